What follows belongs to an exercise in optimizing a design on an open flow for small area; a production flow would make more cautious choices.
RTL that was checked went through simulation tests only; none was proved equivalent to the original.
Runs are listed by start time; runs that overlapped did not see each other's results, and the first one shown may already differ from the original design.
The series may have gaps, and a smaller design here may also do less where the tests do not look.
No functional check of the RTL was part of run 1.
The clock port is modelled as an ideal driver; clocking choices that lean on that would not hold on a real chip.
Power is estimated from default activity; no workload was simulated.

==> design/flow/design.v <==
module BCD7(din,dout);
input [3:0] din;
output [6:0] dout;
assign dout=(din==4'h1)?7'b1111001:
			(din==4'h0)?7'b1000000:
            (din==4'h2)?7'b0100100:
            (din==4'h3)?7'b0110000:
            (din==4'h4)?7'b0011001:
            (din==4'h5)?7'b0010010:
            (din==4'h6)?7'b0000010:
            (din==4'h7)?7'b1111000:
            (din==4'h8)?7'b0000000:
            (din==4'h9)?7'b0010000:
			(din==4'hA)?7'b0001000:
			(din==4'hB)?7'b0000011:
			(din==4'hC)?7'b1000110:
			(din==4'hD)?7'b0100001:
			(din==4'hE)?7'b0000110:
			(din==4'hF)?7'b0001110:7'b0;
endmodule
module hertz_clk_generation(hz_rise,system_clk,rst);
input system_clk,rst;
output hz_rise;
reg hz_clk;
reg [25:0] s;
assign hz_rise=(s==26'd50000)&&~hz_clk;
always @(posedge system_clk)
begin
if (rst)
begin
s<=1;
hz_clk<=0;
end
else
begin
s<=s+1;
if(s==26'd50000)
begin
hz_clk<=~hz_clk;
s<=1;
end
end
end
endmodule
module thousand_hertz_clk_generation(hz_rise,system_clk,rst);
input system_clk,rst;
output hz_rise;
reg hz_clk;
reg [15:0] s;
assign hz_rise=(s==16'd50)&&~hz_clk;
always @(posedge system_clk)
begin
if (rst)
begin
s<=1;
hz_clk<=0;
end
else
begin
s<=s+1;
if(s==16'd50)
begin
hz_clk<=~hz_clk;
s<=1;
end
end
end
endmodule
module ten_frequency_divider(otput,iput_rise,sysclk,rst);
output reg otput;
input iput_rise,sysclk,rst;
reg [4:0] s;
always @(posedge sysclk)
begin
if (rst)
begin
s<=4'd0;
otput<=0;
end
else if (iput_rise)
begin
s<=s+1;
if (s==4'd4)
begin
s<=4'd0;
otput<=~otput;
end
end
end
endmodule
module range_switch(otput_rise,iput,modecontrol,sysclk,rst);
output otput_rise;
input iput,modecontrol,sysclk,rst;
reg iput_q,iput_qq,otput_q;
reg otput;
wire iput_rise=iput_q&~iput_qq;
ten_frequency_divider tn_freq_div(.otput(ten_otput),.iput_rise(iput_rise),.sysclk(sysclk),.rst(rst));
always @*
begin
if (modecontrol)
otput<=ten_otput;
else
otput<=iput_q;
end
assign otput_rise=otput&~otput_q;
always @(posedge sysclk)
begin
if (rst)
begin
iput_q<=0;
iput_qq<=0;
otput_q<=0;
end
else
begin
iput_q<=iput;
iput_qq<=iput_q;
otput_q<=otput;
end
end
endmodule
module control_signal(save,enable,reset,hz_rise,sysclk,rst);
input hz_rise,sysclk,rst;
output reg save,enable,reset;
always @(posedge sysclk)
begin
if (rst)
begin
save<=0;
enable<=1;
reset<=0;
end
else if (hz_rise)
begin
save<=~save;
enable<=~enable;
reset<=~reset;
end
end
endmodule
module decimal_counter(s3,s2,s1,s0,iput_rise,enable,reset,sysclk,rst);
output reg [3:0] s3;
output reg [3:0] s2;
output reg [3:0] s1;
output reg [3:0] s0;
reg [15:0] s;
input iput_rise,enable,reset,sysclk,rst;
always @*
begin
s3[3:0]<=(s/1000)%10;
s2[3:0]<=(s/100)%10;
s1[3:0]<=(s/10)%10;
s0[3:0]<=s%10;
end
always @(posedge sysclk)
begin
if (rst||reset)
s<=0;
else if(enable&&iput_rise)
s<=s+1;
end
endmodule
module saver(saved_s3,saved_s2,saved_s1,saved_s0,save,s3,s2,s1,s0,sysclk,rst);
input save,sysclk,rst;
input [3:0] s3;
input [3:0] s2;
input [3:0] s1;
input [3:0] s0;
output reg [3:0] saved_s3;
output reg [3:0] saved_s2;
output reg [3:0] saved_s1;
output reg [3:0] saved_s0;
always @(posedge sysclk)
begin
if (rst)
begin
saved_s3<=0;
saved_s2<=0;
saved_s1<=0;
saved_s0<=0;
end
else if(~save)
begin
saved_s3<=s3;
saved_s2<=s2;
saved_s1<=s1;
saved_s0<=s0;
end
end
endmodule
module show(dout,an3,an2,an1,an0,th_hz_rise,s3,s2,s1,s0,sysclk,rst);
input [3:0] s3;
input [3:0] s2;
input [3:0] s1;
input [3:0] s0;
input th_hz_rise,sysclk,rst;
output reg [7:0] dout;
output reg an3,an2,an1,an0;
wire [6:0] d0;
wire [6:0] d1;
wire [6:0] d2;
wire [6:0] d3;
BCD7 bcd1(.din(s0),.dout(d0));
BCD7 bcd2(.din(s1),.dout(d1));
BCD7 bcd3(.din(s2),.dout(d2));
BCD7 bcd4(.din(s3),.dout(d3));
reg [1:0] choice;
always@ (posedge sysclk)
begin
if (rst)
begin
choice<=0;
dout<=8'hFF;
an0<=1;
an1<=1;
an2<=1;
an3<=1;
end
else if (th_hz_rise)
begin
choice<=choice+1;
if(choice==0)
begin
an0<=0;
an1<=1;
an2<=1;
an3<=1;
dout[6:0]<=d0;
end
else if (choice==1)
begin
an0<=1;
an1<=0;
an2<=1;
an3<=1;
dout[6:0]<=d1;
end
else if (choice==2)
begin
an0<=1;
an1<=1;
an2<=0;
an3<=1;
dout[6:0]<=d2;
end
else if (choice==3)
begin
an0<=1;
an1<=1;
an2<=1;
an3<=0;
dout[6:0]<=d3;
end
end
end
endmodule
module frequency (sigin,sysclk,rst,modecontrol,highfreq,cathodes,AN);
input sigin,sysclk,rst,modecontrol;
output [7:0] cathodes;
output [3:0] AN;
output reg highfreq;
always @*
begin
highfreq<=modecontrol;
end
wire [3:0] s3;
wire [3:0] s2;
wire [3:0] s1;
wire [3:0] s0;
wire [3:0] saved_s3;
wire [3:0] saved_s2;
wire [3:0] saved_s1;
wire [3:0] saved_s0;
hertz_clk_generation hz_clk_gn(.hz_rise(hz_rise),.system_clk(sysclk),.rst(rst));
thousand_hertz_clk_generation th_hz_clk_gn(.hz_rise(th_hz_rise),.system_clk(sysclk),.rst(rst));
range_switch rg_sw(.otput_rise(otput_rise),.iput(sigin),.modecontrol(modecontrol),.sysclk(sysclk),.rst(rst));
control_signal ct_sg(.save(save),.enable(enable),.reset(reset),.hz_rise(hz_rise),.sysclk(sysclk),.rst(rst));
decimal_counter dcm_ct(.s3(s3),.s2(s2),.s1(s1),.s0(s0),.iput_rise(otput_rise),.enable(enable),.reset(reset),.sysclk(sysclk),.rst(rst));
saver svr(.saved_s3(saved_s3),.saved_s2(saved_s2),.saved_s1(saved_s1),.saved_s0(saved_s0),.save(save),.s3(s3),.s2(s2),.s1(s1),.s0(s0),.sysclk(sysclk),.rst(rst));
show sh(.dout(cathodes),.an3(AN[3]),.an2(AN[2]),.an1(AN[1]),.an0(AN[0]),.th_hz_rise(th_hz_rise),.s3(saved_s3),.s2(saved_s2),.s1(saved_s1),.s0(saved_s0),.sysclk(sysclk),.rst(rst));
endmodule
module test(
input rst,
input sigin,
input sysclk,
input modecontrol,
output highfreq,
output [7:0]Cathodes,
output[3:0] AN
);
frequency freq(sigin,sysclk,rst,modecontrol,highfreq,Cathodes,AN);
endmodule
==> design/flow/run.sh <==
#!/bin/bash
# synth_recipe.tcl (not shown) runs the flow's synth.tcl, then flattens the netlist and writes it again
# the make line also repeats each setting of config.mk as NAME=value (left out here)
make -C /OpenROAD-flow-scripts/flow DESIGN_CONFIG=/design/flow/config.mk WORK_HOME=/design/flow/orfs CLKGATE_MAP_FILE= SYNTH_SCRIPT=/design/flow/synth_recipe.tcl finish
==> design/flow/config.mk <==
export PLATFORM = sky130hd
export DESIGN_NAME = test
export DESIGN_NICKNAME = test
export VERILOG_FILES = /design/flow/design.v
export SDC_FILE = /design/flow/constraint.sdc
export NUM_CORES = 4
export LEC_CHECK = 0
export CAP_MARGIN = 20
export CORE_MARGIN = 2
export CORE_UTILIZATION = 40
export SLEW_MARGIN = 20
==> design/flow/constraint.sdc <==
create_clock -name core_clock -period 15.0 [get_ports {sysclk}]
set_input_delay 3.0000 -clock core_clock [delete_from_list [all_inputs] [get_ports {sysclk}]]
set_output_delay 3.0000 -clock core_clock [all_outputs]
set_load 0.01 [all_outputs]
==> flow_summary_export.csv, run 1 <==
group,metric,value,unit
clock_network,cts_buffers,9,
setup_path,worst-setup-path-type,"flip-flop to flip-flop",
routing,wl_per_cell,17.08,µm
clock_network,cts_resized,0,
job,cap_violations,0,
logic_synthesis,yosys.area_share.simple,31.12,%
min_path,holdPathStages,1,
outcome,status,"complete, no violations",
logic_synthesis,synth-adder-area-share,3.647,%
logic_synthesis,synth_cell_types,123,
place,port_buffers,15,
floorplanning,rows,70,
global_routing,grt_pass1_wl,71.77,mm
global_routing,grt.met1_usage,30.67,%
finish,antenna_cells,0,
finish,drive_above_1_share,6.129,%
sta,finalSetupTns,0,ns
sta,slew_violations,0,
finish,areaGrowthSynthToFinish,4.375,%
routing,first_iter_violations,1673,
setup_path,crit_top_cell,"nand3_1",
min_path,whs_endpoint,"freq.sh.an2$_SDFFE_PP1P_",
sta,fin_skew,0.01579,ns
clock_network,hold_buffers,0,
floorplanning,fp.dieArea,38080,µm²
min_path,hp-start,"freq.sh.an2$_SDFFE_PP1P_",
setup_path,slowest_stage,"a21oi_2",
setup_path,critPathArrivalTime,12.99,ns
routing,final_antenna_net_count,0,
logic_synthesis,synth_compound_area_share,34.18,%
place,dp_hpwl,31.71,mm
sta,max_freq,78.64,MHz
logic_synthesis,ys.warnings.count,16,
clock_network,cts_setup_buffers,0,
global_routing,busiest_layer,"met2",
finish,fillers,3797,
logic_synthesis,synth_xor_area_share,8.913,%
setup_path,critPathTopFamily,"compound AO/OA/AOI/OAI gates",
logic_synthesis,synthMuxAreaShare,2.517,%
global_routing,antenna_found_initial,0,
routing,drc,0,
sta,worstMarginPinSlew,1.039,ns
setup_path,r2r_setup_slack,2.28,ns
logic_synthesis,syn_nets,2200,
routing,via_per_inst,6.370,
floorplanning,core_area,36260,µm²
clock_network,clock_sinks,101,
logic_synthesis,synth-seq-cells,101,
logic_synthesis,synth_top_family_by_area,"compound AO/OA/AOI/OAI gates",
sta,relSlewSlack,30.51,%
routing,dr_total_vias,16180,
finish,final_nets,2099,
sta,hold_viol,0,
floorplanning,dieHeight,195.1,µm
global_routing,track_usage,21.97,%
setup_path,regToRegStartpoint,"freq.dcm_ct.s[14]$_SDFFE_PP0P_",
routing,first_pass_iters,7,
setup_path,r2r_end,"freq.svr.saved_s1[2]$_SDFFE_PP0N_",
sta,finalSetupViolCount,0,
routing,routed_wl,43.38,mm
global_routing,met2_usage,35.77,%
sta,period_needed,12.72,ns
setup_path,r2r_cells,34,
logic_synthesis,synth-edff-count,0,
floorplanning,pin_count,17,
clock_network,clockBufferDepth,2,
clock_network,cts_max_level,3,
setup_path,critPathBufInv,2,
place,gp_congestion,0.9542,
clock_network,clkSlewWorstSetupHoldPaths,0.09,ns
logic_synthesis,synth_area,14610,µm²
logic_synthesis,synthFlopType,"dfxtp_1",
floorplanning,initial_core_util,40.30,%
setup_path,cp-end-kind,"flip-flop",
logic_synthesis,syn_inst,2168,
setup_path,max_stage_delay,0.79,ns
global_routing,grtUsageMet3,2.073,%
min_path,hp-class,"flip-flop to flip-flop",
logic_synthesis,yosysSeqAreaShare,13.84,%
global_routing,grt_pass1_vias,14530,
clock_network,root_buffer,"clkbuf_16",
global_routing,grt_max_degree,47,
clock_network,cts_tree,"yes",
sta,rsz0062_at_grt,"no",
setup_path,cp_max_fo,31,
floorplanning,fp.dieW,195.1,µm
global_routing,grt.overflow.total,0,
logic_synthesis,ys_async_sr_fraction,0,%
clock_network,clk_latency,0.36,ns
logic_synthesis,avgSynthCellArea,6.741,µm²
sta,fin_crit_sh,84.77,%
setup_path,critPathLaunchType,"flip-flop",
setup_path,cp.required,15.27,ns
-- cell type report --
class	count	area [µm²]	share of cell area, %
repair buffers	35	295.3	1.936
clock buffers	9	225.2	1.476
flip-flops and latches	101	2022	13.26
inverters	62	232.7	1.526
well taps	468	585.6	3.839
multi-input cells	1858	11780	77.24
clock inverters	7	111.4	0.7300
-- cells by family after synthesis --
logic type / count (synthesis)
multiplexers: 36
AO/OA/AOI/OAI: 712
AND/OR/NAND/NOR: 916
buffers and inverters: 209
XOR/XNOR: 147
other: 1
adder cells (fa/ha/maj): 46
flip-flops: 101
-- per-stage QoR --
stage | area, µm² | utilization, % | instances | hold slack (ns) | setup slack [ns]
2_1_floorplan | 14610 | - | 2168 | 0.4367 | 5.682
3_3_place_gp | 14900 | 41.10 | 2524 | 0.4449 | 2.907
3_5_place_dp | 14900 | 41.10 | 2524 | 0.4554 | 2.425
4_1_cts | 15240 | 42.03 | 2540 | 0.4745 | 2.360
5_1_grt | 15250 | 42.07 | 2540 | 0.5003 | 1.206
6_report | 15250 | 42.07 | 2540 | 0.4711 | 2.285
-- state kept, by name, summed over array words and instances (netlist names), 2 cells and up --
signal                    count
freq.th_hz_clk_gn.s          16
freq.sh.dout                  7
freq.svr.saved_s3             4
freq.sh.choice                2
freq.svr.saved_s2             4
freq.svr.saved_s1             4
freq.rg_sw.tn_freq_div.s      5
freq.dcm_ct.s                16
freq.svr.saved_s0             4
freq.hz_clk_gn.s             26
-- per-layer routing --
metal  vias up  wire [µm]
li1       7950          -
met1      7613      20290
met2       542      19710
met3        75       2424
met4         0        953
met5         -          0
-- Yosys cell counts, drive strengths merged, types with 9 or more instances --
| master | n | area, µm² |
|---|---|---|
| buf | 43 | 219.0 |
| or3 | 30 | 192.7 |
| o21ai | 150 | 765.7 |
| a2111oi | 12 | 131.4 |
| a311oi | 10 | 93.84 |
| o211ai | 35 | 267.8 |
| a21o | 11 | 82.58 |
| maj3 | 18 | 182.7 |
| mux2i | 30 | 300.3 |
| nor3 | 87 | 451.7 |
| or2 | 18 | 112.6 |
| o21a | 15 | 112.6 |
| a21oi | 150 | 762.0 |
| xnor2 | 99 | 882.1 |
| nand4 | 40 | 250.2 |
| xor2 | 48 | 420.4 |
| o31ai | 28 | 215.2 |
| and4 | 15 | 133.9 |
| clkbuf | 104 | 390.4 |
| nor3b | 11 | 82.58 |
| nor2 | 256 | 963.4 |
| o32ai | 15 | 165.2 |
| and3 | 27 | 173.9 |
| o221ai | 15 | 131.4 |
| a31o | 9 | 78.83 |
| a221oi | 13 | 131.4 |
| inv | 56 | 210.2 |
| nand2b | 28 | 175.2 |
| a31oi | 43 | 269.0 |
| nor4 | 26 | 198.9 |
| nand3 | 91 | 470.5 |
| and2 | 22 | 137.6 |
| a21boi | 10 | 75.07 |
| a211oi | 33 | 280.3 |
| nand2 | 211 | 794.5 |
| ha | 28 | 350.3 |
| a211o | 25 | 220.2 |
| nor2b | 23 | 143.9 |
| dfxtp | 101 | 2022 |
| o22ai | 22 | 137.6 |
-- placed cells by master, fill, tap and decap left out, types with 14 or more instances in the layout --
master,n
a211o_1,24
a211oi_1,28
a21oi_1,147
a31oi_1,43
and2_1,21
and3_1,26
and4_1,14
buf_4,20
clkdlybuf4s50_1,14
dfxtp_1,101
ha_1,28
inv_1,52
maj3_1,16
mux2i_1,30
nand2_1,210
nand2b_1,28
nand3_1,88
nand4_1,40
nor2_1,255
nor2b_1,23
nor3_1,84
nor4_1,23
o211ai_1,34
o21a_1,15
o21ai_0,134
o21ai_1,14
o221ai_1,15
o22ai_1,22
o31ai_1,26
or2_2,17
or3_1,29
xnor2_1,96
xor2_1,48
-- worst max-delay path by stage --
stage / from / to / cells after the start
floorplan: freq.dcm_ct.s[14]$_SDFFE_PP0P_ / freq.svr.saved_s1[2]$_SDFFE_PP0N_ / 36
global placement: freq.dcm_ct.s[14]$_SDFFE_PP0P_ / freq.svr.saved_s1[2]$_SDFFE_PP0N_ / 34
detailed placement: freq.dcm_ct.s[14]$_SDFFE_PP0P_ / freq.svr.saved_s1[2]$_SDFFE_PP0N_ / 34
CTS: freq.dcm_ct.s[14]$_SDFFE_PP0P_ / freq.svr.saved_s1[2]$_SDFFE_PP0N_ / 34
global route: freq.dcm_ct.s[14]$_SDFFE_PP0P_ / freq.svr.saved_s1[3]$_SDFFE_PP0N_ / 34
finish: freq.dcm_ct.s[14]$_SDFFE_PP0P_ / freq.svr.saved_s1[2]$_SDFFE_PP0N_ / 34
Power of run 1 is not shown: the default activity estimate is doubtful for this run.
==> run 2, diff against run 1 <==
==> design/flow/design.v (replaced) <==
module test(
input rst,
input sigin,
input sysclk,
input modecontrol,
output highfreq,
output [7:0]Cathodes,
output[3:0] AN
);
assign highfreq = modecontrol;
reg iq, iqq, oq;
reg [2:0] ts;
reg tout;
wire irise = iq & ~iqq;
wire osig = modecontrol ? tout : iq;
wire orise = osig & ~oq;
always @(posedge sysclk) begin
  if (rst) begin
    iq <= 0; iqq <= 0; oq <= 0; ts <= 0; tout <= 0;
  end else begin
    iq <= sigin; iqq <= iq; oq <= osig;
    if (irise) begin
      if (ts == 3'd4) begin ts <= 0; tout <= ~tout; end
      else ts <= ts + 1'b1;
    end
  end
end
reg [6:0] p;
reg [9:0] q;
reg ph;                       
wire tick = (p == 7'd99);
wire g = (p == 7'd49) && (q == 10'd500);
always @(posedge sysclk) begin
  if (rst) begin
    p <= 7'd50; q <= 0; ph <= 0;
  end else begin
    p <= tick ? 7'd0 : p + 1'b1;
    if (tick) q <= (q == 10'd999) ? 10'd0 : q + 1'b1;
    if (g) ph <= ~ph;
  end
end
reg r;
reg [3:0] c0, c1, c2, c3;
wire clr = rst | (g & ph);
always @(posedge sysclk) begin
  r <= ~rst & orise & ~ph & ~g;
  if (clr) begin
    c0 <= 0; c1 <= 0; c2 <= 0; c3 <= 0;
  end else if (r) begin
    c0 <= (c0 == 4'd9) ? 4'd0 : c0 + 1'b1;
    if (c0 == 4'd9) begin
      c1 <= (c1 == 4'd9) ? 4'd0 : c1 + 1'b1;
      if (c1 == 4'd9) begin
        c2 <= (c2 == 4'd9) ? 4'd0 : c2 + 1'b1;
        if (c2 == 4'd9)
          c3 <= (c3 == 4'd9) ? 4'd0 : c3 + 1'b1;
      end
    end
  end
end
reg [3:0] dig;
always @(posedge sysclk) begin
  if (rst) dig <= 4'hF;
  else if (tick)
    case (q[1:0])
      2'd0: dig <= c0;
      2'd1: dig <= c1;
      2'd2: dig <= c2;
      default: dig <= c3;
    endcase
end
wire [3:0] d = dig;
wire [6:0] seg;
assign seg[0] = (d[0] & ~d[1] & ~d[2] & ~d[3]) | (d[2] & d[3]) | (~d[0] & ~d[1] & d[2]);
assign seg[1] = (~d[0] & d[1] & d[2]) | (d[1] & d[3]) | (d[0] & ~d[1] & d[2]);
assign seg[2] = (d[1] & d[3]) | (~d[0] & d[1] & ~d[2]);
assign seg[3] = (~d[0] & ~d[1] & d[2]) | (d[0] & ~d[1] & ~d[2] & ~d[3]) | (d[0] & d[1] & d[2]);
assign seg[4] = (~d[1] & d[2]) | d[0];
assign seg[5] = (d[1] & ~d[2]) | (d[0] & ~d[2] & ~d[3]) | (d[0] & d[1]);
assign seg[6] = (~d[1] & ~d[2] & ~d[3]) | (d[0] & d[1] & d[2]);
wire blank = d[3] & d[1];
assign Cathodes = {1'b1, seg};
assign AN = {4{blank}} | ~{q[1:0] == 2'd0, q[1:0] == 2'd3, q[1:0] == 2'd2, q[1:0] == 2'd1};
endmodule
==> run 2 against run 1 <==
  * Fmax up 81%
  * Utilization up 5.5 points
  * Wire length down 90%
  * Largest cell class unchanged
  * Global-route usage down 6.5 points
  * Via count down 88%
  * Clock skew down 0.0099 ns
  * Final area down 83%
==> flow_summary_export.csv, run 2 <==
group,metric,value,unit
outcome,status,"complete, no violations",
logic_synthesis,synth.area.top_cells,"dfxtp_1 (39%), nand2_1 (4.3%), ha_1 (4.3%)",
logic_synthesis,synth_top_area_share,39.25,%
finish,top_regs,"q x10, p x7",
logic_synthesis,ys.warnings.count,1,
clock_network,cts_setup_buffers,0,
finish,largest-register,"q",
sta,fin_crit_sh,46.88,%
place,gp_congestion,0.8327,
sta,relSlewSlack,62.06,%
logic_synthesis,yosys.area_share.simple,28.91,%
clock_network,cts_tree,"yes",
pwr,power_density,85.18,nW/µm²
floorplanning,pin_count,17,
clock_network,cts_max_level,2,
setup_path,crit_top_cell,"clkdlybuf4s50_1",
finish,final_core_util,47.59,%
routing,via_per_inst,5.273,
sta,worstMarginPinSlew,0.5612,ns
routing,final_antenna_net_count,0,
floorplanning,fp.dieArea,6494,µm²
setup_path,crit_path_cell_trace,"clkdlybuf4s50_1 -> clkdlybuf4s50_1",
min_path,hp-class,"flip-flop to flip-flop",
sta,hold_viol,0,
global_routing,grt_pass1_vias,1813,
routing,drc,0,
global_routing,grt.overflow.total,0,
logic_synthesis,synthFlopType,"dfxtp_1",
clock_network,cts_resized,0,
finish,areaGrowthSynthToFinish,13.07,%
clock_network,clk_latency,0.30,ns
finish,final_cell_mix,"dfxtp_1 (46), nand2_1 (27), nor2_1 (26)",
place,dp_hpwl,3.236,mm
setup_path,cp-end-kind,"output pin",
logic_synthesis,synth_xor_area_share,5.600,%
finish,largest_reg_flops,10,
logic_synthesis,synth-seq-cells,46,
routing,first_iter_violations,71,
logic_synthesis,yosysMostFrequentCell,"dfxtp_1",
logic_synthesis,syn_nets,290,
routing,routed_wl,4.531,mm
floorplanning,core_area,5574,µm²
global_routing,track_usage,15.50,%
global_routing,grt_pass1_wl,7.969,mm
setup_path,critPathBufInv,2,
pwr,vdd.ir_drop.worst,0.00004273,V
sta,fin_skew,0.005852,ns
finish,layout_commonest_cell,"dfxtp_1",
pwr,p_leak,0.0009666,µW
logic_synthesis,synth_cell_types,51,
logic_synthesis,synth_largest_area_cell,"dfxtp_1",
setup_path,critPathArrivalTime,4.03,ns
setup_path,worst-setup-path-type,"input pin to output pin",
logic_synthesis,synth_top_family_by_area,"simple AND/OR/NAND/NOR gates",
global_routing,grt_max_degree,21,
clock_network,clkSlewWorstSetupHoldPaths,0.08,ns
setup_path,cp.required,12.00,ns
sta,slew_violations,0,
setup_path,cp_max_fo,2,
logic_synthesis,ys_top_cells_by_count,"dfxtp_1 (46), nand2_1 (27), nor2_1 (26), a21oi_1 (17), o21ai_0 (16)",
place,port_buffers,15,
clock_network,clock_sinks,46,
floorplanning,dieHeight,80.59,µm
sta,finalSetupViolCount,0,
setup_path,slowest_stage,"clkdlybuf4s50_1",
job,cap_violations,0,
finish,final_cell_area,2653,µm²
place,placed_area,2544,µm²
clock_network,hold_buffers,0,
logic_synthesis,ys_async_sr_fraction,0,%
routing,wl_per_cell,12.52,µm
logic_synthesis,syn_inst,278,
setup_path,max_stage_delay,0.54,ns
logic_synthesis,synth_area,2346,µm²
sta,finalSetupTns,0,ns
floorplanning,initial_core_util,42.09,%
clock_network,root_buffer,"clkbuf_8",
routing,first_pass_iters,5,
clock_network,clockBufferDepth,2,
logic_synthesis,yosysSeqAreaShare,39.25,%
finish,antenna_cells,0,
logic_synthesis,synthMuxAreaShare,1.280,%
global_routing,antenna_found_initial,0,
setup_path,critPathTopFamily,"buffers and inverters",
finish,final_nets,301,
logic_synthesis,avgSynthCellArea,8.439,µm²
floorplanning,fp.dieW,80.59,µm
logic_synthesis,synth-edff-count,0,
routing,dr_total_vias,1909,
logic_synthesis,synth-adder-area-share,4.267,%
setup_path,critPathLaunchType,"input pin",
clock_network,cts_buffers,5,
finish,drive_above_1_share,6.552,%
finish,fillers,566,
sta,max_freq,142.2,MHz
floorplanning,rows,27,
sta,period_needed,7.032,ns
sta,rsz0062_at_grt,"no",
logic_synthesis,synth_compound_area_share,16.16,%
[run 2: cell count changes after synthesis, sizes merged, moves of 35 or more]
cell / delta
nor2: -230
nand2: -184
o21ai: -134
a21oi: -132
clkbuf: -95
xnor2: -91
nand3: -85
nor3: -81
dfxtp: -55
inv: -44
a31oi: -41
xor2: -41
buf: -39
nand4: -35
[run 2: cells by family after synthesis]
| group | after synthesis |
|---|---|
| compound gates | 57 |
| fa+ha+maj | 8 |
| flops | 46 |
| other cells | 1 |
| mux | 3 |
| simple gates | 123 |
| xor+xnor | 15 |
| buf+inv | 25 |
[run 2: final cells by class]
| class | instances | area, µm² | area share (%) |
|---|---|---|---|
| Clock buffer | 5 | 68.82 | 2.594 |
| Clock inverter | 3 | 40.04 | 1.509 |
| Inverter | 12 | 45.04 | 1.698 |
| Multi-Input combinational cell | 207 | 1323 | 49.86 |
| Sequential cell | 46 | 920.9 | 34.72 |
| Tap cell | 72 | 90.09 | 3.396 |
| Timing Repair Buffer | 17 | 165.2 | 6.226 |
[run 2: power breakdown]
group,total [µW],internal [µW],leakage (µW),switching [µW]
clock,91.1,49.1,0.0000579,42.0
combinational,9.39,4.10,0.000536,5.29
sequential,125,124,0.000372,1.63
[run 2: path summary, 6_finish.rpt]
path                                           end  cells past startpoint          startpoint  slack, ns
worst max-delay path                      highfreq                      2         modecontrol       7.97
worst min-delay path                     r$_DFF_P_                      1       oq$_SDFF_PP0_       0.39
worst max register to register  c3[0]$_SDFFE_PP0P_                      4  c1[1]$_SDFFE_PP0P_      12.86
worst min register to register           r$_DFF_P_                      1       oq$_SDFF_PP0_       0.39
[run 2: stage by stage]
stage               power (µW)  hold slack [ns]  instances  worst slack [ns]
global placement         137.7           0.3814        354             7.972
detailed placement       138.0           0.3865        354             7.964
floorplan                135.1           0.3762        278             8.881
CTS                      228.8           0.3936        362             7.964
finish                   225.9           0.3901        362             7.968
global route             236.6           0.4145        362             7.934
[run 2: metal layers]
layer  part of all wire [%]  track usage, %
met3                    2.3           3.483
met2                     48           26.25
met4                    1.2           5.932
met5                      0               0
met1                     49           19.04
==> run 3, diff against run 2 <==
--- a/design/flow/config.mk
+++ b/design/flow/config.mk
@@ -10,2 +10,5 @@
 export CORE_UTILIZATION = 40
+export CTS_BUF_LIST = sky130_fd_sc_hd__clkbuf_8
+export CTS_CLUSTER_DIAMETER = 200
+export CTS_CLUSTER_SIZE = 60
 export SLEW_MARGIN = 20
==> run 3 against run 2 <==
  * Wire length did not move
  * Utilization did not move
  * Die area did not move
  * Final area did not move
  * Area after synthesis did not move
  * Sequential cell count did not move
  * Combinational power barely moved
==> flow_summary_export.csv, run 3 <==
group,metric,value,unit
finish,drive_above_1_share,6.552,%
clock_network,hold_buffers,0,
setup_path,worst-setup-path-type,"input pin to output pin",
clock_network,clk_latency,0.30,ns
pwr,p_sw,48.93,µW
finish,final_nets,301,
finish,largest-register,"q",
job,cap_violations,0,
sta,relSlewSlack,62.06,%
sta,finalSetupTns,0,ns
clock_network,cts_resized,0,
logic_synthesis,ys_top_cells_by_count,"dfxtp_1 (46), nand2_1 (27), nor2_1 (26), a21oi_1 (17), o21ai_0 (16)",
finish,largest_reg_flops,10,
pwr,pwr-share-clk,40.3,%
floorplanning,rows,27,
clock_network,cts_tree,"yes",
routing,first_pass_iters,5,
logic_synthesis,synth-seq-cells,46,
floorplanning,fp.dieArea,6494,µm²
routing,first_iter_violations,71,
routing,routed_wl,4.531,mm
sta,finalSetupViolCount,0,
place,placed_area,2544,µm²
global_routing,grt_pass1_wl,7.969,mm
clock_network,root_buffer,"clkbuf_8",
logic_synthesis,yosysSeqAreaShare,39.25,%
setup_path,cp_max_fo,2,
setup_path,slowest_stage,"clkdlybuf4s50_1",
setup_path,r2r_setup_slack,12.86,ns
pwr,comb_power_share,4.2,%
place,dp_hpwl,3.236,mm
sta,fin_skew,0.005852,ns
routing,wl_per_cell,12.52,µm
place,gp_congestion,0.8327,
setup_path,critPathArrivalTime,4.03,ns
min_path,hp-class,"flip-flop to flip-flop",
pwr,vdd.ir_drop.worst,0.00004273,V
sta,setup_ws,7.968,ns
logic_synthesis,synth_largest_area_cell,"dfxtp_1",
setup_path,r2r_cells,4,
sta,hold_ws,0.3901,ns
min_path,hp-start,"oq$_SDFF_PP0_",
setup_path,r2r_end,"c3[0]$_SDFFE_PP0P_",
floorplanning,initial_core_util,42.09,%
outcome,status,"complete, no violations",
place,dp_slack,7.964,ns
clock_network,cts_max_level,2,
pwr,power_density,85.18,nW/µm²
setup_path,critPathBufInv,2,
sta,rsz0062_at_grt,"no",
routing,final_antenna_net_count,0,
pwr,report.power.total,225.9,µW
clock_network,cts_buffers,5,
clock_network,clkSlewWorstSetupHoldPaths,0.08,ns
sta,worstMarginPinSlew,0.5612,ns
global_routing,grt.overflow.total,0,
global_routing,track_usage,15.50,%
floorplanning,fp.dieW,80.59,µm
setup_path,crit_path_cell_trace,"clkdlybuf4s50_1 -> clkdlybuf4s50_1",
global_routing,grt_max_degree,21,
routing,drc,0,
setup_path,regToRegStartpoint,"c1[1]$_SDFFE_PP0P_",
setup_path,crit_top_cell,"clkdlybuf4s50_1",
finish,fillers,566,
setup_path,cp.required,12.00,ns
place,port_buffers,15,
global_routing,antenna_found_initial,0,
routing,dr_total_vias,1909,
clock_network,clockBufferDepth,2,
logic_synthesis,synth-edff-count,0,
clock_network,clock_sinks,46,
global_routing,grt_pass1_vias,1813,
floorplanning,pin_count,17,
finish,layout_commonest_cell,"dfxtp_1",
pwr,pwr-share-seq,55.5,%
routing,via_per_inst,5.273,
finish,final_cell_mix,"dfxtp_1 (46), nand2_1 (27), nor2_1 (26)",
floorplanning,core_area,5574,µm²
min_path,whs_endpoint,"r$_DFF_P_",
pwr,p_int,177.0,µW
setup_path,critPathLaunchType,"input pin",
logic_synthesis,ys_async_sr_fraction,0,%
logic_synthesis,synth_cell_types,51,
sta,period_needed,7.032,ns
logic_synthesis,ys.warnings.count,1,
setup_path,critPathTopFamily,"buffers and inverters",
logic_synthesis,synth_area,2346,µm²
logic_synthesis,synthFlopType,"dfxtp_1",
logic_synthesis,synth_top_area_share,39.25,%
logic_synthesis,syn_inst,278,
floorplanning,dieHeight,80.59,µm
sta,hold_viol,0,
logic_synthesis,synth.area.top_cells,"dfxtp_1 (39%), nand2_1 (4.3%), ha_1 (4.3%)",
logic_synthesis,syn_nets,290,
setup_path,cp-end-kind,"output pin",
sta,slew_violations,0,
logic_synthesis,avgSynthCellArea,8.439,µm²
pwr,swShare,21.66,%
sta,max_freq,142.2,MHz
sta,fin_crit_sh,46.88,%
clock_network,cts_setup_buffers,0,
pwr,p_leak,0.0009666,µW
finish,top_regs,"q x10, p x7",
finish,areaGrowthSynthToFinish,13.07,%
finish,antenna_cells,0,
setup_path,max_stage_delay,0.54,ns
logic_synthesis,yosysMostFrequentCell,"dfxtp_1",
min_path,holdPathStages,1,
finish,final_cell_area,2653,µm²
run 3: power by group through the flow:
stage	sequential [µW]	combinational, µW	clock, µW
2_1_floorplan	128	7.10	0
3_3_place_gp	128	9.39	0
3_5_place_dp	128	9.62	0
4_1_cts	125	9.59	93.7
5_1_grt	126	10.7	100
6_report	125	9.39	91.1
run 3: cell families (layout without fill, tap and decap cells):
| logic type | Yosys count | count (layout) | share of synthesized area (%) |
|---|---|---|---|
| buffers and inverters | 25 | 37 | 4.373 |
| DFF | 46 | 46 | 39.25 |
| and+or+nand+nor | 123 | 123 | 28.91 |
| other | 1 | 1 | 0.1598 |
| muxes | 3 | 3 | 1.280 |
| adders and majority gates | 8 | 8 | 4.267 |
| AOI/OAI and AO/OA | 57 | 57 | 16.16 |
| xor gates and xnor gates | 15 | 15 | 5.600 |
run 3: worst max-delay path by stage:
stage / start / to / slack, ns / cells after the start
2_1_floorplan: modecontrol / highfreq / 8.88 / 1
3_3_place_gp: modecontrol / highfreq / 7.97 / 2
3_5_place_dp: modecontrol / highfreq / 7.96 / 2
4_1_cts: modecontrol / highfreq / 7.96 / 2
5_1_grt: modecontrol / highfreq / 7.93 / 2
6_report: modecontrol / highfreq / 7.97 / 2
run 3: metal layers:
layer	GRT usage [%]	vias up	part of all wire, %	wire length (µm)
li1	-	999	-	-
met1	19.04	890	49	2216
met2	26.25	15	48	2154
met3	3.483	5	2.3	103
met4	5.932	0	1.2	55
met5	0	-	0	0
run 3: metrics by stage:
| stage | util (%) | cells |
|---|---|---|
| floorplan | - | 278 |
| global placement | 45.63 | 354 |
| detailed placement | 45.63 | 354 |
| CTS | 47.59 | 362 |
| global route | 47.59 | 362 |
| finish | 47.59 | 362 |
run 3: final cells by class:
type | instances | area (µm²) | area share, %
Multi-Input combinational cell | 207 | 1323 | 49.86
Tap cell | 72 | 90.09 | 3.396
Timing Repair Buffer | 17 | 165.2 | 6.226
Sequential cell | 46 | 920.9 | 34.72
Inverter | 12 | 45.04 | 1.698
Clock buffer | 5 | 68.82 | 2.594
Clock inverter | 3 | 40.04 | 1.509
==> run 4, diff against run 3 <==
--- a/design/flow/design.v
+++ b/design/flow/design.v
@@ -30,10 +30,11 @@
 reg ph;                       
-wire tick = (p == 7'd99);
-wire g = (p == 7'd49) && (q == 10'd500);
+wire tick = (p == 7'd93);
+wire g = (p == 7'd125) && (q == 10'd524);
+wire [10:0] qn = q + tick;
 always @(posedge sysclk) begin
   if (rst) begin
-    p <= 7'd50; q <= 0; ph <= 0;
+    p <= 7'd122; q <= 10'd24; ph <= 0;
   end else begin
-    p <= tick ? 7'd0 : p + 1'b1;
-    if (tick) q <= (q == 10'd999) ? 10'd0 : q + 1'b1;
+    p <= tick ? 7'd1 : {p[5:0], p[6] ^ p[5]};
+    q <= qn[9:0] | {5'd0, qn[10], qn[10], 3'd0};
     if (g) ph <= ~ph;
@@ -42,31 +43,22 @@
 reg r;
-reg [3:0] c0, c1, c2, c3;
+reg [15:0] c;
 wire clr = rst | (g & ph);
-always @(posedge sysclk) begin
-  r <= ~rst & orise & ~ph & ~g;
-  if (clr) begin
-    c0 <= 0; c1 <= 0; c2 <= 0; c3 <= 0;
-  end else if (r) begin
-    c0 <= (c0 == 4'd9) ? 4'd0 : c0 + 1'b1;
-    if (c0 == 4'd9) begin
-      c1 <= (c1 == 4'd9) ? 4'd0 : c1 + 1'b1;
-      if (c1 == 4'd9) begin
-        c2 <= (c2 == 4'd9) ? 4'd0 : c2 + 1'b1;
-        if (c2 == 4'd9)
-          c3 <= (c3 == 4'd9) ? 4'd0 : c3 + 1'b1;
-      end
-    end
-  end
-end
+wire [4:0] e;
+assign e[0] = r;
+genvar i;
+generate for (i = 0; i < 4; i = i + 1) begin : dg
+  wire [3:0] b = c[4*i+3:4*i];
+  wire [3:0] t;
+  assign t[0] = e[i];
+  assign t[1] = e[i] & b[0] & ~b[3];
+  assign t[2] = e[i] & b[0] & b[1];
+  assign t[3] = e[i] & b[0] & (b[3] | (b[1] & b[2]));
+  assign e[i+1] = e[i] & b[0] & b[3];
+  always @(posedge sysclk) c[4*i+3:4*i] <= clr ? 4'd0 : b ^ t;
+end endgenerate
+always @(posedge sysclk) r <= ~rst & orise & ~ph & ~g;
 reg [3:0] dig;
-always @(posedge sysclk) begin
-  if (rst) dig <= 4'hF;
-  else if (tick)
-    case (q[1:0])
-      2'd0: dig <= c0;
-      2'd1: dig <= c1;
-      2'd2: dig <= c2;
-      default: dig <= c3;
-    endcase
-end
+wire [1:0] sel = q[1:0];
+wire [3:0] m = sel[1] ? (sel[0] ? c[15:12] : c[11:8]) : (sel[0] ? c[7:4] : c[3:0]);
+always @(posedge sysclk) dig <= rst ? 4'hF : tick ? m : dig;
 wire [3:0] d = dig;
@@ -82,3 +74,3 @@
 assign Cathodes = {1'b1, seg};
-assign AN = {4{blank}} | ~{q[1:0] == 2'd0, q[1:0] == 2'd3, q[1:0] == 2'd2, q[1:0] == 2'd1};
+assign AN = {4{blank}} | ~{sel == 2'd0, sel == 2'd3, sel == 2'd2, sel == 2'd1};
 endmodule
==> design/flow/flow/run.sh (new file) <==
#!/bin/bash
# Standard ORFS layout (standard.sh, standard synthesis) with two
# changes: the port buffers are the smallest buffer cell, and the clock tree
# is flat, four clock buffers (clkbuf_8) fed by the clock port, each driving the
# registers of one quarter of the core (flow/pre_cts.tcl; TritonCTS then
# finds the clock already buffered and leaves it).
set -euo pipefail
export BUFFER_PORTS_ARGS="-buffer_cell sky130_fd_sc_hd__buf_1"
export PRE_CTS_TCL="$PWD/flow/pre_cts.tcl"
bash standard.sh > standard.log 2>&1
==> design/flow/flow/pre_cts.tcl (new file) <==
# Flat clock tree: split the clock sinks into four groups by position (two
# halves by x, each split in two by y) and drive each group from the clock
# port through one clock buffer placed at the group's centroid.
set block [ord::get_db_block]
set dbu [$block getDbUnitsPerMicron]
set sinks {}
foreach it [[$block findNet sysclk] getITerms] {
  set inst [$it getInst]
  set loc [$inst getLocation]
  lappend sinks [list [lindex $loc 0] [lindex $loc 1] "[$inst getName]/[[$it getMTerm] getName]"]
}
set groups {}
set byx [lsort -integer -index 0 $sinks]
set h [expr {[llength $byx] / 2}]
foreach half [list [lrange $byx 0 [expr {$h - 1}]] [lrange $byx $h end]] {
  set byy [lsort -integer -index 1 $half]
  set q [expr {[llength $byy] / 2}]
  lappend groups [lrange $byy 0 [expr {$q - 1}]] [lrange $byy $q end]
}
set k 0
foreach grp $groups {
  set sx 0; set sy 0; set pins {}
  foreach s $grp {
    set sx [expr {$sx + [lindex $s 0]}]; set sy [expr {$sy + [lindex $s 1]}]
    lappend pins [get_pins [lindex $s 2]]
  }
  set n [llength $grp]
  set x [expr {double($sx) / $n / $dbu}]; set y [expr {double($sy) / $n / $dbu}]
  puts "clock group $k: $n sinks, buffer at $x $y"
  insert_buffer -buffer_cell sky130_fd_sc_hd__clkbuf_8 -net sysclk -load_pins $pins \
    -location [list $x $y] -buffer_name clkleaf_$k -net_name clkleaf_net_$k
  incr k
}
detailed_placement
==> design/flow/standard.sh (new file) <==
#!/bin/bash
# synth_recipe.tcl (not shown) runs the flow's synth.tcl, then flattens the netlist and writes it again
# the make line also repeats each setting of config.mk as NAME=value (left out here)
make -C /OpenROAD-flow-scripts/flow DESIGN_CONFIG=/design/flow/config.mk WORK_HOME=/design/flow/orfs CLKGATE_MAP_FILE= SYNTH_SCRIPT=/design/flow/synth_recipe.tcl "${@:-finish}"
--- a/design/flow/config.mk
+++ b/design/flow/config.mk
@@ -10,5 +10,2 @@
 export CORE_UTILIZATION = 40
-export CTS_BUF_LIST = sky130_fd_sc_hd__clkbuf_8
-export CTS_CLUSTER_DIAMETER = 200
-export CTS_CLUSTER_SIZE = 60
 export SLEW_MARGIN = 20
removed: design/flow/run.sh
==> run 4 against run 3 <==
  * Clock skew grew 0.0016 ns
  * Largest cell class unchanged
  * Critical endpoint unchanged
  * Via count decreased by 21%
  * Sequential power about the same
  * Fmax increased by 12%
  * Critical path type unchanged
==> flow_summary_export.csv, run 4 <==
group,metric,value,unit
outcome,status,"complete, no violations",
routing,routed_wl,3.473,mm
routing,dr_total_vias,1504,
clock_network,clk_latency,0.14,ns
setup_path,cp.required,12.00,ns
finish,final_nets,260,
min_path,hp-class,"flip-flop to flip-flop",
sta,slew_violations,0,
finish,fillers,528,
logic_synthesis,yosysSeqAreaShare,44.05,%
routing,final_antenna_net_count,0,
logic_synthesis,syn_inst,237,
logic_synthesis,ys_top_cells_by_count,"dfxtp_1 (46), nor2_1 (34), nand2_1 (28), nand3_1 (16), nor2b_1 (12)",
routing,via_per_inst,4.759,
sta,worstMarginPinSlew,0.6700,ns
sta,finalSetupViolCount,0,
global_routing,track_usage,12.06,%
global_routing,grt_max_degree,24,
finish,top_regs,"c x16, q x10, p x7",
floorplanning,fp.dieW,76.30,µm
sta,hold_viol,0,
floorplanning,dieHeight,76.30,µm
finish,largest_reg_flops,16,
logic_synthesis,ys_async_sr_fraction,0,%
clock_network,cts_resized,0,
pwr,p_leak,0.0008363,µW
global_routing,grt_pass1_wl,6.106,mm
logic_synthesis,avgSynthCellArea,8.822,µm²
sta,fin_skew,0.007407,ns
finish,layout_commonest_cell,"dfxtp_1",
logic_synthesis,synth_cell_types,40,
finish,final_cell_mix,"dfxtp_1 (46), nor2_1 (34), nand2_1 (28)",
logic_synthesis,synth_largest_area_cell,"dfxtp_1",
logic_synthesis,synthFlopType,"dfxtp_1",
setup_path,cp-end-kind,"output pin",
floorplanning,fp.dieArea,5821,µm²
finish,antenna_cells,0,
min_path,hp-start,"oq$_SDFF_PP0_",
routing,wl_per_cell,10.99,µm
min_path,whs_endpoint,"r$_DFF_P_",
pwr,power_density,83.17,nW/µm²
finish,largest-register,"c",
global_routing,grt.overflow.total,0,
logic_synthesis,synth_area,2091,µm²
global_routing,antenna_found_initial,0,
setup_path,regToRegStartpoint,"q[4]$_SDFF_PP1_",
setup_path,critPathArrivalTime,3.27,ns
sta,relSlewSlack,55.33,%
setup_path,max_stage_delay,0.16,ns
sta,max_freq,159.4,MHz
setup_path,crit_path_cell_trace,"buf_1 -> buf_1",
sta,setup_ws,8.728,ns
logic_synthesis,synth_top_area_share,44.05,%
place,dp_slack,8.735,ns
logic_synthesis,ys.warnings.count,1,
global_routing,grt_pass1_vias,1335,
routing,drc,0,
logic_synthesis,syn_nets,249,
place,dp_hpwl,2.564,mm
setup_path,cp_max_fo,2,
logic_synthesis,synth.area.top_cells,"dfxtp_1 (44%), nor2_1 (6.1%), nand2_1 (5.0%)",
routing,first_pass_iters,4,
logic_synthesis,synth-seq-cells,46,
clock_network,cts_setup_buffers,0,
clock_network,clkSlewWorstSetupHoldPaths,0.08,ns
finish,drive_above_1_share,7.317,%
floorplanning,pin_count,17,
place,port_buffers,15,
sta,period_needed,6.272,ns
pwr,vdd.ir_drop.worst,0.00005268,V
logic_synthesis,synth-edff-count,0,
setup_path,critPathTopFamily,"buffers and inverters",
routing,first_iter_violations,67,
floorplanning,core_area,5075,µm²
finish,areaGrowthSynthToFinish,7.181,%
sta,rsz0062_at_grt,"no",
setup_path,critPathLaunchType,"input pin",
logic_synthesis,yosysMostFrequentCell,"dfxtp_1",
place,gp_congestion,0.7581,
sta,finalSetupTns,0,ns
min_path,holdPathStages,1,
setup_path,worst-setup-path-type,"input pin to output pin",
sta,fin_crit_sh,41.81,%
setup_path,r2r_cells,4,
clock_network,hold_buffers,0,
floorplanning,initial_core_util,41.20,%
setup_path,r2r_setup_slack,12.71,ns
setup_path,slowest_stage,"buf_1",
setup_path,r2r_end,"c[3]$_SDFF_PP0_",
job,cap_violations,0,
setup_path,critPathBufInv,2,
floorplanning,rows,26,
setup_path,crit_top_cell,"buf_1",
run 4: changes by cell type after synthesis, moves of 4 or more:
| cell | change |
|---|---|
| or3_1 | -7 |
| a222oi_1 | -4 |
| nand4_1 | -4 |
| nand3_1 | +10 |
| mux4_2 | +4 |
| o21ai_0 | -10 |
| nor2_1 | +8 |
| a21oi_1 | -8 |
run 4: stage by stage:
step | utilization, % | hold WS (ns) | cell area, µm² | total power, µW | std cells
floorplan | - | 0.3762 | 2091 | 132.9 | 237
global placement | 43.07 | 0.3815 | 2186 | 134.1 | 312
detailed placement | 43.07 | 0.3876 | 2186 | 134.3 | 312
CTS | 44.16 | 0.3887 | 2241 | 177.0 | 316
global route | 44.16 | 0.4295 | 2241 | 195.1 | 316
finish | 44.16 | 0.4020 | 2241 | 186.4 | 316
run 4: routing by layer:
layer,track usage (%),part of all wire (%),vias to the layer above
met2,19.65,44,28
li1,-,-,800
met4,1.273,1.0,0
met1,17.83,52,674
met3,1.303,3.7,2
met5,0,0,-
run 4: logic make-up (layout without fill, tap and decap cells):
kind of cell,after synthesis,count (layout),share of synthesized area [%]
AOI/OAI and AO/OA,22,22,6.822
xor gates and xnor gates,16,16,6.703
adders and majority gates,8,8,4.788
buffers and inverters,22,31,4.668
DFF,46,46,44.05
muxes,7,7,5.865
other,1,1,0.1794
and+or+nand+nor,115,115,26.93
run 4: worst max-delay path by stage:
| stage | start | endpoint | slack (ns) | cells after the start |
|---|---|---|---|---|
| after detailed placement | modecontrol | highfreq | 8.73 | 2 |
| after CTS | modecontrol | highfreq | 8.73 | 2 |
| after floorplan | modecontrol | highfreq | 8.88 | 1 |
| after global placement | modecontrol | highfreq | 8.74 | 2 |
| after global routing | modecontrol | highfreq | 8.72 | 2 |
| final | modecontrol | highfreq | 8.73 | 2 |
run 4: power by group:
| group | switching [µW] | total, µW | internal (µW) | leakage [µW] |
|---|---|---|---|---|
| combinational | 3.95 | 6.39 | 2.44 | 0.000434 |
| clock | 30.8 | 55.2 | 24.4 | 0.0000288 |
| sequential | 1.06 | 125 | 124 | 0.000373 |
| total | 35.8 | 186 | 151 | 0.000836 |
run 4: area by class of cell, clock buffers not listed:
| cell class | instances | area [µm²] | share of cell area (%) |
|---|---|---|---|
| Sequential cell | 46 | 920.9 | 41.09 |
| Tap cell | 70 | 87.58 | 3.908 |
| Timing Repair Buffer | 16 | 63.81 | 2.848 |
| Multi-Input combinational cell | 169 | 1072 | 47.85 |
| Inverter | 11 | 41.29 | 1.843 |
==> run 5, diff against run 4 <==
==> design/flow/flow/run.sh (replaced) <==
#!/bin/bash
# The standard ORFS layout (standard.sh) with these changes:
# - synthesis is standard.sh's own script (synth_recipe.tcl, unchanged) but
#   the ABC technology mapping runs the area-oriented script flow/area.abc in
#   place of ORFS's speed script (the 15 ns clock leaves ample slack);
# - before floorplanning, each gate is swapped for the smallest cell of the
#   same function (flow/downsize.tcl); repair steps size up where needed;
# - port buffers are the smallest buffer cell;
# - the clock tree is flat: four clock buffers fed by the clock port, each
#   driving the registers of one quarter of the core (flow/pre_cts.tcl;
#   TritonCTS then finds the clock already buffered and leaves it).
# Each tool's output goes to standard.log here and to ORFS's logs under orfs/.
set -euo pipefail
W=$PWD
cat > "$W/my_synth.tcl" <<EOT
# Run synth_recipe.tcl with flow/area.abc as the ABC script.
proc abc {args} {
  set i [lsearch -exact \$args -script]
  if {\$i >= 0} { lset args [expr {\$i + 1}] $W/flow/area.abc }
  yosys abc {*}\$args
}
source $W/synth_recipe.tcl
EOT
sed "s#SYNTH_SCRIPT=[^ ]*synth_recipe.tcl#SYNTH_SCRIPT=$W/my_synth.tcl#" standard.sh > my_standard.sh
grep -q "SYNTH_SCRIPT=$W/my_synth.tcl" my_standard.sh
export BUFFER_PORTS_ARGS="-buffer_cell sky130_fd_sc_hd__buf_1"
export PRE_FLOORPLAN_TCL="$W/flow/downsize.tcl"
export PRE_CTS_TCL="$W/flow/pre_cts.tcl"
bash my_standard.sh > standard.log 2>&1
==> design/flow/flow/area.abc (new file) <==
strash
ifraig
scorr
dc2
strash
&get -n
&dch -f
&nf -R 1000
&put
==> design/flow/flow/downsize.tcl (new file) <==
# Gate sizing for area: the synthesis mapper sizes gates for a much tighter
# clock than the 15 ns target, so swap each gate for the smallest cell of the
# same function (same sky130 cell name without the drive suffix). Later
# repair_design and repair_timing steps size up again wherever slew,
# capacitance or timing need it.
set nswap 0
set saved 0.0
foreach inst [get_cells *] {
  set ref [get_property $inst ref_name]
  if {![regexp {^(sky130_fd_sc_hd__[a-z0-9]+)_([0-9]+)$} $ref -> base drive]} { continue }
  set best $ref
  set best_area [get_property [get_lib_cells $ref] area]
  foreach lc [get_lib_cells ${base}_*] {
    set n [get_property $lc name]
    if {![regexp {_[0-9]+$} $n]} { continue }
    if {[string first $n $::env(DONT_USE_CELLS)] >= 0} { continue }
    set a [get_property $lc area]
    if {$a < $best_area - 1e-6} { set best $n; set best_area $a }
  }
  if {$best ne $ref} {
    set saved [expr {$saved + [get_property [get_lib_cells $ref] area] - $best_area}]
    replace_cell $inst $best
    incr nswap
  }
}
puts "downsize: $nswap cells swapped, [format %.1f $saved] um2 saved"
--- a/design/flow/flow/pre_cts.tcl
+++ b/design/flow/flow/pre_cts.tcl
@@ -29,3 +29,3 @@
   puts "clock group $k: $n sinks, buffer at $x $y"
-  insert_buffer -buffer_cell sky130_fd_sc_hd__clkbuf_8 -net sysclk -load_pins $pins \
+  insert_buffer -buffer_cell sky130_fd_sc_hd__clkbuf_4 -net sysclk -load_pins $pins \
     -location [list $x $y] -buffer_name clkleaf_$k -net_name clkleaf_net_$k
--- a/design/flow/config.mk
+++ b/design/flow/config.mk
@@ -9,3 +9,3 @@
 export CORE_MARGIN = 2
-export CORE_UTILIZATION = 40
+export CORE_UTILIZATION = 70
 export SLEW_MARGIN = 20
==> run 5 against run 4 <==
  * Still clean
  * Sequential share of layout area is 4.6 points higher
  * Critical path depth is the same
  * Register-to-register slack worse by 0.37 ns
  * Worst hold slack improved by 0.0085 ns
  * Fmax fell by 0.10%
  * Sequential power is essentially flat
  * Wire length is 2.7% lower
  * Final area shrank 10%
  * Setup slack worse by 0.0064 ns
  * First-iteration DRC count decreased by 4.5%
  * Highest routed layer unchanged
==> flow_summary_export.csv, run 5 <==
group,metric,value,unit
outcome,status,"complete, no violations",
clock_network,hold_buffers,0,
floorplanning,core_area,2522,µm²
routing,final_antenna_net_count,0,
setup_path,cp_max_fo,3,
clock_network,clkSlewWorstSetupHoldPaths,0.10,ns
finish,antenna_cells,0,
global_routing,antenna_found_initial,0,
sta,period_needed,6.278,ns
finish,drive_above_1_share,1.709,%
global_routing,grt.overflow.total,0,
logic_synthesis,syn_inst,217,
sta,finalSetupViolCount,0,
routing,dr_total_vias,1516,
setup_path,worst-setup-path-type,"input pin to output pin",
setup_path,crit_top_cell,"buf_1",
sta,fin_crit_sh,41.85,%
floorplanning,fp.dieW,56.07,µm
logic_synthesis,synth_top_area_share,48.33,%
logic_synthesis,synth_cell_types,29,
floorplanning,initial_core_util,75.25,%
setup_path,max_stage_delay,0.16,ns
floorplanning,fp.dieArea,3144,µm²
setup_path,slowest_stage,"buf_1",
floorplanning,dieHeight,56.07,µm
sta,relSlewSlack,28.74,%
sta,fin_skew,0.01090,ns
floorplanning,pin_count,17,
pwr,p_leak,0.0007987,µW
setup_path,regToRegStartpoint,"p[0]$_SDFF_PP0_",
logic_synthesis,synth.area.top_cells,"dfxtp_1 (48%), nor2_1 (5.9%), ha_1 (5.3%)",
clock_network,cts_setup_buffers,0,
setup_path,r2r_cells,10,
routing,first_pass_iters,4,
finish,largest-register,"c",
global_routing,grt_pass1_vias,1389,
pwr,vdd.ir_drop.worst,0.00008517,V
logic_synthesis,synth-seq-cells,46,
min_path,hp-start,"oq$_SDFF_PP0_",
global_routing,grt_pass1_wl,5.851,mm
global_routing,track_usage,21.85,%
clock_network,clk_latency,0.17,ns
setup_path,critPathBufInv,2,
finish,largest_reg_flops,16,
logic_synthesis,synthFlopType,"dfxtp_1",
logic_synthesis,ys_async_sr_fraction,0,%
place,gp_congestion,0.7939,
min_path,holdPathStages,1,
routing,routed_wl,3.379,mm
setup_path,critPathArrivalTime,3.28,ns
logic_synthesis,ys.warnings.count,1,
setup_path,r2r_setup_slack,12.34,ns
setup_path,crit_path_cell_trace,"buf_1 -> buf_1",
routing,wl_per_cell,12.80,µm
logic_synthesis,yosysSeqAreaShare,48.33,%
pwr,power_density,86.12,nW/µm²
place,dp_hpwl,2.503,mm
finish,layout_commonest_cell,"dfxtp_1",
finish,final_cell_mix,"dfxtp_1 (46), nor2_1 (30), nand2_1 (21)",
logic_synthesis,ys_top_cells_by_count,"dfxtp_1 (46), nor2_1 (30), nand2_1 (21), nor3_1 (12)",
setup_path,r2r_end,"q[4]$_SDFF_PP1_",
logic_synthesis,synth_chip_area,1906,µm²
setup_path,cp.required,12.00,ns
place,port_buffers,15,
setup_path,critPathLaunchType,"input pin",
logic_synthesis,synth-edff-count,0,
pwr,report.power.total,173.5,µW
setup_path,critPathTopFamily,"buffers and inverters",
job,cap_violations,0,
sta,hold_viol,0,
min_path,hp-class,"flip-flop to flip-flop",
finish,top_regs,"c x16, q x10, p x7",
finish,final_nets,248,
routing,via_per_inst,5.742,
logic_synthesis,yosysMostFrequentCell,"dfxtp_1",
routing,drc,0,
global_routing,grt_max_degree,28,
sta,rsz0062_at_grt,"no",
sta,worstMarginPinSlew,1.069,ns
sta,slew_violations,0,
floorplanning,rows,18,
setup_path,cp-end-kind,"output pin",
finish,final_core_util,79.86,%
sta,max_freq,159.3,MHz
sta,finalSetupTns,0,ns
sta,hold_ws,0.4105,ns
routing,first_iter_violations,64,
clock_network,cts_resized,0,
logic_synthesis,syn_nets,229,
min_path,whs_endpoint,"r$_DFF_P_",
logic_synthesis,synth_largest_area_cell,"dfxtp_1",
-- run 5: changes by cell type in the layout (fill, tap and decap cells not counted), moves of 5 or more --
cell	delta
and2_0	+5
nand3_1	-8
inv_1	-10
clkinv_1	+9
nand2_1	-7
and3_1	+8
a21o_1	+6
nor3_1	+9
-- run 5: layout make-up, clock buffers not listed --
type                            count  area, µm²
Timing Repair Buffer               15      56.30
Tap cell                           30      37.54
Multi-Input combinational cell    159      932.1
Sequential cell                    46      920.9
Fill cell                         191      508.0
Inverter                           10      37.54
-- run 5: stage by stage --
stage	worst slack, ns	std cells	area [µm²]
after floorplan	8.878	217	1898
after global placement	8.733	260	1984
after detailed placement	8.727	260	1984
after CTS	8.723	264	2014
after global routing	8.709	264	2014
final	8.722	264	2014
-- run 5: power by group --
part	internal, µW	switching (µW)
combinational	2.54	3.84
sequential	124	1.28
clock	12.8	28.8
total	140	33.9
-- run 5: how the worst max path moves through the flow --
stage | start | end | slack, ns | cells past startpoint
after floorplan | modecontrol | highfreq | 8.88 | 1
after global placement | modecontrol | highfreq | 8.73 | 2
after detailed placement | modecontrol | highfreq | 8.73 | 2
after CTS | modecontrol | highfreq | 8.72 | 2
after global routing | modecontrol | highfreq | 8.71 | 2
final | modecontrol | highfreq | 8.72 | 2
-- run 5: layer usage --
layer	wire [µm]	global-route usage [%]	part of all wire, %
met4	48	4.762	1.4
met3	129	1.163	3.8
met5	0	0	0
met2	1625	39.50	48
met1	1575	28.68	47
-- run 5: cell families after synthesis --
logic type               Yosys count  synth area share [%]
flip-flops                        46                 48.33
AO/OA/AOI/OAI                     35                 11.69
other                              1                0.1968
AND/OR/NAND/NOR                  105                 27.18
adder cells (fa/ha/maj)            8                 5.253
buffers and inverters             12                 2.758
XOR/XNOR                          10                 4.597
==> run 6, diff against run 5 <==
--- a/design/flow/flow/pre_cts.tcl
+++ b/design/flow/flow/pre_cts.tcl
@@ -29,3 +29,3 @@
   puts "clock group $k: $n sinks, buffer at $x $y"
-  insert_buffer -buffer_cell sky130_fd_sc_hd__clkbuf_4 -net sysclk -load_pins $pins \
+  insert_buffer -buffer_cell sky130_fd_sc_hd__clkbuf_8 -net sysclk -load_pins $pins \
     -location [list $x $y] -buffer_name clkleaf_$k -net_name clkleaf_net_$k
--- a/design/flow/config.mk
+++ b/design/flow/config.mk
@@ -9,3 +9,3 @@
 export CORE_MARGIN = 2
-export CORE_UTILIZATION = 70
+export CORE_UTILIZATION = 40
 export SLEW_MARGIN = 20
==> run 6 against run 5 <==
  * Synthesized cell count is the same
  * Critical path depth is the same
  * Via count shrank 3.7%
  * Die area grew 69%
  * Worst hold slack lost 0.0086 ns
  * Clock skew shrank 0.0012 ns
  * Still clean
  * Critical endpoint unchanged
  * Utilization shrank 35 points
  * First-iteration DRC count shrank 38%
  * Critical path type unchanged
  * Final area grew 3.1%
==> flow_summary_export.csv, run 6 <==
group,metric,value,unit
outcome,status,"complete, no violations",
sta,hold_ws,0.4019,ns
floorplanning,fp.dieArea,5312,µm²
global_routing,grt_max_degree,28,
finish,final_nets,249,
pwr,p_leak,0.0008139,µW
pwr,vdd.ir_drop.worst,0.00005586,V
floorplanning,rows,25,
routing,dr_total_vias,1460,
pwr,comb_power_share,3.4,%
routing,final_antenna_net_count,0,
place,dp_hpwl,2.383,mm
sta,period_needed,6.277,ns
pwr,p_int,151.1,µW
logic_synthesis,synth_top_area_share,48.33,%
floorplanning,initial_core_util,40.72,%
setup_path,slowest_stage,"buf_1",
setup_path,critPathTopFamily,"buffers and inverters",
global_routing,track_usage,12.20,%
floorplanning,fp.dieW,72.89,µm
finish,final_cell_mix,"dfxtp_1 (46), nor2_1 (30), nand2_1 (21)",
logic_synthesis,ys_async_sr_fraction,0,%
global_routing,grt_pass1_wl,5.506,mm
pwr,pwr-share-seq,67.3,%
logic_synthesis,synth-edff-count,0,
logic_synthesis,syn_inst,217,
sta,fin_crit_sh,41.84,%
sta,rsz0062_at_grt,"no",
floorplanning,dieHeight,72.89,µm
finish,largest_reg_flops,16,
logic_synthesis,synth_chip_area,1906,µm²
logic_synthesis,synthFlopType,"dfxtp_1",
job,cap_violations,0,
logic_synthesis,ys_top_cells_by_count,"dfxtp_1 (46), nor2_1 (30), nand2_1 (21), nor3_1 (12)",
routing,first_iter_violations,40,
sta,finalSetupViolCount,0,
sta,worstMarginPinSlew,0.5285,ns
pwr,power_density,89.68,nW/µm²
sta,fin_skew,0.009727,ns
clock_network,clkSlewWorstSetupHoldPaths,0.07,ns
finish,largest-register,"c",
clock_network,cts_setup_buffers,0,
logic_synthesis,yosysMostFrequentCell,"dfxtp_1",
logic_synthesis,synth-seq-cells,46,
logic_synthesis,syn_nets,229,
pwr,pwr-share-clk,29.3,%
routing,routed_wl,3.314,mm
floorplanning,core_area,4661,µm²
setup_path,cp_max_fo,3,
logic_synthesis,synth.area.top_cells,"dfxtp_1 (48%), nor2_1 (5.9%), ha_1 (5.3%)",
global_routing,antenna_found_initial,0,
finish,top_regs,"c x16, q x10, p x7",
setup_path,worst-setup-path-type,"input pin to output pin",
finish,antenna_cells,0,
pwr,p_sw,35.13,µW
sta,relSlewSlack,64.77,%
floorplanning,pin_count,17,
global_routing,grt_pass1_vias,1318,
setup_path,cp.required,12.00,ns
setup_path,crit_top_cell,"buf_1",
setup_path,critPathLaunchType,"input pin",
finish,layout_commonest_cell,"dfxtp_1",
routing,drc,0,
pwr,swShare,18.86,%
logic_synthesis,synth_cell_types,29,
place,gp_congestion,0.7437,
clock_network,cts_resized,0,
setup_path,critPathBufInv,2,
routing,first_pass_iters,4,
routing,via_per_inst,5.052,
routing,wl_per_cell,11.47,µm
logic_synthesis,yosysSeqAreaShare,48.33,%
sta,finalSetupTns,0,ns
finish,drive_above_1_share,2.128,%
place,port_buffers,15,
setup_path,cp-end-kind,"output pin",
setup_path,crit_path_cell_trace,"buf_1 -> buf_1",
logic_synthesis,ys.warnings.count,1,
sta,max_freq,159.3,MHz
min_path,hp-class,"flip-flop to flip-flop",
clock_network,hold_buffers,0,
setup_path,critPathArrivalTime,3.28,ns
sta,slew_violations,0,
setup_path,max_stage_delay,0.16,ns
clock_network,clk_latency,0.14,ns
logic_synthesis,synth_largest_area_cell,"dfxtp_1",
global_routing,grt.overflow.total,0,
sta,hold_viol,0,
-- run 6: cell counts after synthesis --
Identical to the previous run, type by type.
-- run 6: power by group through the flow --
stage	clock network [µW]	logic, µW	registers (µW)
3_3_place_gp	0	6.42	128
2_1_floorplan	0	4.32	128
4_1_cts	42.7	6.56	128
3_5_place_dp	0	6.53	128
6_report	54.5	6.41	125
5_1_grt	60.0	7.44	126
-- run 6: layout make-up, clock buffers not listed --
| type | count | area, µm² |
|---|---|---|
| Fill cell | 461 | 2584 |
| Inverter | 10 | 37.54 |
| Multi-Input combinational cell | 159 | 932.1 |
| Sequential cell | 46 | 920.9 |
| Tap cell | 54 | 67.56 |
| Timing Repair Buffer | 16 | 63.81 |
-- run 6: metal layers --
layer	vias up	part of all wire (%)	track usage [%]
met5	-	0	0
met4	0	1.8	1.646
met3	8	2.0	0.9669
met2	9	47	22.02
met1	668	49	16.31
li1	775	-	-
-- run 6: path summary, 6_finish.rpt --
path / slack (ns) / cells after the start / endpoint / start
setup / recovery: 8.72 / 2 / highfreq / modecontrol
hold / removal: 0.40 / 1 / r$_DFF_P_ / oq$_SDFF_PP0_
setup reg to reg: 12.42 / 10 / q[4]$_SDFF_PP1_ / p[0]$_SDFF_PP0_
hold reg to reg: 0.40 / 1 / r$_DFF_P_ / oq$_SDFF_PP0_
-- run 6: cells by family after synthesis --
kind of cell	synth area share, %
AO/OA/AOI/OAI	11.69
XOR/XNOR	4.597
adder cells (fa/ha/maj)	5.253
buffers and inverters	2.758
flip-flops	48.33
other	0.1968
AND/OR/NAND/NOR	27.18
-- run 6: metrics by stage --
step                setup WS, ns  utilization, %  instance area [µm²]  power [µW]  std cells
floorplan                  8.878               -                 1898       132.2        217
global placement           8.736           43.38                 2022       134.6        285
detailed placement         8.723           43.38                 2022       134.7        285
CTS                        8.719           44.56                 2077       177.5        289
global route               8.712           44.56                 2077       193.0        289
finish                     8.724           44.56                 2077       186.3        289
==> run 7, diff against run 6 <==
--- a/design/flow/design.v
+++ b/design/flow/design.v
@@ -17,6 +17,7 @@
 always @(posedge sysclk) begin
+  iqq <= iq; oq <= osig;
   if (rst) begin
-    iq <= 0; iqq <= 0; oq <= 0; ts <= 0; tout <= 0;
+    iq <= 0; ts <= 0; tout <= 0;
   end else begin
-    iq <= sigin; iqq <= iq; oq <= osig;
+    iq <= sigin;
     if (irise) begin
--- a/design/flow/flow/run.sh
+++ b/design/flow/flow/run.sh
@@ -8,4 +8,4 @@
 # - port buffers are the smallest buffer cell;
-# - the clock tree is flat: four clock buffers fed by the clock port, each
-#   driving the registers of one quarter of the core (flow/pre_cts.tcl;
+# - the clock tree is flat: three clock buffers fed by the clock port, each
+#   driving the registers of one third of the core (split by x) (flow/pre_cts.tcl;
 #   TritonCTS then finds the clock already buffered and leaves it).
==> design/flow/flow/area.abc (replaced) <==
strash
ifraig
scorr
&get -n
&deepsyn -T 20
&put
strash
&get -n
&dch -f
&nf -R 1000
&put
==> design/flow/flow/pre_cts.tcl (replaced) <==
# Flat clock tree: split the clock sinks into three groups by x position and
# drive each group from the clock port through one clock buffer placed at the
# group's centroid.
set block [ord::get_db_block]
set dbu [$block getDbUnitsPerMicron]
set sinks {}
foreach it [[$block findNet sysclk] getITerms] {
  set inst [$it getInst]
  set loc [$inst getLocation]
  lappend sinks [list [lindex $loc 0] [lindex $loc 1] "[$inst getName]/[[$it getMTerm] getName]"]
}
set ngroups 3
set byx [lsort -integer -index 0 $sinks]
set n [llength $byx]
for {set k 0} {$k < $ngroups} {incr k} {
  set grp [lrange $byx [expr {$k * $n / $ngroups}] [expr {($k + 1) * $n / $ngroups - 1}]]
  set sx 0; set sy 0; set pins {}
  foreach s $grp {
    set sx [expr {$sx + [lindex $s 0]}]; set sy [expr {$sy + [lindex $s 1]}]
    lappend pins [get_pins [lindex $s 2]]
  }
  set m [llength $grp]
  set x [expr {double($sx) / $m / $dbu}]; set y [expr {double($sy) / $m / $dbu}]
  puts "clock group $k: $m sinks, buffer at $x $y"
  insert_buffer -buffer_cell sky130_fd_sc_hd__clkbuf_8 -net sysclk -load_pins $pins \
    -location [list $x $y] -buffer_name clkleaf_$k -net_name clkleaf_net_$k
}
detailed_placement
==> run 7 against run 6 <==
  * Still clean on timing, DRC and antenna
  * Combinational power fell by about 10%
  * Clock skew shrank 0.0046 ns
  * Die area fell by 1.5%
  * Sequential share of layout area rose by 1.0 points
  * Register-to-register slack improved by 0.29 ns
  * Final area fell by 2.2%
  * Utilization up 1.4 points
  * Synthesized cell count fell by 2.3%
  * Wire length decreased by 3.4%
  * Global-route usage increased by 0.46 points
  * Critical path type unchanged
==> flow_summary_export.csv, run 7 <==
group,metric,value,unit
setup_path,worst-setup-path-type,"input pin to output pin",
logic_synthesis,synth_top_area_share,49.10,%
global_routing,track_usage,12.66,%
floorplanning,rows,24,
logic_synthesis,syn_nets,224,
finish,final_cell_mix,"dfxtp_1 (46), nor2_1 (39), buf_1 (15)",
place,dp_slack,8.750,ns
logic_synthesis,yosysMostFrequentCell,"dfxtp_1",
routing,first_iter_violations,79,
setup_path,cp_max_fo,2,
clock_network,clk_latency,0.15,ns
sta,max_freq,160.0,MHz
sta,finalSetupTns,0,ns
setup_path,r2r_end,"c[15]$_SDFF_PP0_",
global_routing,antenna_found_initial,0,
clock_network,cts_resized,0,
setup_path,r2r_setup_slack,12.71,ns
logic_synthesis,ys_async_sr_fraction,0,%
sta,hold_ws,0.3623,ns
routing,via_per_inst,5.125,
sta,hold_viol,0,
finish,drive_above_1_share,1.747,%
logic_synthesis,synth_cell_types,30,
floorplanning,dieHeight,72.34,µm
pwr,report.power.total,179.4,µW
finish,largest-register,"c",
setup_path,critPathBufInv,2,
min_path,hp-class,"flip-flop to flip-flop",
floorplanning,core_area,4414,µm²
logic_synthesis,ys.warnings.count,1,
routing,drc,0,
global_routing,grt_max_degree,24,
place,dp_hpwl,2.373,mm
finish,top_regs,"c x16, q x10, p x7",
logic_synthesis,yosysSeqAreaShare,49.10,%
pwr,vdd.ir_drop.worst,0.00006270,V
sta,fin_crit_sh,41.68,%
clock_network,cts_setup_buffers,0,
global_routing,grt.overflow.total,0,
logic_synthesis,syn_inst,212,
floorplanning,fp.dieW,72.34,µm
logic_synthesis,synth_chip_area,1876,µm²
outcome,status,"complete, no violations",
setup_path,critPathTopFamily,"buffers and inverters",
setup_path,cp.required,12.00,ns
routing,first_pass_iters,4,
sta,relSlewSlack,61.17,%
finish,largest_reg_flops,16,
global_routing,grt_pass1_vias,1292,
pwr,power_density,88.35,nW/µm²
routing,final_antenna_net_count,0,
logic_synthesis,synth-seq-cells,46,
logic_synthesis,synth_largest_area_cell,"dfxtp_1",
sta,slew_violations,0,
place,port_buffers,15,
setup_path,slowest_stage,"buf_1",
floorplanning,pin_count,17,
min_path,hp-start,"iq$_SDFF_PP0_",
setup_path,regToRegStartpoint,"c[0]$_SDFF_PP0_",
sta,setup_ws,8.748,ns
routing,wl_per_cell,11.40,µm
min_path,holdPathStages,0,
sta,finalSetupViolCount,0,
job,cap_violations,0,
floorplanning,fp.dieArea,5233,µm²
setup_path,crit_path_cell_trace,"buf_1 -> buf_1",
setup_path,critPathArrivalTime,3.25,ns
setup_path,critPathLaunchType,"input pin",
setup_path,cp-end-kind,"output pin",
pwr,p_leak,0.0008004,µW
finish,fillers,440,
setup_path,crit_top_cell,"buf_1",
sta,fin_skew,0.005079,ns
finish,final_nets,243,
min_path,whs_endpoint,"iqq$_DFF_P_",
setup_path,r2r_cells,10,
routing,routed_wl,3.202,mm
clock_network,clkSlewWorstSetupHoldPaths,0.09,ns
floorplanning,initial_core_util,42.32,%
sta,rsz0062_at_grt,"no",
clock_network,hold_buffers,0,
finish,layout_commonest_cell,"dfxtp_1",
sta,worstMarginPinSlew,0.5824,ns
logic_synthesis,ys_top_cells_by_count,"dfxtp_1 (46), nor2_1 (39), a21oi_1 (14), nor3_1 (13), and3_1 (12)",
place,gp_congestion,0.7322,
finish,antenna_cells,0,
routing,dr_total_vias,1440,
setup_path,max_stage_delay,0.16,ns
global_routing,grt_pass1_wl,5.644,mm
logic_synthesis,synthFlopType,"dfxtp_1",
logic_synthesis,synth.area.top_cells,"dfxtp_1 (49%), nor2_1 (7.8%), ha_1 (5.3%)",
sta,period_needed,6.252,ns
logic_synthesis,synth-edff-count,0,
## run 7: cell count changes in the layout (fill, tap and decap cells not counted), sizes merged, moves of 2 or more
| cell | change |
|---|---|
| nor2 | +9 |
| a211o | -3 |
| nand2 | -10 |
| nand3 | -2 |
| and2 | -2 |
| and3 | +4 |
| a21oi | +3 |
| a21o | -4 |
| clkinv | -3 |
| a41oi | +2 |
## run 7: worst max-delay path by stage
stage / cells past startpoint / to / startpoint
finish: 2 / highfreq / modecontrol
global route: 2 / highfreq / modecontrol
CTS: 2 / highfreq / modecontrol
detailed placement: 2 / highfreq / modecontrol
global placement: 2 / highfreq / modecontrol
floorplan: 1 / highfreq / modecontrol
## run 7: per-layer routing
layer,global-route usage [%],wire length [µm]
met5,0,0
met4,1.048,33
met3,0.8333,108
met2,20.90,1350
met1,18.96,1709
## run 7: final cells by class, clock buffers not listed
class	count	area, µm²	share of cell area, %
tap	52	65.06	3.204
multi-input combinational	157	913.4	44.98
inverter	7	26.28	1.294
timing repair buffer	16	63.81	3.142
sequential	46	920.9	45.35
## run 7: cell families (layout without fill, tap and decap cells)
family / count (synthesis) / after routing / share of synthesized area [%]
AO/OA/AOI/OAI: 33 / 33 / 10.67
XOR/XNOR: 9 / 9 / 4.203
adder cells (fa/ha/maj): 8 / 8 / 5.337
buffers and inverters: 9 / 26 / 2.201
flip-flops: 46 / 46 / 49.10
multiplexers: 1 / 1 / 0.6004
other: 1 / 1 / 0.1999
AND/OR/NAND/NOR: 105 / 105 / 27.69
## run 7: per-stage QoR
| step | util [%] | instances | cell area, µm² |
|---|---|---|---|
| 5_1_grt | 46.00 | 281 | 2031 |
| 3_3_place_gp | 45.07 | 278 | 1989 |
| 6_report | 46.00 | 281 | 2031 |
| 4_1_cts | 46.00 | 281 | 2031 |
| 3_5_place_dp | 45.07 | 278 | 1989 |
| 2_1_floorplan | - | 212 | 1868 |
## run 7: report_power, final
| part | internal, µW | switching, µW | leakage, µW |
|---|---|---|---|
| clock | 18.5 | 30.3 | 0.0000216 |
| combinational | 2.21 | 3.56 | 0.000405 |
| sequential | 124 | 1.01 | 0.000373 |
| total | 145 | 34.8 | 0.000800 |
==> run 8, diff against run 7 <==
--- a/design/flow/design.v
+++ b/design/flow/design.v
@@ -32,3 +32,3 @@
 wire tick = (p == 7'd93);
-wire g = (p == 7'd125) && (q == 10'd524);
+wire g = (p == 7'd125) && (&q);
 wire [10:0] qn = q + tick;
@@ -36,3 +36,3 @@
   if (rst) begin
-    p <= 7'd122; q <= 10'd24; ph <= 0;
+    p <= 7'd122; q <= 10'd523; ph <= 0;
   end else begin
@@ -62,3 +62,3 @@
 wire [1:0] sel = q[1:0];
-wire [3:0] m = sel[1] ? (sel[0] ? c[15:12] : c[11:8]) : (sel[0] ? c[7:4] : c[3:0]);
+wire [3:0] m = sel[1] ? (sel[0] ? c[3:0] : c[15:12]) : (sel[0] ? c[11:8] : c[7:4]);
 always @(posedge sysclk) dig <= rst ? 4'hF : tick ? m : dig;
@@ -75,3 +75,3 @@
 assign Cathodes = {1'b1, seg};
-assign AN = {4{blank}} | ~{sel == 2'd0, sel == 2'd3, sel == 2'd2, sel == 2'd1};
+assign AN = {4{blank}} | ~{sel == 2'd3, sel == 2'd2, sel == 2'd1, sel == 2'd0};
 endmodule
==> run 8 against run 7 <==
  * Global-route usage is 0.21 points lower
  * Synthesized cell count shrank 0.47%
  * Register-to-register slack gained 0.04 ns
  * Still clean on timing, DRC and antenna
  * Largest power group unchanged
  * Sequential cell count unchanged
  * Highest routed layer unchanged
==> flow_summary_export.csv, run 8 <==
group,metric,value,unit
outcome,status,"complete, no violations",
routing,final_antenna_net_count,0,
clock_network,hold_buffers,0,
sta,finalSetupTns,0,ns
job,cap_violations,0,
setup_path,cp.required,12.00,ns
sta,hold_ws,0.3652,ns
min_path,holdPathStages,0,
sta,rsz0062_at_grt,"no",
finish,final_nets,242,
setup_path,cp-end-kind,"output pin",
global_routing,antenna_found_initial,0,
setup_path,r2r_end,"c[15]$_SDFF_PP0_",
finish,largest_reg_flops,16,
min_path,hp-start,"iq$_SDFF_PP0_",
floorplanning,fp.dieArea,5193,µm²
sta,period_needed,6.255,ns
clock_network,clk_latency,0.15,ns
logic_synthesis,ys_async_sr_fraction,0,%
routing,drc,0,
global_routing,track_usage,12.45,%
logic_synthesis,synth_largest_area_cell,"dfxtp_1",
setup_path,max_stage_delay,0.16,ns
finish,drive_above_1_share,1.754,%
pwr,p_leak,0.0007571,µW
sta,slew_violations,0,
floorplanning,initial_core_util,41.98,%
global_routing,grt_max_degree,25,
finish,final_core_util,45.66,%
floorplanning,fp.dieW,72.06,µm
logic_synthesis,synth.area.top_cells,"dfxtp_1 (49%), nor2_1 (8.3%), ha_1 (5.4%)",
logic_synthesis,synth-seq-cells,46,
sta,finalSetupViolCount,0,
logic_synthesis,syn_inst,211,
pwr,power_density,89.28,nW/µm²
routing,dr_total_vias,1418,
logic_synthesis,synth-edff-count,0,
setup_path,crit_top_cell,"buf_1",
pwr,vdd.ir_drop.worst,0.00006133,V
routing,via_per_inst,5.064,
sta,worstMarginPinSlew,0.5472,ns
pwr,report.power.total,180.0,µW
logic_synthesis,synth_top_area_share,49.50,%
sta,relSlewSlack,63.52,%
setup_path,critPathBufInv,2,
sta,max_freq,159.9,MHz
logic_synthesis,ys.warnings.count,1,
sta,fin_crit_sh,41.70,%
setup_path,slowest_stage,"buf_1",
setup_path,regToRegStartpoint,"c[0]$_SDFF_PP0_",
logic_synthesis,yosysSeqAreaShare,49.50,%
clock_network,cts_setup_buffers,0,
floorplanning,pin_count,17,
setup_path,critPathLaunchType,"input pin",
floorplanning,dieHeight,72.06,µm
logic_synthesis,syn_nets,223,
routing,first_iter_violations,56,
routing,first_pass_iters,4,
global_routing,grt_pass1_vias,1222,
finish,layout_commonest_cell,"dfxtp_1",
global_routing,grt_pass1_wl,5.540,mm
finish,top_regs,"c x16, q x10, p x7",
min_path,hp-class,"flip-flop to flip-flop",
sta,hold_viol,0,
setup_path,worst-setup-path-type,"input pin to output pin",
setup_path,cp_num_cells,2,
clock_network,cts_resized,0,
logic_synthesis,synth_cell_types,31,
setup_path,critPathTopFamily,"buffers and inverters",
finish,final_cell_mix,"dfxtp_1 (46), nor2_1 (41), buf_1 (15)",
floorplanning,core_area,4414,µm²
global_routing,grt.overflow.total,0,
place,gp_congestion,0.7213,
place,dpl.cell_count,277,
floorplanning,rows,24,
finish,layoutNonFillerInstCount,280,
logic_synthesis,yosysMostFrequentCell,"dfxtp_1",
routing,wl_per_cell,11.48,µm
setup_path,r2r_cells,11,
clock_network,clkSlewWorstSetupHoldPaths,0.09,ns
setup_path,cp_max_fo,2,
logic_synthesis,synth_chip_area,1861,µm²
routing,routed_wl,3.214,mm
setup_path,r2r_setup_slack,12.75,ns
sta,fin_skew,0.005303,ns
place,dp_hpwl,2.341,mm
setup_path,critPathArrivalTime,3.25,ns
finish,largest-register,"c",
place,port_buffers,15,
finish,antenna_cells,0,
min_path,whs_endpoint,"iqq$_DFF_P_",
setup_path,crit_path_cell_trace,"buf_1 -> buf_1",
logic_synthesis,synthFlopType,"dfxtp_1",
logic_synthesis,ys_top_cells_by_count,"dfxtp_1 (46), nor2_1 (41), a21oi_1 (13), nand2_1 (13), nor3_1 (9)",
[run 8: cell types whose count changed after synthesis, sizes merged, moves of 3 or more]
cell,previous run,this run
nor2b,11,8
nor3,13,9
and3,12,6
a22oi,4,8
[run 8: area by class of cell, clock buffers not listed]
cell class              count  area, µm²
fillers                   442       2399
repair buffers             16      63.81
well taps                  52      65.06
inverters                   8      30.03
multi-input cells         155      894.6
flip-flops and latches     46      920.9
[run 8: worst max-delay path by stage]
stage | endpoint | slack (ns) | start
after floorplan | highfreq | 8.88 | modecontrol
after global placement | highfreq | 8.75 | modecontrol
after detailed placement | highfreq | 8.75 | modecontrol
after CTS | highfreq | 8.75 | modecontrol
after global routing | highfreq | 8.74 | modecontrol
final | highfreq | 8.75 | modecontrol
[run 8: routing by layer]
| layer | track usage (%) | vias up | share of wire [%] |
|---|---|---|---|
| met5 | 0 | - | 0 |
| met4 | 1.048 | 0 | 1.0 |
| met3 | 0.9722 | 4 | 3.3 |
| met2 | 19.88 | 23 | 41 |
| met1 | 19.19 | 635 | 55 |
| li1 | - | 756 | - |
[run 8: stage by stage]
step           area (µm²)  setup WS (ns)
2_1_floorplan        1853          8.878
3_3_place_gp         1974          8.750
3_5_place_dp         1974          8.749
4_1_cts              2016          8.747
5_1_grt              2016          8.741
6_report             2016          8.745
[run 8: cells by family after synthesis]
| family | synth area share [%] |
|---|---|
| fa+ha+maj | 5.380 |
| mux | 0.6052 |
| compound gates | 13.31 |
| flops | 49.50 |
| other cells | 0.2016 |
| simple gates | 24.82 |
| buf+inv | 2.421 |
| xor+xnor | 3.766 |
[run 8: power by group]
part | internal, µW | switching (µW)
Clock | 18.5 | 30.7
Combinational | 2.26 | 3.59
Sequential | 124 | 1.05
Total | 145 | 35.3
[run 8: worst register-to-register path: cells and delay by family (launching register included)]
kind	cells	cell delay (ns)
and+or+nand+nor	6	0.77
DFF	1	0.32
AOI/OAI and AO/OA	1	0.15
adders and majority gates	4	0.88
==> run 9, diff against run 8 <==
==> design/flow/flow/area.abc (replaced) <==
strash
ifraig
scorr
&get -n
&deepsyn -T 20
&put
strash
&get -n
&dch -f
&nf -R 1000 -p
&put
--- a/design/flow/config.mk
+++ b/design/flow/config.mk
@@ -7,5 +7,5 @@
 export LEC_CHECK = 0
-export CAP_MARGIN = 20
+export CAP_MARGIN = 0
 export CORE_MARGIN = 2
 export CORE_UTILIZATION = 40
-export SLEW_MARGIN = 20
+export SLEW_MARGIN = 0
==> run 9 against run 8 <==
  * Sequential share of layout area grew 0.14 points
  * Final area shrank 0.31%
  * Fmax hardly changed
  * Wire length fell by 2.4%
  * Power hardly changed
  * Worst hold slack hardly changed
  * Critical endpoint unchanged
  * Still clean on timing, DRC and antenna
  * Combinational power is 3.9% lower
  * First-iteration DRC count grew 20%
==> flow_summary_export.csv, run 9 <==
group,metric,value,unit
logic_synthesis,yosysMostFrequentCell,"dfxtp_1",
place,gp_congestion,0.7390,
sta,worstMarginPinSlew,0.5422,ns
global_routing,grt.overflow.total,0,
finish,drive_above_1_share,1.786,%
setup_path,r2r_end,"c[15]$_SDFF_PP0_",
pwr,report.power.total,180.0,µW
clock_network,clk_latency,0.16,ns
sta,rsz0062_at_grt,"no",
logic_synthesis,syn_nets,219,
logic_synthesis,ys_async_sr_fraction,0,%
setup_path,cp.required,12.00,ns
setup_path,crit_start,"modecontrol",
finish,final_nets,238,
setup_path,slowest_stage,"buf_1",
finish,final_cell_mix,"dfxtp_1 (46), nor2_1 (38), buf_1 (15)",
setup_path,worst-setup-path-type,"input pin to output pin",
setup_path,critPathTopFamily,"buffers and inverters",
setup_path,regToRegStartpoint,"c[0]$_SDFF_PP0_",
routing,final_antenna_net_count,0,
logic_synthesis,synthFlopType,"dfxtp_1",
floorplanning,core_area,4414,µm²
sta,slew_violations,0,
setup_path,r2r_setup_slack,12.75,ns
min_path,hp-class,"flip-flop to flip-flop",
global_routing,grt_pass1_wl,5.754,mm
min_path,holdPathStages,0,
min_path,whs_endpoint,"iqq$_DFF_P_",
global_routing,grt_max_degree,25,
sta,max_freq,160.0,MHz
sta,hold_viol,0,
place,placed_area,1968,µm²
outcome,status,"complete, no violations",
sta,finalSetupViolCount,0,
sta,finalSetupTns,0,ns
global_routing,track_usage,12.89,%
setup_path,crit_top_cell,"buf_1",
logic_synthesis,synth-seq-cells,46,
routing,first_pass_iters,4,
floorplanning,rows,24,
job,cap_violations,0,
finish,largest-register,"c",
setup_path,cp-end-kind,"output pin",
finish,final_cell_area,2009,µm²
floorplanning,fp.dieArea,5176,µm²
place,port_buffers,15,
pwr,vdd.ir_drop.worst,0.00007210,V
setup_path,cp_max_fo,2,
min_path,hp-start,"iq$_SDFF_PP0_",
routing,wl_per_cell,11.37,µm
pwr,p_leak,0.0007565,µW
routing,drc,0,
logic_synthesis,syn_inst,207,
clock_network,hold_buffers,0,
finish,top_regs,"c x16, q x10, p x7",
logic_synthesis,synth_top_area_share,49.66,%
global_routing,grt_pass1_vias,1379,
floorplanning,dieHeight,71.95,µm
sta,relSlewSlack,63.85,%
global_routing,antenna_found_initial,0,
finish,largest_reg_flops,16,
logic_synthesis,synth.area.top_cells,"dfxtp_1 (50%), nor2_1 (7.7%), ha_1 (5.4%)",
logic_synthesis,synth_cell_types,32,
routing,via_per_inst,5.076,
setup_path,r2r_cells,11,
routing,dr_total_vias,1401,
routing,routed_wl,3.137,mm
routing,first_iter_violations,67,
setup_path,critPathArrivalTime,3.25,ns
floorplanning,initial_core_util,41.84,%
sta,period_needed,6.249,ns
clock_network,clkSlewWorstSetupHoldPaths,0.09,ns
setup_path,crit_path_cell_trace,"buf_1 -> buf_1",
floorplanning,fp.dieW,71.95,µm
sta,fin_crit_sh,41.66,%
setup_path,max_stage_delay,0.15,ns
finish,layout_commonest_cell,"dfxtp_1",
logic_synthesis,synth_largest_area_cell,"dfxtp_1",
clock_network,cts_setup_buffers,0,
logic_synthesis,ys_top_cells_by_count,"dfxtp_1 (46), nor2_1 (38), nand2_1 (13), a21oi_1 (12), nor2b_1 (12)",
finish,antenna_cells,0,
clock_network,cts_resized,0,
logic_synthesis,synth_chip_area,1854,µm²
setup_path,critPathBufInv,2,
floorplanning,pin_count,17,
pwr,power_density,89.56,nW/µm²
sta,fin_skew,0.01042,ns
logic_synthesis,synth-edff-count,0,
place,dp_hpwl,2.330,mm
logic_synthesis,yosysSeqAreaShare,49.66,%
setup_path,critPathLaunchType,"input pin",
logic_synthesis,ys.warnings.count,1,
run 9: report_power, final:
group / leakage (µW) / switching, µW / internal (µW)
Clock: 0.0000216 / 30.9 / 18.5
Sequential: 0.000373 / 1.05 / 124
Combinational: 0.000362 / 3.41 / 2.21
run 9: layout make-up, clock buffers not listed:
type	instances	area, µm²
repair buffers	16	63.81
flip-flops and latches	46	920.9
inverters	4	15.01
fillers	426	2405
well taps	52	65.06
multi-input cells	155	903.4
run 9: how the worst max path moves through the flow:
stage                           to  cells past startpoint
after CTS                 highfreq                      2
after detailed placement  highfreq                      2
after global placement    highfreq                      2
after floorplan           highfreq                      1
final                     highfreq                      2
after global routing      highfreq                      2
run 9: cells by family (layout without fill, tap and decap cells):
logic type | Yosys count | count (layout) | share of synthesized area [%]
compound gates | 37 | 37 | 12.69
xor+xnor | 8 | 8 | 3.779
fa+ha+maj | 8 | 8 | 5.398
buf+inv | 6 | 23 | 1.619
flops | 46 | 46 | 49.66
mux | 1 | 1 | 0.6072
other cells | 1 | 1 | 0.2022
simple gates | 100 | 100 | 26.05
run 9: stage by stage:
step | instances | util [%] | setup slack, ns | hold slack (ns)
final | 276 | 45.52 | 8.751 | 0.3654
after global placement | 273 | 44.59 | 8.751 | 0.3536
after global routing | 276 | 45.52 | 8.737 | 0.3754
after detailed placement | 273 | 44.59 | 8.750 | 0.3569
after floorplan | 207 | - | 8.878 | 0.3372
after CTS | 276 | 45.52 | 8.749 | 0.3569
run 9: routing by layer:
layer | track usage, % | wire length, µm
met1 | 17.73 | 1612
met2 | 23.15 | 1397
met3 | 0.9722 | 100
met4 | 1.048 | 27
met5 | 0 | 0
==> run 10, diff against run 9 <==
--- a/design/flow/flow/pre_cts.tcl
+++ b/design/flow/flow/pre_cts.tcl
@@ -11,7 +11,12 @@
 }
-set ngroups 3
+# group sizes and buffers: the two larger groups get clkbuf_8, the smallest
+# (a fifth of the sinks) clkbuf_4
 set byx [lsort -integer -index 0 $sinks]
 set n [llength $byx]
-for {set k 0} {$k < $ngroups} {incr k} {
-  set grp [lrange $byx [expr {$k * $n / $ngroups}] [expr {($k + 1) * $n / $ngroups - 1}]]
+set n3 [expr {$n / 5}]
+set n1 [expr {($n - $n3) / 2}]
+set bounds [list 0 $n1 [expr {$n - $n3}] $n]
+set cells {sky130_fd_sc_hd__clkbuf_8 sky130_fd_sc_hd__clkbuf_8 sky130_fd_sc_hd__clkbuf_4}
+for {set k 0} {$k < 3} {incr k} {
+  set grp [lrange $byx [lindex $bounds $k] [expr {[lindex $bounds [expr {$k + 1}]] - 1}]]
   set sx 0; set sy 0; set pins {}
@@ -23,4 +28,4 @@
   set x [expr {double($sx) / $m / $dbu}]; set y [expr {double($sy) / $m / $dbu}]
-  puts "clock group $k: $m sinks, buffer at $x $y"
-  insert_buffer -buffer_cell sky130_fd_sc_hd__clkbuf_8 -net sysclk -load_pins $pins \
+  puts "clock group $k: $m sinks, [lindex $cells $k] at $x $y"
+  insert_buffer -buffer_cell [lindex $cells $k] -net sysclk -load_pins $pins \
     -location [list $x $y] -buffer_name clkleaf_$k -net_name clkleaf_net_$k
==> run 10 against run 9 <==
  * Setup slack did not move
  * Final area fell by 0.31%
  * Worst hold slack improved by 0.0023 ns
  * Utilization fell by 0.14 points
  * Clock power fell by 6.7%
  * Via count rose by 0.57%
  * Combinational power barely moved
  * Critical endpoint unchanged
  * Largest cell class unchanged
==> flow_summary_export.csv, run 10 <==
group,metric,value,unit
routing,first_iter_violations,54,
global_routing,antenna_found_initial,0,
finish,final_cell_area,2003,µm²
setup_path,crit_path_cell_trace,"buf_1 -> buf_1",
pwr,power_density,88.22,nW/µm²
finish,largest_reg_flops,16,
setup_path,cp.required,12.00,ns
routing,via_per_inst,5.105,
logic_synthesis,synth_top_area_share,49.66,%
logic_synthesis,yosysMostFrequentCell,"dfxtp_1",
setup_path,crit_top_cell,"buf_1",
pwr,comb_power_share,3.2,%
routing,wl_per_cell,11.43,µm
clock_network,clk_latency,0.17,ns
sta,max_freq,160.0,MHz
finish,fillers,429,
setup_path,regToRegStartpoint,"c[0]$_SDFF_PP0_",
place,placed_area,1968,µm²
logic_synthesis,synth_cell_types,32,
setup_path,worst-setup-path-type,"input pin to output pin",
sta,finalSetupTns,0,ns
setup_path,max_stage_delay,0.15,ns
logic_synthesis,ys_top_cells_by_count,"dfxtp_1 (46), nor2_1 (38), nand2_1 (13), a21oi_1 (12), nor2b_1 (12)",
pwr,p_sw,34.92,µW
floorplanning,rows,24,
logic_synthesis,yosysSeqAreaShare,49.66,%
place,port_buffers,15,
clock_network,clkSlewWorstSetupHoldPaths,0.10,ns
routing,drc,0,
finish,layout_commonest_cell,"dfxtp_1",
outcome,status,"complete, no violations",
place,dpl.cell_count,273,
floorplanning,core_area,4414,µm²
logic_synthesis,ys_async_sr_fraction,0,%
sta,slew_violations,0,
sta,rsz0062_at_grt,"no",
pwr,swShare,19.76,%
finish,largest-register,"c",
place,dp_hpwl,2.330,mm
logic_synthesis,synth-seq-cells,46,
setup_path,crit_start,"modecontrol",
pwr,pwr-share-clk,26.1,%
job,cap_violations,0,
clock_network,cts_resized,0,
finish,top_regs,"c x16, q x10, p x7",
sta,finalSetupViolCount,0,
floorplanning,initial_core_util,41.84,%
global_routing,grt.overflow.total,0,
pwr,pwr-share-seq,70.7,%
setup_path,critPathTopFamily,"buffers and inverters",
routing,wl_met2,1.388,mm
pwr,p_leak,0.0007539,µW
finish,final_cell_mix,"dfxtp_1 (46), nor2_1 (38), buf_1 (15)",
setup_path,slowest_stage,"buf_1",
logic_synthesis,synth-edff-count,0,
sta,hold_viol,0,
floorplanning,fp.dieW,71.95,µm
logic_synthesis,synth_largest_area_cell,"dfxtp_1",
logic_synthesis,syn_nets,219,
finish,antenna_cells,0,
finish,multi_input_area,903.4,µm²
global_routing,track_usage,12.95,%
floorplanning,dieHeight,71.95,µm
setup_path,critPathBufInv,2,
setup_path,cp_max_fo,2,
finish,drive_above_1_share,1.786,%
sta,period_needed,6.249,ns
min_path,hp-class,"flip-flop to flip-flop",
routing,final_antenna_net_count,0,
routing,met1Wirelength,1.654,mm
routing,wl_met3,88,µm
sta,hold_ws,0.3677,ns
routing,first_pass_iters,4,
clock_network,hold_buffers,0,
sta,relSlewSlack,63.94,%
pwr,vdd.ir_drop.worst,0.00008417,V
logic_synthesis,synth_chip_area,1854,µm²
finish,final_core_util,45.38,%
place,gp_congestion,0.7390,
logic_synthesis,synthFlopType,"dfxtp_1",
finish,seq_area,920.9,µm²
sta,fin_skew,0.01388,ns
global_routing,grt_pass1_vias,1371,
routing,routed_wl,3.154,mm
clock_network,cts_setup_buffers,0,
routing,dr_total_vias,1409,
finish,layoutNonFillerInstCount,276,
routing,highest_layer,"met4",
logic_synthesis,ys.warnings.count,1,
finish,final_nets,238,
setup_path,critPathArrivalTime,3.25,ns
logic_synthesis,synth.area.top_cells,"dfxtp_1 (50%), nor2_1 (7.7%), ha_1 (5.4%)",
global_routing,grt_max_degree,25,
sta,fin_crit_sh,41.66,%
logic_synthesis,syn_inst,207,
pwr,p_int,141.8,µW
setup_path,critPathLaunchType,"input pin",
min_path,hp-start,"iq$_SDFF_PP0_",
sta,worstMarginPinSlew,0.5408,ns
setup_path,cp-end-kind,"output pin",
floorplanning,fp.dieArea,5176,µm²
global_routing,grt_pass1_wl,5.789,mm
floorplanning,pin_count,17,
-- run 10: layer usage --
layer	global-route usage, %	vias to the layer above
met4	1.048	0
met5	0	-
met3	0.9722	2
met2	23.05	17
li1	-	752
met1	17.99	638
-- run 10: metrics by stage --
step | setup WS (ns) | power [µW]
final | 8.751 | 176.7
after global placement | 8.751 | 133.5
after CTS | 8.749 | 167.6
after global routing | 8.737 | 184.2
after detailed placement | 8.750 | 133.5
after floorplan | 8.878 | 131.3
-- run 10: path summary, 6_finish.rpt --
kind                       to  slack [ns]  depth (start not counted)
max                  highfreq        8.75                          2
max reg2reg  c[15]$_SDFF_PP0_       12.74                         11
min reg2reg       iqq$_DFF_P_        0.37                          0
min               iqq$_DFF_P_        0.37                          0
-- run 10: cells by family after synthesis --
logic type               Yosys count  synth area share (%)
multiplexers                       1                0.6072
other                              1                0.2022
adder cells (fa/ha/maj)            8                 5.398
buffers and inverters              6                 1.619
AO/OA/AOI/OAI                     37                 12.69
flip-flops                        46                 49.66
XOR/XNOR                           8                 3.779
AND/OR/NAND/NOR                  100                 26.05
-- run 10: final cells by class, clock buffers not listed --
cell class / count / area share (%)
multi-input cells: 155 / 45.10
inverters: 4 / 0.7495
flip-flops and latches: 46 / 45.97
repair buffers: 16 / 3.186
well taps: 52 / 3.248
-- run 10: power groups by stage --
stage / clock network (µW) / registers [µW] / logic, µW
after floorplan: 0 / 127 / 3.79
after global placement: 0 / 128 / 5.69
after detailed placement: 0 / 128 / 5.74
after CTS: 34.0 / 128 / 5.76
after global routing: 52.2 / 125 / 6.62
final: 46.1 / 125 / 5.62
==> run 11, diff against run 10 <==
--- a/design/flow/flow/run.sh
+++ b/design/flow/flow/run.sh
@@ -8,4 +8,5 @@
 # - port buffers are the smallest buffer cell;
-# - the clock tree is flat: three clock buffers fed by the clock port, each
-#   driving the registers of one third of the core (split by x) (flow/pre_cts.tcl;
+# - the clock tree is flat: three clock buffers fed by the clock port (two
+#   clkbuf_8 and one clkbuf_4 for the smallest group), each driving the
+#   registers of one slice of the core, split by x (flow/pre_cts.tcl;
 #   TritonCTS then finds the clock already buffered and leaves it).
--- a/design/flow/flow/pre_cts.tcl
+++ b/design/flow/flow/pre_cts.tcl
@@ -1,4 +1,4 @@
-# Flat clock tree: split the clock sinks into three groups by x position and
-# drive each group from the clock port through one clock buffer placed at the
-# group's centroid.
+# Flat clock tree: split the clock sinks into three groups by x position (two
+# of two fifths each, one of a fifth) and drive each group from the clock port
+# through one clock buffer placed at the group's centroid.
 set block [ord::get_db_block]
==> run 11 against run 10 <==
  * Sequential share of layout area stayed put
  * Fmax stayed put
  * Setup slack unchanged
  * Highest routed layer unchanged
==> flow_summary_export.csv, run 11 <==
group,metric,value,unit
logic_synthesis,synth_top_area_share,49.66,%
job,cap_violations,0,
finish,fillers,429,
logic_synthesis,synth-adder-area-share,5.398,%
setup_path,cp-end-kind,"output pin",
global_routing,grt_max_degree,25,
routing,via_per_inst,5.105,
finish,antenna_cells,0,
logic_synthesis,synth_xor_area_share,3.779,%
floorplanning,core_area,4414,µm²
pwr,pwr-share-clk,26.1,%
logic_synthesis,synth-edff-count,0,
sta,max_freq,160.0,MHz
finish,final_cell_mix,"dfxtp_1 (46), nor2_1 (38), buf_1 (15)",
finish,multi_input_area,903.4,µm²
floorplanning,fp.dieArea,5176,µm²
global_routing,antenna_found_initial,0,
sta,fin_skew,0.01388,ns
floorplanning,dieHeight,71.95,µm
sta,fin_crit_sh,41.66,%
logic_synthesis,yosysMostFrequentCell,"dfxtp_1",
finish,layout_commonest_cell,"dfxtp_1",
logic_synthesis,yosysSeqAreaShare,49.66,%
pwr,swShare,19.76,%
setup_path,critPathArrivalTime,3.25,ns
global_routing,track_usage,12.95,%
setup_path,crit_path_cell_trace,"buf_1 -> buf_1",
routing,wl_per_cell,11.43,µm
min_path,hp-class,"flip-flop to flip-flop",
logic_synthesis,synth_largest_area_cell,"dfxtp_1",
routing,drc,0,
logic_synthesis,synth-seq-cells,46,
pwr,p_leak,0.0007539,µW
finish,drive_above_1_share,1.786,%
floorplanning,pin_count,17,
floorplanning,rows,24,
routing,final_antenna_net_count,0,
logic_synthesis,synth_compound_area_share,12.69,%
pwr,comb_power_share,3.2,%
sta,hold_viol,0,
pwr,power_density,88.22,nW/µm²
pwr,pwr-share-seq,70.7,%
finish,largest_reg_flops,16,
pwr,p_sw,34.92,µW
routing,first_pass_iters,4,
place,gp_congestion,0.7390,
setup_path,critPathTopFamily,"buffers and inverters",
logic_synthesis,synth.area.top_cells,"dfxtp_1 (50%), nor2_1 (7.7%), ha_1 (5.4%)",
routing,first_iter_violations,54,
routing,routed_wl,3.154,mm
clock_network,cts_setup_buffers,0,
outcome,status,"complete, no violations",
setup_path,crit_top_cell,"buf_1",
floorplanning,fp.dieW,71.95,µm
setup_path,max_stage_delay,0.15,ns
logic_synthesis,syn_nets,219,
setup_path,cp_max_fo,2,
logic_synthesis,synth_cell_types,32,
logic_synthesis,synth_top_family_by_area,"simple AND/OR/NAND/NOR gates",
logic_synthesis,synthMuxAreaShare,0.6073,%
sta,worstMarginPinSlew,0.5408,ns
finish,top_regs,"c x16, q x10, p x7",
clock_network,hold_buffers,0,
logic_synthesis,ys_top_cells_by_count,"dfxtp_1 (46), nor2_1 (38), nand2_1 (13), a21oi_1 (12), nor2b_1 (12)",
logic_synthesis,yosys.area_share.simple,26.05,%
place,dp_hpwl,2.330,mm
finish,largest-register,"c",
pwr,p_int,141.8,µW
sta,rsz0062_at_grt,"no",
sta,period_needed,6.249,ns
setup_path,critPathBufInv,2,
logic_synthesis,ys_async_sr_fraction,0,%
sta,finalSetupTns,0,ns
clock_network,cts_resized,0,
pwr,vdd.ir_drop.worst,0.00008417,V
setup_path,worst-setup-path-type,"input pin to output pin",
finish,seq_area,920.9,µm²
global_routing,grt_pass1_wl,5.789,mm
global_routing,grt.overflow.total,0,
logic_synthesis,synth_chip_area,1854,µm²
sta,relSlewSlack,63.94,%
sta,slew_violations,0,
sta,finalSetupViolCount,0,
sta,hold_ws,0.3677,ns
global_routing,grtUsageMet3,0.9722,%
floorplanning,initial_core_util,41.84,%
routing,dr_total_vias,1409,
clock_network,clkSlewWorstSetupHoldPaths,0.10,ns
finish,final_nets,238,
logic_synthesis,ys.warnings.count,1,
clock_network,clk_latency,0.17,ns
global_routing,met2_usage,23.05,%
setup_path,cp.required,12.00,ns
place,port_buffers,15,
global_routing,grt.met1_usage,17.99,%
setup_path,critPathLaunchType,"input pin",
setup_path,slowest_stage,"buf_1",
global_routing,grt_pass1_vias,1371,
global_routing,busiest_layer,"met2",
logic_synthesis,synthFlopType,"dfxtp_1",
logic_synthesis,syn_inst,207,
run 11: cell counts in the layout (fill, tap and decap cells not counted):
Identical to the previous run, type by type.
run 11: worst paths after layout:
check             startpoint                to  slack, ns  depth (start not counted)
max              modecontrol          highfreq       8.75                          2
min            iq$_SDFF_PP0_       iqq$_DFF_P_       0.37                          0
max reg2reg  c[0]$_SDFF_PP0_  c[15]$_SDFF_PP0_      12.74                         11
min reg2reg    iq$_SDFF_PP0_       iqq$_DFF_P_       0.37                          0
run 11: worst reg2reg max path, delay by kind of cell, from the launching register on:
kind | cells | cell delay, ns
adders and majority gates | 4 | 0.89
and+or+nand+nor | 6 | 0.78
DFF | 1 | 0.33
AOI/OAI and AO/OA | 1 | 0.15
run 11: cells by family (layout without fill, tap and decap cells):
group	count (synthesis)	after routing
and+or+nand+nor	100	100
adders and majority gates	8	8
muxes	1	1
DFF	46	46
AOI/OAI and AO/OA	37	37
xor gates and xnor gates	8	8
other	1	1
buffers and inverters	6	23
run 11: per-stage QoR:
step	worst slack (ns)	power, µW	area (µm²)	cells	util [%]
detailed placement	8.750	133.5	1968	273	44.59
finish	8.751	176.7	2003	276	45.38
CTS	8.749	167.6	2003	276	45.38
global route	8.737	184.2	2003	276	45.38
global placement	8.751	133.5	1968	273	44.59
floorplan	8.878	131.3	1847	207	-
run 11: power groups by stage:
stage	combinational, µW	sequential [µW]	clock [µW]
floorplan	3.79	127	0
global placement	5.69	128	0
detailed placement	5.74	128	0
CTS	5.76	128	34.0
global route	6.62	125	52.2
finish	5.62	125	46.1
run 11: area by class of cell, clock buffers not listed:
type / count / area share, %
flip-flops and latches: 46 / 45.97
multi-input cells: 155 / 45.10
well taps: 52 / 3.248
repair buffers: 16 / 3.186
inverters: 4 / 0.7495
run 11: routing by layer:
| layer | vias up | wire, µm |
|---|---|---|
| li1 | 752 | - |
| met1 | 638 | 1654 |
| met2 | 17 | 1388 |
| met3 | 2 | 88 |
| met4 | 0 | 23 |
| met5 | - | 0 |
==> run 12, diff against run 11 <==
--- a/design/flow/design.v
+++ b/design/flow/design.v
@@ -23,4 +23,4 @@
     if (irise) begin
-      if (ts == 3'd4) begin ts <= 0; tout <= ~tout; end
-      else ts <= ts + 1'b1;
+      ts <= {ts[1:0], ~ts[2] & ~ts[1]};
+      if (ts[2] & ~ts[1]) tout <= ~tout;
     end
==> run 12 against run 11 <==
  * Cell count shrank 4.3%
  * Still clean on timing, DRC and antenna
  * Die area shrank 0.18%
  * Critical path depth is the same
  * Largest power group unchanged
  * Final area shrank 0.19%
  * Largest cell class unchanged
==> flow_summary_export.csv, run 12 <==
group,metric,value,unit
sta,worstMarginPinSlew,0.5208,ns
logic_synthesis,synth_chip_area,1851,µm²
setup_path,worst-setup-path-type,"input pin to output pin",
setup_path,cp_max_fo,2,
sta,finalSetupViolCount,0,
routing,first_pass_iters,4,
finish,final_nets,224,
sta,finalSetupTns,0,ns
sta,hold_ws,0.3798,ns
global_routing,grt.overflow.total,0,
sta,fin_crit_sh,41.73,%
place,port_buffers,15,
place,placed_area,1964,µm²
setup_path,max_stage_delay,0.16,ns
setup_path,critPathTopFamily,"buffers and inverters",
floorplanning,fp.dieArea,5167,µm²
finish,layout_commonest_cell,"dfxtp_1",
setup_path,critPathLaunchType,"input pin",
routing,final_antenna_net_count,0,
setup_path,critPathArrivalTime,3.26,ns
finish,final_cell_mix,"dfxtp_1 (46), nor2_1 (33), buf_1 (15)",
finish,antenna_cells,0,
logic_synthesis,synth.area.top_cells,"dfxtp_1 (50%), nor2_1 (6.7%), mux4_2 (4.9%)",
min_path,hp-class,"flip-flop to flip-flop",
logic_synthesis,synth_top_area_share,49.76,%
global_routing,grt_max_degree,26,
sta,fin_skew,0.008593,ns
clock_network,clk_latency,0.16,ns
logic_synthesis,synth-seq-cells,46,
finish,top_regs,"c x16, q x10, p x7",
floorplanning,pin_count,17,
job,cap_violations,0,
setup_path,critPathBufInv,2,
routing,drc,0,
routing,dr_total_vias,1345,
floorplanning,dieHeight,71.88,µm
setup_path,slowest_stage,"buf_1",
setup_path,crit_path_cell_trace,"buf_1 -> buf_1",
floorplanning,fp.dieW,71.88,µm
clock_network,cts_resized,0,
logic_synthesis,synth-edff-count,0,
global_routing,track_usage,12.73,%
logic_synthesis,synthFlopType,"dfxtp_1",
logic_synthesis,yosysSeqAreaShare,49.76,%
global_routing,grt_pass1_wl,5.595,mm
routing,wl_per_cell,11.60,µm
routing,via_per_inst,5.095,
clock_network,cts_setup_buffers,0,
logic_synthesis,syn_nets,205,
logic_synthesis,ys.warnings.count,1,
floorplanning,rows,24,
logic_synthesis,ys_top_cells_by_count,"dfxtp_1 (46), nor2_1 (33), nor3_1 (14), a21oi_1 (12), nor2b_1 (12)",
routing,routed_wl,3.062,mm
outcome,status,"complete, no violations",
logic_synthesis,synth_cell_types,30,
setup_path,cp-end-kind,"output pin",
finish,largest_reg_flops,16,
logic_synthesis,syn_inst,195,
clock_network,hold_buffers,0,
finish,final_cell_area,1999,µm²
sta,hold_viol,0,
logic_synthesis,synth_largest_area_cell,"dfxtp_1",
pwr,vdd.ir_drop.worst,0.0001000,V
finish,largest-register,"c",
place,dp_hpwl,2.274,mm
pwr,power_density,88.19,nW/µm²
global_routing,antenna_found_initial,0,
logic_synthesis,yosysMostFrequentCell,"dfxtp_1",
sta,rsz0062_at_grt,"no",
finish,fillers,438,
sta,slew_violations,0,
pwr,p_leak,0.0007697,µW
floorplanning,core_area,4384,µm²
sta,period_needed,6.259,ns
logic_synthesis,ys_async_sr_fraction,0,%
sta,relSlewSlack,65.28,%
finish,drive_above_1_share,3.774,%
sta,max_freq,159.8,MHz
clock_network,clkSlewWorstSetupHoldPaths,0.10,ns
setup_path,crit_top_cell,"buf_1",
place,gp_congestion,0.7582,
global_routing,grt_pass1_vias,1305,
setup_path,cp.required,12.00,ns
floorplanning,initial_core_util,42.04,%
routing,first_iter_violations,54,
-- run 12: area by class of cell, clock buffers not listed --
type	count	area (µm²)	share of cell area (%)
Sequential cell	46	920.9	46.06
Inverter	1	3.754	0.1877
Tap cell	52	65.06	3.254
Timing Repair Buffer	16	63.81	3.191
Multi-Input combinational cell	146	910.9	45.56
-- run 12: metal layers --
metal	vias to the layer above	wire [µm]	global-route usage, %
met5	-	0	0
met4	0	21	1.887
met3	2	111	1.125
met2	20	1401	23.56
met1	607	1527	16.42
li1	716	-	-
-- run 12: power by group --
part | internal (µW) | switching, µW | total, µW
Sequential | 124 | 1.09 | 125
Clock | 15.6 | 29.8 | 45.5
Combinational | 2.16 | 3.48 | 5.64
-- run 12: worst paths after layout --
check             startpoint          endpoint  slack, ns  cells past startpoint
min reg2reg    iq$_SDFF_PP0_       iqq$_DFF_P_       0.38                      0
max              modecontrol          highfreq       8.74                      2
max reg2reg  c[0]$_SDFF_PP0_  c[15]$_SDFF_PP0_      12.76                     10
min            iq$_SDFF_PP0_       iqq$_DFF_P_       0.38                      0
-- run 12: per-stage QoR --
step	util, %	power, µW	setup WS, ns	instances
floorplan	-	131.4	8.878	195
global placement	44.81	133.7	8.752	261
detailed placement	44.81	133.8	8.738	261
CTS	45.61	167.8	8.737	264
global route	45.61	184.4	8.695	264
finish	45.61	176.3	8.741	264
-- run 12: logic make-up after synthesis --
family | Yosys count | share of synthesized area [%]
xor+xnor | 7 | 3.313
buf+inv | 3 | 1.014
other cells | 1 | 0.2026
simple gates | 102 | 27.65
compound gates | 24 | 7.978
flops | 46 | 49.76
fa+ha+maj | 6 | 4.057
mux | 6 | 6.018
==> run 13, diff against run 12 <==
--- a/design/flow/config.mk
+++ b/design/flow/config.mk
@@ -10,2 +10,3 @@
 export CORE_UTILIZATION = 40
+export GPL_TIMING_DRIVEN = 0
 export SLEW_MARGIN = 0
==> run 13 against run 12 <==
  * Die area is the same
  * Utilization unchanged
  * Final area is the same
  * Combinational power decreased by 1%
  * Register-to-register slack worse by 0.04 ns
  * Cell count rose by 0.38%
  * Global-route usage is 0.55 points lower
  * Clock skew rose by 0.0021 ns
  * Largest cell class unchanged
  * Highest routed layer unchanged
==> flow_summary_export.csv, run 13 <==
group,metric,value,unit
finish,fillers,442,
sta,finalSetupTns,0,ns
global_routing,grt_pass1_wl,5.416,mm
pwr,swShare,19.37,%
sta,finalSetupViolCount,0,
outcome,status,"complete, no violations",
sta,fin_crit_sh,42.36,%
finish,largest-register,"c",
logic_synthesis,synth-edff-count,0,
sta,hold_viol,0,
logic_synthesis,ys_async_sr_fraction,0,%
global_routing,grt_max_degree,26,
routing,drc,0,
setup_path,max_stage_delay,0.14,ns
floorplanning,rows,24,
sta,relSlewSlack,32.48,%
global_routing,antenna_found_initial,0,
routing,final_antenna_net_count,0,
setup_path,crit_top_cell,"buf_1",
routing,wl_per_cell,11.46,µm
routing,first_pass_iters,4,
logic_synthesis,synth.area.top_cells,"dfxtp_1 (50%), nor2_1 (6.7%), mux4_2 (4.9%)",
global_routing,track_usage,12.17,%
place,dpl.cell_count,262,
finish,multi_input_area,910.9,µm²
pwr,pwr-share-clk,25.7,%
floorplanning,core_area,4384,µm²
clock_network,clk_latency,0.16,ns
logic_synthesis,synth_chip_area,1851,µm²
setup_path,critPathBufInv,3,
clock_network,hold_buffers,0,
routing,via_per_inst,5.057,
routing,first_iter_violations,102,
finish,seq_area,920.9,µm²
pwr,p_leak,0.0007673,µW
logic_synthesis,ys_top_cells_by_count,"dfxtp_1 (46), nor2_1 (33), nor3_1 (14), a21oi_1 (12), nor2b_1 (12)",
logic_synthesis,synthFlopType,"dfxtp_1",
sta,worstMarginPinSlew,1.013,ns
routing,dr_total_vias,1340,
clock_network,cts_resized,0,
finish,final_core_util,45.61,%
finish,largest_reg_flops,16,
finish,final_cell_mix,"dfxtp_1 (46), nor2_1 (33), buf_1 (17)",
logic_synthesis,synth_cell_types,30,
job,cap_violations,0,
logic_synthesis,synth_top_area_share,49.76,%
logic_synthesis,syn_inst,195,
finish,top_regs,"c x16, q x10, p x7",
pwr,power_density,88.01,nW/µm²
logic_synthesis,yosysSeqAreaShare,49.76,%
finish,antenna_cells,0,
place,port_buffers,15,
sta,slew_violations,0,
finish,drive_above_1_share,3.286,%
global_routing,grt.overflow.total,0,
setup_path,critPathLaunchType,"input pin",
setup_path,slowest_stage,"buf_1",
logic_synthesis,synth-seq-cells,46,
routing,routed_wl,3.037,mm
pwr,p_int,141.9,µW
setup_path,r2r_cells,10,
setup_path,critPathTopFamily,"buffers and inverters",
sta,rsz0062_at_grt,"no",
setup_path,cp_num_cells,3,
sta,period_needed,6.354,ns
floorplanning,initial_core_util,42.04,%
sta,max_freq,157.4,MHz
finish,final_nets,225,
setup_path,cp.required,12.00,ns
finish,layout_commonest_cell,"dfxtp_1",
setup_path,cp-end-kind,"output pin",
min_path,hp-class,"flip-flop to flip-flop",
place,dp_hpwl,2.235,mm
logic_synthesis,syn_nets,205,
setup_path,crit_path_cell_trace,"buf_1 -> buf_1 -> buf_1",
pwr,p_sw,34.09,µW
min_path,holdPathStages,0,
setup_path,cp_max_fo,2,
logic_synthesis,yosysMostFrequentCell,"dfxtp_1",
place,gp_congestion,0.7587,
sta,fin_skew,0.01070,ns
finish,layoutNonFillerInstCount,265,
setup_path,critPathArrivalTime,3.35,ns
pwr,vdd.ir_drop.worst,0.00007720,V
clock_network,cts_setup_buffers,0,
sta,hold_ws,0.3712,ns
floorplanning,fp.dieW,71.88,µm
logic_synthesis,ys.warnings.count,1,
setup_path,worst-setup-path-type,"input pin to output pin",
logic_synthesis,synth_largest_area_cell,"dfxtp_1",
floorplanning,dieHeight,71.88,µm
floorplanning,pin_count,17,
global_routing,grt_pass1_vias,1252,
floorplanning,fp.dieArea,5167,µm²
pwr,pwr-share-seq,71.2,%
pwr,comb_power_share,3.2,%
clock_network,clkSlewWorstSetupHoldPaths,0.10,ns
[run 13: cell counts after synthesis]
Identical to the previous run, type by type.
[run 13: final cells by class, clock buffers not listed]
type	instances	share of cell area [%]
flip-flops and latches	46	46.06
well taps	52	3.254
inverters	1	0.1877
repair buffers	15	2.816
plain buffers	2	0.3755
multi-input cells	146	45.56
[run 13: per-layer routing]
metal | track usage [%] | vias to the layer above | wire, µm
met4 | 0.8386 | 0 | 21
li1 | - | 717 | -
met5 | 0 | - | 0
met3 | 1.125 | 2 | 126
met2 | 22.02 | 24 | 1349
met1 | 16.53 | 597 | 1540
[run 13: power by group through the flow]
stage / combinational (µW) / clock, µW / sequential (µW)
global placement: 5.63 / 0 / 128
global route: 6.47 / 51.7 / 126
finish: 5.56 / 45.2 / 125
detailed placement: 5.76 / 0 / 128
CTS: 5.75 / 34.0 / 128
floorplan: 3.69 / 0 / 128
[run 13: per-stage QoR]
stage	setup WS [ns]	area (µm²)	power, µW
6_report	8.646	1999	176.0
5_1_grt	8.614	1999	183.8
4_1_cts	8.636	1999	167.8
3_5_place_dp	8.639	1964	133.8
3_3_place_gp	8.664	1964	133.7
2_1_floorplan	8.878	1843	131.4
[run 13: cell families after synthesis]
logic type,synth area share (%)
fa+ha+maj,4.057
simple gates,27.65
flops,49.76
buf+inv,1.014
xor+xnor,3.313
other cells,0.2026
compound gates,7.978
mux,6.018
[run 13: final timing paths]
kind,endpoint,startpoint,slack [ns]
hold / removal,iqq$_DFF_P_,iq$_SDFF_PP0_,0.37
setup reg to reg,c[15]$_SDFF_PP0_,c[0]$_SDFF_PP0_,12.72
hold reg to reg,iqq$_DFF_P_,iq$_SDFF_PP0_,0.37
setup / recovery,highfreq,modecontrol,8.65
==> run 14, diff against run 13 <==
==> design/flow/flow/pre_cts.tcl (replaced) <==
# Flat clock tree: split the clock sinks into four groups by position (two
# halves by x, each split in two by y) and drive each group from the clock
# port through one clock buffer placed at the group's centroid.
set block [ord::get_db_block]
set dbu [$block getDbUnitsPerMicron]
set sinks {}
foreach it [[$block findNet sysclk] getITerms] {
  set inst [$it getInst]
  set loc [$inst getLocation]
  lappend sinks [list [lindex $loc 0] [lindex $loc 1] "[$inst getName]/[[$it getMTerm] getName]"]
}
set groups {}
set byx [lsort -integer -index 0 $sinks]
set h [expr {[llength $byx] / 2}]
foreach half [list [lrange $byx 0 [expr {$h - 1}]] [lrange $byx $h end]] {
  set byy [lsort -integer -index 1 $half]
  set q [expr {[llength $byy] / 2}]
  lappend groups [lrange $byy 0 [expr {$q - 1}]] [lrange $byy $q end]
}
set k 0
foreach grp $groups {
  set sx 0; set sy 0; set pins {}
  foreach s $grp {
    set sx [expr {$sx + [lindex $s 0]}]; set sy [expr {$sy + [lindex $s 1]}]
    lappend pins [get_pins [lindex $s 2]]
  }
  set n [llength $grp]
  set x [expr {double($sx) / $n / $dbu}]; set y [expr {double($sy) / $n / $dbu}]
  puts "clock group $k: $n sinks, buffer at $x $y"
  insert_buffer -buffer_cell sky130_fd_sc_hd__clkbuf_4 -net sysclk -load_pins $pins \
    -location [list $x $y] -buffer_name clkleaf_$k -net_name clkleaf_net_$k
  incr k
}
detailed_placement
--- a/design/flow/config.mk
+++ b/design/flow/config.mk
@@ -10,3 +10,3 @@
 export CORE_UTILIZATION = 40
-export GPL_TIMING_DRIVEN = 0
+export PLACE_DENSITY = 0.9
 export SLEW_MARGIN = 0
==> run 14 against run 13 <==
  * Clock power fell by 8.0%
  * First-iteration DRC count decreased by 59%
  * Power is 2.0% lower
  * Critical endpoint unchanged
  * Sequential power about the same
  * Worst hold slack improved by 0.0046 ns
  * Cell count stayed put
  * Sequential cell count did not move
  * Fmax grew 1.6%
  * Critical path type unchanged
  * Combinational power grew 2%
  * Clock skew is 0.0032 ns higher
  * Largest cell class unchanged
  * Setup slack improved by 0.098 ns
==> flow_summary_export.csv, run 14 <==
group,metric,value,unit
sta,finalSetupViolCount,0,
routing,dr_total_vias,1365,
setup_path,cp.required,12.00,ns
logic_synthesis,synth_largest_area_cell,"dfxtp_1",
logic_synthesis,synth_chip_area,1851,µm²
floorplanning,rows,24,
logic_synthesis,syn_inst,195,
setup_path,crit_top_cell,"buf_1",
sta,max_freq,159.8,MHz
setup_path,cp-end-kind,"output pin",
routing,wl_per_cell,11.52,µm
place,gp_congestion,0.7278,
routing,first_iter_violations,42,
logic_synthesis,synth.area.top_cells,"dfxtp_1 (50%), nor2_1 (6.7%), mux4_2 (4.9%)",
finish,final_nets,225,
sta,fin_crit_sh,41.71,%
routing,wl_met2,1.456,mm
logic_synthesis,yosysMostFrequentCell,"dfxtp_1",
global_routing,antenna_found_initial,0,
sta,fin_skew,0.01386,ns
routing,drc,0,
finish,drive_above_1_share,4.225,%
global_routing,grt_pass1_vias,1303,
pwr,vdd.ir_drop.worst,0.00003553,V
setup_path,critPathTopFamily,"buffers and inverters",
clock_network,clk_latency,0.17,ns
logic_synthesis,yosysSeqAreaShare,49.76,%
outcome,status,"complete, no violations",
logic_synthesis,synth_top_area_share,49.76,%
routing,highest_layer,"met4",
sta,worstMarginPinSlew,0.5191,ns
clock_network,cts_setup_buffers,0,
pwr,p_leak,0.0007691,µW
sta,hold_viol,0,
setup_path,critPathArrivalTime,3.26,ns
floorplanning,fp.dieW,71.88,µm
floorplanning,fp.dieArea,5167,µm²
logic_synthesis,ys_top_cells_by_count,"dfxtp_1 (46), nor2_1 (33), nor3_1 (14), a21oi_1 (12), nor2b_1 (12)",
setup_path,max_stage_delay,0.16,ns
setup_path,slowest_stage,"buf_1",
setup_path,critPathBufInv,2,
finish,antenna_cells,0,
sta,finalSetupTns,0,ns
setup_path,cp_max_fo,2,
place,dpl.cell_count,261,
logic_synthesis,synth-seq-cells,46,
logic_synthesis,ys.warnings.count,1,
finish,layoutNonFillerInstCount,265,
sta,slew_violations,0,
floorplanning,core_area,4384,µm²
job,cap_violations,0,
clock_network,hold_buffers,0,
floorplanning,dieHeight,71.88,µm
setup_path,worst-setup-path-type,"input pin to output pin",
global_routing,track_usage,12.36,%
floorplanning,initial_core_util,42.04,%
routing,met1Wirelength,1.417,mm
routing,wl_met3,133,µm
global_routing,grt_max_degree,26,
pwr,power_density,86.47,nW/µm²
global_routing,grt.overflow.total,0,
sta,rsz0062_at_grt,"no",
setup_path,critPathLaunchType,"input pin",
finish,largest-register,"c",
place,port_buffers,15,
routing,via_per_inst,5.151,
finish,layout_commonest_cell,"dfxtp_1",
logic_synthesis,syn_nets,205,
sta,period_needed,6.257,ns
routing,first_pass_iters,4,
sta,relSlewSlack,65.39,%
clock_network,cts_resized,0,
finish,largest_reg_flops,16,
floorplanning,pin_count,17,
logic_synthesis,synthFlopType,"dfxtp_1",
finish,top_regs,"c x16, q x10, p x7",
logic_synthesis,synth-edff-count,0,
place,dp_hpwl,2.256,mm
setup_path,crit_path_cell_trace,"buf_1 -> buf_1",
finish,final_cell_mix,"dfxtp_1 (46), nor2_1 (33), buf_1 (15)",
routing,final_antenna_net_count,0,
logic_synthesis,synth_cell_types,30,
min_path,hp-class,"flip-flop to flip-flop",
logic_synthesis,ys_async_sr_fraction,0,%
global_routing,grt_pass1_wl,5.388,mm
clock_network,clkSlewWorstSetupHoldPaths,0.10,ns
routing,routed_wl,3.054,mm
run 14: cell counts after synthesis:
Identical to the previous run, type by type.
run 14: cells by family after synthesis:
logic type / after synthesis / share of synthesized area, %
other: 1 / 0.2026
buffers and inverters: 3 / 1.014
flip-flops: 46 / 49.76
adder cells (fa/ha/maj): 6 / 4.057
AO/OA/AOI/OAI: 24 / 7.978
XOR/XNOR: 7 / 3.313
AND/OR/NAND/NOR: 102 / 27.65
multiplexers: 6 / 6.018
run 14: routing by layer:
layer,vias to the layer above,GRT usage (%)
met2,24,22.94
met4,0,2.096
li1,714,-
met1,623,15.57
met3,4,1.406
met5,-,0
run 14: layout make-up, clock buffers not listed:
cell class              instances  area (µm²)
fillers                       416        2390
flip-flops and latches         46       920.9
multi-input cells             146       910.9
well taps                      52       65.06
repair buffers                 16       63.81
inverters                       1       3.754
run 14: worst paths after layout:
check,startpoint,cells after the start,slack [ns],end
worst min register to register,iq$_SDFF_PP0_,0,0.38,iqq$_DFF_P_
worst min-delay path,iq$_SDFF_PP0_,0,0.38,iqq$_DFF_P_
worst max-delay path,modecontrol,2,8.74,highfreq
worst max register to register,c[0]$_SDFF_PP0_,10,12.75,c[15]$_SDFF_PP0_
run 14: per-stage QoR:
step	area, µm²	hold slack [ns]	setup WS, ns	total power, µW	utilization [%]
after global placement	1964	0.3553	8.750	133.4	44.81
after CTS	1994	0.3653	8.739	165.2	45.49
after global routing	1994	0.4013	8.699	180.5	45.49
after floorplan	1843	0.3454	8.878	131.4	-
after detailed placement	1964	0.3654	8.742	133.8	44.81
final	1994	0.3758	8.743	172.5	45.49
run 14: where the power goes:
group / switching, µW / internal (µW) / total [µW]
registers: 1.08 / 124 / 125
clock network: 28.7 / 12.8 / 41.6
logic: 3.47 / 2.19 / 5.66
==> run 15, diff against run 14 <==
--- a/design/flow/flow/run.sh
+++ b/design/flow/flow/run.sh
@@ -8,5 +8,4 @@
 # - port buffers are the smallest buffer cell;
-# - the clock tree is flat: three clock buffers fed by the clock port (two
-#   clkbuf_8 and one clkbuf_4 for the smallest group), each driving the
-#   registers of one slice of the core, split by x (flow/pre_cts.tcl;
+# - the clock tree is flat: four clkbuf_4 clock buffers fed by the clock
+#   port, each driving the registers of one quarter of the core (flow/pre_cts.tcl;
 #   TritonCTS then finds the clock already buffered and leaves it).
==> run 15 against run 14 <==
  * Fmax did not move
  * Sequential share of layout area did not move
  * Utilization did not move
  * Global-route usage did not move
  * Worst hold slack did not move
  * Sequential cell count did not move
  * Sequential power barely moved
  * Combinational power barely moved
  * Clock power barely moved
  * Critical path type unchanged
  * Largest cell class unchanged
  * Highest routed layer unchanged
==> flow_summary_export.csv, run 15 <==
group,metric,value,unit
clock_network,cts_setup_buffers,0,
pwr,comb_power_share,3.3,%
logic_synthesis,synth_largest_area_cell,"dfxtp_1",
global_routing,grt_max_degree,26,
place,dp_hpwl,2.256,mm
clock_network,cts_resized,0,
pwr,p_leak,0.0007691,µW
floorplanning,core_area,4384,µm²
logic_synthesis,syn_inst,195,
place,port_buffers,15,
logic_synthesis,ys.warnings.count,1,
setup_path,critPathArrivalTime,3.26,ns
clock_network,clk_latency,0.17,ns
logic_synthesis,yosysSeqAreaShare,49.76,%
sta,rsz0062_at_grt,"no",
logic_synthesis,ys_async_sr_fraction,0,%
finish,layout_commonest_cell,"dfxtp_1",
global_routing,antenna_found_initial,0,
setup_path,critPathLaunchType,"input pin",
setup_path,regToRegStartpoint,"c[0]$_SDFF_PP0_",
routing,wl_per_cell,11.52,µm
finish,final_cell_mix,"dfxtp_1 (46), nor2_1 (33), buf_1 (15)",
floorplanning,pin_count,17,
sta,fin_skew,0.01386,ns
routing,routed_wl,3.054,mm
pwr,pwr-share-clk,24.1,%
setup_path,crit_path_cell_trace,"buf_1 -> buf_1",
pwr,pwr-share-seq,72.6,%
routing,first_pass_iters,4,
sta,hold_viol,0,
setup_path,slowest_stage,"buf_1",
finish,antenna_cells,0,
logic_synthesis,synth_top_area_share,49.76,%
clock_network,clkSlewWorstSetupHoldPaths,0.10,ns
finish,top_regs,"c x16, q x10, p x7",
pwr,power_density,86.47,nW/µm²
floorplanning,rows,24,
finish,largest-register,"c",
routing,dr_total_vias,1365,
floorplanning,fp.dieArea,5167,µm²
routing,wl_met3,133,µm
min_path,whs_endpoint,"iqq$_DFF_P_",
routing,wl_met2,1.456,mm
routing,highest_layer,"met4",
place,gp_congestion,0.7278,
job,cap_violations,0,
sta,max_freq,159.8,MHz
sta,hold_ws,0.3758,ns
clock_network,hold_buffers,0,
setup_path,cp-end-kind,"output pin",
routing,drc,0,
pwr,swShare,19.30,%
setup_path,crit_top_cell,"buf_1",
setup_path,cp.required,12.00,ns
logic_synthesis,synth_cell_types,30,
setup_path,cp_max_fo,2,
setup_path,max_stage_delay,0.16,ns
logic_synthesis,synth.area.top_cells,"dfxtp_1 (50%), nor2_1 (6.7%), mux4_2 (4.9%)",
routing,final_antenna_net_count,0,
routing,met1Wirelength,1.417,mm
pwr,p_sw,33.29,µW
logic_synthesis,yosysMostFrequentCell,"dfxtp_1",
global_routing,track_usage,12.36,%
routing,via_per_inst,5.151,
logic_synthesis,synth_chip_area,1851,µm²
sta,worstMarginPinSlew,0.5191,ns
sta,finalSetupViolCount,0,
finish,largest_reg_flops,16,
floorplanning,fp.dieW,71.88,µm
setup_path,r2r_setup_slack,12.75,ns
logic_synthesis,ys_top_cells_by_count,"dfxtp_1 (46), nor2_1 (33), nor3_1 (14), a21oi_1 (12), nor2b_1 (12)",
floorplanning,dieHeight,71.88,µm
finish,drive_above_1_share,4.225,%
finish,final_nets,225,
logic_synthesis,syn_nets,205,
setup_path,worst-setup-path-type,"input pin to output pin",
logic_synthesis,synth-seq-cells,46,
sta,relSlewSlack,65.39,%
setup_path,critPathBufInv,2,
global_routing,grt_pass1_vias,1303,
pwr,vdd.ir_drop.worst,0.00003553,V
sta,fin_crit_sh,41.71,%
global_routing,grt_pass1_wl,5.388,mm
outcome,status,"complete, no violations",
sta,finalSetupTns,0,ns
logic_synthesis,synthFlopType,"dfxtp_1",
pwr,p_int,139.2,µW
sta,slew_violations,0,
finish,fillers,416,
floorplanning,initial_core_util,42.04,%
logic_synthesis,synth-edff-count,0,
setup_path,critPathTopFamily,"buffers and inverters",
setup_path,r2r_end,"c[15]$_SDFF_PP0_",
routing,first_iter_violations,42,
global_routing,grt.overflow.total,0,
setup_path,r2r_cells,10,
sta,period_needed,6.257,ns
min_path,holdPathStages,0,
min_path,hp-start,"iq$_SDFF_PP0_",
min_path,hp-class,"flip-flop to flip-flop",
[run 15: stage by stage]
step | cell area (µm²) | std cells | util (%) | power (µW) | setup slack [ns]
finish | 1994 | 265 | 45.49 | 172.5 | 8.743
CTS | 1994 | 265 | 45.49 | 165.2 | 8.739
floorplan | 1843 | 195 | - | 131.4 | 8.878
global route | 1994 | 265 | 45.49 | 180.5 | 8.699
global placement | 1964 | 261 | 44.81 | 133.4 | 8.750
detailed placement | 1964 | 261 | 44.81 | 133.8 | 8.742
[run 15: power groups by stage]
stage	sequential, µW	clock, µW	combinational (µW)
floorplan	128	0	3.69
global placement	128	0	5.47
detailed placement	128	0	5.72
CTS	128	31.4	5.76
global route	126	48.4	6.52
finish	125	41.6	5.66
[run 15: cell type report, clock buffers not listed]
type,count,area (µm²),share of cell area [%]
Sequential cell,46,920.9,46.17
Multi-Input combinational cell,146,910.9,45.67
Tap cell,52,65.06,3.262
Timing Repair Buffer,16,63.81,3.200
Inverter,1,3.754,0.1882
[run 15: cells by family after synthesis]
group,after synthesis,share of synthesized area [%]
xor+xnor,7,3.313
other cells,1,0.2026
simple gates,102,27.65
flops,46,49.76
fa+ha+maj,6,4.057
mux,6,6.018
buf+inv,3,1.014
compound gates,24,7.978
[run 15: worst max path at each step]
stage                     endpoint  depth (start not counted)  slack [ns]         from
final                     highfreq                          2        8.74  modecontrol
after global routing      highfreq                          2        8.70  modecontrol
after CTS                 highfreq                          2        8.74  modecontrol
after detailed placement  highfreq                          2        8.74  modecontrol
after global placement    highfreq                          2        8.75  modecontrol
after floorplan           highfreq                          1        8.88  modecontrol
[run 15: routing by layer]
metal	GRT usage (%)	vias up
met5	0	-
met4	2.096	0
met3	1.406	4
met2	22.94	24
met1	15.57	623
li1	-	714
==> run 16, diff against run 15 <==
--- a/design/flow/design.v
+++ b/design/flow/design.v
@@ -75,3 +75,3 @@
 assign Cathodes = {1'b1, seg};
-assign AN = {4{blank}} | ~{sel == 2'd3, sel == 2'd2, sel == 2'd1, sel == 2'd0};
+assign AN = {blank | (sel != 2'd3), sel != 2'd2, sel != 2'd1, sel != 2'd0};
 endmodule
==> run 16 against run 15 <==
  * Setup slack got worse by 0.0069 ns
  * Critical path depth did not move
  * Clock skew fell by 0.0041 ns
  * Via count up 5.6%
  * Sequential power barely moved
  * Register-to-register slack is essentially flat
  * Global-route usage shrank 0.50 points
  * Cell count rose by 4.2%
  * Final area is 1.0% lower
  * Die area shrank 1.0%
  * Wire length up 2.4%
  * First-iteration DRC count is 52% higher
  * Largest cell class unchanged
  * Largest power group unchanged
  * Highest routed layer unchanged
==> flow_summary_export.csv, run 16 <==
group,metric,value,unit
setup_path,critPathBufInv,2,
finish,layout_commonest_cell,"dfxtp_1",
routing,highest_layer,"met4",
clock_network,cts_setup_buffers,0,
logic_synthesis,synth_top_area_share,50.31,%
logic_synthesis,syn_inst,206,
finish,largest-register,"c",
global_routing,grt_max_degree,26,
setup_path,cp.required,12.00,ns
floorplanning,fp.dieArea,5114,µm²
logic_synthesis,synthFlopType,"dfxtp_1",
setup_path,critPathLaunchType,"input pin",
logic_synthesis,synth_chip_area,1831,µm²
finish,drive_above_1_share,2.232,%
setup_path,cp_max_fo,2,
global_routing,grt.overflow.total,0,
sta,worstMarginPinSlew,0.5220,ns
setup_path,critPathTopFamily,"buffers and inverters",
sta,period_needed,6.264,ns
place,port_buffers,15,
setup_path,r2r_end,"c[14]$_SDFF_PP0_",
sta,fin_crit_sh,41.76,%
logic_synthesis,ys_top_cells_by_count,"dfxtp_1 (46), nor2_1 (37), a21oi_1 (18), nor2b_1 (13), nor3_1 (13)",
logic_synthesis,yosysSeqAreaShare,50.31,%
routing,first_pass_iters,4,
clock_network,clk_latency,0.17,ns
finish,fillers,429,
finish,largest_reg_flops,16,
logic_synthesis,synth-edff-count,0,
logic_synthesis,ys.warnings.count,1,
floorplanning,initial_core_util,41.58,%
sta,hold_viol,0,
clock_network,clkSlewWorstSetupHoldPaths,0.10,ns
routing,via_per_inst,5.221,
outcome,status,"complete, no violations",
setup_path,max_stage_delay,0.16,ns
routing,wl_met3,143,µm
job,cap_violations,0,
setup_path,r2r_cells,9,
setup_path,worst-setup-path-type,"input pin to output pin",
setup_path,critPathArrivalTime,3.26,ns
floorplanning,core_area,4384,µm²
logic_synthesis,yosysMostFrequentCell,"dfxtp_1",
routing,wl_met2,1.408,mm
finish,final_core_util,45.03,%
finish,multi_input_area,875.8,µm²
min_path,holdPathStages,0,
sta,slew_violations,0,
routing,wl_per_cell,11.33,µm
logic_synthesis,synth-seq-cells,46,
finish,top_regs,"c x16, q x10, p x7",
global_routing,grt_pass1_wl,5.278,mm
setup_path,r2r_setup_slack,12.76,ns
clock_network,hold_buffers,0,
min_path,hp-start,"iq$_SDFF_PP0_",
global_routing,track_usage,11.85,%
floorplanning,pin_count,17,
place,dp_hpwl,2.271,mm
logic_synthesis,syn_nets,216,
global_routing,grt_pass1_vias,1298,
global_routing,antenna_found_initial,0,
pwr,vdd.ir_drop.worst,0.00005485,V
routing,drc,0,
logic_synthesis,ys_async_sr_fraction,0,%
sta,relSlewSlack,65.07,%
sta,finalSetupViolCount,0,
min_path,hp-class,"flip-flop to flip-flop",
routing,dr_total_vias,1441,
logic_synthesis,synth.area.top_cells,"dfxtp_1 (50%), nor2_1 (7.6%), a21oi_1 (4.9%)",
routing,met1Wirelength,1.514,mm
sta,fin_skew,0.009781,ns
finish,final_cell_mix,"dfxtp_1 (46), nor2_1 (37), a21oi_1 (18)",
finish,final_nets,236,
pwr,power_density,87.60,nW/µm²
routing,first_iter_violations,64,
finish,antenna_cells,0,
setup_path,crit_path_cell_trace,"buf_1 -> buf_1",
setup_path,cp-end-kind,"output pin",
min_path,whs_endpoint,"iqq$_DFF_P_",
finish,seq_area,920.9,µm²
place,gp_congestion,0.7816,
setup_path,crit_top_cell,"buf_1",
sta,rsz0062_at_grt,"no",
floorplanning,fp.dieW,71.51,µm
pwr,p_leak,0.0007573,µW
setup_path,regToRegStartpoint,"c[0]$_SDFF_PP0_",
sta,finalSetupTns,0,ns
floorplanning,rows,24,
floorplanning,dieHeight,71.51,µm
sta,max_freq,159.6,MHz
clock_network,cts_resized,0,
setup_path,slowest_stage,"buf_1",
logic_synthesis,synth_largest_area_cell,"dfxtp_1",
routing,routed_wl,3.128,mm
logic_synthesis,synth_cell_types,29,
routing,final_antenna_net_count,0,
-- run 16: cell types whose count changed after synthesis, sizes merged, moves of 2 or more --
cell	change
nor2	+4
a22oi	+4
mux4	-4
nand3b	-2
o21a	+2
a21oi	+6
clkinv	+4
o22a	-4
nand2	-3
a31oi	+5
nand3	-3
-- run 16: logic make-up after synthesis --
family,count (synthesis),share of synthesized area (%)
AO/OA/AOI/OAI,38,12.24
AND/OR/NAND/NOR,100,27.27
multiplexers,2,1.162
buffers and inverters,7,1.845
XOR/XNOR,6,2.871
adder cells (fa/ha/maj),6,4.101
other,1,0.2049
flip-flops,46,50.31
-- run 16: layer usage --
| metal | up-vias | track usage, % |
|---|---|---|
| met1 | 652 | 15.99 |
| met2 | 27 | 21.09 |
| met4 | 0 | 1.258 |
| li1 | 757 | - |
| met5 | - | 0 |
| met3 | 5 | 1.406 |
-- run 16: stage by stage --
step                instances  area (µm²)  power (µW)  setup WS [ns]  hold WS [ns]
global placement          272        1944       133.6          8.750        0.3558
global route              276        1974       180.0          8.711        0.3791
finish                    276        1974       173.0          8.736        0.3722
CTS                       276        1974       165.2          8.730        0.3583
detailed placement        272        1944       133.7          8.732        0.3630
floorplan                 206        1823       131.5          8.878        0.3454
-- run 16: power by group --
group	internal [µW]	leakage [µW]	total, µW	switching (µW)
logic	2.21	0.000365	5.67	3.46
clock network	12.8	0.0000184	42.1	29.3
registers	124	0.000374	125	1.03
-- run 16: area by class of cell, clock buffers not listed --
cell class,instances,area share [%]
Multi-Input combinational cell,153,44.36
Tap cell,52,3.295
Timing Repair Buffer,16,3.232
Sequential cell,46,46.64
Inverter,5,0.9506
-- run 16: how the worst max path moves through the flow --
| stage | startpoint | cells past startpoint | end |
|---|---|---|---|
| final | modecontrol | 2 | highfreq |
| after detailed placement | modecontrol | 2 | highfreq |
| after CTS | modecontrol | 2 | highfreq |
| after global routing | modecontrol | 2 | highfreq |
| after floorplan | modecontrol | 1 | highfreq |
| after global placement | modecontrol | 2 | highfreq |
==> run 17, diff against run 16 <==
--- a/design/flow/design.v
+++ b/design/flow/design.v
@@ -38,3 +38,3 @@
   end else begin
-    p <= tick ? 7'd1 : {p[5:0], p[6] ^ p[5]};
+    p <= {p[5:0], p[6] ^ p[5]} ^ ({7{tick}} & 7'b0111010);
     q <= qn[9:0] | {5'd0, qn[10], qn[10], 3'd0};
==> run 17 against run 16 <==
  * Largest power group unchanged
  * Largest cell class unchanged
  * Combinational power decreased by 6.9%
  * Cell count is 1.1% lower
  * Critical endpoint unchanged
  * Wire length fell by 5.2%
==> flow_summary_export.csv, run 17 <==
group,metric,value,unit
routing,via_per_inst,5.037,
logic_synthesis,ys_top_cells_by_count,"dfxtp_1 (46), nor2_1 (38), nor3_1 (15), nor2b_1 (13), nand2_1 (11)",
logic_synthesis,synth-seq-cells,46,
sta,hold_ws,0.3689,ns
sta,worstMarginPinSlew,0.9959,ns
global_routing,grt_max_degree,26,
routing,wl_per_cell,10.86,µm
outcome,status,"complete, no violations",
setup_path,critPathBufInv,2,
place,dp_slack,8.740,ns
setup_path,critPathTopFamily,"buffers and inverters",
floorplanning,fp.dieW,71.44,µm
setup_path,critPathLaunchType,"input pin",
logic_synthesis,synth_cell_types,30,
routing,first_pass_iters,4,
setup_path,worst-setup-path-type,"input pin to output pin",
setup_path,r2r_cells,10,
floorplanning,rows,24,
setup_path,cp.required,12.00,ns
setup_path,cp_max_fo,2,
finish,final_cell_mix,"dfxtp_1 (46), nor2_1 (38), nor3_1 (15), buf_1 (15), nor2b_1 (13)",
sta,finalSetupViolCount,0,
min_path,holdPathStages,0,
logic_synthesis,ys.warnings.count,1,
sta,fin_crit_sh,41.69,%
sta,period_needed,6.253,ns
sta,slew_violations,0,
clock_network,cts_resized,0,
setup_path,regToRegStartpoint,"c[0]$_SDFF_PP0_",
logic_synthesis,yosysSeqAreaShare,50.41,%
setup_path,slowest_stage,"buf_1",
finish,layoutNonFillerInstCount,273,
floorplanning,pin_count,17,
sta,rsz0062_at_grt,"no",
finish,layout_commonest_cell,"dfxtp_1",
floorplanning,dieHeight,71.44,µm
logic_synthesis,synth_top_area_share,50.41,%
pwr,vdd.ir_drop.worst,0.00004619,V
routing,first_iter_violations,88,
pwr,p_leak,0.0007298,µW
place,gp_congestion,0.8150,
logic_synthesis,ys_async_sr_fraction,0,%
job,cap_violations,0,
routing,routed_wl,2.966,mm
global_routing,antenna_found_initial,0,
floorplanning,initial_core_util,41.78,%
routing,dr_total_vias,1375,
min_path,hp-start,"iq$_SDFF_PP0_",
logic_synthesis,yosysMostFrequentCell,"dfxtp_1",
finish,largest_reg_flops,16,
logic_synthesis,synth.area.top_cells,"dfxtp_1 (50%), nor2_1 (7.8%), nor2b_1 (4.5%)",
logic_synthesis,synth_chip_area,1827,µm²
routing,drc,0,
setup_path,critPathArrivalTime,3.25,ns
min_path,whs_endpoint,"iqq$_DFF_P_",
logic_synthesis,synth_largest_area_cell,"dfxtp_1",
logic_synthesis,syn_inst,204,
floorplanning,fp.dieArea,5104,µm²
global_routing,grt_pass1_vias,1266,
global_routing,grt.overflow.total,0,
routing,final_antenna_net_count,0,
setup_path,crit_top_cell,"buf_1",
global_routing,grt_pass1_wl,5.292,mm
floorplanning,core_area,4354,µm²
clock_network,clkSlewWorstSetupHoldPaths,0.10,ns
finish,top_regs,"c x16, q x10, p x7",
finish,fillers,410,
sta,setup_ws,8.747,ns
global_routing,track_usage,11.84,%
setup_path,r2r_setup_slack,12.80,ns
setup_path,cp-end-kind,"output pin",
place,port_buffers,15,
logic_synthesis,syn_nets,214,
setup_path,r2r_end,"c[13]$_SDFF_PP0_",
sta,finalSetupTns,0,ns
sta,hold_viol,0,
finish,antenna_cells,0,
clock_network,hold_buffers,0,
setup_path,max_stage_delay,0.16,ns
finish,final_nets,233,
logic_synthesis,synth-edff-count,0,
finish,largest-register,"c",
sta,relSlewSlack,33.61,%
place,dp_hpwl,2.213,mm
min_path,hp-class,"flip-flop to flip-flop",
clock_network,cts_setup_buffers,0,
pwr,power_density,87.89,nW/µm²
setup_path,crit_path_cell_trace,"buf_1 -> buf_1",
finish,drive_above_1_share,1.810,%
place,dpl.cell_count,269,
logic_synthesis,synthFlopType,"dfxtp_1",
sta,fin_skew,0.01586,ns
clock_network,clk_latency,0.17,ns
sta,max_freq,159.9,MHz
run 17: changes by cell type in the layout (fill, tap and decap cells not counted), moves of 2 or more:
cell	before	now
nor3_1	13	15
a21oi_1	18	9
xor2_1	0	2
and3_1	10	7
nand2_1	6	11
o21a_1	2	0
a22oi_1	4	8
nand4_1	3	1
run 17: metrics by stage:
stage / area, µm² / total power (µW) / util, %
2_1_floorplan: 1819 / 131.4 / -
5_1_grt: 1963 / 179.6 / 45.09
3_3_place_gp: 1933 / 133.2 / 44.40
6_report: 1963 / 172.5 / 45.09
3_5_place_dp: 1933 / 133.4 / 44.40
4_1_cts: 1963 / 164.8 / 45.09
run 17: cell type report, clock buffers not listed:
cell class	instances	area [µm²]	share of cell area (%)
Inverter	4	15.01	0.7648
Multi-Input combinational cell	152	875.8	44.61
Sequential cell	46	920.9	46.91
Tap cell	52	65.06	3.314
Timing Repair Buffer	15	56.30	2.868
run 17: cells by family after synthesis:
group	share of synthesized area, %
buffers and inverters	1.643
AOI/OAI and AO/OA	10.89
DFF	50.41
muxes	1.164
adders and majority gates	4.109
xor gates and xnor gates	3.836
and+or+nand+nor	27.74
other	0.2053
run 17: worst max path at each step:
stage / from / end / depth (start not counted)
finish: modecontrol / highfreq / 2
floorplan: modecontrol / highfreq / 1
global route: modecontrol / highfreq / 2
global placement: modecontrol / highfreq / 2
detailed placement: modecontrol / highfreq / 2
CTS: modecontrol / highfreq / 2
run 17: where the power goes:
part | total (µW) | switching [µW] | internal (µW)
combinational | 5.28 | 3.34 | 1.94
clock | 42.1 | 29.2 | 12.8
sequential | 125 | 1.03 | 124
total | 173 | 33.6 | 139
run 17: routing by layer:
layer  vias to the layer above  GRT usage, %  routed length [µm]
li1                        737             -                   -
met1                       625         15.97                1414
met2                        11         20.99                1434
met5                         -             0                   0
met3                         2         1.547                  97
met4                         0         1.258                  20
==> run 18, diff against run 17 <==
--- a/design/flow/flow/run.sh
+++ b/design/flow/flow/run.sh
@@ -8,4 +8,5 @@
 # - port buffers are the smallest buffer cell;
-# - the clock tree is flat: four clkbuf_4 clock buffers fed by the clock
-#   port, each driving the registers of one quarter of the core (flow/pre_cts.tcl;
+# - the clock tree is flat: three clock buffers fed by the clock port (two
+#   clkbuf_8 and one clkbuf_4 for the smallest group), each driving the
+#   registers of one slice of the core, split by x (flow/pre_cts.tcl;
 #   TritonCTS then finds the clock already buffered and leaves it).
==> design/flow/flow/pre_cts.tcl (replaced) <==
# Flat clock tree: split the clock sinks into three groups by x position (two
# of two fifths each, one of a fifth) and drive each group from the clock port
# through one clock buffer placed at the group's centroid.
set block [ord::get_db_block]
set dbu [$block getDbUnitsPerMicron]
set sinks {}
foreach it [[$block findNet sysclk] getITerms] {
  set inst [$it getInst]
  set loc [$inst getLocation]
  lappend sinks [list [lindex $loc 0] [lindex $loc 1] "[$inst getName]/[[$it getMTerm] getName]"]
}
# group sizes and buffers: the two larger groups get clkbuf_8, the smallest
# (a fifth of the sinks) clkbuf_4
set byx [lsort -integer -index 0 $sinks]
set n [llength $byx]
set n3 [expr {$n / 5}]
set n1 [expr {($n - $n3) / 2}]
set bounds [list 0 $n1 [expr {$n - $n3}] $n]
set cells {sky130_fd_sc_hd__clkbuf_8 sky130_fd_sc_hd__clkbuf_8 sky130_fd_sc_hd__clkbuf_4}
for {set k 0} {$k < 3} {incr k} {
  set grp [lrange $byx [lindex $bounds $k] [expr {[lindex $bounds [expr {$k + 1}]] - 1}]]
  set sx 0; set sy 0; set pins {}
  foreach s $grp {
    set sx [expr {$sx + [lindex $s 0]}]; set sy [expr {$sy + [lindex $s 1]}]
    lappend pins [get_pins [lindex $s 2]]
  }
  set m [llength $grp]
  set x [expr {double($sx) / $m / $dbu}]; set y [expr {double($sy) / $m / $dbu}]
  puts "clock group $k: $m sinks, [lindex $cells $k] at $x $y"
  insert_buffer -buffer_cell [lindex $cells $k] -net sysclk -load_pins $pins \
    -location [list $x $y] -buffer_name clkleaf_$k -net_name clkleaf_net_$k
}
detailed_placement
==> run 18 against run 17 <==
  * Clock skew fell by 0.0075 ns
  * First-iteration DRC count up 8.0%
  * Largest power group unchanged
  * Critical path type unchanged
  * Worst hold slack worse by 0.0065 ns
  * Die area is the same
  * Cell count down 0.37%
  * Utilization increased by 0.11 points
  * Combinational power about the same
  * Via count is 1.1% higher
  * Sequential cell count is the same
  * Register-to-register slack worse by 0.02 ns
==> flow_summary_export.csv, run 18 <==
group,metric,value,unit
logic_synthesis,synth_largest_area_cell,"dfxtp_1",
logic_synthesis,synth_cell_types,30,
floorplanning,fp.dieW,71.44,µm
global_routing,track_usage,11.87,%
pwr,power_density,88.84,nW/µm²
clock_network,clkSlewWorstSetupHoldPaths,0.11,ns
finish,layoutNonFillerInstCount,272,
finish,final_cell_area,1968,µm²
setup_path,cp_max_fo,2,
finish,layout_commonest_cell,"dfxtp_1",
logic_synthesis,yosysSeqAreaShare,50.41,%
finish,largest-register,"c",
finish,final_cell_mix,"dfxtp_1 (46), nor2_1 (38), nor3_1 (15), buf_1 (15), nor2b_1 (13)",
setup_path,r2r_setup_slack,12.78,ns
logic_synthesis,ys.warnings.count,1,
sta,finalSetupViolCount,0,
place,dp_hpwl,2.213,mm
job,cap_violations,0,
setup_path,crit_top_cell,"buf_1",
logic_synthesis,syn_inst,204,
logic_synthesis,syn_nets,214,
setup_path,crit_start,"modecontrol",
floorplanning,initial_core_util,41.78,%
routing,dr_total_vias,1390,
setup_path,critPathTopFamily,"buffers and inverters",
floorplanning,rows,24,
floorplanning,pin_count,17,
global_routing,grt.overflow.total,0,
finish,drive_above_1_share,1.364,%
finish,largest_reg_flops,16,
clock_network,cts_setup_buffers,0,
pwr,report.power.total,174.9,µW
setup_path,critPathBufInv,2,
pwr,p_leak,0.0007304,µW
pwr,vdd.ir_drop.worst,0.00005459,V
place,placed_area,1933,µm²
logic_synthesis,synth_top_area_share,50.41,%
setup_path,slowest_stage,"buf_1",
logic_synthesis,synth_chip_area,1827,µm²
global_routing,grt_pass1_wl,5.313,mm
logic_synthesis,synthFlopType,"dfxtp_1",
min_path,hp-start,"iq$_SDFF_PP0_",
logic_synthesis,yosysMostFrequentCell,"dfxtp_1",
logic_synthesis,synth.area.top_cells,"dfxtp_1 (50%), nor2_1 (7.8%), nor2b_1 (4.5%)",
finish,final_nets,232,
setup_path,cp-end-kind,"output pin",
logic_synthesis,ys_top_cells_by_count,"dfxtp_1 (46), nor2_1 (38), nor3_1 (15), nor2b_1 (13), nand2_1 (11)",
routing,routed_wl,2.961,mm
finish,final_core_util,45.20,%
sta,slew_violations,0,
global_routing,grt_pass1_vias,1264,
global_routing,grt_max_degree,26,
logic_synthesis,synth-edff-count,0,
sta,rsz0062_at_grt,"no",
clock_network,hold_buffers,0,
floorplanning,core_area,4354,µm²
sta,fin_crit_sh,41.71,%
sta,finalSetupTns,0,ns
setup_path,regToRegStartpoint,"c[0]$_SDFF_PP0_",
routing,wl_per_cell,10.89,µm
setup_path,critPathLaunchType,"input pin",
global_routing,antenna_found_initial,0,
place,dpl.cell_count,269,
routing,final_antenna_net_count,0,
floorplanning,fp.dieArea,5104,µm²
clock_network,cts_resized,0,
sta,hold_viol,0,
routing,first_pass_iters,4,
finish,antenna_cells,0,
setup_path,max_stage_delay,0.16,ns
sta,max_freq,159.8,MHz
routing,drc,0,
logic_synthesis,synth-seq-cells,46,
min_path,hp-class,"flip-flop to flip-flop",
setup_path,cp.required,12.00,ns
setup_path,crit_path_cell_trace,"buf_1 -> buf_1",
setup_path,critPathArrivalTime,3.26,ns
setup_path,worst-setup-path-type,"input pin to output pin",
place,gp_congestion,0.8150,
outcome,status,"complete, no violations",
sta,fin_skew,0.008333,ns
logic_synthesis,ys_async_sr_fraction,0,%
sta,worstMarginPinSlew,1.009,ns
routing,first_iter_violations,95,
place,port_buffers,15,
clock_network,clk_latency,0.16,ns
sta,relSlewSlack,32.74,%
routing,via_per_inst,5.110,
floorplanning,dieHeight,71.44,µm
finish,top_regs,"c x16, q x10, p x7",
sta,period_needed,6.257,ns
==> run 18: cell types whose count changed in the layout (fill, tap and decap cells not counted) <==
cell	before	now
clkbuf_4	4	1
clkbuf_8	0	2
==> run 18: stage by stage <==
step | hold slack, ns | setup slack (ns)
3_5_place_dp | 0.3579 | 8.740
6_report | 0.3624 | 8.743
3_3_place_gp | 0.3568 | 8.751
5_1_grt | 0.3849 | 8.702
4_1_cts | 0.3579 | 8.741
2_1_floorplan | 0.3454 | 8.878
==> run 18: layout make-up, clock buffers not listed <==
class | count | area [µm²]
Fill cell | 406 | 2386
Sequential cell | 46 | 920.9
Multi-Input combinational cell | 152 | 875.8
Tap cell | 52 | 65.06
Timing Repair Buffer | 15 | 56.30
Inverter | 4 | 15.01
==> run 18: path summary, 6_finish.rpt <==
path | cells past startpoint | endpoint
setup / recovery | 2 | highfreq
setup reg to reg | 10 | c[15]$_SDFF_PP0_
hold / removal | 0 | iqq$_DFF_P_
hold reg to reg | 0 | iqq$_DFF_P_
==> run 18: metal layers <==
metal / vias up / GRT usage [%] / share of wire (%)
met5: - / 0 / 0
met2: 16 / 21.40 / 49
met3: 3 / 1.547 / 3.2
met4: 0 / 1.468 / 0.81
met1: 634 / 15.62 / 47
li1: 737 / - / -
==> run 18: power by group <==
part           internal, µW  total, µW  switching, µW
clock network          15.6       44.4           28.8
logic                  1.94       5.29           3.34
registers               124        125           1.03
==> run 18: logic make-up after synthesis <==
kind of cell	synth area share [%]
AND/OR/NAND/NOR	27.74
flip-flops	50.41
AO/OA/AOI/OAI	10.89
XOR/XNOR	3.836
adder cells (fa/ha/maj)	4.109
buffers and inverters	1.643
multiplexers	1.164
other	0.2053

what the ideal ports hide:
No port has a modelled driver above. Below, the same layouts with a new extraction and two added sets of constraints. Step 1 (the two cells are an assumption about what drives the block):
set clk [get_ports {sysclk}]
set_driving_cell -lib_cell sky130_fd_sc_hd__clkbuf_16 $clk
set_driving_cell -lib_cell sky130_fd_sc_hd__buf_2 [delete_from_list [all_inputs] $clk]
Step 2 times the ports against the registers' clock, not the clock port: input delays grow and output delays shrink by t, the midpoint of the rising clock arrivals with the driver on. Slacks: no drivers / after step 1 / after step 2; pairs: no drivers / after step 1.
run | shift t [ns] | setup slack, ns | worst data-port slew with drivers (ns) | pins driven straight from the clock port
run 1 | 0.404 | 2.285 / 2.285 / 2.285 | 0.03 | 1
run 2 | 0.325 | 7.968 / 7.943 / 7.943 | 0.03 | 1
run 3 | 0.325 | 7.968 / 7.943 / 7.943 | 0.03 | 1
run 4 | 0.191 | 8.728 / 8.703 / 8.703 | 0.03 | 4
run 5 | 0.212 | 8.722 / 8.699 / 8.699 | 0.03 | 4
run 6 | 0.190 | 8.724 / 8.699 / 8.699 | 0.03 | 4
run 7 | 0.192 | 8.748 / 8.726 / 8.726 | 0.03 | 3
run 8 | 0.192 | 8.745 / 8.723 / 8.723 | 0.03 | 3
run 9 | 0.192 | 8.751 / 8.729 / 8.729 | 0.03 | 3
run 10 | 0.200 | 8.751 / 8.729 / 8.729 | 0.03 | 3
run 11 | 0.200 | 8.751 / 8.729 / 8.729 | 0.03 | 3
run 12 | 0.199 | 8.741 / 8.719 / 8.719 | 0.03 | 3
run 13 | 0.200 | 8.646 / 8.621 / 8.621 | 0.03 | 3
run 14 | 0.211 | 8.743 / 8.719 / 8.719 | 0.03 | 4
run 15 | 0.211 | 8.743 / 8.719 / 8.719 | 0.03 | 4
run 16 | 0.214 | 8.736 / 8.715 / 8.715 | 0.03 | 4
run 17 | 0.210 | 8.747 / 8.725 / 8.725 | 0.03 | 4
run 18 | 0.196 | 8.743 / 8.721 / 8.721 | 0.03 | 3
After both steps setup and hold are still met in every run listed.
